What follows belongs to an exercise in optimizing a design on an open flow for small area; a production flow would make more cautious choices. At most, simulation tests tie the RTL to the original design; equivalence was not proved. The runs stand in the order in which they began. Some may have run side by side, so a run need not build on the results above it, and the first need not be the original design. The series may have gaps, and a smaller design here may also do less where the tests do not look. Function not checked in runs 2 to 4 and 7: the RTL went through the layout flow alone. The flow treats the clock pin as an ideal source, which a real chip does not have.

## run.sh

```bash
#!/bin/bash
# synth_recipe.tcl (not shown) runs the flow's synth.tcl, then flattens the netlist and writes it again
# the make line also repeats each setting of config.mk as NAME=value (left out here)
make -C /OpenROAD-flow-scripts/flow DESIGN_CONFIG=/design/flow/config.mk WORK_HOME=/design/flow/orfs CLKGATE_MAP_FILE= SYNTH_SCRIPT=/design/flow/synth_recipe.tcl finish
```

## config.mk

```make
export PLATFORM = sky130hd
export DESIGN_NAME = clock
export DESIGN_NICKNAME = clock
export VERILOG_FILES = /design/flow/design.v
export SDC_FILE = /design/flow/constraint.sdc
export NUM_CORES = 4
export LEC_CHECK = 0
export CAP_MARGIN = 20
export CORE_MARGIN = 2
export CORE_UTILIZATION = 40
export PLACE_DENSITY = 0.6
export SLEW_MARGIN = 20
```

## constraint.sdc

```tcl
create_clock -name core_clock -period 10.0 [get_ports {clk}]
set_input_delay 2.0000 -clock core_clock [delete_from_list [all_inputs] [get_ports {clk}]]
set_output_delay 2.0000 -clock core_clock [all_outputs]
set_load 0.01 [all_outputs]
```

## design.v

```verilog
`timescale 1ns / 1ps
module clock
(
    input clk,
    input rst_n,
    input [2:0]key,
    output led,
    output  reg[3:0]dig,
    output reg dp,
    output  reg[7:0]smg
);
    parameter CLK_FRE = 26'd1_000;
    parameter SCAN_DIV = 4;
reg [4:0] rstn_cnt;
always @(posedge clk)
begin
	if(!rst_n)
		rstn_cnt <=  5'd0;
	else if(rstn_cnt==5'h1f)  
		rstn_cnt <=  rstn_cnt;
	else 
		rstn_cnt <=  rstn_cnt + 1'b1;
end 
wire rstn;
assign rstn = rstn_cnt[4] & rst_n;
wire [3:0] hour_h_o,hour_l_o,minutes_h_o,minutes_l_o;
wire [2:0] state_flag;
watch_data_gen #(
    .CLK_FRE    (CLK_FRE    )
) u_watch_data_gen
(
	.clk		(clk		), 
	.rstn		(rstn		), 
	.key		(key		),
	.hour_h_o	(hour_h_o	), 
	.hour_l_o	(hour_l_o	), 
	.minutes_h_o(minutes_h_o), 
	.minutes_l_o(minutes_l_o), 
	.second_led	(led		), 
	.state_flag (state_flag )  
);
wire clk_100khz;
div_clk #(
    .CLK_FRE      (CLK_FRE    ),
    .CLK_DIV_10US (SCAN_DIV   )
)  div_clk
(
	.clk		(clk),
	.rstn		(rstn),
	.clk_100khz (clk_100khz)
);
reg  [1:0]sel;
wire [3:0]dig0;
wire [7:0]smg0;
always @(posedge clk)
begin
	if(!rstn)
		sel <=  2'd0;
	else if(clk_100khz)
		sel <=  sel+1'b1;
end 
seq_control seq_control_0
(
	.clk(clk),
	.sec_en(led),
	.control_dig(state_flag),
	.sel(2'd0),
	.key(hour_h_o),         
	.dig(dig0),
	.smg(smg0)
);
wire [3:0]dig1;
wire [7:0]smg1;
seq_control seq_control_1
(
	.clk(clk),
	.sec_en(led),
	.control_dig(state_flag),
	.sel(2'd1),
	.key(hour_l_o),
	.dig(dig1),
	.smg(smg1)
);
wire [3:0]dig2;
wire [7:0]smg2;
seq_control seq_control_2
(
	.clk(clk),
	.sec_en(led),
	.control_dig(state_flag),
	.sel(2'd2),
	.key(minutes_h_o),
	.dig(dig2),
	.smg(smg2)
);
wire [3:0]dig3;
wire [7:0]smg3;
seq_control seq_control_3
(
	.clk(clk),
	.sec_en(led),
	.control_dig(state_flag),
	.sel(2'd3),
	.key(minutes_l_o),   
	.dig(dig3),
	.smg(smg3)
);
always @(posedge clk)
begin
    if(!rstn)
        dp <= 1'b0;
    else if(clk_100khz) begin
        if(state_flag!=5)
            dp <= 1'b0;
        else if(state_flag==5)
            dp <= 1'b1;
    end
end
always @(posedge clk)
begin
	if(!rstn)
		dig <=  4'd0;
	else if(clk_100khz) begin
		if(sel==2'b00)
			dig <=  dig0;
		else if(sel==2'b01)
			dig <=  dig1;
		else if(sel==2'b10)
			dig <=  dig2;
		else if(sel==2'b11)
			dig <=  dig3;
	end
end 
always @(posedge clk)
begin
	if(!rstn)
		smg <=  8'd0;
	else if(clk_100khz) begin
		if(sel==2'b00)
			smg <=  smg0;
		else if(sel==2'b01)
			smg <=  smg1;
		else if(sel==2'b10)
			smg <=  smg2;
		else if(sel==2'b11)
			smg <=  smg3;
	end
end
endmodule
`timescale 1ns / 1ps
module watch_data_gen #(
    parameter CLK_FRE = 26'd27_000_000
)
(
	input clk,
	input rstn,
	input [2:0]key,
	output reg [3:0]hour_h_o,
	output reg [3:0]hour_l_o,
	output reg [3:0]minutes_h_o,
	output reg [3:0]minutes_l_o,
	output reg second_led,
	output reg [2:0]state_flag
);
reg [25:0]second_cnt;
always @(posedge clk)
begin
    if(!rstn)
        second_cnt <= 1'b1;
    else begin
        if(second_cnt==CLK_FRE-1'b1)
            second_cnt <=  26'd0;
        else 
            second_cnt <=  second_cnt + 1'b1;
    end
end 
always @(posedge clk)
begin
    if(!rstn)
        second_led <=  1'b0;
    if(second_cnt==(CLK_FRE>>1)-1'b1)
        second_led <=  1'b1;
    else if(second_cnt==CLK_FRE-1'b1)
        second_led <=  1'b0;
end 
reg [3:0]minutes_h;
reg [3:0]minutes_l;
reg [3:0]hour_h;
reg [3:0]hour_l;
reg [3:0]minutes_l_fix;
reg [3:0]minutes_h_fix;
reg [3:0]hour_l_fix;
reg [3:0]hour_h_fix;
wire [2:0]key_out;
btn_deb #(
   .BT_WIDTH(4'd3),
   .CLK_FRE (CLK_FRE)
)
u_btn_deb
(
    .clk	(clk),
    .rstn	(rstn),
    .btn_in (key),                              
    .btn_out(key_out)
);
reg [2:0]key_out_reg;
always @(posedge clk)
begin
	if(!rstn)
		key_out_reg <=  3'd0;
	else
		key_out_reg <=  key_out;
end 
reg [2:0]key_cnt;
always @(posedge clk)
begin
	if(!rstn)
		key_cnt <=  3'd0;
	else if(key_cnt==3'd5 && (!key_out[0] && key_out_reg[0]))
		key_cnt <=  3'd0;
	else if(!key_out[0] && key_out_reg[0])
		key_cnt <=  key_cnt + 1'b1;
end 
always @(posedge clk)
begin
    if(!rstn)
        minutes_l_fix <=  4'd0;
    else if(key_cnt==3'd0)
        minutes_l_fix <=  minutes_l;
    else if(!key_out[1] && key_out_reg[1] && key_cnt==3'd1 && minutes_l_fix == 4'd9)
        minutes_l_fix <=  4'd0; 
    else if(!key_out[2] && key_out_reg[2] && key_cnt==3'd1 && minutes_l_fix == 4'd0)
        minutes_l_fix <=  4'd9; 
    else if(!key_out[1] && key_out_reg[1] && key_cnt==3'd1)
        minutes_l_fix <=  minutes_l_fix + 1'b1; 
    else if(!key_out[2] && key_out_reg[2] && key_cnt==3'd1)
        minutes_l_fix <=  minutes_l_fix - 1'b1;	 
end 
always @(posedge clk)
begin
	if(!rstn)
		minutes_h_fix <=  4'd0;
	else if(key_cnt!=3'd2)
		minutes_h_fix <=  minutes_h; 
	else if(!key_out[1] && key_out_reg[1] && key_cnt==3'd2 && minutes_h_fix == 4'd5)
		minutes_h_fix <=  4'd0; 
	else if(!key_out[2] && key_out_reg[2] && key_cnt==3'd2 && minutes_h_fix == 4'd0)
		minutes_h_fix <=  4'd5; 
	else if(!key_out[1] && key_out_reg[1] && key_cnt==3'd2)
		minutes_h_fix <=  minutes_h_fix + 1'b1; 
	else if(!key_out[2] && key_out_reg[2] && key_cnt==3'd2)
		minutes_h_fix <=  minutes_h_fix - 1'b1; 
end 
always @(posedge clk)
begin
	if(!rstn)
		hour_l_fix <=  4'd0;
	else if(key_cnt!=3'd3 )
		hour_l_fix <=  hour_l;
	else if(!key_out[1] && key_out_reg[1] && key_cnt==3'd3 && hour_h_o != 4'd2 && hour_l_fix==4'd9)
		hour_l_fix <=  4'd0; 
	else if(!key_out[1] && key_out_reg[1] && key_cnt==3'd3 && hour_h_o == 4'd2 && hour_l_fix==4'd3)
		hour_l_fix <=  4'd0; 
	else if(!key_out[2] && key_out_reg[2] && key_cnt==3'd3 && hour_h_o != 4'd2 && hour_l_fix==4'd0)
		hour_l_fix <=  4'd9; 
	else if(!key_out[2] && key_out_reg[2] && key_cnt==3'd3 && hour_h_o == 4'd2 && hour_l_fix==4'd0)
		hour_l_fix <=  4'd3; 
	else if(!key_out[1] && key_out_reg[1] && key_cnt==3'd3)
		hour_l_fix <=  hour_l_fix + 1'b1; 
	else if(!key_out[2] && key_out_reg[2] && key_cnt==3'd3)
		hour_l_fix <=  hour_l_fix - 1'b1;		
end 
always @(posedge clk)
begin
	if(!rstn)
		hour_h_fix <=  4'd0;
	else if(key_cnt!=3'd4)
		hour_h_fix <=  hour_h;
	else if(!key_out[1] && key_out_reg[1] && key_cnt==3'd4 && hour_h_fix == 4'd2)
		hour_h_fix <=  4'd0; 
	else if(!key_out[2] && key_out_reg[2] && key_cnt==3'd4 && hour_h_fix == 4'd0)
		hour_h_fix <=  4'd2; 
	else if(!key_out[1] && key_out_reg[1] && key_cnt==3'd4 )
		hour_h_fix <=  hour_h_fix + 1'b1; 
	else if(!key_out[2] && key_out_reg[2] && key_cnt==3'd4)
		hour_h_fix <=  hour_h_fix - 1'b1; 
end 
reg [5:0]second_flag;
always @(posedge clk)
begin
    begin
        if(!rstn)
            second_flag <= 6'd0;
        else if(second_cnt==CLK_FRE-1'b1 && second_flag==6'd59)
            second_flag <= 6'd0;
        else if(second_cnt==CLK_FRE-1'b1)
            second_flag <= second_flag + 1'b1;
    end
end 
reg pause;
reg [3:0]sec_h;
reg [3:0]sec_l;
reg [3:0]min_h;
reg [3:0]min_l;
always@(posedge clk) begin
    if(!rstn)
        pause <= 1'b0;
    else if(key_cnt == 3'd5 && (!key_out[1] && key_out_reg[1]))
        pause <= ~pause;
    else if(key_cnt != 3'd5)
        pause <= 1'b0; 
    else    
        pause <= pause;            
end
always @(posedge clk)
begin
    if(!rstn || (!key_out[2] && key_out_reg[2]))
        sec_l <=  4'd0;  
    else if(~pause && key_cnt==3'd5)begin
             if(second_cnt==CLK_FRE-1'b1)begin
                if(sec_l==6'd9)
                    sec_l <= 1'b0;	
                else 
                    sec_l <=  sec_l+1'b1;
              end
      end
    else if(pause==1&& key_cnt==3'd5)
        sec_l <= sec_l;
end 
always @(posedge clk)
begin
    if(!rstn || (!key_out[2] && key_out_reg[2]))
        sec_h <=  4'd0;
    else if(~pause && key_cnt==3'd5)
        if(second_cnt==CLK_FRE-1'b1)begin
            if(sec_l==6'd9)
                sec_h <= sec_h +1'b1;
                if(sec_h==6'd9)
                    sec_h <= 1'b0;
        end
    else if(pause==1&& key_cnt==3'd5)
        sec_h <= sec_h;
end
always @(posedge clk)
begin
    if(!rstn)
        minutes_l <=  4'd0;
    else if(key_cnt==3'd1)
        minutes_l <=  minutes_l_fix;
    else if(second_cnt==CLK_FRE-1'b1 && second_flag==6'd59 && minutes_l==4'd9)
        minutes_l <=  4'd0;	
    else if(second_cnt==CLK_FRE-1'b1 && second_flag==6'd59)
        minutes_l <=  minutes_l +1'b1;	
end 
always @(posedge clk)
begin
	if(!rstn)
		minutes_h <=  4'd0;
	else if(key_cnt==3'd2)
		minutes_h <=  minutes_h_fix;
	else if(second_cnt==CLK_FRE-1'b1 && second_flag==6'd59 && minutes_h==4'd5  && minutes_l==4'd9)
		minutes_h <=  4'd0;
	else if(second_cnt==CLK_FRE-1'b1 && second_flag==6'd59 && minutes_l==4'd9 )
		minutes_h <=  minutes_h +1'b1;		
end 
always @(posedge clk)
begin
	if(!rstn)
		hour_l <=  4'd0;
	else if(key_cnt==3'd3)
		hour_l <=  hour_l_fix;
	else if(hour_h!=4'd2 && hour_l==4'd9 && second_cnt==CLK_FRE-1'b1 && second_flag==6'd59 && minutes_h==4'd5 && minutes_l==4'd9 )
		hour_l <=  4'd0;
	else if(hour_h==4'd2 && hour_l==4'd3 && second_cnt==CLK_FRE-1'b1 && second_flag==6'd59  && minutes_h==4'd5 && minutes_l==4'd9 )
		hour_l <=  4'd0;			
	else if(second_cnt==CLK_FRE-1'b1 && minutes_h==4'd5 && minutes_l==4'd9 && second_flag==6'd59)
		hour_l <=  hour_l +1'b1;			
end 
always @(posedge clk)
begin
	if(!rstn)
		hour_h <=  4'd0;
	else if(key_cnt==3'd4)
		hour_h <=  hour_h_fix;
	else if(hour_h==4'd2 && hour_l==4'd3 && second_cnt==CLK_FRE-1'b1 && minutes_h==4'd5 && minutes_l==4'd9 && second_flag==6'd59)
		hour_h <=  4'd0;
	else if(hour_l==4'd9 && second_cnt==CLK_FRE-1'b1 && minutes_h==4'd5 && minutes_l==4'd9 && second_flag==6'd59)
		hour_h <=  hour_h + 1'b1;		
end 
always @(posedge clk)
begin
    if(!rstn)begin
        minutes_l_o <= 4'd0;
        minutes_h_o <= 4'd0;
        hour_l_o <= 4'd0;
        hour_h_o <= 4'd0;
        state_flag <=  3'd0;
    end
    else if(key_cnt!=3'd5)begin
        minutes_l_o <= minutes_l;
        minutes_h_o <= minutes_h;	
        hour_l_o <= hour_l;
        hour_h_o <= hour_h;
        state_flag <=  key_cnt;
    end
    else if  (key_cnt==3'd5)
        begin
        minutes_l_o <= sec_l;
        minutes_h_o <= sec_h;	
        state_flag <=  key_cnt;
    end
end 
endmodule
`timescale 1ns / 1ps
module btn_deb #(
    parameter     BT_WIDTH = 4'd8,
    parameter     CLK_FRE  = 26'd50_000_000
)
(
    input                          clk,
    input                          rstn,
    input      [BT_WIDTH-1:0]      btn_in,
    output reg [BT_WIDTH-1:0]      btn_out
);
    localparam  CLK_DIV = CLK_FRE/50;
    reg [19:0] time_cnt;  
    always @(posedge clk)
    begin
        if(!rstn)
            time_cnt <=  20'd0;
        else if(time_cnt == CLK_DIV-1'b1)
            time_cnt <=  20'd0;
        else
            time_cnt <=  time_cnt + 20'd1;
    end
    always @(posedge clk)
    begin
        if(!rstn)
            btn_out <=  {BT_WIDTH{1'b1}};
        else if(time_cnt == 0)    
            btn_out <=  btn_in;
    end
endmodule
`timescale 1ns / 1ps
module div_clk #(
    parameter     CLK_FRE  = 26'd50_000_000,
    parameter     CLK_DIV_10US = CLK_FRE/100_000
)
(
	input clk,
	input rstn,
	output  clk_100khz
);
reg [8:0]cnt;
always @(posedge clk)
begin
	if(!rstn)
		cnt<=  9'd0;
	else if(cnt == CLK_DIV_10US - 1'b1)
		cnt<=  9'd0;
	else 
		cnt <=  cnt + 1'b1;
end  
reg flag;
always @(posedge clk)
begin
	if(!rstn)
		flag <=  1'b0;
	else if(cnt == (CLK_DIV_10US>>1) - 1'b1)
		flag <=  1'b1;
	else if(cnt == CLK_DIV_10US - 1'b1)
		flag <=  1'b0;
end 
assign clk_100khz = rstn && (cnt == (CLK_DIV_10US>>1) - 1'b1);
endmodule
`timescale 1ns / 1ps
module seq_control
(
	input clk,
	input sec_en,
	input [2:0]control_dig,
	input [1:0]sel,
	input [3:0]key,
	output reg [3:0]dig,
	output reg [7:0]smg
);
reg [3:0] shin_control;
always @(posedge clk)
begin
	if(shin_control==4'd8)
		shin_control <=  4'd0;
	else 
		shin_control <=  shin_control + 1'b1;
end 
always @(*)
begin
	case(control_dig)
		4'd0:
			case(sel)
				2'd0:dig = 4'b0001;
				2'd1:dig = 4'b0010;
				2'd2:dig = 4'b0100;
				2'd3:dig = 4'b1000;
			default:dig =  4'b0000;
			endcase
		4'd5:
			case(sel)
				2'd0:dig = 4'b0000;
				2'd1:dig = 4'b0000;
				2'd2:dig = 4'b0100;
				2'd3:dig = 4'b1000;
			default:dig =  4'b0000;
			endcase        
		4'd4:
			case(sel)
				2'd0:begin if(sec_en) dig = 4'b0001 ;else dig = 4'b0000; end
				2'd1:dig = 4'b0010;
				2'd2:dig = 4'b0100;
				2'd3:dig = 4'b1000;
			default:dig =  4'b0000;
			endcase
		4'd3:
			case(sel)
				2'd0:dig = 4'b0001;
				2'd1:begin if(sec_en) dig = 4'b0010 ;else dig = 4'b0000; end 
				2'd2:dig = 4'b0100;
				2'd3:dig = 4'b1000;
			default:dig =  4'b0000;
			endcase
		4'd2:
			case(sel)
				2'd0:dig = 4'b0001;
				2'd1:dig = 4'b0010;
				2'd2:begin if(sec_en) dig = 4'b0100 ;else dig = 4'b0000; end 
				2'd3:dig = 4'b1000;
			default:dig = 4'b0000;
			endcase
		4'd1:
			case(sel)
				2'd0:dig = 4'b0001;
				2'd1:dig = 4'b0010;
				2'd2:dig = 4'b0100;
				2'd3:begin if(sec_en) dig = 4'b1000 ;else dig = 4'b0000; end 
			default:dig = 4'b0000;
			endcase
		default:dig = 4'b0000;
	endcase 
end
always @(*)
begin
	case(key)
		4'd0:smg = ~(8'h3f); 
		4'd1:smg = ~(8'h06); 
		4'd2:smg = ~(8'h5b); 
		4'd3:smg = ~(8'h4f); 
		4'd4:smg = ~(8'h66); 
		4'd5:smg = ~(8'h6d); 
		4'd6:smg = ~(8'h7d); 
		4'd7:smg = ~(8'h07); 
		4'd8:smg = ~(8'h7f); 
		4'd9:smg = ~(8'h6f); 
		default:smg = ~(8'h00);		
	endcase
end 
endmodule
```

==> results of run 1 <==
-- synthesized netlist by cell type, types with 25 or more instances --
| master | count | area (sq um) |
|---|---|---|
| nor2_1 | 120 | 450 |
| dfxtp_1 | 171 | 3420 |
| ha_1 | 53 | 663 |
| o21ai_0 | 51 | 255 |
| nor4_1 | 25 | 156 |
| mux2i_1 | 35 | 350 |
| inv_1 | 50 | 188 |
| xor2_1 | 25 | 219 |
| nand2_1 | 90 | 338 |
| nand3_1 | 51 | 255 |
| clkbuf_1 | 31 | 116 |
| xnor2_1 | 47 | 412 |
| a21oi_1 | 57 | 285 |
| nor3_1 | 30 | 150 |
-- through the flow --
stage / cells / setup WS, ns / util, % / hold WS [ns]
after floorplan: 1070 / 6.39 / - / 0.440
after global placement: 1333 / 5.36 / 42.9 / 0.434
after detailed placement: 1333 / 5.26 / 42.9 / 0.436
after CTS: 1365 / 5.74 / 45.6 / 0.446
after global routing: 1365 / 5.54 / 45.6 / 0.469
final: 1365 / 5.83 / 45.6 / 0.448
-- cells in the final DEF (no fill, tap or decap), drive strengths merged, types with 21 or more instances in the layout --
| cell type | instances |
|---|---|
| nand2 | 90 |
| xor2 | 25 |
| xnor2 | 47 |
| a31oi | 22 |
| a21oi | 57 |
| nand3 | 51 |
| inv | 57 |
| o21ai | 52 |
| mux2i | 35 |
| ha | 53 |
| nor3 | 30 |
| and3 | 21 |
| dfxtp | 171 |
| nor2 | 120 |
| nor4 | 25 |
-- final cells by class --
type / instances / area (sq um) / area share, %
Multi-Input combinational cell: 807 / 5240 / 52.3
Sequential cell: 171 / 3420 / 34.2
Clock buffer: 18 / 429 / 4.29
Tap cell: 280 / 350 / 3.50
Timing Repair Buffer: 25 / 233 / 2.32
Inverter: 50 / 188 / 1.87
Clock inverter: 14 / 154 / 1.54
-- worst paths after layout --
path                                                                       end                                     start
worst max register to register  u_watch_data_gen.minutes_h_fix[3]$_SDFFE_PN0P_  u_watch_data_gen.key_cnt[0]$_SDFFE_PP0P_
worst max-delay path                                           smg3[4]$_DFF_P_                                     rst_n
worst min-delay path                                       smg[7]$_SDFFE_PN0P_                       smg[7]$_SDFFE_PN0P_
worst min register to register                             smg[7]$_SDFFE_PN0P_                       smg[7]$_SDFFE_PN0P_
-- worst max-delay path, cell delays in order --
cell and delay, ns:
clkdlybuf4s50_1 0.62, and2_2 0.37, buf_4 0.43, o21ai_0 0.36
inv_1 0.18, ha_1 0.18, nor2_1 0.05, a221oi_1 0.23
nor2_1 0.07
-- routing by layer --
| layer | share of wire (%) | global-route usage (%) | vias to the layer above | wire [um] |
|---|---|---|---|---|
| met2 | 45 | 27.0 | 108 | 8750 |
| met1 | 51 | 23.4 | 3354 | 9720 |
| met5 | 0 | 0 | - | 0 |
| met4 | 0.82 | 4.32 | 0 | 158 |
| met3 | 3.1 | 3.52 | 13 | 605 |
| li1 | - | - | 3803 | - |
-- cells by family (layout without fill, tap and decap cells) --
family	after synthesis	in the layout	synth area share (%)
flip-flops	171	171	38.0
multiplexers	38	38	4.26
AO/OA/AOI/OAI	199	199	13.6
adder cells (fa/ha/maj)	57	57	8.24
AND/OR/NAND/NOR	441	441	24.7
XOR/XNOR	72	72	7.00
buffers and inverters	92	107	4.15
==> run_results.csv, run 1 <==
group,metric,value,unit
floorplanning,start_util,41.1,%
sta,rsz0062_at_grt,"false",
global_route,grt_max_degree,54,
placed_design,place_area,9420,sq um
setup_path,critPathLaunchType,"primary input",
setup_path,ff2ff_setup_slack,6.94,ns
hold_path,min_path_type,"reg2reg",
floorplanning,dieWidth,154,um
placed_design,post-dp-hpwl,13.6,mm
route,vias_per_cell,5.33,
logic_synthesis,seq_area_frac_synth,38.0,%
sta,timing.fmax,240,MHz
sta,finalSetupViolCount,0,
logic_synthesis,syn_avg_cell_area,8.43,sq um
logic_synthesis,synthArstFlopShare,0,%
sta,period_minus_slack,4.17,ns
placed_design,place.gp.congestion,0.788,
global_route,grt_pass1_wl,33.3,mm
clock_tree,numCtsBuffers,17,
route,drt_iter0_markers,458,
sta,final_max_slew_viol_count,0,
clock_tree,insertion_delay,0.44,ns
sta,fin_skew,0.0101,ns
final_layout,largest_reg_flops,26,
route,wirelength,19.2,mm
route,drtPass1Iterations,6,
setup_path,crit_type,"in2reg",
clock_tree,cts_tree,"done",
setup_path,cp.required,10.32,ns
sta,tightest_slew,0.942,ns
clock_tree,cts_root_buffer,"clkbuf_16",
run_status,status,"no timing/DRC/antenna violations",
route,wl_per_cell,14.1,um
final_layout,insertedDiodeCount,0,
final_layout,layout.nets,1134,
floorplanning,ios,19,
global_route,grt_overflow,0,
logic_synthesis,syn-cell-area,9010,sq um
sta,fin_crit_sh,41.7,%
setup_path,arrival,4.50,ns
final_layout,fillCellCount,2133,
hold_path,worst_hold_path.num_cells,2,
final_layout,synthToLayoutAreaGrowth,11.1,%
job,drv_cap,0,
clock_tree,ctsHoldBuffers,0,
floorplanning,rows,54,
floorplanning,die_h,154,um
global_route,grt_usage,16.9,%
floorplanning,coreArea,22000,sq um
clock_tree,htree_levels,4,
clock_tree,cts.clk_slew.worst_paths,0.07,ns
clock_tree,cts_sinks,171,
sta,tns,0,ns
logic_synthesis,ys_warn_count,5,
placed_design,io_buffer_count,18,
route,drtAntennaViolNets,0,
route,drc,0,
floorplanning,die_area,23800,sq um
logic_synthesis,syn_inst,1070,
clock_tree,clockBufferDepth,2,
logic_synthesis,synth_ff_type,"dfxtp_1",
setup_path,end_kind,"flop",
logic_synthesis,synthesis.nets,1132,
final_layout,design_area,10000,sq um
setup_path,ff2ff_path_depth,10,
logic_synthesis,netlist-cell-type-count,71,
final_layout,largestRegisters,"u_watch_data_gen.second_cnt x26, u_watch_data_gen.u_btn_deb.time_cnt x20, div_clk.cnt x9",
sta,hold_viol,0,
global_route,antenna_found_initial,0,
final_layout,drive_gt1_share,5.16,%
clock_tree,ctsResizeCount,0,
clock_tree,cts_setup_buffers,0,
route,num_vias,7278,
final_layout,largest-register,"u_watch_data_gen.second_cnt",
setup_path,crit_fanout,37,
global_route,grt_pass1_vias,6765,
logic_synthesis,synth_edf_count,0,
sta,relSlewSlack,36.3,%
logic_synthesis,synth_seq_cells,171,
Power of run 1 is not shown: the default activity estimate is doubtful for this run.
==> run 2: changes to the inputs <==
==> design.v (replaced) <==
`timescale 1ns / 1ps
module clock
(
    input        clk,
    input        rst_n,
    input  [2:0] key,
    output reg   led,
    output [3:0] dig,
    output       dp,
    output [7:0] smg
);
reg  [3:0] scq;
wire [1:0] q  = scq[1:0];
wire [1:0] sc = scq[3:2];
reg  [2:0] u;       
reg  [4:0] w;       
reg        h;       
reg        run;     
wire q3   = (q == 2'd3);
wire u4   = u[2];
wire w24  = w[4] & w[3];
wire wrap = q3 & u4 & w24 & h;         
wire tick = wrap & run;                
wire e_key   = (q == 2'd2) & u4;       
wire e_press = q3 & (u == 3'd0);       
wire e_led   = (q == 2'd0) & u4 & w24;  
always @(posedge clk) begin
    if (!rst_n) begin
        scq <= 4'b0010;
        u   <= 3'd0;
        w   <= 5'd24;
        h   <= 1'b1;
        run <= 1'b0;
    end else begin
        scq <= scq + 1'b1;
        if (q3) begin
            u <= u4 ? 3'd0 : u + 1'b1;
            if (u4) begin
                w <= w24 ? 5'd0 : w + 1'b1;
                if (w24)
                    h <= ~h;
            end
        end
        if (wrap)
            run <= 1'b1;
    end
end
always @(posedge clk)
    led <= run & (e_led ? (~h & ~led) : (led & rst_n));
reg [2:0] key_s;
reg [2:0] prs;
always @(posedge clk) begin
    if (!rst_n) begin
        key_s <= 3'b111;
        prs   <= 3'b000;
    end else if (e_key) begin
        key_s <= key;
        prs   <= key_s & ~key;
    end
end
wire p_mode  = e_press & prs[0];
wire p_plus  = prs[1];
wire p_minus = prs[2];
reg [2:0] mode;
reg       pause;
reg [3:0] sec_l, sec_h;
reg [3:0] min_l;
reg [2:0] min_h;
reg [3:0] hour_l, hour_h;
reg [3:0] hdisp_l, hdisp_h;    
reg [5:0] sec_cnt;
wire m1 = (mode == 3'd1);
wire m2 = (mode == 3'd2);
wire m3 = (mode == 3'd3);
wire m4 = (mode == 3'd4);
wire m5 = (mode == 3'd5);
wire ed   = e_press & ~prs[0];       
wire cm   = tick & (sec_cnt == 6'd59);
wire ml9  = (min_l == 4'd9);
wire cmh  = cm & ml9;
wire ch   = cmh & (min_h == 3'd5);
wire hh2  = (hour_h == 4'd2);
reg [3:0] min_l_n, hour_l_n, hour_h_n;
reg [2:0] min_h_n;
reg [2:0] mode_n;
always @(*) begin
    min_l_n = min_l;
    if (ed & m1) begin
        if (p_plus & ml9)                 min_l_n = 4'd0;
        else if (p_minus & min_l == 4'd0) min_l_n = 4'd9;
        else if (p_plus)                  min_l_n = min_l + 1'b1;
        else if (p_minus)                 min_l_n = min_l - 1'b1;
    end else if (cm & ~m1)
        min_l_n = ml9 ? 4'd0 : min_l + 1'b1;
    min_h_n = min_h;
    if (ed & m2) begin
        if (p_plus & min_h == 3'd5)       min_h_n = 3'd0;
        else if (p_minus & min_h == 3'd0) min_h_n = 3'd5;
        else if (p_plus)                  min_h_n = min_h + 1'b1;
        else if (p_minus)                 min_h_n = min_h - 1'b1;
    end else if (cmh & ~m2)
        min_h_n = (min_h == 3'd5) ? 3'd0 : min_h + 1'b1;
    hour_l_n = hour_l;
    if (ed & m3) begin
        if (p_plus & ~hh2 & hour_l == 4'd9)       hour_l_n = 4'd0;
        else if (p_plus & hh2 & hour_l == 4'd3)   hour_l_n = 4'd0;
        else if (p_minus & ~hh2 & hour_l == 4'd0) hour_l_n = 4'd9;
        else if (p_minus & hh2 & hour_l == 4'd0)  hour_l_n = 4'd3;
        else if (p_plus)                          hour_l_n = hour_l + 1'b1;
        else if (p_minus)                         hour_l_n = hour_l - 1'b1;
    end else if (ch & ~m3) begin
        if ((~hh2 & hour_l == 4'd9) | (hh2 & hour_l == 4'd3))
            hour_l_n = 4'd0;
        else
            hour_l_n = hour_l + 1'b1;
    end
    hour_h_n = hour_h;
    if (ed & m4) begin
        if (p_plus & hh2)                  hour_h_n = 4'd0;
        else if (p_minus & hour_h == 4'd0) hour_h_n = 4'd2;
        else if (p_plus)                   hour_h_n = hour_h + 1'b1;
        else if (p_minus)                  hour_h_n = hour_h - 1'b1;
    end else if (ch & ~m4) begin
        if (hh2 & hour_l == 4'd3)
            hour_h_n = 4'd0;
        else if (hour_l == 4'd9)
            hour_h_n = hour_h + 1'b1;
    end
    mode_n = mode;
    if (p_mode)
        mode_n = m5 ? 3'd0 : mode + 1'b1;
end
always @(posedge clk) begin
    if (!rst_n) begin
        mode    <= 3'd0;
        pause   <= 1'b0;
        sec_l   <= 4'd0;
        sec_h   <= 4'd0;
        min_l   <= 4'd0;
        min_h   <= 3'd0;
        hour_l  <= 4'd0;
        hour_h  <= 4'd0;
        hdisp_l <= 4'd0;
        hdisp_h <= 4'd0;
        sec_cnt <= 6'd0;
    end else begin
        mode   <= mode_n;
        min_l  <= min_l_n;
        min_h  <= min_h_n;
        hour_l <= hour_l_n;
        hour_h <= hour_h_n;
        if (mode_n != 3'd5) begin
            hdisp_l <= hour_l_n;
            hdisp_h <= hour_h_n;
        end
        if (e_press)
            pause <= m5 & ~prs[0] & (pause ^ p_plus);
        if (tick)
            sec_cnt <= (sec_cnt == 6'd59) ? 6'd0 : sec_cnt + 1'b1;
        if (e_press & p_minus) begin
            sec_l <= 4'd0;
            sec_h <= 4'd0;
        end else if (tick & m5 & ~pause) begin
            sec_l <= (sec_l == 4'd9) ? 4'd0 : sec_l + 1'b1;
            if (sec_h == 4'd9)
                sec_h <= 4'd0;
            else if (sec_l == 4'd9)
                sec_h <= sec_h + 1'b1;
        end
    end
end
wire [1:0] dsel = sc - 1'b1;
reg  [3:0] val;
always @(*) begin
    case (dsel)
        2'd0: val = hdisp_h;
        2'd1: val = hdisp_l;
        2'd2: val = m5 ? sec_h : {1'b0, min_h};
        default: val = m5 ? sec_l : min_l;
    endcase
end
reg [6:0] seg;
always @(*) begin
    case (val)
        4'd0: seg = 7'h3f;
        4'd1: seg = 7'h06;
        4'd2: seg = 7'h5b;
        4'd3: seg = 7'h4f;
        4'd4: seg = 7'h66;
        4'd5: seg = 7'h6d;
        4'd6: seg = 7'h7d;
        4'd7: seg = 7'h07;
        4'd8: seg = 7'h7f;
        4'd9: seg = 7'h6f;
        default: seg = 7'h00;
    endcase
end
assign smg = {run, ~seg[6] & run, ~seg[5:0]};
assign dp  = m5;
wire blink = ~h & ((m4 & dsel == 2'd0) | (m3 & dsel == 2'd1) |
                   (m2 & dsel == 2'd2) | (m1 & dsel == 2'd3));
wire blank = ~run | blink | (m5 & ~dsel[1]);
assign dig = blank ? 4'b0000 : (4'b0001 << dsel);
endmodule
==> run 2 against run 1 <==
Effect of this change:
- register-to-register slack improved by 0.38 ns
- final cell count decreased by 50%
- synthesized cell count decreased by 50%
- synthesized area decreased by 51%
- count of clock-buffer cells in the layout is 6 lower
- hold slack better by 0.019 ns
- first-iteration DRC count shrank 20%
- critical endpoint is now smg[1]
==> run_results.csv, run 2 <==
group,metric,value,unit
run_status,status,"no timing/DRC/antenna violations",
route,wl_per_cell,16.5,um
sta,tns,0,ns
setup_path,ff2ff_setup_slack,7.32,ns
sta,relSlewSlack,29.3,%
logic_synthesis,synthesis.nets,571,
floorplanning,dieWidth,109,um
final_layout,insertedDiodeCount,0,
floorplanning,rows,38,
global_route,grt_pass1_vias,3910,
clock_tree,ctsResizeCount,0,
route,drtAntennaViolNets,0,
setup_path,cp_cell_sequence,"nand3b_4 > inv_2 > mux2_1 > a21oi_1 > nor2_1 > ha_1 > and2_1 > o21ai_0 > clkdlybuf4s50_1",
logic_synthesis,syn_avg_cell_area,8.25,sq um
sta,final_max_slew_viol_count,0,
logic_synthesis,synth_most_common_cell,"dfxtp_1",
setup_path,cp.required,8.00,ns
logic_synthesis,synth_top_area_share,28.2,%
logic_synthesis,synthTopCellsByCount,"dfxtp_1 (62), nor2_1 (42), a21oi_1 (33), ha_1 (33), nand2_1 (32)",
logic_synthesis,syn-cell-area,4400,sq um
floorplanning,die_h,109,um
setup_path,crit_fanout,13,
clock_tree,numCtsBuffers,9,
logic_synthesis,synth_seq_cells,62,
placed_design,place.gp.congestion,0.921,
logic_synthesis,netlist-cell-type-count,81,
setup_path,crit_type,"reg2out",
final_layout,largest-register,"sec_cnt",
logic_synthesis,synthArstFlopShare,0,%
setup_path,cpPeakStageDelay,0.60,ns
final_layout,synthToLayoutAreaGrowth,9.78,%
logic_synthesis,syn_inst,533,
logic_synthesis,synth_edf_count,0,
sta,rsz0062_at_grt,"false",
placed_design,post-dp-hpwl,8.35,mm
clock_tree,cts.clk_slew.worst_paths,0.07,ns
clock_tree,clockBufferDepth,2,
final_layout,drive_gt1_share,6.11,%
setup_path,arrival,3.28,ns
placed_design,io_buffer_count,18,
final_layout,layout.nets,573,
global_route,antenna_found_initial,0,
setup_path,r2r_start,"scq[1]$_SDFF_PN1_",
hold_path,hp-start,"key_s[2]$_SDFFE_PN1P_",
hold_path,min_path_type,"reg2reg",
clock_tree,cts_tree,"done",
sta,finalSetupViolCount,0,
hold_path,hold_end,"key_s[2]$_SDFFE_PN1P_",
route,drt_iter0_markers,365,
floorplanning,start_util,40.8,%
clock_tree,ctsHoldBuffers,0,
setup_path,ff2ff_path_depth,6,
route,num_vias,4010,
setup_path,end_kind,"primary output",
final_layout,final_common_cell,"dfxtp_1",
route,drtPass1Iterations,5,
logic_synthesis,synthTopCellsByArea,"dfxtp_1 (28%), ha_1 (9.4%), a21oi_1 (3.8%)",
final_layout,final_cell_mix,"dfxtp_1 (62), nor2_1 (42), a21oi_1 (33), ha_1 (33), nand2_1 (32)",
setup_path,cp_slowest_cell,"dfxtp_1",
route,drc,0,
clock_tree,cts_setup_buffers,0,
global_route,grt_pass1_wl,18.8,mm
clock_tree,htree_levels,3,
logic_synthesis,seq_area_frac_synth,28.2,%
clock_tree,insertion_delay,0.34,ns
setup_path,critPathLaunchType,"flop",
sta,period_minus_slack,5.28,ns
clock_tree,cts_root_buffer,"clkbuf_8",
route,vias_per_cell,5.90,
setup_path,r2r_end,"hdisp_h[0]$_SDFFE_PN0P_",
floorplanning,die_area,11900,sq um
sta,fin_crit_sh,52.8,%
logic_synthesis,synth_ff_type,"dfxtp_1",
global_route,grt_usage,20.0,%
sta,tightest_slew,1.06,ns
job,drv_cap,0,
sta,hold_viol,0,
floorplanning,ios,19,
route,wirelength,11.2,mm
global_route,grt_max_degree,35,
global_route,grt_overflow,0,
hold_path,worst_hold_path.num_cells,2,
logic_synthesis,ys_warn_count,1,
sta,timing.fmax,189,MHz
floorplanning,coreArea,10800,sq um
clock_tree,cts_sinks,62,
logic_synthesis,yosysTopAreaCell,"dfxtp_1",
final_layout,largest_reg_flops,6,
sta,fin_skew,0.0107,ns
final_layout,largestRegisters,"sec_cnt x6, w x5",
-- run 2: cell count changes in the layout (fill, tap and decap cells not counted), moves of 23 or more --
cell,change
mux2i_1,-24
nand2_1,-57
o21ai_0,-23
nor2_1,-78
nand3_1,-24
xnor2_1,-35
a21oi_1,-24
dfxtp_1,-109
-- run 2: routing by layer --
metal	vias to the layer above	wire length (um)	track usage (%)
met3	22	430	4.78
met2	87	5450	33.7
li1	1970	-	-
met5	-	0	0
met4	0	179	6.59
met1	1931	5160	25.2
-- run 2: final cells by class --
type	instances	area (sq um)
repair buffers	19	188
inverters	32	120
clock buffers	12	145
flip-flops and latches	62	1240
well taps	140	175
multi-input cells	411	2890
fillers	1054	5960
clock inverters	4	70.1
-- run 2: worst max-delay path by stage --
| stage | to | startpoint | slack, ns |
|---|---|---|---|
| 2_1_floorplan | smg[1] | scq[2]$_SDFF_PN0_ | 5.88 |
| 3_3_place_gp | smg[1] | mode[0]$_SDFF_PN0_ | 5.18 |
| 3_5_place_dp | smg[1] | mode[0]$_SDFF_PN0_ | 5.09 |
| 4_1_cts | smg[1] | mode[0]$_SDFF_PN0_ | 4.72 |
| 5_1_grt | smg[1] | mode[0]$_SDFF_PN0_ | 4.48 |
| 6_report | smg[1] | mode[0]$_SDFF_PN0_ | 4.72 |
-- run 2: worst max-delay path: cells and delay by family (launching register included) --
kind | cells | cell delay (ns)
buffers and inverters | 2 | 0.78
DFF | 1 | 0.60
and+or+nand+nor | 3 | 0.45
muxes | 1 | 0.36
AOI/OAI and AO/OA | 2 | 0.44
adders and majority gates | 1 | 0.31
-- run 2: logic make-up (layout without fill, tap and decap cells) --
group | count (synthesis) | in the layout | share of synthesized area [%]
AOI/OAI and AO/OA | 145 | 145 | 22.3
xor gates and xnor gates | 16 | 16 | 3.19
adders and majority gates | 33 | 33 | 9.39
buffers and inverters | 60 | 67 | 6.09
DFF | 62 | 62 | 28.2
muxes | 14 | 14 | 3.27
and+or+nand+nor | 203 | 203 | 27.6
-- run 2: stage by stage --
step	instance area [sq um]	setup WS, ns	cells	util, %	hold slack, ns
after floorplan	4400	5.88	533	-	0.430
after global placement	4610	5.18	664	42.8	0.440
after detailed placement	4610	5.09	664	42.8	0.452
after CTS	4830	4.72	680	44.7	0.470
after global routing	4830	4.48	680	44.7	0.496
final	4830	4.72	680	44.7	0.467
Power of run 2 is not shown: the default activity estimate is doubtful for this run.
==> run 3: changes to the inputs <==
--- a/config.mk
+++ b/config.mk
@@ -5,8 +5,12 @@
 export SDC_FILE = /design/flow/constraint.sdc
 export NUM_CORES = 4
 export LEC_CHECK = 0
+export ABC_AREA = 1
 export CAP_MARGIN = 20
 export CORE_MARGIN = 2
-export CORE_UTILIZATION = 40
-export PLACE_DENSITY = 0.6
+export CORE_UTILIZATION = 65
+export CTS_BUF_LIST = sky130_fd_sc_hd__clkbuf_4
+export CTS_CLUSTER_DIAMETER = 100
+export CTS_CLUSTER_SIZE = 40
+export PLACE_DENSITY = 0.8
 export SLEW_MARGIN = 20
==> run 3 against run 2 <==
Effect of this change:
- largest cell class unchanged
- core utilization increased by 27 points
- die area shrank 39%
- non-clock buffer count stayed put
- count of clock-buffer cells in the layout is 3 lower
- critical endpoint is now smg[3]
==> run_results.csv, run 3 <==
group,metric,value,unit
setup_path,critPathLaunchType,"flop",
route,vias_per_cell,5.64,
global_route,grt_max_degree,29,
sta,finalSetupViolCount,0,
clock_tree,cts_sinks,62,
route,num_vias,4093,
clock_tree,cts_root_buffer,"clkbuf_4",
floorplanning,dieWidth,85.3,um
setup_path,cp_cell_sequence,"inv_1 > ha_1 > inv_1 > nand3_1 > o21bai_1 > inv_1 > ha_1 > nand2_1 > nand2_1 > nand2_1 > nand2_1 > clkdlybuf4s50_1",
clock_tree,cts.clk_slew.worst_paths,0.12,ns
final_layout,layout.nets,682,
sta,relSlewSlack,42.7,%
sta,tightest_slew,0.858,ns
sta,fin_crit_sh,50.0,%
hold_path,hp-start,"scq[0]$_SDFF_PN0_",
setup_path,ff2ff_setup_slack,7.59,ns
placed_design,post-dp-hpwl,7.38,mm
job,drv_cap,0,
logic_synthesis,synthTopCellsByCount,"nand2_1 (134), inv_1 (100), dfxtp_1 (62)",
final_layout,insertedDiodeCount,0,
sta,fin_skew,0.0138,ns
final_layout,largest_reg_flops,6,
logic_synthesis,syn_avg_cell_area,6.82,sq um
floorplanning,die_area,7270,sq um
floorplanning,start_util,67.2,%
final_layout,stdcell_count,726,
logic_synthesis,seq_area_frac_synth,28.9,%
route,drc,0,
logic_synthesis,netlist-cell-type-count,48,
final_layout,synthToLayoutAreaGrowth,6.50,%
clock_tree,ctsHoldBuffers,0,
sta,final_max_slew_viol_count,0,
route,drtPass1Iterations,5,
final_layout,final_common_cell,"nand2_1",
setup_path,cp.required,8.00,ns
final_layout,drive_gt1_share,5.24,%
floorplanning,rows,29,
sta,period_minus_slack,5.00,ns
setup_path,cpPeakStageDelay,0.53,ns
global_route,grt_overflow,0,
clock_tree,clockBufferDepth,2,
sta,rsz0062_at_grt,"false",
logic_synthesis,synth_edf_count,0,
floorplanning,die_h,85.3,um
clock_tree,ctsResizeCount,0,
logic_synthesis,synthArstFlopShare,0,%
hold_path,hold_end,"scq[0]$_SDFF_PN0_",
setup_path,crit_path_frequent_cell,"nand2_1",
setup_path,crit_fanout,5,
setup_path,crit_buf_inv,4,
logic_synthesis,syn_inst,630,
setup_path,end_kind,"primary output",
logic_synthesis,synth_seq_cells,62,
final_layout,largest-register,"sec_cnt",
logic_synthesis,ys_warn_count,1,
placed_design,dpl.cell_count,710,
route,wirelength,9.95,mm
sta,timing.fmax,200,MHz
clock_tree,numCtsBuffers,9,
logic_synthesis,synth_top_area_share,28.9,%
placed_design,place.gp.congestion,0.918,
placed_design,place_area,4460,sq um
global_route,grt_pass1_vias,3904,
placed_design,io_buffer_count,18,
setup_path,arrival,3.00,ns
final_layout,largestRegisters,"sec_cnt x6, w x5",
setup_path,path_depth,12,
run_status,status,"no timing/DRC/antenna violations",
setup_path,cpLargestDelayFamily,"buffers and inverters",
clock_tree,cts_setup_buffers,0,
setup_path,cp_slowest_cell,"clkdlybuf4s50_1",
floorplanning,coreArea,6390,sq um
setup_path,crit_type,"reg2out",
sta,tns,0,ns
setup_path,r2r_start,"scq[0]$_SDFF_PN0_",
logic_synthesis,yosysTopAreaCell,"dfxtp_1",
global_route,grt_usage,29.1,%
setup_path,r2r_end,"sec_h[1]$_SDFFE_PP0P_",
route,drt_iter0_markers,219,
logic_synthesis,synth_ff_type,"dfxtp_1",
logic_synthesis,synthTopCellsByArea,"dfxtp_1 (29%), nand2_1 (12%), ha_1 (9.6%)",
clock_tree,insertion_delay,0.42,ns
final_layout,final_cell_mix,"nand2_1 (134), inv_1 (100), dfxtp_1 (62), o21ai_0 (50), a21oi_1 (50)",
logic_synthesis,syn-cell-area,4290,sq um
route,drtAntennaViolNets,0,
final_layout,design_area,4570,sq um
floorplanning,ios,19,
clock_tree,cts_tree,"done",
global_route,grt_pass1_wl,17.2,mm
hold_path,min_path_type,"reg2reg",
route,wl_per_cell,13.7,um
logic_synthesis,synthesis.nets,668,
setup_path,ff2ff_path_depth,8,
sta,hold_viol,0,
hold_path,worst_hold_path.num_cells,1,
global_route,antenna_found_initial,0,
clock_tree,htree_levels,3,
logic_synthesis,synth_most_common_cell,"nand2_1",
-- run 3: how the worst max path moves through the flow --
stage               endpoint          startpoint
finish                smg[3]   scq[2]$_SDFF_PN0_
global route          smg[3]   scq[2]$_SDFF_PN0_
CTS                   smg[3]   scq[2]$_SDFF_PN0_
detailed placement    smg[3]   scq[2]$_SDFF_PN0_
global placement      smg[3]   scq[2]$_SDFF_PN0_
floorplan             smg[1]  mode[2]$_SDFF_PN0_
-- run 3: layer usage --
metal,track usage (%),share of wire (%),up-vias
met5,0,0,-
li1,-,-,2102
met2,49.4,47,105
met1,37.4,47,1868
met4,9.38,1.3,0
met3,5.35,5.1,18
-- run 3: stage by stage --
step	util [%]	hold slack (ns)	setup WS (ns)
final	71.6	0.484	5.00
after global routing	71.6	0.524	4.77
after CTS	71.6	0.489	4.98
after detailed placement	69.8	0.459	5.46
after global placement	69.8	0.445	5.65
after floorplan	-	0.430	6.17
-- run 3: cell type report --
cell class	count	area (sq um)
fillers	566	1810
flip-flops and latches	62	1240
inverters	101	379
well taps	77	96.3
clock inverters	7	50.0
multi-input cells	451	2550
clock buffers	9	67.6
repair buffers	19	188
-- run 3: kinds of logic (layout without fill, tap and decap cells) --
family | after synthesis | after routing | share of synthesized area, %
flip-flops | 62 | 62 | 28.9
buffers and inverters | 117 | 136 | 11.7
XOR/XNOR | 13 | 13 | 2.65
AO/OA/AOI/OAI | 128 | 128 | 16.8
AND/OR/NAND/NOR | 277 | 277 | 30.4
adder cells (fa/ha/maj) | 33 | 33 | 9.62
Power of run 3 is not shown: the default activity estimate is doubtful for this run.
==> run 4: changes to the inputs <==
==> config.mk (replaced) <==
export PLATFORM = sky130hd
export DESIGN_NAME = clock
export DESIGN_NICKNAME = clock
export VERILOG_FILES = /design/flow/design.v
export SDC_FILE = /design/flow/constraint.sdc
export NUM_CORES = 4
export LEC_CHECK = 0
export ABC_AREA = 1
export CAP_MARGIN = 20
export CORE_MARGIN = 2
export CORE_UTILIZATION = 55
export CTS_BUF_LIST = sky130_fd_sc_hd__clkbuf_8
export CTS_CLUSTER_DIAMETER = 200
export CTS_CLUSTER_SIZE = 64
export PLACE_DENSITY = 0.7
export SLEW_MARGIN = 20
==> run 4 against run 3 <==
Effect of this change:
- worst setup slack better by 0.15 ns
- register-to-register slack worse by 0.03 ns
- die area is 17% higher
- global-route usage is 4.3 points lower
- synthesized cell count stayed put
- count of clock-buffer cells in the layout is 3 higher
- fmax is 3.1% higher
- critical endpoint unchanged
==> run_results.csv, run 4 <==
group,metric,value,unit
run_status,status,"no timing/DRC/antenna violations",
clock_tree,cts_sinks,62,
sta,fin_crit_sh,48.5,%
logic_synthesis,syn_inst,630,
hold_path,min_path_type,"reg2reg",
global_route,grt_usage,24.8,%
sta,period_minus_slack,4.85,ns
clock_tree,ctsResizeCount,0,
sta,relSlewSlack,40.8,%
route,top_layer,"met4",
global_route,grt_max_degree,29,
sta,hold_viol,0,
clock_tree,clockBufferDepth,2,
final_layout,largest-register,"sec_cnt",
logic_synthesis,syn_avg_cell_area,6.82,sq um
setup_path,arrival,2.85,ns
setup_path,cp.required,8.00,ns
logic_synthesis,synthArstFlopShare,0,%
clock_tree,cts_setup_buffers,0,
sta,tns,0,ns
logic_synthesis,synthesis.nets,668,
clock_tree,htree_levels,3,
route,num_vias,4003,
floorplanning,coreArea,7650,sq um
logic_synthesis,synthTopCellsByArea,"dfxtp_1 (29%), nand2_1 (12%), ha_1 (9.6%)",
route,drtPass1Iterations,4,
job,drv_cap,0,
sta,rsz0062_at_grt,"false",
clock_tree,cts_root_buffer,"clkbuf_8",
placed_design,io_buffer_count,18,
global_route,antenna_found_initial,0,
floorplanning,rows,32,
route,drt_iter0_markers,261,
logic_synthesis,ys_warn_count,1,
route,route.met2.wl,4.61,mm
route,vias_per_cell,5.33,
final_layout,drive_gt1_share,5.24,%
clock_tree,cts.clk_slew.worst_paths,0.06,ns
setup_path,crit_type,"reg2out",
floorplanning,dieWidth,92.4,um
global_route,grt_pass1_vias,3774,
sta,timing.fmax,206,MHz
logic_synthesis,synth_most_common_cell,"nand2_1",
setup_path,critPathLaunchType,"flop",
final_layout,insertedDiodeCount,0,
route,wl_met1,4.75,mm
final_layout,largestRegisters,"sec_cnt x6, w x5",
route,wl_per_cell,13.3,um
final_layout,largest_reg_flops,6,
route,drc,0,
route,met3_wirelength,442,um
logic_synthesis,syn-cell-area,4290,sq um
logic_synthesis,synth_seq_cells,62,
logic_synthesis,synthTopCellsByCount,"nand2_1 (134), inv_1 (100), dfxtp_1 (62)",
floorplanning,die_area,8530,sq um
final_layout,stdcell_count,751,
route,wirelength,9.95,mm
clock_tree,ctsHoldBuffers,0,
clock_tree,insertion_delay,0.34,ns
placed_design,place.gp.congestion,0.923,
clock_tree,numCtsBuffers,9,
sta,fin_skew,0.00640,ns
placed_design,post-dp-hpwl,7.29,mm
final_layout,final_common_cell,"nand2_1",
sta,tightest_slew,0.879,ns
floorplanning,die_h,92.4,um
clock_tree,cts_tree,"done",
placed_design,dpl.cell_count,735,
global_route,grt_pass1_wl,17.1,mm
logic_synthesis,synth_top_area_share,28.9,%
final_layout,layout.nets,682,
floorplanning,start_util,56.2,%
logic_synthesis,synth_edf_count,0,
sta,final_max_slew_viol_count,0,
setup_path,crit_fanout,5,
logic_synthesis,synth_ff_type,"dfxtp_1",
logic_synthesis,yosysTopAreaCell,"dfxtp_1",
sta,finalSetupViolCount,0,
global_route,grt_overflow,0,
final_layout,synthToLayoutAreaGrowth,8.83,%
setup_path,end_kind,"primary output",
logic_synthesis,seq_area_frac_synth,28.9,%
floorplanning,ios,19,
final_layout,final_cell_mix,"nand2_1 (134), inv_1 (101), dfxtp_1 (62), o21ai_0 (50), a21oi_1 (50)",
logic_synthesis,netlist-cell-type-count,48,
route,drtAntennaViolNets,0,
## run 4: cell types whose count changed in the layout (fill, tap and decap cells not counted)
| cell | before | now |
|---|---|---|
| clkbuf_8 | 0 | 12 |
| clkbuf_4 | 9 | 0 |
| clkinv_4 | 2 | 0 |
| clkinv_1 | 1 | 0 |
| clkinv_2 | 1 | 2 |
| clkinvlp_4 | 2 | 1 |
| inv_1 | 100 | 101 |
| inv_6 | 1 | 0 |
## run 4: path summary, 6_finish.rpt
| check | end | slack, ns | start | depth (start not counted) |
|---|---|---|---|---|
| worst max register to register | sec_h[1]$_SDFFE_PP0P_ | 7.56 | scq[1]$_SDFF_PN1_ | 8 |
| worst max-delay path | smg[3] | 5.15 | scq[2]$_SDFF_PN0_ | 12 |
| worst min-delay path | scq[0]$_SDFF_PN0_ | 0.47 | scq[0]$_SDFF_PN0_ | 1 |
| worst min register to register | scq[0]$_SDFF_PN0_ | 0.47 | scq[0]$_SDFF_PN0_ | 1 |
## run 4: metal layers
metal | up-vias | global-route usage (%)
met1 | 1806 | 31.7
met4 | 0 | 8.33
met5 | - | 0
met3 | 15 | 4.96
met2 | 81 | 42.0
li1 | 2101 | -
## run 4: logic make-up after synthesis
| family | Yosys count | share of synthesized area [%] |
|---|---|---|
| AOI/OAI and AO/OA | 128 | 16.8 |
| DFF | 62 | 28.9 |
| adders and majority gates | 33 | 9.62 |
| xor gates and xnor gates | 13 | 2.65 |
| and+or+nand+nor | 277 | 30.4 |
| buffers and inverters | 117 | 11.7 |
## run 4: worst max-delay path, cell delays in order, from the launching register on
cell and delay, ns:
dfxtp_1 0.39, inv_1 0.12, ha_1 0.26, inv_1 0.13, nand3_1 0.10, o21bai_1 0.33
inv_1 0.12, ha_1 0.31, nand2_1 0.05, nand2_1 0.06, nand2_1 0.05, nand2_1 0.05
clkdlybuf4s50_1 0.53
## run 4: through the flow
stage,hold WS (ns),setup WS (ns),cell area [sq um],util [%]
finish,0.474,5.15,4670,61.1
CTS,0.481,5.14,4670,61.1
global placement,0.456,5.64,4490,58.7
floorplan,0.430,6.17,4290,-
detailed placement,0.465,5.53,4490,58.7
global route,0.503,4.88,4670,61.1
## run 4: cell type report
type / count / area [sq um]
timing repair buffer: 19 / 188
inverter: 101 / 379
tap: 102 / 128
fill: 721 / 2970
clock buffer: 12 / 165
multi-input combinational: 451 / 2550
sequential: 62 / 1240
clock inverter: 4 / 21.3
Power of run 4 is not shown: the default activity estimate is doubtful for this run.
==> run 5: changes to the inputs <==
==> design.v (replaced) <==
`timescale 1ns / 1ps
module clock
(
    input        clk,
    input        rst_n,
    input  [2:0] key,
    output reg   led,
    output [3:0] dig,
    output       dp,
    output [7:0] smg
);
reg  [3:0] scq;
wire [1:0] q  = scq[1:0];
wire [1:0] sc = scq[3:2];
reg  [2:0] u;       
reg  [4:0] w;       
reg        h;       
wire q3     = (q == 2'd3);
wire u4     = u[2];
wire w24    = w[4] & w[3];
wire notrun = w24 & w[0];
wire tick   = q3 & u4 & w24 & ~w[0] & h;          
wire e_key   = (q == 2'd2) & u4;                  
wire e_press = q3 & (u == 3'd0) & ~notrun;        
wire e_led   = (q == 2'd0) & u4 & w24;            
always @(posedge clk) begin
    if (!rst_n) begin
        scq <= 4'b0010;
        u   <= 3'd0;
        w   <= 5'd25;
        h   <= 1'b1;
    end else begin
        scq <= scq + 1'b1;
        if (q3) begin
            u <= u4 ? 3'd0 : u + 1'b1;
            if (u4) begin
                w <= w24 ? 5'd0 : w + 1'b1;
                if (w24)
                    h <= ~h;
            end
        end
    end
end
always @(posedge clk)
    led <= ~notrun & (e_led ? (~h & ~led) : (led & rst_n));
reg [2:0] key_s;
reg [2:0] prs;
always @(posedge clk) begin
    if (!rst_n)
        key_s <= 3'b111;
    else if (e_key)
        key_s <= key;
    if (e_key)
        prs <= key_s & ~key;
end
wire p_mode  = prs[0];
wire p_plus  = prs[1];
wire p_minus = prs[2];
reg [2:0] mode;
reg       pause;
reg [3:0] sec_l, sec_h;
reg [3:0] min_l;
reg [2:0] min_h;
reg [3:0] hour_l, hour_h;
reg [3:0] hdisp_l, hdisp_h;    
reg [5:0] sec_cnt;
wire m1 = (mode == 3'd1);
wire m2 = (mode == 3'd2);
wire m3 = (mode == 3'd3);
wire m4 = (mode == 3'd4);
wire m5 = (mode == 3'd5);
wire ed   = e_press & ~p_mode;       
wire cm   = tick & (sec_cnt == 6'd59);
wire ml9  = (min_l == 4'd9);
wire mh5  = (min_h == 3'd5);
wire cmh  = cm & ml9;
wire ch   = cmh & mh5;
wire hh2  = (hour_h == 4'd2);
wire e1 = ed & m1, e2 = ed & m2, e3 = ed & m3, e4 = ed & m4;
wire ml0 = (min_l == 4'd0);
wire ml_dw = e1 & p_minus & ml0;
wire ml_up = ((e1 & p_plus) | (cm & ~m1)) & ~ml_dw;
wire ml_dn = e1 & p_minus & ~p_plus & ~ml0;
wire [3:0] min_l_n = ml_dw ? 4'd9 :
                     (ml_up & ml9) ? 4'd0 :
                     ml_up ? min_l + 4'd1 :
                     ml_dn ? min_l - 4'd1 : min_l;
wire mh0 = (min_h == 3'd0);
wire mh_dw = e2 & p_minus & mh0;
wire mh_up = ((e2 & p_plus) | (cmh & ~m2)) & ~mh_dw;
wire mh_dn = e2 & p_minus & ~p_plus & ~mh0;
wire [2:0] min_h_n = mh_dw ? 3'd5 :
                     (mh_up & mh5) ? 3'd0 :
                     mh_up ? min_h + 3'd1 :
                     mh_dn ? min_h - 3'd1 : min_h;
wire hl0 = (hour_l == 4'd0);
wire hl_top = hh2 ? (hour_l == 4'd3) : (hour_l == 4'd9);
wire hl_dw = e3 & p_minus & hl0;
wire hl_up = ((e3 & p_plus) | (ch & ~m3)) & ~hl_dw;
wire hl_dn = e3 & p_minus & ~p_plus & ~hl0;
wire [3:0] hour_l_n = hl_dw ? (hh2 ? 4'd3 : 4'd9) :
                      (hl_up & hl_top) ? 4'd0 :
                      hl_up ? hour_l + 4'd1 :
                      hl_dn ? hour_l - 4'd1 : hour_l;
wire hh0 = (hour_h == 4'd0);
wire hh_dw = e4 & p_minus & hh0;
wire hh_clr = (e4 & p_plus & hh2) | (ch & ~m4 & hh2 & (hour_l == 4'd3));
wire hh_up = ((e4 & p_plus) | (ch & ~m4 & (hour_l == 4'd9))) & ~hh_dw;
wire hh_dn = e4 & p_minus & ~p_plus & ~hh0;
wire [3:0] hour_h_n = hh_dw ? 4'd2 :
                      hh_clr ? 4'd0 :
                      hh_up ? hour_h + 4'd1 :
                      hh_dn ? hour_h - 4'd1 : hour_h;
wire [2:0] mode_n = (e_press & p_mode) ? (m5 ? 3'd0 : mode + 3'd1) : mode;
wire [3:0] min_l_d  = rst_n ? min_l_n  : 4'd0;
wire [2:0] min_h_d  = rst_n ? min_h_n  : 3'd0;
wire [3:0] hour_l_d = rst_n ? hour_l_n : 4'd0;
wire [3:0] hour_h_d = rst_n ? hour_h_n : 4'd0;
wire [2:0] mode_d   = rst_n ? mode_n   : 3'd0;
wire sw_clr = ~rst_n | (e_press & p_minus);
wire sw_run = tick & m5 & ~pause;
wire sl9 = (sec_l == 4'd9);
always @(posedge clk) begin
    mode   <= mode_d;
    min_l  <= min_l_d;
    min_h  <= min_h_d;
    hour_l <= hour_l_d;
    hour_h <= hour_h_d;
    if (mode_d != 3'd5) begin
        hdisp_l <= hour_l_d;
        hdisp_h <= hour_h_d;
    end
    if (!rst_n)
        pause <= 1'b0;
    else if (e_press)
        pause <= m5 & (pause ^ p_plus);
    if (!rst_n)
        sec_cnt <= 6'd0;
    else if (tick)
        sec_cnt <= (sec_cnt == 6'd59) ? 6'd0 : sec_cnt + 6'd1;
    if (sw_clr) begin
        sec_l <= 4'd0;
        sec_h <= 4'd0;
    end else if (sw_run) begin
        sec_l <= sl9 ? 4'd0 : sec_l + 4'd1;
        if (sec_h == 4'd9)
            sec_h <= 4'd0;
        else if (sl9)
            sec_h <= sec_h + 4'd1;
    end
end
wire [1:0] dsel = sc - 2'd1;
reg  [3:0] val;
always @(*) begin
    case (dsel)
        2'd0: val = hdisp_h;
        2'd1: val = hdisp_l;
        2'd2: val = m5 ? sec_h : {1'b0, min_h};
        default: val = m5 ? sec_l : min_l;
    endcase
end
reg [6:0] seg;
always @(*) begin
    case (val)
        4'd0: seg = 7'h3f;
        4'd1: seg = 7'h06;
        4'd2: seg = 7'h5b;
        4'd3: seg = 7'h4f;
        4'd4: seg = 7'h66;
        4'd5: seg = 7'h6d;
        4'd6: seg = 7'h7d;
        4'd7: seg = 7'h07;
        4'd8: seg = 7'h7f;
        4'd9: seg = 7'h6f;
        default: seg = 7'h00;
    endcase
end
assign smg = {~notrun, ~seg[6] & ~notrun, ~seg[5:0]};
assign dp  = m5;
wire blink = ~h & ((m4 & dsel == 2'd0) | (m3 & dsel == 2'd1) |
                   (m2 & dsel == 2'd2) | (m1 & dsel == 2'd3));
wire blank = notrun | blink | (m5 & ~dsel[1]);
assign dig = blank ? 4'b0000 : (4'b0001 << dsel);
endmodule
==> config.mk (replaced) <==
export PLATFORM = sky130hd
export DESIGN_NAME = clock
export DESIGN_NICKNAME = clock
export VERILOG_FILES = /design/flow/design.v
export SDC_FILE = /design/flow/constraint.sdc
export NUM_CORES = 4
export LEC_CHECK = 0
export ABC_AREA = 1
export CAP_MARGIN = 20
export CORE_MARGIN = 2
export CORE_UTILIZATION = 65
export CTS_BUF_LIST = sky130_fd_sc_hd__clkbuf_4 sky130_fd_sc_hd__clkbuf_8
export CTS_CLUSTER_DIAMETER = 100
export CTS_CLUSTER_SIZE = 40
export PLACE_DENSITY = 0.8
export SLEW_MARGIN = 20
==> run 5 against run 4 <==
Effect of this change:
- critical path depth is 1 lower
- worst setup slack worse by 0.023 ns
- register-to-register slack worse by 0.46 ns
- critical path type unchanged
- still clean on timing, DRC and antenna
- synthesized cell count is 15% lower
- highest routed layer unchanged
==> run_results.csv, run 5 <==
group,metric,value,unit
clock_tree,cts_tree,"done",
floorplanning,coreArea,5890,sq um
floorplanning,rows,28,
setup_path,end_kind,"primary output",
run_status,status,"no timing/DRC/antenna violations",
clock_tree,htree_levels,3,
route,vias_per_cell,5.43,
setup_path,r2r_start,"scq[1]$_SDFF_PN1_",
logic_synthesis,seq_area_frac_synth,33.7,%
final_layout,insertedDiodeCount,0,
setup_path,cp.required,8.00,ns
sta,fin_skew,0.0117,ns
placed_design,post-dp-hpwl,6.46,mm
hold_path,min_path_type,"reg2reg",
logic_synthesis,synth_ff_type,"dfxtp_1",
route,drtPass1Iterations,5,
logic_synthesis,synthesis.nets,567,
final_layout,synthToLayoutAreaGrowth,12.4,%
logic_synthesis,synthTopCellsByCount,"nand2_1 (94), inv_1 (78), dfxtp_1 (50)",
final_layout,regArea,1330,sq um
clock_tree,ctsResizeCount,0,
floorplanning,die_area,6720,sq um
logic_synthesis,yosysTopAreaCell,"dfxtp_1",
route,drc,0,
final_layout,fillCellCount,465,
logic_synthesis,syn_avg_cell_area,7.42,sq um
logic_synthesis,synth_edf_count,11,
route,drt_iter0_markers,275,
setup_path,r2r_end,"min_l[3]$_SDFFE_PN0P_",
global_route,top_usage_layer,"met2",
final_layout,final_cell_mix,"nand2_1 (94), inv_1 (78), dfxtp_1 (50), nor2_1 (49), nand3_1 (43)",
sta,timing.fmax,205,MHz
logic_synthesis,synthTopCellsByArea,"dfxtp_1 (25%), nand2_1 (8.9%), ha_1 (8.5%)",
final_layout,layout.nets,589,
logic_synthesis,netlist-cell-type-count,49,
logic_synthesis,ys_warn_count,1,
floorplanning,start_util,67.2,%
clock_tree,cts.clk_slew.worst_paths,0.07,ns
job,drv_cap,0,
sta,hold_viol,0,
hold_path,worst_hold_path.num_cells,2,
floorplanning,dieWidth,82.0,um
sta,finalSetupViolCount,0,
sta,relSlewSlack,33.6,%
logic_synthesis,syn_inst,533,
global_route,grt_overflow,0,
logic_synthesis,syn-cell-area,3950,sq um
route,wirelength,8.45,mm
placed_design,io_buffer_count,18,
global_route,antenna_found_initial,0,
sta,tightest_slew,0.992,ns
logic_synthesis,synth_top_area_share,25.3,%
setup_path,ff2ff_setup_slack,7.10,ns
setup_path,arrival,2.87,ns
setup_path,crit_fanout,5,
clock_tree,cts_sinks,61,
hold_path,hp-start,"w[1]$_SDFFE_PN0N_",
final_layout,multi_input_area,2280,sq um
global_route,grt_pass1_vias,3323,
clock_tree,insertion_delay,0.35,ns
placed_design,place.gp.congestion,0.910,
global_route,grt_max_degree,26,
setup_path,critPathLaunchType,"flop",
global_route,grtUsageMet1,32.0,%
final_layout,final_common_cell,"nand2_1",
sta,final_max_slew_viol_count,0,
route,drtAntennaViolNets,0,
setup_path,ff2ff_path_depth,15,
logic_synthesis,synth_most_common_cell,"nand2_1",
floorplanning,ios,19,
final_layout,fin_util,75.5,%
sta,period_minus_slack,4.87,ns
global_route,grt_use_met2,47.6,%
sta,fin_crit_sh,48.7,%
global_route,use_met3,6.92,%
logic_synthesis,synth_seq_cells,61,
clock_tree,cts_root_buffer,"clkbuf_8",
route,num_vias,3451,
hold_path,hold_end,"w[1]$_SDFFE_PN0N_",
global_route,grt_pass1_wl,14.0,mm
final_layout,drive_gt1_share,11.1,%
sta,rsz0062_at_grt,"false",
final_layout,largest-register,"sec_cnt",
final_layout,largest_reg_flops,6,
clock_tree,cts_setup_buffers,0,
clock_tree,clockBufferDepth,2,
clock_tree,ctsHoldBuffers,0,
setup_path,crit_type,"reg2out",
route,wl_per_cell,13.3,um
clock_tree,numCtsBuffers,9,
final_layout,largestRegisters,"sec_cnt x6, w x5",
floorplanning,die_h,82.0,um
logic_synthesis,synthArstFlopShare,0,%
global_route,grt_usage,27.1,%
sta,tns,0,ns
-- run 5: changes by cell type after synthesis, sizes merged, moves of 12 or more --
cell	delta
dfxtp	-12
a21oi	-20
inv	-18
nand2	-25
nand4	-13
-- run 5: per-stage QoR --
stage / cell area, sq um / setup slack, ns / hold slack [ns] / instances
after floorplan: 3950 / 6.09 / 0.430 / 533
after global placement: 4200 / 5.61 / 0.458 / 619
after detailed placement: 4200 / 5.49 / 0.481 / 619
after global routing: 4440 / 4.88 / 0.536 / 635
final: 4440 / 5.13 / 0.492 / 635
after CTS: 4440 / 5.12 / 0.493 / 635
-- run 5: cells by family (layout without fill, tap and decap cells) --
logic type | after synthesis | after routing | share of synthesized area, %
mux | 1 | 1 | 0.253
buf+inv | 90 | 117 | 8.67
flops | 61 | 61 | 33.7
compound gates | 90 | 90 | 13.0
xor+xnor | 14 | 14 | 3.10
simple gates | 248 | 248 | 31.7
fa+ha+maj | 29 | 29 | 9.56
-- run 5: layer usage --
layer / share of wire (%) / up-vias
li1: - / 1792
met1: 45 / 1568
met2: 48 / 76
met3: 4.7 / 15
met4: 1.5 / 0
met5: 0 / -
-- run 5: layout make-up --
cell class / instances / area share [%]
inverter: 83 / 7.01
clock buffer: 12 / 3.43
sequential: 61 / 30.0
multi-input combinational: 382 / 51.3
tap: 75 / 2.11
clock inverter: 4 / 2.14
timing repair buffer: 18 / 4.05
-- run 5: worst max-delay path by stage --
stage / slack (ns) / start / to / cells after the start
after floorplan: 6.09 / scq[2]$_SDFF_PN0_ / smg[1] / 9
after global placement: 5.61 / scq[2]$_SDFF_PN0_ / smg[1] / 10
after detailed placement: 5.49 / scq[2]$_SDFF_PN0_ / smg[3] / 11
after CTS: 5.12 / scq[2]$_SDFF_PN0_ / smg[3] / 11
after global routing: 4.88 / scq[2]$_SDFF_PN0_ / smg[3] / 13
final: 5.13 / scq[2]$_SDFF_PN0_ / smg[3] / 11
-- run 5: worst max-delay path, cell delays in order, from the launching register on --
cell,delay [ns]
dfxtp_1,0.42
inv_1,0.09
ha_1,0.25
a22o_1,0.22
inv_1,0.05
nand2_1,0.04
o21ai_1,0.29
inv_1,0.12
ha_1,0.30
o21ai_0,0.19
nand2_1,0.08
clkdlybuf4s50_1,0.48
Power of run 5 is not shown: the default activity estimate is doubtful for this run.
==> run 6: changes to the inputs <==
==> flow/run.sh (new file) <==
#!/bin/bash
# Own flow: the standard synthesis, then the combinational logic re-mapped
# for area (flip-flops kept as synthesised), then the standard layout.
set -euo pipefail
W=$PWD
F=$W/flow
R=$W/orfs/results/$FLOW_PLATFORM/clock/base
LIB=$FLOW_HOME/platforms/$FLOW_PLATFORM/lib/sky130_fd_sc_hd__tt_025C_1v80.lib

bash standard.sh synth > $W/synth.log 2>&1

cp $R/1_2_yosys.v $W/standard_synth.v
RESYN_LIB=$LIB RESYN_ABC=$F/resyn.abc RESYN_DONTUSE="$(cat $F/dontuse.txt)" \
RESYN_IN=$W/standard_synth.v RESYN_TOP=$FLOW_TOP RESYN_OUT=$W/resyn.v \
    yosys -c $F/resyn.tcl > $W/resyn.log 2>&1
cp $W/resyn.v $R/1_2_yosys.v
rm -f $R/1_synth.odb $R/1_synth.sdc

export BUFFER_PORTS_ARGS="${BUFFER_PORTS_ARGS:-}"
bash standard.sh finish > $W/layout.log 2>&1
==> flow/dontuse.txt (new file) <==
-dont_use sky130_fd_sc_hd__lpflow_bleeder_1 -dont_use sky130_fd_sc_hd__lpflow_clkbufkapwr_1 -dont_use sky130_fd_sc_hd__lpflow_clkbufkapwr_16 -dont_use sky130_fd_sc_hd__lpflow_clkbufkapwr_2 -dont_use sky130_fd_sc_hd__lpflow_clkbufkapwr_4 -dont_use sky130_fd_sc_hd__lpflow_clkbufkapwr_8 -dont_use sky130_fd_sc_hd__lpflow_clkinvkapwr_1 -dont_use sky130_fd_sc_hd__lpflow_clkinvkapwr_16 -dont_use sky130_fd_sc_hd__lpflow_clkinvkapwr_2 -dont_use sky130_fd_sc_hd__lpflow_clkinvkapwr_4 -dont_use sky130_fd_sc_hd__lpflow_clkinvkapwr_8 -dont_use sky130_fd_sc_hd__lpflow_decapkapwr_12 -dont_use sky130_fd_sc_hd__lpflow_decapkapwr_3 -dont_use sky130_fd_sc_hd__lpflow_decapkapwr_4 -dont_use sky130_fd_sc_hd__lpflow_decapkapwr_6 -dont_use sky130_fd_sc_hd__lpflow_decapkapwr_8 -dont_use sky130_fd_sc_hd__lpflow_inputiso0n_1 -dont_use sky130_fd_sc_hd__lpflow_inputiso0p_1 -dont_use sky130_fd_sc_hd__lpflow_inputiso1n_1 -dont_use sky130_fd_sc_hd__lpflow_inputiso1p_1 -dont_use sky130_fd_sc_hd__lpflow_inputisolatch_1 -dont_use sky130_fd_sc_hd__lpflow_isobufsrc_1 -dont_use sky130_fd_sc_hd__lpflow_isobufsrc_16 -dont_use sky130_fd_sc_hd__lpflow_isobufsrc_2 -dont_use sky130_fd_sc_hd__lpflow_isobufsrc_4 -dont_use sky130_fd_sc_hd__lpflow_isobufsrc_8 -dont_use sky130_fd_sc_hd__lpflow_isobufsrckapwr_16 -dont_use sky130_fd_sc_hd__lpflow_lsbuf_lh_hl_isowell_tap_1 -dont_use sky130_fd_sc_hd__lpflow_lsbuf_lh_hl_isowell_tap_2 -dont_use sky130_fd_sc_hd__lpflow_lsbuf_lh_hl_isowell_tap_4 -dont_use sky130_fd_sc_hd__lpflow_lsbuf_lh_isowell_4 -dont_use sky130_fd_sc_hd__lpflow_lsbuf_lh_isowell_tap_1 -dont_use sky130_fd_sc_hd__lpflow_lsbuf_lh_isowell_tap_2 -dont_use sky130_fd_sc_hd__lpflow_lsbuf_lh_isowell_tap_4 -dont_use sky130_fd_sc_hd__probe_p_8 -dont_use sky130_fd_sc_hd__probec_p_8 
==> flow/resyn.abc (new file) <==
strash
&get -n
&deepsyn -T 20
&put
dch -f
amap
topo
==> flow/resyn.tcl (new file) <==
# Re-map the combinational logic of the standard synthesis for area.
# The flip-flops are kept as they are (same instances, names and cells).
yosys -import
set lib $::env(RESYN_LIB)
set script $::env(RESYN_ABC)
read_liberty -ignore_miss_func $lib
# flip-flops, latches and clock gates stay black boxes

blackbox {sky130_fd_sc_hd__df*} {sky130_fd_sc_hd__edf*} {sky130_fd_sc_hd__sdf*} {sky130_fd_sc_hd__sedf*} {sky130_fd_sc_hd__dl*} {sky130_fd_sc_hd__sdl*} {sky130_fd_sc_hd__conb*}
read_verilog $::env(RESYN_IN)
hierarchy -top $::env(RESYN_TOP)
flatten
opt -full
opt_clean -purge
stat
abc -liberty $lib {*}$::env(RESYN_DONTUSE) -script $script
opt_clean -purge
stat -liberty $lib
write_verilog -noattr -noexpr $::env(RESYN_OUT)
==> standard.sh (new file) <==
#!/bin/bash
# synth_recipe.tcl (not shown) runs the flow's synth.tcl, then flattens the netlist and writes it again
# the make line also repeats each setting of config.mk as NAME=value (left out here)
make -C /OpenROAD-flow-scripts/flow DESIGN_CONFIG=/design/flow/config.mk WORK_HOME=/design/flow/orfs CLKGATE_MAP_FILE= SYNTH_SCRIPT=/design/flow/synth_recipe.tcl "${@:-finish}"
removed: run.sh
==> run 6 against run 5 <==
Effect of this change:
- still clean
- synthesized cell count is 26% lower
- synthesized area is 25% lower
- count of clock-buffer cells in the layout is 3 higher
- flip-flop and latch count stayed put
- global-route usage is 2.6 points higher
- register-to-register slack worse by 1.9 ns
- final cell count is 25% lower
- core utilization is 2.6 points higher
- first-iteration DRC count is 24% higher
- clock skew is 0.0058 ns lower
==> run_results.csv, run 6 <==
group,metric,value,unit
setup_path,r2r_end,"hdisp_h[3]$_DFFE_PP_",
hold_path,min_path_type,"reg2reg",
route,wirelength,7.16,mm
sta,timing.fmax,180,MHz
global_route,grt_max_degree,20,
floorplanning,die_area,5110,sq um
final_layout,largestRegisters,"sec_cnt x6, w x5",
logic_synthesis,syn-cell-area,2960,sq um
final_layout,largest_reg_flops,6,
run_status,status,"no timing/DRC/antenna violations",
clock_tree,insertion_delay,0.34,ns
route,drtPass1Iterations,5,
final_layout,insertedDiodeCount,0,
floorplanning,coreArea,4380,sq um
final_layout,synthToLayoutAreaGrowth,15.6,%
route,num_vias,2899,
route,drc,0,
final_layout,largest-register,"sec_cnt",
sta,period_minus_slack,5.57,ns
hold_path,hold_end,"scq[0]$_SDFF_PN0_",
logic_synthesis,ys_warn_count,1,
final_layout,design_area,3420,sq um
sta,rsz0062_at_grt,"false",
global_route,grt_usage,29.7,%
global_route,grt_pass1_wl,11.8,mm
logic_synthesis,synthesis.nets,398,
route,drt_iter0_markers,341,
sta,finalSetupViolCount,0,
floorplanning,ios,19,
final_layout,final_cell_mix,"nor2_1 (84), clkinv_1 (59), dfxtp_1 (50), nand2_1 (32), o21ai_0 (26)",
global_route,grt_overflow,0,
sta,fin_crit_sh,55.7,%
sta,relSlewSlack,52.1,%
route,vias_per_cell,6.05,
final_layout,layout.nets,427,
placed_design,io_buffer_count,18,
clock_tree,ctsResizeCount,0,
setup_path,critPathLaunchType,"flop",
global_route,grt_pass1_vias,2593,
setup_path,end_kind,"primary output",
clock_tree,cts_tree,"done",
clock_tree,htree_levels,3,
clock_tree,cts_setup_buffers,0,
floorplanning,rows,24,
hold_path,hp-start,"scq[0]$_SDFF_PN0_",
final_layout,final_common_cell,"nor2_1",
sta,tns,0,ns
floorplanning,start_util,67.6,%
sta,tightest_slew,0.701,ns
setup_path,cp.required,8.00,ns
floorplanning,die_h,71.5,um
job,drv_cap,0,
setup_path,r2r_start,"scq[1]$_SDFF_PN1_",
clock_tree,clockBufferDepth,2,
route,drtAntennaViolNets,0,
logic_synthesis,syn_avg_cell_area,7.54,sq um
final_layout,drive_gt1_share,3.75,%
setup_path,arrival,3.57,ns
placed_design,place_area,3210,sq um
clock_tree,cts.clk_slew.worst_paths,0.07,ns
clock_tree,numCtsBuffers,9,
sta,fin_skew,0.00585,ns
global_route,antenna_found_initial,0,
setup_path,crit_type,"reg2out",
sta,final_max_slew_viol_count,0,
placed_design,post-dp-hpwl,5.24,mm
clock_tree,cts_sinks,61,
sta,hold_viol,0,
clock_tree,ctsHoldBuffers,0,
placed_design,place.gp.congestion,0.941,
setup_path,crit_fanout,7,
setup_path,cp-startpoint,"mode[0]$_DFF_P_",
setup_path,ff2ff_setup_slack,5.19,ns
clock_tree,cts_root_buffer,"clkbuf_8",
hold_path,worst_hold_path.num_cells,1,
route,wl_per_cell,14.9,um
logic_synthesis,syn_inst,393,
setup_path,ff2ff_path_depth,18,
floorplanning,dieWidth,71.5,um
run 6: critical path, stage by stage, from the launching register on:
cell	delay [ns]
dfxtp_1	0.43
clkinv_1	0.12
nor2_1	0.40
clkinv_1	0.21
nand2_1	0.17
nor2_1	0.07
o22a_1	0.21
o21ai_0	0.16
nand2_1	0.12
nand2_1	0.15
nand2_1	0.09
or3_1	0.38
o21ai_0	0.16
clkdlybuf4s50_1	0.56
run 6: worst max path at each step:
stage	end	depth (start not counted)
after global placement	smg[1]	13
final	smg[1]	13
after global routing	smg[1]	13
after detailed placement	smg[1]	13
after CTS	smg[1]	13
after floorplan	smg[1]	12
run 6: per-stage QoR:
step | hold WS, ns | utilization (%) | instances | setup WS [ns]
floorplan | 0.407 | - | 393 | 5.48
global placement | 0.415 | 73.1 | 463 | 5.13
detailed placement | 0.418 | 73.1 | 463 | 4.91
CTS | 0.444 | 78.1 | 479 | 4.53
global route | 0.454 | 78.1 | 479 | 4.22
finish | 0.447 | 78.1 | 479 | 4.43
run 6: layer usage:
layer  GRT usage (%)  vias up  routed length [um]
met1            38.7     1303                3140
met5               0        -                   0
met4            14.3        0                 230
met3            5.06       32                 474
met2            48.3      137                3320
li1                -     1427                   -
run 6: layout make-up:
class / instances / area [sq um]
repair buffers: 18 / 180
fillers: 341 / 960
well taps: 52 / 65.1
multi-input cells: 273 / 1410
inverters: 59 / 221
clock inverters: 1 / 30.0
flip-flops and latches: 61 / 1330
clock buffers: 15 / 188
Power of run 6 is not shown: the default activity estimate is doubtful for this run.
==> run 7: changes to the inputs <==
--- a/design.v
+++ b/design.v
@@ -25,7 +25,7 @@
 wire e_led   = (q == 2'd0) & u4 & w24;            
 always @(posedge clk) begin
     if (!rst_n) begin
-        scq <= 4'b0010;
+        scq <= 4'b1110;
         u   <= 3'd0;
         w   <= 5'd25;
         h   <= 1'b1;
@@ -57,7 +57,6 @@
 wire p_plus  = prs[1];
 wire p_minus = prs[2];
 reg [2:0] mode;
-reg       pause;
 reg [3:0] sec_l, sec_h;
 reg [3:0] min_l;
 reg [2:0] min_h;
@@ -67,8 +66,9 @@
 wire m1 = (mode == 3'd1);
 wire m2 = (mode == 3'd2);
 wire m3 = (mode == 3'd3);
-wire m4 = (mode == 3'd4);
-wire m5 = (mode == 3'd5);
+wire m4 = mode[2] & ~mode[0];
+wire m5 = mode[2] & mode[0];
+wire pause = mode[1];
 wire ed   = e_press & ~p_mode;       
 wire cm   = tick & (sec_cnt == 6'd59);
 wire ml9  = (min_l == 4'd9);
@@ -111,7 +111,8 @@
                       hh_clr ? 4'd0 :
                       hh_up ? hour_h + 4'd1 :
                       hh_dn ? hour_h - 4'd1 : hour_h;
-wire [2:0] mode_n = (e_press & p_mode) ? (m5 ? 3'd0 : mode + 3'd1) : mode;
+wire [2:0] mode_n = (e_press & p_mode) ? (m5 ? 3'd0 : mode + 3'd1) :
+                    (e_press & m5 & p_plus) ? (mode ^ 3'b010) : mode;
 wire [3:0] min_l_d  = rst_n ? min_l_n  : 4'd0;
 wire [2:0] min_h_d  = rst_n ? min_h_n  : 3'd0;
 wire [3:0] hour_l_d = rst_n ? hour_l_n : 4'd0;
@@ -126,14 +127,10 @@
     min_h  <= min_h_d;
     hour_l <= hour_l_d;
     hour_h <= hour_h_d;
-    if (mode_d != 3'd5) begin
+    if (~(mode_d[2] & mode_d[0])) begin
         hdisp_l <= hour_l_d;
         hdisp_h <= hour_h_d;
     end
-    if (!rst_n)
-        pause <= 1'b0;
-    else if (e_press)
-        pause <= m5 & (pause ^ p_plus);
     if (!rst_n)
         sec_cnt <= 6'd0;
     else if (tick)
@@ -149,7 +146,7 @@
             sec_h <= sec_h + 4'd1;
     end
 end
-wire [1:0] dsel = sc - 2'd1;
+wire [1:0] dsel = sc;
 reg  [3:0] val;
 always @(*) begin
     case (dsel)
==> flow/run.sh (replaced) <==
#!/bin/bash
# Own flow: the standard synthesis with its combinational logic re-mapped
# for area (flip-flops kept as synthesised), the standard floorplan and
# placement, a small clock tree of its own, then the standard routing.
set -euo pipefail
W=$PWD
F=$W/flow
R=$W/orfs/results/$FLOW_PLATFORM/clock/base
P=$FLOW_HOME/platforms/$FLOW_PLATFORM
LIB=$P/lib/sky130_fd_sc_hd__tt_025C_1v80.lib

bash standard.sh synth > $W/synth.log 2>&1

cp $R/1_2_yosys.v $W/standard_synth.v
RESYN_LIB=$LIB RESYN_ABC=$F/resyn.abc RESYN_DONTUSE="$(cat $F/dontuse.txt)" \
RESYN_IN=$W/standard_synth.v RESYN_TOP=$FLOW_TOP RESYN_OUT=$W/resyn.v \
    yosys -c $F/resyn.tcl > $W/resyn.log 2>&1
cp $W/resyn.v $R/1_2_yosys.v
rm -f $R/1_synth.odb $R/1_synth.sdc

export BUFFER_PORTS_ARGS="-buffer_cell sky130_fd_sc_hd__buf_1"
bash standard.sh place > $W/place.log 2>&1

CTS_RESULTS=$R CTS_PLATFORM_DIR=$P CTS_NBUF=4 CTS_BUF=sky130_fd_sc_hd__clkbuf_8 \
CTS_DONT_USE="$(sed 's/-dont_use //g' $F/dontuse.txt)" \
    openroad -no_init -exit $F/cts.tcl > $W/cts.log 2>&1

bash standard.sh finish > $W/layout.log 2>&1
==> flow/cts.tcl (new file) <==
# Clock tree: the flip-flops split into CTS_NBUF groups by k-means on their
# placement, each group driven by one clock buffer at its centre, all
# buffers driven by the clock port.
set R $::env(CTS_RESULTS)
set P $::env(CTS_PLATFORM_DIR)
read_lef $P/lef/sky130_fd_sc_hd.tlef
read_lef $P/lef/sky130_fd_sc_hd_merged.lef
read_liberty $P/lib/sky130_fd_sc_hd__tt_025C_1v80.lib
read_db $R/3_place.odb
read_sdc $R/3_place.sdc
source $P/setRC.tcl
set_dont_use $::env(CTS_DONT_USE)

set block [ord::get_db_block]
set dbu [$block getDbUnitsPerMicron]
# flip-flop clock pins and their positions
set pins {}
foreach inst [$block getInsts] {
  if {[[$inst getMaster] isSequential]} {
    set bb [$inst getBBox]
    lappend pins [list [$inst getName] [expr {([$bb xMin] + [$bb xMax]) / 2.0 / $dbu}] [expr {([$bb yMin] + [$bb yMax]) / 2.0 / $dbu}]]
  }
}
set k $::env(CTS_NBUF)
# k-means, seeded with flip-flops spread along x
set sorted [lsort -real -index 1 $pins]
set n [llength $sorted]
set cent {}
for {set i 0} {$i < $k} {incr i} {
  set p [lindex $sorted [expr {int(($i + 0.5) * $n / $k)}]]
  lappend cent [list [lindex $p 1] [lindex $p 2]]
}
for {set it 0} {$it < 50} {incr it} {
  set groups {}
  for {set i 0} {$i < $k} {incr i} { lappend groups {} }
  foreach p $pins {
    set best 0; set bd 1e30
    for {set i 0} {$i < $k} {incr i} {
      set c [lindex $cent $i]
      set d [expr {abs([lindex $p 1] - [lindex $c 0]) + abs([lindex $p 2] - [lindex $c 1])}]
      if {$d < $bd} { set bd $d; set best $i }
    }
    lset groups $best [concat [lindex $groups $best] [list $p]]
  }
  set cent {}
  foreach g $groups {
    set sx 0; set sy 0
    foreach p $g { set sx [expr {$sx + [lindex $p 1]}]; set sy [expr {$sy + [lindex $p 2]}] }
    set m [llength $g]
    if {$m == 0} { set m 1 }
    lappend cent [list [expr {$sx / $m}] [expr {$sy / $m}]]
  }
}
for {set i 0} {$i < $k} {incr i} {
  set g [lindex $groups $i]
  if {[llength $g] == 0} continue
  set loads {}
  foreach p $g { lappend loads [get_pins [lindex $p 0]/CLK] }
  set c [lindex $cent $i]
  puts "clock buffer $i: [llength $g] flip-flops at $c"
  insert_buffer -buffer_cell $::env(CTS_BUF) -net clk -load_pins $loads -location $c -buffer_name clkbuf_$i -net_name clknet_$i
}
detailed_placement
check_placement -verbose
set_propagated_clock [all_clocks]
estimate_parasitics -placement
report_clock_skew
report_worst_slack -min
report_worst_slack -max
report_check_types -max_slew -max_capacitance -violators
set worst 0
foreach pin [get_pins -hierarchical */CLK] { set s [get_property $pin slew_max]; if {$s > $worst} {set worst $s} }
puts "worst flip-flop clock slew: $worst"
write_db $R/4_1_cts.odb
file copy -force $R/4_1_cts.odb $R/4_cts.odb
write_sdc $R/4_cts.sdc
==> run 7 against run 6 <==
Effect of this change:
- register-to-register slack barely moved
- largest cell class unchanged
- routed wire length fell by 12%
- clock skew rose by 0.021 ns
==> run_results.csv, run 7 <==
group,metric,value,unit
run_status,status,"no timing/DRC/antenna violations",
final_layout,drive_gt1_share,1.21,%
final_layout,final_cell_mix,"nor2_1 (89), clkinv_1 (55), dfxtp_1 (49), nand2_1 (37), nor3_1 (25)",
floorplanning,ios,19,
sta,fin_skew,0.0266,ns
setup_path,arrival,3.61,ns
setup_path,cpPeakStageDelay,0.48,ns
final_layout,largestRegisters,"sec_cnt x6, w x5",
sta,final_max_slew_viol_count,0,
global_route,grt_overflow,0,
logic_synthesis,syn-cell-area,2930,sq um
final_layout,largest-register,"sec_cnt",
setup_path,critPathLaunchType,"flop",
hold_path,min_path_type,"reg2reg",
final_layout,largest_reg_flops,6,
setup_path,cp_cell_sequence,"clkinv_1 > nor2_1 > clkinv_1 > nand3_1 > o22ai_1 > nor3_1 > clkinv_1 > or2_0 > nand2_1 > and2_0 > o21ai_0 > nand2_1 > o21ai_0 > or2_0 > o21ai_0 > buf_1",
global_route,grt_usage,25.6,%
route,drc,0,
route,wl_per_cell,13.5,um
final_layout,multi_input_area,1410,sq um
logic_synthesis,ys_warn_count,1,
floorplanning,die_area,5060,sq um
logic_synthesis,syn_inst,390,
final_layout,insertedDiodeCount,0,
route,drt_iter0_markers,190,
final_layout,regArea,1310,sq um
floorplanning,rows,24,
setup_path,crit_type,"reg2out",
placed_design,io_buffer_count,18,
setup_path,end_kind,"primary output",
setup_path,path_depth,16,
global_route,grt_pass1_vias,2426,
sta,rsz0062_at_grt,"false",
final_layout,final_common_cell,"nor2_1",
sta,finalSetupViolCount,0,
floorplanning,coreArea,4350,sq um
sta,fin_crit_sh,56.1,%
route,drtPass1Iterations,7,
sta,tightest_slew,0.716,ns
clock_tree,insertion_delay,0.16,ns
floorplanning,start_util,67.3,%
floorplanning,dieWidth,71.2,um
placed_design,post-dp-hpwl,4.94,mm
setup_path,crit_buf_inv,4,
route,vias_per_cell,5.87,
global_route,antenna_found_initial,0,
route,drtAntennaViolNets,0,
hold_path,worst_hold_path.num_cells,1,
logic_synthesis,syn_avg_cell_area,7.52,sq um
final_layout,synthToLayoutAreaGrowth,6.66,%
setup_path,cp_slowest_cell,"dfxtp_1",
route,num_vias,2730,
sta,tns,0,ns
setup_path,cp.required,8.00,ns
final_layout,layout.nets,420,
placed_design,place.gp.congestion,0.929,
logic_synthesis,synthesis.nets,395,
route,wirelength,6.30,mm
setup_path,ff2ff_path_depth,19,
final_layout,fillCellCount,352,
sta,timing.fmax,178,MHz
floorplanning,die_h,71.2,um
sta,relSlewSlack,51.9,%
global_route,grt_max_degree,23,
global_route,grt_pass1_wl,10.8,mm
setup_path,crit_fanout,8,
clock_tree,cts.clk_slew.worst_paths,0.10,ns
sta,period_minus_slack,5.61,ns
sta,hold_viol,0,
job,drv_cap,0,
setup_path,cpLargestDelayFamily,"simple AND/OR/NAND/NOR gates",
## run 7: final timing paths
check | start | end | slack (ns)
min reg2reg | sec_l[3]$_SDFFE_PP0P_ | sec_l[3]$_SDFFE_PP0P_ | 0.46
max reg2reg | scq[0]$_SDFF_PN0_ | hdisp_h[3]$_DFFE_PN_ | 5.19
min | sec_l[3]$_SDFFE_PP0P_ | sec_l[3]$_SDFFE_PP0P_ | 0.46
max | mode[0]$_DFF_P_ | smg[1] | 4.39
## run 7: layout make-up
cell class                      count  share of cell area (%)
Inverter                           55                    6.60
Multi-Input combinational cell    275                    45.2
Sequential cell                    60                    41.9
Timing Repair Buffer               19                    2.40
Tap cell                           52                    2.08
Clock buffer                        4                    1.76
## run 7: per-layer routing
metal  part of all wire, %  GRT usage, %
met5                     0             0
met4                   2.0          3.35
met3                   5.0          2.71
met2                    46          44.9
met1                    47          35.3
## run 7: metrics by stage
step           util, %  hold WS [ns]  std cells  instance area [sq um]  setup slack [ns]
2_1_floorplan        -         0.431        390                   2930              4.74
3_3_place_gp      70.5         0.441        461                   3070              4.92
3_5_place_dp      70.5         0.456        461                   3070              4.70
5_1_grt           71.8         0.483        465                   3130              3.94
6_report          71.8         0.456        465                   3130              4.39
## run 7: worst reg2reg max path: cells and delay by family (launching register included)
| kind | cells | cell delay (ns) |
|---|---|---|
| flops | 1 | 0.43 |
| buf+inv | 3 | 0.43 |
| simple gates | 11 | 2.66 |
| xor+xnor | 1 | 0.17 |
| compound gates | 4 | 1.02 |
Power of run 7 is not shown: the default activity estimate is doubtful for this run.
==> run 8: changes to the inputs <==
--- a/design.v
+++ b/design.v
@@ -22,7 +22,7 @@
 wire tick   = q3 & u4 & w24 & ~w[0] & h;          
 wire e_key   = (q == 2'd2) & u4;                  
 wire e_press = q3 & (u == 3'd0) & ~notrun;        
-wire e_led   = (q == 2'd0) & u4 & w24;            
+wire e_led   = (q == 2'd0) & (u == 3'd4) & (w == 5'd24);
 always @(posedge clk) begin
     if (!rst_n) begin
         scq <= 4'b1110;
==> run 8 against run 7 <==
Effect of this change:
- register-to-register slack improved by 0.50 ns
- via count up 0.11%
- final cell count unchanged
- clock skew grew 0.0090 ns
- fmax rose by 6.6%
- non-clock buffer count fell by 1
- hold slack got worse by 0.025 ns
- cell area did not move
- routed wire length is 0.29% lower
- first-iteration DRC count grew 25%
- worst setup slack better by 0.35 ns
- core utilization did not move
- critical endpoint unchanged
- largest cell class unchanged
==> run_results.csv, run 8 <==
group,metric,value,unit
run_status,status,"no timing/DRC/antenna violations",
final_layout,largest-register,"sec_cnt",
global_route,grt_overflow,0,
final_layout,largestRegisters,"sec_cnt x6, w x5",
setup_path,crit_path_frequent_cell,"o21ai_0",
final_layout,fillCellCount,367,
global_route,grt_usage,26.4,%
logic_synthesis,synthesis.nets,396,
final_layout,insertedDiodeCount,0,
setup_path,cpLargestDelayFamily,"compound AO/OA/AOI/OAI gates",
placed_design,io_buffer_count,18,
route,wl_per_cell,13.5,um
sta,tns,0,ns
floorplanning,die_h,71.2,um
setup_path,crit_buf_inv,3,
route,wirelength,6.28,mm
final_layout,final_cell_mix,"nor2_1 (93), clkinv_1 (53), dfxtp_1 (49), nand2_1 (31), o21ai_0 (27)",
sta,final_max_slew_viol_count,0,
setup_path,crit_type,"reg2out",
setup_path,end_kind,"primary output",
logic_synthesis,syn_avg_cell_area,7.52,sq um
final_layout,synthToLayoutAreaGrowth,6.39,%
job,drv_cap,0,
route,drc,0,
logic_synthesis,ys_warn_count,1,
sta,fin_crit_sh,52.6,%
floorplanning,dieWidth,71.2,um
clock_tree,cts.clk_slew.worst_paths,0.09,ns
sta,relSlewSlack,51.6,%
logic_synthesis,syn-cell-area,2940,sq um
placed_design,place.gp.congestion,0.919,
final_layout,layout.nets,420,
setup_path,cpPeakStageDelay,0.41,ns
sta,timing.fmax,190,MHz
route,drtAntennaViolNets,0,
setup_path,cp-startpoint,"mode[2]$_DFF_P_",
final_layout,largest_reg_flops,6,
global_route,grt_pass1_wl,11.3,mm
sta,finalSetupViolCount,0,
setup_path,crit_fanout,5,
setup_path,cp.required,8.00,ns
final_layout,final_common_cell,"nor2_1",
placed_design,post-dp-hpwl,4.86,mm
sta,tightest_slew,0.722,ns
setup_path,arrival,3.26,ns
hold_path,min_path_type,"reg2reg",
floorplanning,start_util,67.5,%
global_route,antenna_found_initial,0,
sta,period_minus_slack,5.26,ns
floorplanning,die_area,5080,sq um
sta,fin_skew,0.0357,ns
route,num_vias,2733,
final_layout,drive_gt1_share,0.969,%
route,drtPass1Iterations,4,
global_route,grt_pass1_vias,2644,
route,drt_iter0_markers,238,
route,vias_per_cell,5.88,
global_route,grt_max_degree,23,
setup_path,critPathLaunchType,"flop",
setup_path,r2r_start,"scq[1]$_SDFF_PN1_",
setup_path,cp_slowest_cell,"dfxtp_1",
sta,rsz0062_at_grt,"false",
sta,hold_viol,0,
clock_tree,insertion_delay,0.16,ns
floorplanning,rows,24,
floorplanning,ios,19,
logic_synthesis,syn_inst,391,
setup_path,cp_cell_sequence,"clkinv_1 > nor2_1 > clkinv_1 > nor2_1 > a21oi_1 > o221a_1 > o21ai_0 > nand2_1 > nand2_1 > o21ai_0 > o21a_1 > a21o_1 > or2_0 > o21ai_0 > buf_1",
floorplanning,coreArea,4350,sq um
hold_path,hp-start,"scq[0]$_SDFF_PN0_",
==> run 8: layout make-up <==
class	instances	area, sq um	share of cell area, %
Clock buffer	4	55.1	1.76
Inverter	53	199	6.36
Multi-Input combinational cell	278	1430	45.7
Sequential cell	60	1310	41.9
Tap cell	52	65.1	2.08
Timing Repair Buffer	18	67.6	2.16
==> run 8: path summary, 6_finish.rpt <==
kind / to / slack [ns] / depth (start not counted)
worst max-delay path: smg[1] / 4.74 / 15
worst min-delay path: scq[0]$_SDFF_PN0_ / 0.43 / 1
worst max register to register: hdisp_l[2]$_DFFE_PN_ / 5.69 / 21
worst min register to register: scq[0]$_SDFF_PN0_ / 0.43 / 1
==> run 8: worst reg2reg max path: cells and delay by family, from the launching register on <==
| family | cells | cell delay [ns] |
|---|---|---|
| compound gates | 3 | 0.93 |
| buf+inv | 6 | 0.70 |
| flops | 1 | 0.34 |
| simple gates | 12 | 2.09 |
==> run 8: per-layer routing <==
metal	share of wire, %	vias to the layer above	global-route usage (%)
met5	0	-	0
met3	5.4	16	1.83
li1	-	1415	-
met1	45	1226	36.2
met2	47	76	45.6
met4	2.3	0	7.13
==> run 8: through the flow <==
stage | cell area, sq um | util, % | hold WS [ns] | cells | setup WS [ns]
6_report | 3130 | 71.8 | 0.431 | 465 | 4.74
5_1_grt | 3130 | 71.8 | 0.475 | 465 | 4.29
3_5_place_dp | 3070 | 70.5 | 0.424 | 461 | 4.97
3_3_place_gp | 3070 | 70.5 | 0.421 | 461 | 5.18
2_1_floorplan | 2940 | - | 0.413 | 391 | 5.13
Power of run 8 is not shown: the default activity estimate is doubtful for this run.
==> run 9: changes to the inputs <==
--- a/flow/run.sh
+++ b/flow/run.sh
@@ -21,7 +21,7 @@
 export BUFFER_PORTS_ARGS="-buffer_cell sky130_fd_sc_hd__buf_1"
 bash standard.sh place > $W/place.log 2>&1
 
-CTS_RESULTS=$R CTS_PLATFORM_DIR=$P CTS_NBUF=4 CTS_BUF=sky130_fd_sc_hd__clkbuf_8 \
+CTS_RESULTS=$R CTS_PLATFORM_DIR=$P CTS_NBUF=3 CTS_BUF=sky130_fd_sc_hd__clkbuf_8 \
 CTS_DONT_USE="$(sed 's/-dont_use //g' $F/dontuse.txt)" \
     openroad -no_init -exit $F/cts.tcl > $W/cts.log 2>&1
 
==> config.mk (replaced) <==
export PLATFORM = sky130hd
export DESIGN_NAME = clock
export DESIGN_NICKNAME = clock
export VERILOG_FILES = /design/flow/design.v
export SDC_FILE = /design/flow/constraint.sdc
export NUM_CORES = 4
export LEC_CHECK = 0
export ABC_AREA = 1
export CAP_MARGIN = 20
export CORE_MARGIN = 2
export CORE_UTILIZATION = 85
export PLACE_DENSITY = 0.92
export SLEW_MARGIN = 20
==> run 9 against run 8 <==
Effect of this change:
- the flow now stops in global placement without I/O (3_1_place_gp_skip_io)
- synthesized area unchanged
- synthesized cell count unchanged
==> run_results.csv, run 9 <==
group,metric,value,unit
run_status,status,"aborted with a tool error",
run_status,first-error,"[ERROR GPL-0301] Utilization 102.629 % exceeds 100%.",
logic_synthesis,syn_avg_cell_area,7.52,sq um
floorplanning,die_h,62.8,um
floorplanning,dieWidth,62.8,um
logic_synthesis,ys_warn_count,1,
logic_synthesis,synthesis.nets,396,
logic_synthesis,syn_inst,391,
run_status,haltStage,"global placement without I/O (3_1_place_gp_skip_io)",
logic_synthesis,syn-cell-area,2940,sq um
floorplanning,start_util,88.1,%
floorplanning,rows,21,
==> run 10: changes to the inputs <==
--- a/design.v
+++ b/design.v
@@ -70,9 +70,9 @@
 wire m5 = mode[2] & mode[0];
 wire pause = mode[1];
 wire ed   = e_press & ~p_mode;       
-wire cm   = tick & (sec_cnt == 6'd59);
-wire ml9  = (min_l == 4'd9);
-wire mh5  = (min_h == 3'd5);
+wire cm   = tick & (sec_cnt[5:3] == 3'b111) & sec_cnt[1] & sec_cnt[0];    
+wire ml9  = min_l[3] & min_l[0];      
+wire mh5  = min_h[2] & min_h[0];      
 wire cmh  = cm & ml9;
 wire ch   = cmh & mh5;
 wire hh2  = (hour_h == 4'd2);
@@ -120,27 +120,27 @@
 wire [2:0] mode_d   = rst_n ? mode_n   : 3'd0;
 wire sw_clr = ~rst_n | (e_press & p_minus);
 wire sw_run = tick & m5 & ~pause;
-wire sl9 = (sec_l == 4'd9);
+wire sl9 = sec_l[3] & sec_l[0];        
 always @(posedge clk) begin
     mode   <= mode_d;
     min_l  <= min_l_d;
     min_h  <= min_h_d;
     hour_l <= hour_l_d;
     hour_h <= hour_h_d;
-    if (~(mode_d[2] & mode_d[0])) begin
+    if (~rst_n | ~m5 | (e_press & p_mode)) begin    
         hdisp_l <= hour_l_d;
         hdisp_h <= hour_h_d;
     end
     if (!rst_n)
         sec_cnt <= 6'd0;
     else if (tick)
-        sec_cnt <= (sec_cnt == 6'd59) ? 6'd0 : sec_cnt + 6'd1;
+        sec_cnt <= (sec_cnt[5:3] == 3'b111 && sec_cnt[1] && sec_cnt[0]) ? 6'd0 : sec_cnt + 6'd1;
     if (sw_clr) begin
         sec_l <= 4'd0;
         sec_h <= 4'd0;
     end else if (sw_run) begin
         sec_l <= sl9 ? 4'd0 : sec_l + 4'd1;
-        if (sec_h == 4'd9)
+        if (sec_h[3] & sec_h[0])
             sec_h <= 4'd0;
         else if (sl9)
             sec_h <= sec_h + 4'd1;
==> flow/run.sh (replaced) <==
#!/bin/bash
# Own flow: the standard synthesis with its combinational logic re-mapped
# for area (flip-flops kept as synthesised; the smallest of four ABC runs is
# kept), the standard floorplan and placement, a small clock tree of its
# own, then the standard routing and finishing.
set -euo pipefail
W=$PWD
F=$W/flow
R=$W/orfs/results/$FLOW_PLATFORM/clock/base
P=$FLOW_HOME/platforms/$FLOW_PLATFORM
LIB=$P/lib/sky130_fd_sc_hd__tt_025C_1v80.lib

bash standard.sh synth > $W/synth.log 2>&1

cp $R/1_2_yosys.v $W/standard_synth.v
for S in 1 2 3 4; do
  sed "s/@SEED@/$S/" $F/resyn.abc > $W/resyn_$S.abc
  RESYN_LIB=$LIB RESYN_ABC=$W/resyn_$S.abc RESYN_DONTUSE="$(cat $F/dontuse.txt)" \
  RESYN_IN=$W/standard_synth.v RESYN_TOP=$FLOW_TOP RESYN_OUT=$W/resyn_$S.v \
      yosys -c $F/resyn.tcl > $W/resyn_$S.log 2>&1 &
done
wait
best=""; besta=""
for S in 1 2 3 4; do
  a=$(grep "Chip area" $W/resyn_$S.log | tail -1 | awk '{print $NF}')
  if [[ -n "$a" ]] && { [[ -z "$besta" ]] || awk "BEGIN{exit !($a < $besta)}"; }; then best=$S; besta=$a; fi
done
echo "resyn areas: $(grep -h 'Chip area' $W/resyn_*.log | awk '{print $NF}' | tr '\n' ' ') -> seed $best" > $W/resyn_choice.log
cp $W/resyn_$best.v $R/1_2_yosys.v
rm -f $R/1_synth.odb $R/1_synth.sdc

export BUFFER_PORTS_ARGS="-buffer_cell sky130_fd_sc_hd__buf_1"
bash standard.sh place > $W/place.log 2>&1

CTS_RESULTS=$R CTS_PLATFORM_DIR=$P CTS_NBUF=4 CTS_BUF=sky130_fd_sc_hd__clkbuf_8 \
CTS_DONT_USE="$(sed 's/-dont_use //g' $F/dontuse.txt)" \
    openroad -no_init -exit $F/cts.tcl > $W/cts.log 2>&1

bash standard.sh finish > $W/layout.log 2>&1
==> flow/resyn.abc (replaced) <==
strash
&get -n
&deepsyn -T 40 -S @SEED@
&put
dch -f
amap
topo
--- a/config.mk
+++ b/config.mk
@@ -8,6 +8,9 @@
 export ABC_AREA = 1
 export CAP_MARGIN = 20
 export CORE_MARGIN = 2
-export CORE_UTILIZATION = 85
-export PLACE_DENSITY = 0.92
+export CORE_UTILIZATION = 65
+export CTS_BUF_LIST = sky130_fd_sc_hd__clkbuf_4 sky130_fd_sc_hd__clkbuf_8
+export CTS_CLUSTER_DIAMETER = 100
+export CTS_CLUSTER_SIZE = 40
+export PLACE_DENSITY = 0.8
 export SLEW_MARGIN = 20
==> run 10 against run 9 <==
Effect of this change:
- now clean on timing, DRC and antenna
- synthesized cell count fell by 4.3%
- synthesized area down 2.6%
==> run_results.csv, run 10 <==
group,metric,value,unit
run_status,status,"no timing/DRC/antenna violations",
final_layout,drive_gt1_share,1.01,%
hold_path,min_path_type,"reg2reg",
final_layout,largest-register,"sec_cnt",
sta,tightest_slew,0.695,ns
setup_path,arrival,3.16,ns
final_layout,largestRegisters,"sec_cnt x6, w x5",
sta,hold_viol,0,
final_layout,layout.nets,403,
floorplanning,ios,19,
final_layout,final_cell_mix,"nor2_1 (93), dfxtp_1 (49), clkinv_1 (46), nor3_1 (29), nand2_1 (25)",
setup_path,cp.required,8.00,ns
sta,final_max_slew_viol_count,0,
route,drtAntennaViolNets,0,
floorplanning,coreArea,4290,sq um
final_layout,insertedDiodeCount,0,
route,wl_met1,3.02,mm
final_layout,final_common_cell,"nor2_1",
global_route,antenna_found_initial,0,
sta,period_minus_slack,5.16,ns
route,vias_per_cell,5.93,
final_layout,largest_reg_flops,6,
route,top_layer,"met4",
global_route,grt_usage,26.3,%
setup_path,critPathLaunchType,"flop",
route,wirelength,6.32,mm
floorplanning,start_util,66.7,%
sta,fin_crit_sh,51.6,%
logic_synthesis,syn-cell-area,2860,sq um
floorplanning,dieWidth,70.4,um
global_route,grt_max_degree,20,
floorplanning,rows,24,
clock_tree,cts.clk_slew.worst_paths,0.10,ns
sta,finalSetupViolCount,0,
sta,timing.fmax,194,MHz
placed_design,post-dp-hpwl,4.83,mm
global_route,grt_pass1_vias,2522,
final_layout,synthToLayoutAreaGrowth,6.56,%
logic_synthesis,syn_inst,374,
route,met3_wirelength,284,um
clock_tree,insertion_delay,0.16,ns
global_route,grt_pass1_wl,11.1,mm
route,drtPass1Iterations,4,
sta,rsz0062_at_grt,"false",
job,drv_cap,0,
route,drt_iter0_markers,196,
setup_path,end_kind,"primary output",
setup_path,crit_fanout,7,
logic_synthesis,synthesis.nets,379,
sta,tns,0,ns
sta,fin_skew,0.0241,ns
sta,relSlewSlack,53.7,%
floorplanning,die_area,4950,sq um
route,num_vias,2655,
placed_design,place.gp.congestion,1.01,
route,drc,0,
setup_path,crit_type,"reg2out",
floorplanning,die_h,70.4,um
route,wl_per_cell,14.1,um
placed_design,io_buffer_count,18,
logic_synthesis,syn_avg_cell_area,7.65,sq um
route,route.met2.wl,2.93,mm
global_route,grt_overflow,0,
logic_synthesis,ys_warn_count,1,
-- run 10: cell type report --
cell class,instances,area [sq um]
fill,375,1240
sequential,60,1310
multi-input combinational,268,1380
tap,52,65.1
timing repair buffer,18,67.6
inverter,46,173
clock buffer,4,55.1
-- run 10: path summary, 6_finish.rpt --
kind | from | to | slack [ns] | depth (start not counted)
worst max-delay path | mode[0]$_SDFFE_PN0P_ | smg[1] | 4.84 | 12
worst min-delay path | key_s[2]$_SDFFE_PN1P_ | key_s[2]$_SDFFE_PN1P_ | 0.48 | 1
worst max register to register | scq[0]$_SDFF_PN0_ | hdisp_h[3]$_DFFE_PP_ | 5.79 | 16
worst min register to register | key_s[2]$_SDFFE_PN1P_ | key_s[2]$_SDFFE_PN1P_ | 0.48 | 1
-- run 10: worst max-delay path, cell delays in order, from the launching register on --
cell and delay [ns]:
dfxtp_1 0.43, clkinv_1 0.18, nor2_1 0.31, clkinv_1 0.25
and3_1 0.23, a2111oi_0 0.45, nor2_1 0.11, o21ai_0 0.20
nand2_1 0.17, nor2_1 0.18, o22ai_1 0.14, o21ai_0 0.16
buf_1 0.18
-- run 10: through the flow --
step	hold slack (ns)	std cells	setup WS (ns)	util (%)	area (sq um)
final	0.478	448	4.84	71.0	3050
after global routing	0.501	448	4.43	71.0	3050
after detailed placement	0.457	444	5.12	69.8	3000
after global placement	0.445	444	5.33	69.8	3000
after floorplan	0.431	374	5.29	-	2860
-- run 10: routing by layer --
metal	up-vias	global-route usage [%]
met5	-	0
met4	0	4.27
met3	7	2.16
met2	55	45.0
met1	1235	37.2
li1	1358	-
Power of run 10 is not shown: the default activity estimate is doubtful for this run.
==> run 11: changes to the inputs <==
--- a/flow/run.sh
+++ b/flow/run.sh
@@ -32,8 +32,14 @@
 export BUFFER_PORTS_ARGS="-buffer_cell sky130_fd_sc_hd__buf_1"
 bash standard.sh place > $W/place.log 2>&1
 
-CTS_RESULTS=$R CTS_PLATFORM_DIR=$P CTS_NBUF=4 CTS_BUF=sky130_fd_sc_hd__clkbuf_8 \
-CTS_DONT_USE="$(sed 's/-dont_use //g' $F/dontuse.txt)" \
-    openroad -no_init -exit $F/cts.tcl > $W/cts.log 2>&1
+export CTS_RESULTS=$R CTS_PLATFORM_DIR=$P CTS_BUF=sky130_fd_sc_hd__clkbuf_8 CTS_ROOT_BUF=sky130_fd_sc_hd__clkbuf_4
+export CTS_DONT_USE="$(sed 's/-dont_use //g' $F/dontuse.txt)"
+nbuf=8
+for k in 4 5 6 7; do
+  CTS_NBUF=$k CTS_WRITE=0 openroad -no_init -exit $F/cts.tcl > $W/cts_try$k.log 2>&1
+  s=$(grep "worst flip-flop clock slew" $W/cts_try$k.log | awk '{print $NF}')
+  if awk "BEGIN{exit !($s <= 0.105)}"; then nbuf=$k; break; fi
+done
+CTS_NBUF=$nbuf CTS_WRITE=1 openroad -no_init -exit $F/cts.tcl > $W/cts.log 2>&1
 
 bash standard.sh finish > $W/layout.log 2>&1
--- a/flow/cts.tcl
+++ b/flow/cts.tcl
@@ -1,5 +1,5 @@
-# Clock tree: the flip-flops split into CTS_NBUF groups by k-means on their
-# placement, each group driven by one clock buffer at its centre, all
+# Clock tree: the flip-flops split into CTS_NBUF balanced groups by k-means
+# on their placement, each group driven by one clock buffer at its centre, all
 # buffers driven by the clock port.
 set R $::env(CTS_RESULTS)
 set P $::env(CTS_PLATFORM_DIR)
@@ -30,17 +30,30 @@
   set p [lindex $sorted [expr {int(($i + 0.5) * $n / $k)}]]
   lappend cent [list [lindex $p 1] [lindex $p 2]]
 }
-for {set it 0} {$it < 50} {incr it} {
-  set groups {}
-  for {set i 0} {$i < $k} {incr i} { lappend groups {} }
-  foreach p $pins {
-    set best 0; set bd 1e30
+# k-means with balanced groups: each round assigns flip-flops greedily by
+# distance to the nearest centre that still has room
+set cap [expr {($n + $k - 1) / $k}]
+for {set it 0} {$it < 30} {incr it} {
+  set pairs {}
+  for {set j 0} {$j < $n} {incr j} {
+    set p [lindex $pins $j]
     for {set i 0} {$i < $k} {incr i} {
       set c [lindex $cent $i]
-      set d [expr {abs([lindex $p 1] - [lindex $c 0]) + abs([lindex $p 2] - [lindex $c 1])}]
-      if {$d < $bd} { set bd $d; set best $i }
+      lappend pairs [list [expr {abs([lindex $p 1] - [lindex $c 0]) + abs([lindex $p 2] - [lindex $c 1])}] $j $i]
     }
-    lset groups $best [concat [lindex $groups $best] [list $p]]
+  }
+  set pairs [lsort -real -index 0 $pairs]
+  set done {}
+  set size {}
+  set groups {}
+  for {set i 0} {$i < $k} {incr i} { lappend size 0; lappend groups {} }
+  foreach pr $pairs {
+    set j [lindex $pr 1]; set i [lindex $pr 2]
+    if {[dict exists $done $j]} continue
+    if {[lindex $size $i] >= $cap} continue
+    dict set done $j 1
+    lset size $i [expr {[lindex $size $i] + 1}]
+    lset groups $i [concat [lindex $groups $i] [list [lindex $pins $j]]]
   }
   set cent {}
   foreach g $groups {
@@ -60,6 +73,11 @@
   puts "clock buffer $i: [llength $g] flip-flops at $c"
   insert_buffer -buffer_cell $::env(CTS_BUF) -net clk -load_pins $loads -location $c -buffer_name clkbuf_$i -net_name clknet_$i
 }
+if {$k > 4} {
+  set sx 0; set sy 0
+  foreach c $cent { set sx [expr {$sx + [lindex $c 0]}]; set sy [expr {$sy + [lindex $c 1]}] }
+  insert_buffer -buffer_cell $::env(CTS_ROOT_BUF) -net clk -location [list [expr {$sx / $k}] [expr {$sy / $k}]] -buffer_name clkbuf_root -net_name clknet_root
+}
 detailed_placement
 check_placement -verbose
 set_propagated_clock [all_clocks]
@@ -71,6 +89,8 @@
 set worst 0
 foreach pin [get_pins -hierarchical */CLK] { set s [get_property $pin slew_max]; if {$s > $worst} {set worst $s} }
 puts "worst flip-flop clock slew: $worst"
-write_db $R/4_1_cts.odb
-file copy -force $R/4_1_cts.odb $R/4_cts.odb
-write_sdc $R/4_cts.sdc
+if {$::env(CTS_WRITE)} {
+  write_db $R/4_1_cts.odb
+  file copy -force $R/4_1_cts.odb $R/4_cts.odb
+  write_sdc $R/4_cts.sdc
+}
--- a/config.mk
+++ b/config.mk
@@ -9,8 +9,5 @@
 export CAP_MARGIN = 20
 export CORE_MARGIN = 2
 export CORE_UTILIZATION = 65
-export CTS_BUF_LIST = sky130_fd_sc_hd__clkbuf_4 sky130_fd_sc_hd__clkbuf_8
-export CTS_CLUSTER_DIAMETER = 100
-export CTS_CLUSTER_SIZE = 40
 export PLACE_DENSITY = 0.8
 export SLEW_MARGIN = 20
==> run 11 against run 10 <==
Effect of this change:
- still clean on timing, DRC and antenna
- via count shrank 2.0%
- cell area grew 0.53%
- core utilization up 0.38 points
- final cell count unchanged
- flip-flop and latch count did not move
- critical path depth unchanged
- worst setup slack better by 0.11 ns
- critical path type unchanged
- critical endpoint is now smg[2]
==> run_results.csv, run 11 <==
group,metric,value,unit
final_layout,largestRegisters,"sec_cnt x6, w x5",
global_route,grt_max_degree,18,
setup_path,ff2ff_path_depth,14,
floorplanning,die_area,4930,sq um
run_status,status,"no timing/DRC/antenna violations",
floorplanning,ios,19,
job,drv_cap,0,
final_layout,final_cell_mix,"nor2_1 (84), dfxtp_1 (49), clkinv_1 (46), nand2_1 (30), nor3_1 (26)",
global_route,grt_pass1_wl,10.6,mm
route,wl_per_cell,13.5,um
global_route,antenna_found_initial,0,
logic_synthesis,ys_warn_count,1,
sta,tightest_slew,0.736,ns
sta,tns,0,ns
floorplanning,coreArea,4290,sq um
placed_design,post-dp-hpwl,4.59,mm
placed_design,place_ws,5.38,ns
route,vias_per_cell,5.81,
logic_synthesis,synthesis.nets,376,
clock_tree,insertion_delay,0.37,ns
hold_path,min_path_type,"reg2reg",
setup_path,crit_end,"smg[2]",
final_layout,final_common_cell,"nor2_1",
route,drtAntennaViolNets,0,
global_route,grt_overflow,0,
placed_design,dpl.cell_count,442,
route,drc,0,
sta,finalSetupViolCount,0,
floorplanning,rows,24,
setup_path,end_kind,"primary output",
final_layout,layout.nets,403,
setup_path,arrival,3.05,ns
sta,relSlewSlack,50.2,%
setup_path,crit_fanout,7,
sta,fin_crit_sh,50.5,%
sta,period_minus_slack,5.05,ns
final_layout,stdcell_count,448,
final_layout,synthToLayoutAreaGrowth,7.59,%
setup_path,cp.required,8.00,ns
route,num_vias,2603,
sta,final_max_slew_viol_count,0,
clock_tree,cts.clk_slew.worst_paths,0.07,ns
route,drtPass1Iterations,5,
final_layout,insertedDiodeCount,0,
setup_path,r2r_end,"hdisp_h[3]$_DFFE_PP_",
global_route,grt_pass1_vias,2385,
route,wirelength,6.03,mm
floorplanning,start_util,66.4,%
setup_path,r2r_start,"scq[0]$_SDFF_PN0_",
floorplanning,dieWidth,70.2,um
final_layout,largest-register,"sec_cnt",
sta,rsz0062_at_grt,"false",
final_layout,drive_gt1_share,1.77,%
placed_design,io_buffer_count,18,
setup_path,critPathLaunchType,"flop",
placed_design,place.gp.congestion,0.897,
floorplanning,die_h,70.2,um
logic_synthesis,syn-cell-area,2850,sq um
sta,holdWs,0.476,ns
logic_synthesis,syn_inst,371,
sta,fin_skew,0.00617,ns
setup_path,cp-startpoint,"mode[0]$_SDFFE_PN0P_",
sta,hold_viol,0,
sta,timing.fmax,198,MHz
logic_synthesis,syn_avg_cell_area,7.68,sq um
sta,fin_ws,4.95,ns
setup_path,crit_type,"reg2out",
setup_path,ff2ff_setup_slack,6.09,ns
final_layout,largest_reg_flops,6,
global_route,grt_usage,25.4,%
route,drt_iter0_markers,142,
run 11: area by class of cell:
cell class | instances | area, sq um
clock buffer | 6 | 76.3
fill | 346 | 1230
timing repair buffer | 19 | 75.1
multi-input combinational | 265 | 1370
inverter | 46 | 173
sequential | 60 | 1310
tap | 52 | 65.1
run 11: worst min-delay path by stage:
| stage | start | to | slack (ns) | cells past startpoint |
|---|---|---|---|---|
| after global placement | key_s[2]$_SDFFE_PN1P_ | key_s[2]$_SDFFE_PN1P_ | 0.45 | 1 |
| after global routing | key_s[1]$_SDFFE_PN1P_ | key_s[1]$_SDFFE_PN1P_ | 0.49 | 1 |
| after floorplan | sec_cnt[5]$_SDFFE_PN0N_ | sec_cnt[5]$_SDFFE_PN0N_ | 0.44 | 2 |
| final | key_s[0]$_SDFFE_PN1P_ | key_s[0]$_SDFFE_PN1P_ | 0.48 | 1 |
| after detailed placement | key_s[1]$_SDFFE_PN1P_ | key_s[1]$_SDFFE_PN1P_ | 0.46 | 1 |
run 11: stage by stage:
| stage | area, sq um | util (%) |
|---|---|---|
| detailed placement | 2990 | 69.6 |
| global route | 3070 | 71.4 |
| floorplan | 2850 | - |
| global placement | 2990 | 69.6 |
| finish | 3070 | 71.4 |
run 11: critical path, stage by stage, from the launching register on:
cell	delay [ns]
dfxtp_1	0.45
clkinv_1	0.17
nor2_1	0.26
clkinv_1	0.19
nand3_1	0.17
o22ai_1	0.09
nor3_1	0.25
clkinv_1	0.14
or2_0	0.28
o21ai_0	0.24
nor2_1	0.09
nor3_1	0.17
buf_1	0.17
run 11: metal layers:
layer  vias up  part of all wire, %  GRT usage [%]
met4         0                  2.6           6.20
li1       1362                    -              -
met1      1176                   48           36.1
met2        48                   46           42.5
met5         -                    0              0
met3        17                  3.3           1.88
Power of run 11 is not shown: the default activity estimate is doubtful for this run.
==> run 12: changes to the inputs <==
--- a/config.mk
+++ b/config.mk
@@ -8,6 +8,6 @@
 export ABC_AREA = 1
 export CAP_MARGIN = 20
 export CORE_MARGIN = 2
-export CORE_UTILIZATION = 65
-export PLACE_DENSITY = 0.8
+export CORE_UTILIZATION = 75
+export PLACE_DENSITY = 0.88
 export SLEW_MARGIN = 20
==> run 12 against run 11 <==
Effect of this change:
- synthesized area about the same
- flip-flop and latch count unchanged
- highest routed layer unchanged
- global-route usage up 4.6 points
- final cell count down 2.0%
- hold slack better by 0.0063 ns
- critical endpoint is now smg[1]
- clock skew up 0.0061 ns
- count of clock-buffer cells in the layout down 2
- sequential share of layout area up 0.49 points
- register-to-register slack worse by 0.25 ns
- fmax down 9.7%
==> run_results.csv, run 12 <==
group,metric,value,unit
final_layout,stdcell_count,439,
route,drtPass1Iterations,5,
setup_path,cp_slowest_cell,"a221oi_1",
route,vias_per_cell,6.18,
setup_path,crit_fanout,6,
route,drc,0,
sta,period_minus_slack,5.59,ns
logic_synthesis,synthesis.nets,374,
final_layout,synthToLayoutAreaGrowth,6.41,%
logic_synthesis,syn_avg_cell_area,7.72,sq um
sta,rsz0062_at_grt,"false",
final_layout,layout.nets,398,
sta,finalSetupViolCount,0,
global_route,grt_overflow,0,
setup_path,arrival,3.59,ns
floorplanning,coreArea,3660,sq um
setup_path,cp_cell_sequence,"clkinv_1 > nor2_1 > clkinv_1 > nand2_1 > o22ai_1 > a211oi_1 > nor2_1 > a221oi_1 > nand2_1 > nand2_1 > o21ai_0 > nor2_1 > o32ai_1 > or2_0 > o21ai_0 > buf_1",
route,drt_iter0_markers,229,
floorplanning,ios,19,
floorplanning,die_h,65.6,um
setup_path,crit_buf_inv,3,
placed_design,dpl.cell_count,435,
placed_design,post-dp-hpwl,4.77,mm
floorplanning,dieWidth,65.6,um
floorplanning,die_area,4310,sq um
setup_path,cpPeakStageDelay,0.54,ns
logic_synthesis,syn_inst,369,
global_route,grt_pass1_vias,2494,
job,drv_cap,0,
setup_path,cpLargestDelayFamily,"simple AND/OR/NAND/NOR gates",
setup_path,crit_type,"reg2out",
sta,fin_skew,0.0123,ns
final_layout,final_cell_mix,"nor2_1 (85), dfxtp_1 (49), clkinv_1 (42), nand2_1 (35), nor3_1 (25)",
run_status,status,"no timing/DRC/antenna violations",
logic_synthesis,ys_warn_count,1,
placed_design,place.gp.congestion,0.918,
sta,relSlewSlack,47.3,%
logic_synthesis,syn-cell-area,2850,sq um
final_layout,largestRegisters,"sec_cnt x6, w x5",
global_route,antenna_found_initial,0,
setup_path,cp.required,8.00,ns
sta,hold_viol,0,
clock_tree,insertion_delay,0.16,ns
global_route,grt_usage,30.0,%
placed_design,io_buffer_count,18,
route,wl_per_cell,14.4,um
setup_path,end_kind,"primary output",
sta,tns,0,ns
clock_tree,cts.clk_slew.worst_paths,0.09,ns
setup_path,critPathLaunchType,"flop",
sta,tightest_slew,0.780,ns
final_layout,largest-register,"sec_cnt",
final_layout,largest_reg_flops,6,
global_route,grt_pass1_wl,10.4,mm
sta,timing.fmax,179,MHz
final_layout,drive_gt1_share,1.02,%
sta,final_max_slew_viol_count,0,
route,drtAntennaViolNets,0,
hold_path,min_path_type,"reg2reg",
floorplanning,rows,22,
route,wirelength,6.31,mm
final_layout,insertedDiodeCount,0,
route,num_vias,2714,
final_layout,final_common_cell,"nor2_1",
sta,fin_crit_sh,55.9,%
floorplanning,start_util,77.8,%
global_route,grt_max_degree,21,
[run 12: cell count changes in the layout (fill, tap and decap cells not counted), moves of 3 or more]
cell / before / now
o21ai_0: 25 / 21
nand2_1: 30 / 35
a221oi_1: 0 / 4
a211oi_1: 7 / 11
clkinv_1: 46 / 42
nand3_1: 9 / 4
a41oi_1: 3 / 0
o21a_1: 4 / 7
[run 12: layout make-up]
| cell class | count | area [sq um] |
|---|---|---|
| clock buffers | 4 | 55.1 |
| fillers | 237 | 629 |
| inverters | 42 | 158 |
| multi-input cells | 267 | 1380 |
| flip-flops and latches | 60 | 1310 |
| well taps | 48 | 60.1 |
| repair buffers | 18 | 67.6 |
[run 12: layer usage]
metal | wire length, um | vias up | GRT usage (%)
met3 | 417 | 20 | 2.91
met2 | 3100 | 113 | 53.7
met1 | 2640 | 1232 | 38.2
met5 | 0 | - | 0
li1 | - | 1349 | -
met4 | 163 | 0 | 9.11
[run 12: final timing paths]
path	from	to	slack, ns	depth (start not counted)
worst max register to register	scq[0]$_SDFF_PN0_	hdisp_l[3]$_DFFE_PP_	5.84	18
worst min register to register	scq[0]$_SDFF_PN0_	scq[0]$_SDFF_PN0_	0.48	1
worst min-delay path	scq[0]$_SDFF_PN0_	scq[0]$_SDFF_PN0_	0.48	1
worst max-delay path	mode[0]$_SDFFE_PN0P_	smg[1]	4.41	16
[run 12: through the flow]
stage          utilization (%)  setup slack [ns]  cell area (sq um)  hold slack [ns]
2_1_floorplan                -              4.91               2850            0.419
3_3_place_gp              81.3              4.90               2980            0.431
3_5_place_dp              81.3              4.71               2980            0.465
5_1_grt                   82.8              4.06               3030            0.513
6_report                  82.8              4.41               3030            0.482
Power of run 12 is not shown: the default activity estimate is doubtful for this run.
==> run 13: changes to the inputs <==
--- a/flow/run.sh
+++ b/flow/run.sh
@@ -34,12 +34,16 @@
 
 export CTS_RESULTS=$R CTS_PLATFORM_DIR=$P CTS_BUF=sky130_fd_sc_hd__clkbuf_8 CTS_ROOT_BUF=sky130_fd_sc_hd__clkbuf_4
 export CTS_DONT_USE="$(sed 's/-dont_use //g' $F/dontuse.txt)"
-nbuf=8
+nbuf=8; bal=1
 for k in 4 5 6 7; do
-  CTS_NBUF=$k CTS_WRITE=0 openroad -no_init -exit $F/cts.tcl > $W/cts_try$k.log 2>&1
-  s=$(grep "worst flip-flop clock slew" $W/cts_try$k.log | awk '{print $NF}')
-  if awk "BEGIN{exit !($s <= 0.105)}"; then nbuf=$k; break; fi
+  found=0
+  for b in 0 1; do
+    CTS_NBUF=$k CTS_BALANCE=$b CTS_WRITE=0 openroad -no_init -exit $F/cts.tcl > $W/cts_try${k}_$b.log 2>&1 || true
+    s=$(grep "worst flip-flop clock slew" $W/cts_try${k}_$b.log | awk '{print $NF}')
+    if [[ -n "$s" ]] && awk "BEGIN{exit !($s <= 0.105)}"; then nbuf=$k; bal=$b; found=1; break; fi
+  done
+  if [[ $found == 1 ]]; then break; fi
 done
-CTS_NBUF=$nbuf CTS_WRITE=1 openroad -no_init -exit $F/cts.tcl > $W/cts.log 2>&1
+CTS_NBUF=$nbuf CTS_BALANCE=$bal CTS_WRITE=1 openroad -no_init -exit $F/cts.tcl > $W/cts.log 2>&1
 
 bash standard.sh finish > $W/layout.log 2>&1
--- a/flow/cts.tcl
+++ b/flow/cts.tcl
@@ -1,6 +1,6 @@
-# Clock tree: the flip-flops split into CTS_NBUF balanced groups by k-means
+# Clock tree: the flip-flops split into CTS_NBUF groups by k-means
 # on their placement, each group driven by one clock buffer at its centre, all
-# buffers driven by the clock port.
+# buffers driven by the clock port (through a root buffer above 4 groups).
 set R $::env(CTS_RESULTS)
 set P $::env(CTS_PLATFORM_DIR)
 read_lef $P/lef/sky130_fd_sc_hd.tlef
@@ -30,9 +30,9 @@
   set p [lindex $sorted [expr {int(($i + 0.5) * $n / $k)}]]
   lappend cent [list [lindex $p 1] [lindex $p 2]]
 }
-# k-means with balanced groups: each round assigns flip-flops greedily by
-# distance to the nearest centre that still has room
-set cap [expr {($n + $k - 1) / $k}]
+# k-means, with balanced groups if CTS_BALANCE: each round assigns
+# flip-flops greedily by distance to the nearest centre that still has room
+set cap [expr {$::env(CTS_BALANCE) ? ($n + $k - 1) / $k : $n}]
 for {set it 0} {$it < 30} {incr it} {
   set pairs {}
   for {set j 0} {$j < $n} {incr j} {
==> run 13 against run 12 <==
Effect of this change:
- still clean
- worst setup slack improved by 0.39 ns
- critical path depth down 4
- cell area rose by 0.99%
- highest routed layer unchanged
==> run_results.csv, run 13 <==
group,metric,value,unit
run_status,status,"no timing/DRC/antenna violations",
final_layout,fillCellCount,236,
floorplanning,coreArea,3660,sq um
sta,timing.fmax,192,MHz
setup_path,crit_type,"reg2out",
setup_path,cp_slowest_cell,"dfxtp_1",
global_route,grt_overflow,0,
final_layout,drive_gt1_share,1.77,%
final_layout,synthToLayoutAreaGrowth,7.42,%
setup_path,crit_fanout,7,
hold_path,min_path_type,"reg2reg",
setup_path,cpLargestDelayFamily,"simple AND/OR/NAND/NOR gates",
global_route,antenna_found_initial,0,
logic_synthesis,syn_inst,371,
final_layout,largest-register,"sec_cnt",
sta,fin_crit_sh,52.0,%
placed_design,dpl.cell_count,438,
logic_synthesis,synthesis.nets,376,
route,vias_per_cell,6.06,
job,drv_cap,0,
clock_tree,cts.clk_slew.worst_paths,0.10,ns
hold_path,worst_hold_path.num_cells,1,
floorplanning,ios,19,
route,drt_iter0_markers,181,
placed_design,place.gp.congestion,1.01,
sta,fin_skew,0.0300,ns
final_layout,final_common_cell,"nor2_1",
floorplanning,die_area,4310,sq um
final_layout,largestRegisters,"sec_cnt x6, w x5",
logic_synthesis,syn_avg_cell_area,7.68,sq um
final_layout,insertedDiodeCount,0,
clock_tree,insertion_delay,0.39,ns
placed_design,io_buffer_count,18,
sta,tns,0,ns
sta,relSlewSlack,51.4,%
floorplanning,rows,22,
route,num_vias,2690,
setup_path,crit_path_frequent_cell,"clkinv_1",
global_route,grt_pass1_vias,2563,
sta,hold_viol,0,
global_route,grt_max_degree,18,
global_route,grt_pass1_wl,10.7,mm
final_layout,layout.nets,403,
route,drtAntennaViolNets,0,
setup_path,crit_buf_inv,4,
logic_synthesis,ys_warn_count,1,
floorplanning,die_h,65.6,um
setup_path,cpPeakStageDelay,0.45,ns
final_layout,largest_reg_flops,6,
final_layout,stdcell_count,444,
sta,final_max_slew_viol_count,0,
route,drtPass1Iterations,4,
global_route,grt_usage,30.8,%
logic_synthesis,syn-cell-area,2850,sq um
setup_path,cp_cell_sequence,"clkinv_1 > nor2_1 > clkinv_1 > nand3_1 > o22ai_1 > nor3_1 > clkinv_1 > or2_0 > o21ai_0 > nor2_1 > nor3_1 > buf_1",
sta,tightest_slew,0.718,ns
route,wirelength,6.51,mm
placed_design,place_area,2990,sq um
route,wl_per_cell,14.7,um
setup_path,arrival,3.20,ns
setup_path,end_kind,"primary output",
route,drc,0,
floorplanning,dieWidth,65.6,um
sta,period_minus_slack,5.20,ns
final_layout,design_area,3060,sq um
floorplanning,start_util,77.9,%
final_layout,final_cell_mix,"nor2_1 (84), dfxtp_1 (49), clkinv_1 (46), nand2_1 (30), nor3_1 (26)",
setup_path,cp.required,8.00,ns
sta,finalSetupViolCount,0,
placed_design,post-dp-hpwl,4.92,mm
setup_path,critPathLaunchType,"flop",
sta,rsz0062_at_grt,"false",
final_layout,fin_util,83.6,%
setup_path,ff2ff_path_depth,14,
setup_path,path_depth,12,
==> run 13: path summary, 6_finish.rpt <==
| kind | from | end | slack (ns) |
|---|---|---|---|
| worst max-delay path | mode[0]$_SDFFE_PN0P_ | smg[2] | 4.80 |
| worst min-delay path | key_s[0]$_SDFFE_PN1P_ | key_s[0]$_SDFFE_PN1P_ | 0.47 |
| worst max register to register | scq[0]$_SDFF_PN0_ | hdisp_h[3]$_DFFE_PP_ | 5.88 |
| worst min register to register | key_s[0]$_SDFFE_PN1P_ | key_s[0]$_SDFFE_PN1P_ | 0.47 |
==> run 13: cell type report <==
class	count	area, sq um	share of cell area [%]
Multi-Input combinational cell	265	1370	44.6
Timing Repair Buffer	19	75.1	2.45
Sequential cell	60	1310	42.8
Inverter	46	173	5.64
Clock buffer	6	76.3	2.49
Tap cell	48	60.1	1.96
==> run 13: through the flow <==
| stage | setup WS, ns | hold WS (ns) |
|---|---|---|
| after floorplan | 5.50 | 0.440 |
| after global placement | 5.56 | 0.450 |
| after detailed placement | 5.38 | 0.463 |
| after global routing | 4.52 | 0.487 |
| final | 4.80 | 0.474 |
==> run 13: metal layers <==
layer  GRT usage, %  vias up  share of wire [%]
li1               -     1352                  -
met5              0        -                  0
met3           4.11       16                6.3
met4           8.59        0                1.9
met2           55.8       80                 49
met1           38.0     1242                 43
Power of run 13 is not shown: the default activity estimate is doubtful for this run.
==> run 14: changes to the inputs <==
--- a/flow/run.sh
+++ b/flow/run.sh
@@ -13,19 +13,23 @@
 bash standard.sh synth > $W/synth.log 2>&1
 
 cp $R/1_2_yosys.v $W/standard_synth.v
-for S in 1 2 3 4; do
-  sed "s/@SEED@/$S/" $F/resyn.abc > $W/resyn_$S.abc
-  RESYN_LIB=$LIB RESYN_ABC=$W/resyn_$S.abc RESYN_DONTUSE="$(cat $F/dontuse.txt)" \
-  RESYN_IN=$W/standard_synth.v RESYN_TOP=$FLOW_TOP RESYN_OUT=$W/resyn_$S.v \
-      yosys -c $F/resyn.tcl > $W/resyn_$S.log 2>&1 &
+# four ABC runs in parallel, each a chain of deepsyn rounds with its own
+# seeds; the smallest result is kept
+V=("2 3 4" "1 2 3" "3 4 1" "4 1 2")
+for i in 0 1 2 3; do
+  : > $W/resyn_$i.abc
+  for S in ${V[$i]}; do sed "s/@SEED@/$S/" $F/resyn.abc >> $W/resyn_$i.abc; done
+  RESYN_LIB=$LIB RESYN_ABC=$W/resyn_$i.abc RESYN_DONTUSE="$(cat $F/dontuse.txt)" \
+  RESYN_IN=$W/standard_synth.v RESYN_TOP=$FLOW_TOP RESYN_OUT=$W/resyn_$i.v \
+      yosys -c $F/resyn.tcl > $W/resyn_$i.log 2>&1 &
 done
 wait
 best=""; besta=""
-for S in 1 2 3 4; do
-  a=$(grep "Chip area" $W/resyn_$S.log | tail -1 | awk '{print $NF}')
-  if [[ -n "$a" ]] && { [[ -z "$besta" ]] || awk "BEGIN{exit !($a < $besta)}"; }; then best=$S; besta=$a; fi
+for i in 0 1 2 3; do
+  a=$(grep "Chip area" $W/resyn_$i.log | tail -1 | awk '{print $NF}')
+  if [[ -n "$a" ]] && { [[ -z "$besta" ]] || awk "BEGIN{exit !($a < $besta)}"; }; then best=$i; besta=$a; fi
 done
-echo "resyn areas: $(grep -h 'Chip area' $W/resyn_*.log | awk '{print $NF}' | tr '\n' ' ') -> seed $best" > $W/resyn_choice.log
+echo "resyn areas: $(grep -h 'Chip area' $W/resyn_?.log | awk '{print $NF}' | tr '\n' ' ') -> run $best" > $W/resyn_choice.log
 cp $W/resyn_$best.v $R/1_2_yosys.v
 rm -f $R/1_synth.odb $R/1_synth.sdc
 
==> run 14 against run 13 <==
Effect of this change:
- final cell count grew 1.1%
- worst setup slack improved by 0.24 ns
- die area rose by 0.17%
- critical path type unchanged
==> run_results.csv, run 14 <==
group,metric,value,unit
floorplanning,die_h,65.7,um
setup_path,end_kind,"primary output",
logic_synthesis,syn-cell-area,2860,sq um
placed_design,post-dp-hpwl,5.00,mm
global_route,grt_pass1_wl,10.9,mm
final_layout,largestRegisters,"sec_cnt x6, w x5",
final_layout,synthToLayoutAreaGrowth,6.66,%
sta,tns,0,ns
placed_design,place.gp.congestion,0.977,
route,drc,0,
route,drt_iter0_markers,258,
floorplanning,start_util,78.0,%
route,wl_per_cell,14.4,um
placed_design,io_buffer_count,18,
sta,fin_crit_sh,49.6,%
clock_tree,insertion_delay,0.15,ns
sta,relSlewSlack,51.7,%
final_layout,drive_gt1_share,1.25,%
logic_synthesis,syn_avg_cell_area,7.55,sq um
global_route,grt_pass1_vias,2521,
job,drv_cap,0,
global_route,grt_overflow,0,
final_layout,final_cell_mix,"nor2_1 (90), dfxtp_1 (49), clkinv_1 (44), nand2_1 (37), nor3_1 (30)",
floorplanning,ios,19,
final_layout,insertedDiodeCount,0,
logic_synthesis,synthesis.nets,383,
route,wirelength,6.46,mm
global_route,grt_max_degree,18,
setup_path,cp.required,8.00,ns
run_status,status,"no timing/DRC/antenna violations",
sta,period_minus_slack,4.96,ns
route,drtAntennaViolNets,0,
setup_path,critPathLaunchType,"flop",
setup_path,crit_fanout,8,
setup_path,crit_type,"reg2out",
setup_path,arrival,2.96,ns
sta,final_max_slew_viol_count,0,
route,num_vias,2795,
logic_synthesis,syn_inst,378,
sta,tightest_slew,0.715,ns
floorplanning,coreArea,3660,sq um
final_layout,largest-register,"sec_cnt",
floorplanning,rows,22,
global_route,grt_usage,31.3,%
clock_tree,cts.clk_slew.worst_paths,0.08,ns
logic_synthesis,ys_warn_count,1,
sta,finalSetupViolCount,0,
floorplanning,die_area,4320,sq um
sta,timing.fmax,202,MHz
hold_path,min_path_type,"reg2reg",
final_layout,final_common_cell,"nor2_1",
final_layout,fillCellCount,245,
route,vias_per_cell,6.22,
final_layout,layout.nets,408,
sta,hold_viol,0,
final_layout,largest_reg_flops,6,
global_route,antenna_found_initial,0,
sta,rsz0062_at_grt,"false",
route,drtPass1Iterations,7,
floorplanning,dieWidth,65.7,um
sta,fin_skew,0.0128,ns
## run 14: changes by cell type in the layout (fill, tap and decap cells not counted), moves of 4 or more
cell and change:
o21ai_0 -10, nor2_1 +6, a21oi_1 +4, nand2_1 +7, nor3_1 +4
## run 14: final cells by class
class,instances,area (sq um),share of cell area [%]
Sequential cell,60,1310,43.1
Tap cell,48,60.1,1.97
Clock buffer,4,55.1,1.81
Multi-Input combinational cell,274,1380,45.3
Inverter,44,165,5.42
Timing Repair Buffer,19,75.1,2.47
## run 14: worst paths after layout
kind | start | endpoint | slack (ns) | cells after the start
worst max register to register | scq[0]$_SDFF_PN0_ | hdisp_h[1]$_DFFE_PP_ | 5.85 | 16
worst max-delay path | mode[0]$_SDFFE_PN0P_ | smg[2] | 5.04 | 12
worst min-delay path | u[0]$_SDFFE_PN0N_ | u[0]$_SDFFE_PN0N_ | 0.48 | 1
worst min register to register | u[0]$_SDFFE_PN0N_ | u[0]$_SDFFE_PN0N_ | 0.48 | 1
## run 14: metrics by stage
step	setup WS, ns	std cells	hold WS [ns]	utilization, %	instance area (sq um)
finish	5.04	449	0.475	83.2	3050
global route	4.76	449	0.499	83.2	3050
detailed placement	5.38	445	0.452	81.7	2990
global placement	5.55	445	0.430	81.7	2990
floorplan	5.53	378	0.419	-	2860
## run 14: critical path, stage by stage (launching register included)
cell and delay (ns):
dfxtp_1 0.41, clkinv_1 0.16, nor2_1 0.40, clkinv_1 0.20
nand3_1 0.18, o22ai_1 0.11, a311oi_1 0.50, nor2b_1 0.26
nor2_1 0.09, a21oi_1 0.16, nor2_1 0.08, nor2_1 0.11
buf_1 0.16
## run 14: metal layers
metal,share of wire (%),GRT usage (%)
met5,0,0
met4,3.8,8.85
met3,7.2,2.91
met2,47,54.4
met1,42,41.3
Power of run 14 is not shown: the default activity estimate is doubtful for this run.
==> run 15: changes to the inputs <==
--- a/config.mk
+++ b/config.mk
@@ -8,6 +8,6 @@
 export ABC_AREA = 1
 export CAP_MARGIN = 20
 export CORE_MARGIN = 2
-export CORE_UTILIZATION = 75
-export PLACE_DENSITY = 0.88
+export CORE_UTILIZATION = 80
+export PLACE_DENSITY = 0.9
 export SLEW_MARGIN = 20
==> run 15 against run 14 <==
Effect of this change:
- still clean
- core utilization rose by 6.4 points
- die area fell by 6.0%
- global-route usage rose by 4.6 points
- final cell count fell by 2.7%
- hold slack got worse by 0.0056 ns
- fmax fell by 9.6%
- routed wire length rose by 6.5%
- register-to-register slack got worse by 0.39 ns
- synthesized cell count fell by 2.6%
- critical endpoint is now smg[4]
- largest cell class unchanged
==> run_results.csv, run 15 <==
group,metric,value,unit
route,drtPass1Iterations,7,
global_route,grt_usage,35.9,%
final_layout,layout.nets,398,
floorplanning,coreArea,3390,sq um
logic_synthesis,synthesis.nets,373,
global_route,grt_overflow,0,
setup_path,arrival,3.48,ns
hold_path,worst_hold_path.num_cells,1,
run_status,status,"no timing/DRC/antenna violations",
setup_path,r2r_end,"hdisp_h[1]$_DFFE_PP_",
final_layout,synthToLayoutAreaGrowth,6.58,%
setup_path,end_kind,"primary output",
setup_path,crit_type,"reg2out",
global_route,grt_pass1_vias,2586,
sta,holdWs,0.470,ns
logic_synthesis,syn_inst,368,
final_layout,largestRegisters,"sec_cnt x6, w x5",
floorplanning,die_h,63.7,um
route,wl_per_cell,15.7,um
placed_design,dpl.cell_count,433,
setup_path,critPathLaunchType,"flop",
route,vias_per_cell,6.56,
sta,tightest_slew,0.772,ns
hold_path,hold_end,"led$_DFF_P_",
setup_path,ff2ff_path_depth,14,
final_layout,largest_reg_flops,6,
setup_path,crit_fanout,8,
setup_path,r2r_start,"scq[0]$_SDFF_PN0_",
floorplanning,ios,19,
placed_design,io_buffer_count,18,
floorplanning,start_util,84.1,%
final_layout,fin_util,89.6,%
setup_path,ff2ff_setup_slack,5.46,ns
global_route,grt_max_degree,19,
sta,timing.fmax,183,MHz
logic_synthesis,ys_warn_count,1,
hold_path,hp-start,"led$_DFF_P_",
floorplanning,rows,21,
final_layout,final_common_cell,"nor2_1",
route,wirelength,6.88,mm
job,drv_cap,0,
route,num_vias,2865,
setup_path,cp.required,8.00,ns
sta,fin_crit_sh,54.8,%
floorplanning,die_area,4060,sq um
sta,rsz0062_at_grt,"false",
final_layout,insertedDiodeCount,0,
route,drtAntennaViolNets,0,
floorplanning,dieWidth,63.7,um
global_route,grt_pass1_wl,11.8,mm
sta,fin_skew,0.0123,ns
global_route,antenna_found_initial,0,
route,drc,0,
logic_synthesis,syn_avg_cell_area,7.75,sq um
placed_design,place.gp.congestion,0.899,
sta,finalSetupViolCount,0,
sta,final_max_slew_viol_count,0,
sta,tns,0,ns
final_layout,largest-register,"sec_cnt",
final_layout,stdcell_count,437,
clock_tree,insertion_delay,0.16,ns
final_layout,final_cell_mix,"nor2_1 (81), dfxtp_1 (49), clkinv_1 (48), nor3_1 (29), nand2_1 (22)",
sta,relSlewSlack,47.2,%
clock_tree,cts.clk_slew.worst_paths,0.09,ns
route,drt_iter0_markers,291,
final_layout,drive_gt1_share,1.28,%
hold_path,min_path_type,"reg2reg",
sta,hold_viol,0,
placed_design,post-dp-hpwl,5.21,mm
sta,period_minus_slack,5.48,ns
logic_synthesis,syn-cell-area,2850,sq um
run 15: layer usage:
layer	vias to the layer above	GRT usage [%]	routed length, um
met4	0	12.2	243
met1	1293	46.6	2660
met3	28	6.07	661
met2	186	60.7	3320
met5	-	0	0
li1	1358	-	-
run 15: cell type report:
cell class | count | area [sq um]
Inverter | 48 | 180
Timing Repair Buffer | 19 | 75.1
Tap cell | 46 | 57.6
Fill cell | 168 | 352
Multi-Input combinational cell | 260 | 1360
Clock buffer | 4 | 55.1
Sequential cell | 60 | 1310
run 15: stage by stage:
| stage | setup WS, ns | instance area (sq um) |
|---|---|---|
| after floorplan | 5.31 | 2850 |
| after global placement | 5.25 | 2980 |
| after detailed placement | 4.95 | 2980 |
| after global routing | 4.26 | 3040 |
| final | 4.52 | 3040 |
run 15: worst max-delay path by stage:
stage                               from  endpoint  slack (ns)  cells after the start
floorplan           mode[0]$_SDFFE_PN0P_    smg[3]        5.31                     14
finish              mode[0]$_SDFFE_PN0P_    smg[4]        4.52                     12
global placement    mode[0]$_SDFFE_PN0P_    smg[4]        5.25                     12
global route        mode[0]$_SDFFE_PN0P_    smg[4]        4.26                     12
detailed placement  mode[0]$_SDFFE_PN0P_    smg[4]        4.95                     15
run 15: critical path, cell delays in order (launching register included):
cell and delay [ns]:
dfxtp_1 0.42, clkinv_1 0.17, nor2_1 0.46, nor2_1 0.16, a32o_1 0.26, a211oi_1 0.55
nor2_1 0.16, a31oi_1 0.34, a22oi_1 0.14, a21oi_1 0.20, o22ai_1 0.13, or2_0 0.22
buf_1 0.13
Power of run 15 is not shown: the default activity estimate is doubtful for this run.

[what the ideal ports hide]
The flow's constraints put no driver on any port. The routed layouts listed below were extracted and timed again, unchanged, in two steps. Step 1 sets driving cells, clkbuf_16 on the clock port and buf_2 on the other inputs (assumed; they add their load-dependent delay and slew). Step 2 moves the port delays by t, midway between the first and last clock arrival at a register: inputs arrive t later, outputs are due t later. That takes back most of the time a late clock gives input paths. Slacks: ideal / step 1 / step 2; pairs: ideal / step 1.
run | t (ns) | slack for setup (ns) | hold WS [ns] | worst setup path at the end | latest minus earliest clock arrival (ns)
run 1 | 0.478 | 5.826 / 5.850 / 5.372 | 0.448 / 0.448 / 0.448 | input to register | 0.010 / 0.010
run 2 | 0.362 | 4.720 / 4.689 / 5.052 | 0.467 / 0.467 / 0.467 | register to output | 0.011 / 0.011
run 3 | 0.447 | 5.001 / 4.970 / 5.417 | 0.484 / 0.484 / 0.484 | register to output | 0.014 / 0.014
run 4 | 0.369 | 5.152 / 5.121 / 5.490 | 0.474 / 0.474 / 0.474 | register to output | 0.006 / 0.006
run 5 | 0.371 | 5.129 / 5.098 / 5.469 | 0.492 / 0.492 / 0.492 | register to output | 0.011 / 0.011
run 6 | 0.364 | 4.429 / 4.404 / 4.768 | 0.447 / 0.447 / 0.447 | register to output | 0.006 / 0.006
run 7 | 0.206 | 4.395 / 4.332 / 4.538 | 0.456 / 0.456 / 0.456 | register to output | 0.027 / 0.027
run 8 | 0.201 | 4.743 / 4.689 / 4.890 | 0.431 / 0.431 / 0.431 | register to output | 0.036 / 0.036
run 10 | 0.204 | 4.843 / 4.782 / 4.986 | 0.478 / 0.478 / 0.478 | register to output | 0.025 / 0.024
run 11 | 0.390 | 4.949 / 4.923 / 5.313 | 0.476 / 0.476 / 0.476 | register to output | 0.007 / 0.006
run 12 | 0.207 | 4.408 / 4.352 / 4.559 | 0.482 / 0.482 / 0.482 | register to output | 0.012 / 0.012
run 13 | 0.404 | 4.800 / 4.775 / 5.179 | 0.474 / 0.474 / 0.474 | register to output | 0.030 / 0.030
run 14 | 0.200 | 5.045 / 4.990 / 5.190 | 0.475 / 0.475 / 0.475 | register to output | 0.012 / 0.012
run 15 | 0.210 | 4.521 / 4.461 / 4.671 | 0.470 / 0.470 / 0.470 | register to output | 0.014 / 0.013
After both steps every run listed still meets setup and hold. The setup slack of run 1, which loses most, moves by +0.024 ns with the drivers and by -0.454 ns with both steps.
